What follows belongs to an exercise in optimizing a design on an open flow for a short achievable clock period and few clock cycles; a production flow would make more cautious choices.
Where RTL was checked, it was by simulation tests only, not by an equivalence proof against the original.
Runs are listed by start time; runs that overlapped did not see each other's results, and the first one shown may already differ from the original design.
Not every run is shown, and edits may drop behaviour that the tests do not exercise.
No functional check of the RTL was part of run 2.
Power is estimated from default activity; no workload was simulated.

File: flow/config.mk
export PLATFORM = sky130hd
export DESIGN_NAME = PipeLineCPU
export DESIGN_NICKNAME = PipeLineCPU
export VERILOG_FILES = /design/flow/design.v
export SDC_FILE = /design/flow/constraint.sdc
export NUM_CORES = 4
export LEC_CHECK = 0
export CAP_MARGIN = 20
export CORE_MARGIN = 2
export CORE_UTILIZATION = 30
export PLACE_DENSITY = 0.5
export SLEW_MARGIN = 20
File: flow/constraint.sdc
create_clock -name core_clock -period 11.0 [get_ports {clk}]
set_input_delay 2.2000 -clock core_clock [delete_from_list [all_inputs] [get_ports {clk}]]
set_output_delay 2.2000 -clock core_clock [all_outputs]
set_load 0.01 [all_outputs]
File: flow/design.v
module ALU_PLUS(
    input  [ 3:0]    ex_op,
    input        ex_branch,
    input  [31:0]     ex_a,
    input  [31:0]     ex_b,
    output    ex_if_branch,
    output [31:0]   ex_cal
    );
    reg [31:0] result;
    assign                      ex_cal = result;
    assign ex_if_branch = result[0] & ex_branch;
    always@(*)
    begin
        case(ex_op)
            4'b0000 :result = ex_a + ex_b;
            4'b0001 :result = ex_a - ex_b;
            4'b0010 :result = ex_a & ex_b;
            4'b0011 :result = ex_a | ex_b;
            4'b0100 :result = ex_a ^ ex_b;
            4'b0101 :result = ex_a << ex_b[4:0];
            4'b0110 :result = ex_a >> ex_b[4:0];
            4'b0111 :result = $signed(ex_a) >>> ex_b[4:0];
            4'b1000 :result = $signed(ex_a) < $signed(ex_b) ?  1 : 0;
            4'b1001 :result = ex_a < ex_b ?  1 : 0;
            4'b1010 :result = ex_a == ex_b ?  1 : 0;
            4'b1011 :result = ex_a != ex_b ?  1 : 0;
            4'b1100 :result = $signed(ex_a) >= $signed(ex_b) ?  1 : 0;
            4'b1101 :result = ex_a >= ex_b ?  1 : 0;
            4'b1110 :result = ex_b;  
            default:result = 32'b0;
        endcase
    end
endmodule
module BUS_PLUS(
    input                     clk,
    input                   rst_n,
    input               mem_write,  
    input  [31:0]   mem_writedata,  
	input  [31:0]     mem_address,  
	output [31:0]    mem_readdata,  
    output [15:0]       dram_addr,
    output                dram_we,
    output [31:0]      dram_wdata,
    input  [31:0]      dram_rdata
    );
    wire bus_en_0;  
    wire bus_en_1;
    wire bus_en_2;
    wire bus_en_3;
    wire bus_en_4;
    wire bus_en_5;
    wire dram_write;
    wire [31:0] dram_address;
    wire [31:0] dram_readdata;
    assign bus_en_0 = mem_address <= 32'h005F_FFFF ? 1 : 0 ;
    assign bus_en_1 = ( mem_address >= 32'hFFFF_F000 && mem_address <= 32'hFFFF_F00E) ? 1 : 0 ;
    assign bus_en_2 = ( mem_address >= 32'hFFFF_F010 && mem_address <= 32'hFFFF_F05E) ? 1 : 0 ;
    assign bus_en_3 = ( mem_address >= 32'hFFFF_F060 && mem_address <= 32'hFFFF_F06E) ? 1 : 0 ;
    assign bus_en_4 = ( mem_address >= 32'hFFFF_F070 && mem_address <= 32'hFFFF_F077) ? 1 : 0 ;
    assign bus_en_5 = mem_address >= 32'hFFFF_F078 ? 1 : 0 ;
    assign mem_readdata = bus_en_0 ? dram_readdata : 
                                                 0 ;
    assign dram_write = bus_en_0 & mem_write;
    assign dram_address = mem_address; 
    assign dram_addr = dram_address[17:2];
    assign dram_we = dram_write;
    assign dram_wdata = mem_writedata;
    assign dram_readdata = dram_rdata;
endmodule
module CTRL_PLUS(
    input  [6:0]   id_opcode,
    input  [6:0]   id_funct7,
    input  [2:0]   id_funct3,
    output [2:0]  id_sext_op,
    output      id_alu_a_sel,
    output      id_alu_b_sel,
    output [3:0]   id_alu_op,
    output [1:0]   id_wd_sel,
    output          id_rf_we,
    output [1:0] id_store_op,
    output         id_bus_we,
    output         id_branch,
    output [1:0]   id_npc_op,
    output [2:0]  id_load_op
    );
    reg [2:0]  SEXT_OP;
    reg      ALU_A_SEL;
    reg      ALU_B_SEL;
    reg [3:0]   ALU_OP;
    reg [1:0]   WD_SEL;
    reg          RF_WE;
    reg [1:0] STORE_OP;
    reg        BUS_WE;
    reg         BRANCH;
    reg [1:0]   NPC_OP;
    reg [2:0]  LOAD_OP;
    assign id_sext_op = SEXT_OP;
    assign id_alu_a_sel = ALU_A_SEL;
    assign id_alu_b_sel = ALU_B_SEL;
    assign id_alu_op = ALU_OP;
    assign id_wd_sel = WD_SEL;
    assign id_rf_we = RF_WE;
    assign id_store_op = STORE_OP;
    assign id_bus_we = BUS_WE;
    assign id_branch = BRANCH;
    assign id_npc_op = NPC_OP;
    assign id_load_op = LOAD_OP;
    always@(*)
    begin
        SEXT_OP = 3'b000;
        ALU_A_SEL = 1'b0;
        ALU_B_SEL = 1'b0;
        ALU_OP = 4'b0000;
        WD_SEL = 2'b11;
        RF_WE = 1'b0;
        STORE_OP = 2'b00;
        BUS_WE = 1'b0;
        BRANCH = 1'b0;
        NPC_OP = 2'b00;
        LOAD_OP = 3'b000;
        case(id_opcode)
            7'b0110011:
            begin
                ALU_A_SEL = 1'b0;
                ALU_B_SEL = 1'b0;
                WD_SEL = 2'b00;
                RF_WE = 1'b1;
                BUS_WE = 1'b0;
                BRANCH = 1'b0;
                NPC_OP = 2'b00;
                case(id_funct3)
                    3'b111:ALU_OP = 4'b0010;
                    3'b110:ALU_OP = 4'b0011;
                    3'b100:ALU_OP = 4'b0100;
                    3'b001:ALU_OP = 4'b0101;
                    3'b010:ALU_OP = 4'b1000;
                    3'b011:ALU_OP = 4'b1001;
                    3'b000:
                    begin
                        if(id_funct7 == 7'b0000000)    ALU_OP = 4'b0000;
                        else if(id_funct7 == 7'b0100000)    ALU_OP = 4'b0001;
                    end
                    3'b101:
                    begin
                        if(id_funct7 == 7'b0000000)    ALU_OP = 4'b0110;
                        else if(id_funct7 == 7'b0100000)    ALU_OP = 4'b0111;
                    end
                    default:;
                endcase
            end
            7'b0010011:
            begin
                ALU_A_SEL = 1'b0;
                ALU_B_SEL = 1'b1;
                WD_SEL = 2'b00;
                RF_WE = 1'b1;
                BUS_WE = 1'b0;
                BRANCH = 1'b0;
                NPC_OP = 2'b00;
                case(id_funct3)
                    3'b000:
                    begin
                        SEXT_OP = 3'b000;
                        ALU_OP = 4'b0000;
                    end
                    3'b111:
                    begin
                        SEXT_OP = 3'b000;
                        ALU_OP = 4'b0010;
                    end
                    3'b110:
                    begin
                        SEXT_OP = 3'b000;
                        ALU_OP = 4'b0011;
                    end
                    3'b100:
                    begin
                        SEXT_OP = 3'b000;
                        ALU_OP = 4'b0100;
                    end
                    3'b010:
                    begin
                        SEXT_OP = 3'b000;
                        ALU_OP = 4'b1000;
                    end
                    3'b011:
                    begin
                        SEXT_OP = 3'b000;
                        ALU_OP = 4'b1001;
                    end
                    3'b001:
                    begin
                        SEXT_OP = 3'b001;
                        ALU_OP = 4'b0101;
                    end
                    3'b101:
                    begin
                        SEXT_OP = 3'b001;
                        if(id_funct7 == 7'b0000000)    ALU_OP = 4'b0110;
                        else if(id_funct7 == 7'b0100000)    ALU_OP = 4'b0111;
                    end
                    default:;
                endcase
            end
            7'b0000011:
            begin
                SEXT_OP = 3'b000;
                ALU_A_SEL = 1'b0;
                ALU_B_SEL = 1'b1;
                ALU_OP = 4'b0000;
                WD_SEL = 2'b01;
                RF_WE = 1'b1;
                BUS_WE = 1'b0;
                BRANCH = 1'b0;
                NPC_OP = 2'b00;
                case(id_funct3)
                    3'b000:LOAD_OP = 3'b000;
                    3'b100:LOAD_OP = 3'b001;
                    3'b001:LOAD_OP = 3'b010;
                    3'b101:LOAD_OP = 3'b011;
                    3'b010:LOAD_OP = 3'b100;
                    default:;
                endcase
            end
            7'b0100011:
            begin
                SEXT_OP = 3'b010;
                ALU_A_SEL = 1'b0;
                ALU_B_SEL = 1'b1;
                ALU_OP = 4'b0000;
                RF_WE = 1'b0;
                case(id_funct3)
                    3'b000:STORE_OP = 2'b00;
                    3'b001:STORE_OP= 2'b01;
                    3'b010:STORE_OP = 2'b10;
                    default:;
                endcase
                BUS_WE = 1'b1;
                BRANCH = 1'b0;
                NPC_OP = 2'b00;
            end
            7'b1100011:
            begin
                SEXT_OP = 3'b011;
                ALU_A_SEL = 1'b0;
                ALU_B_SEL = 1'b0;
                RF_WE = 1'b0;
                BUS_WE = 1'b0;
                BRANCH = 1'b1;
                NPC_OP = 2'b10;
                case(id_funct3)
                    3'b000:ALU_OP = 4'b1010;
                    3'b001:ALU_OP = 4'b1011;
                    3'b100:ALU_OP = 4'b1000;
                    3'b110:ALU_OP = 4'b1001;
                    3'b101:ALU_OP = 4'b1100;
                    3'b111:ALU_OP = 4'b1101;
                    default:;
                endcase
            end
            7'b1100111:
            begin
                if(id_funct3 == 3'b000)
                begin
                    SEXT_OP = 3'b000;
                    ALU_B_SEL = 1'b1;
                    WD_SEL = 2'b10;
                    RF_WE = 1'b1;
                    BUS_WE = 1'b0;
                    BRANCH = 1'b0;
                    NPC_OP = 2'b01;
                end
            end
            7'b0110111:
            begin
                SEXT_OP = 3'b100;
                ALU_A_SEL = 1'b1;
                ALU_B_SEL = 1'b1;
                ALU_OP = 4'b1110;
                WD_SEL = 2'b00;
                RF_WE = 1'b1;
                BUS_WE = 1'b0;
                BRANCH = 1'b0;
                NPC_OP = 2'b00;
            end
            7'b0010111:
            begin
                SEXT_OP = 3'b100;
                ALU_A_SEL = 1'b1;
                ALU_B_SEL = 1'b1;
                ALU_OP = 4'b0000;
                WD_SEL = 2'b00;
                RF_WE = 1'b1;
                BUS_WE = 1'b0;
                BRANCH = 1'b0;
                NPC_OP = 2'b00;
            end
            7'b1101111:
            begin
                SEXT_OP = 3'b101;
                ALU_A_SEL = 1'b1;
                ALU_B_SEL = 1'b1;
                WD_SEL = 2'b10;
                RF_WE = 1'b1;
                BUS_WE = 1'b0;
                BRANCH = 1'b0;
                NPC_OP = 2'b11;
            end
            default:
            begin
                WD_SEL = 2'b11;
                RF_WE = 1'b0;
                BUS_WE = 1'b0;
                NPC_OP = 2'b00;
            end
        endcase
    end
endmodule
module EX_MEM(
    input                    clk,  
    input                  rst_n,  
    input  [4:0]        ex_rf_wr,
    input  [4:0]       ex_rf_rr2,
    input  [1:0]       ex_wd_sel,
    input               ex_rf_we,
    input  [1:0]     ex_store_op,
    input              ex_bus_we,
    input  [2:0]      ex_load_op,
    input  [31:0]      ex_rf_rd2,
    input  [31:0]     ex_alu_cal,
    input  [31:0]     ex_npc_pc4,
    output reg [4:0]      mem_rf_wr,
    output reg [4:0]     mem_rf_rr2,
    output reg [1:0]     mem_wd_sel,
    output reg            mem_rf_we,
    output reg [1:0]   mem_store_op,
    output reg           mem_bus_we,
    output reg [2:0]    mem_load_op,
    output reg [31:0]    mem_rf_rd2,
    output reg [31:0]   mem_alu_cal,
    output reg [31:0]   mem_npc_pc4
    );
    always @(posedge clk or negedge rst_n) 
    begin
        if (~rst_n) mem_rf_wr <= 0;
        else        mem_rf_wr <= ex_rf_wr;
    end
    always @(posedge clk or negedge rst_n) 
    begin
        if (~rst_n) mem_rf_rr2 <= 0;
        else        mem_rf_rr2 <= ex_rf_rr2;
    end
    always @(posedge clk or negedge rst_n) 
    begin
        if (~rst_n) mem_wd_sel <= 0;
        else        mem_wd_sel <= ex_wd_sel;
    end
    always @(posedge clk or negedge rst_n) 
    begin
        if (~rst_n) mem_rf_we <= 0;
        else        mem_rf_we <= ex_rf_we;
    end
    always @(posedge clk or negedge rst_n) 
    begin
        if (~rst_n) mem_store_op <= 0;
        else        mem_store_op <= ex_store_op;
    end
    always @(posedge clk or negedge rst_n) 
    begin
        if (~rst_n) mem_bus_we <= 0;
        else        mem_bus_we <= ex_bus_we;
    end
    always @(posedge clk or negedge rst_n) 
    begin
        if (~rst_n) mem_load_op <= 0;
        else        mem_load_op <= ex_load_op;
    end
    always @(posedge clk or negedge rst_n) 
    begin
        if (~rst_n) mem_rf_rd2 <= 0;
        else        mem_rf_rd2 <= ex_rf_rd2;
    end
    always @(posedge clk or negedge rst_n) 
    begin
        if (~rst_n) mem_alu_cal <= 0;
        else        mem_alu_cal <= ex_alu_cal;
    end
    always @(posedge clk or negedge rst_n) 
    begin
        if (~rst_n) mem_npc_pc4 <= 0;
        else        mem_npc_pc4 <= ex_npc_pc4;
    end
endmodule
module HAVE_INST (
    input              clk,
    input            rst_n,
    input             stop,
    input   [31:0] if_pc_i,
    input   [31:0] if_pc_o,
    input        ex_branch,
    input  [1:0]   ex_npc_op,
    input ex_alu_if_branch,
    output    id_have_inst,
    output    ex_have_inst,
    output   mem_have_inst,
    output    wb_have_inst,
    output    if_if_branch
    );
    reg                id_have;   
    reg                ex_have;   
    reg               mem_have;   
    reg                wb_have;   
    assign if_if_branch = (if_pc_i != if_pc_o + 32'h4 && !(if_pc_i == if_pc_o && stop)) || (ex_branch && ex_alu_if_branch && ex_have_inst) || (ex_npc_op[0] && ex_have_inst) ? 1 : 0;
    assign id_have_inst = id_have;
    assign ex_have_inst = ex_have;
    assign mem_have_inst = mem_have;
    assign wb_have_inst = wb_have;
    always@ (posedge clk or negedge rst_n)
    begin
        if (~rst_n)
        begin
            id_have <= 0;
            ex_have <= 0;
            mem_have <= 0;
            wb_have <= 0;
        end
        else    
        begin
            if (if_if_branch) 
            begin
                id_have <= 0;
                ex_have <= 0;
            end
            else if (stop)
            begin
                id_have <= id_have;
                ex_have <= 0;
            end
            else
            begin
                id_have <= 1;
                ex_have <= id_have;
            end
            mem_have <= ex_have;
            wb_have <= mem_have;
        end
    end
endmodule
module Hazard(
    input             id_rf_rf1,
    input             id_rf_rf2,
    input  [4:0]      id_rf_rr1,
    input  [4:0]      id_rf_rr2,
    input  [4:0]      ex_rf_rr1,
    input  [4:0]     mem_rf_rr2,
    input  [31:0]        id_rd1,
    input  [31:0]        id_rd2,
    input [31:0]           ex_a,
    input [31:0]        mem_rd2,
    input             id_bus_we,
    input             ex_bus_we,
    input              ex_rf_we,
    input  [4:0]       ex_rf_wr,
    input  [31:0]    ex_alu_cal,
    input            mem_bus_we,
    input             mem_rf_we,
    input  [4:0]      mem_rf_wr,
    input  [31:0]   mem_alu_cal,
    input  [31:0]  mem_load_ext,
    input              wb_rf_we,
    input  [4:0]       wb_rf_wr,
    input  [31:0]      wb_rf_wd,
    input  [1:0]      id_wd_sel,
    input  [1:0]      ex_wd_sel,
    input  [1:0]     mem_wd_sel,
    output [31:0]     id_rf_rd1,
    output [31:0]     id_rf_rd2,
    output [31:0]      ex_alu_a,
    output [31:0] mem_store_rd2,
    output                 stop
    );
    reg [31:0] ID_rd1;
    reg [31:0] ID_rd2;
    reg [31:0] EX_a;
    reg [31:0] MEM_rd2;
    reg  if_stop_1;
    reg  if_stop_2;
    assign id_rf_rd1 = ID_rd1;
    assign id_rf_rd2 = ID_rd2;
    assign ex_alu_a = EX_a;
    assign mem_store_rd2 = MEM_rd2;
    assign stop = if_stop_1 || if_stop_2;
    wire rs1_id_ex_hazard;
    wire rs2_id_ex_hazard;
    assign rs1_id_ex_hazard = (ex_rf_wr == id_rf_rr1) && ex_rf_we && id_rf_rf1 && id_rf_rr1 != 0;
    assign rs2_id_ex_hazard = (ex_rf_wr == id_rf_rr2) && ex_rf_we && id_rf_rf2 && id_rf_rr2 != 0;
    wire rs1_id_mem_hazard;
    wire rs2_id_mem_hazard;
    assign rs1_id_mem_hazard = (mem_rf_wr == id_rf_rr1) && mem_rf_we && id_rf_rf1 && id_rf_rr1 != 0;
    assign rs2_id_mem_hazard = (mem_rf_wr == id_rf_rr2) && mem_rf_we && (id_rf_rf2 || (id_bus_we && mem_rf_wr == id_rf_rr2)) && id_rf_rr2 != 0;
    wire rs1_id_wb_hazard;
    wire rs2_id_wb_hazard;
    assign rs1_id_wb_hazard = (wb_rf_wr == id_rf_rr1) && wb_rf_we && id_rf_rf1 && id_rf_rr1 != 0;
    assign rs2_id_wb_hazard = (wb_rf_wr == id_rf_rr2) && wb_rf_we && (id_rf_rf2 || (id_bus_we && wb_rf_wr == id_rf_rr2)) && id_rf_rr2 != 0;
    wire rs1_ex_mem_hazard;
    assign rs1_ex_mem_hazard = (mem_rf_wr == ex_rf_rr1) && mem_rf_we && ex_bus_we && ex_rf_rr1 != 0;
    wire rs2_mem_wb_hazard;
    assign rs2_mem_wb_hazard = (wb_rf_wr == mem_rf_rr2) && wb_rf_we && mem_bus_we && mem_rf_rr2 != 0;
    always@(*)
    begin
        if (rs1_id_ex_hazard)
        begin
            if (ex_wd_sel == 2'b01)
            begin
                ID_rd1 = ex_alu_cal;
                if_stop_1 = 1;
            end
            else
            begin
                ID_rd1 = ex_alu_cal;
                if_stop_1 = 0;
            end
        end   
        else if (rs1_id_mem_hazard)
        begin
            if (mem_wd_sel == 2'b01)
            begin
                ID_rd1 = mem_load_ext;
                if_stop_1 = 0;
            end
            else
            begin
                ID_rd1 = mem_alu_cal;
                if_stop_1 = 0;
            end
        end
        else if (rs1_id_wb_hazard)
        begin
            ID_rd1 = wb_rf_wd;
            if_stop_1 = 0;
        end
        else            
        begin
            ID_rd1 = id_rd1;
            if_stop_1 = 0;
        end
    end
    always@(*)
    begin
        if (rs2_id_ex_hazard)
        begin
            if (ex_wd_sel == 2'b01)
            begin
                ID_rd2 = ex_alu_cal;
                if_stop_2 = 1;
            end
            else
            begin
                ID_rd2 = ex_alu_cal;
                if_stop_2 = 0;
            end
        end   
        else if (rs2_id_mem_hazard)
        begin
            if (mem_wd_sel == 2'b01)
            begin
                ID_rd2 = mem_load_ext;
                if_stop_2 = 0;
            end
            else
            begin
                ID_rd2 = mem_alu_cal;
                if_stop_2 = 0;
            end
        end
        else if (rs2_id_wb_hazard)
        begin
            ID_rd2 = wb_rf_wd;
            if_stop_2 = 0;
        end
        else            
        begin
            ID_rd2 = id_rd2;
            if_stop_2 = 0;
        end
    end
    always@(*)
    begin   
        if(rs1_ex_mem_hazard) 
            EX_a = mem_alu_cal;
        else 
            EX_a = ex_a;
    end
    always@(*)
    begin   
        if(rs2_mem_wb_hazard) 
            MEM_rd2 = wb_rf_wd;
        else 
            MEM_rd2 = mem_rd2;
    end
endmodule
module ID_EX(
    input                    clk,  
    input                  rst_n,  
    input                  flush,  
    input                   stop,  
    input           id_alu_a_sel,
    input           id_alu_b_sel,
    input  [3:0]       id_alu_op,
    input  [4:0]        id_rf_wr,
    input  [1:0]       id_wd_sel,
    input               id_rf_we,
    input  [1:0]     id_store_op,
    input              id_bus_we,
    input  [2:0]      id_load_op,
    input              id_branch,
    input  [1:0]       id_npc_op,
    input  [31:0]        id_pc_o,
    input  [31:0]    id_sext_ext,
    input  [4:0]       id_rf_rr1,
    input  [4:0]       id_rf_rr2,
    input  [31:0]      id_rf_rd1,
    input  [31:0]      id_rf_rd2,
    output reg          ex_alu_a_sel,
    output reg          ex_alu_b_sel,
    output reg [3:0]       ex_alu_op,
    output reg [4:0]        ex_rf_wr,
    output reg [1:0]       ex_wd_sel,
    output reg              ex_rf_we,
    output reg [1:0]     ex_store_op,
    output reg             ex_bus_we,
    output reg [2:0]      ex_load_op,
    output reg             ex_branch,
    output reg [1:0]       ex_npc_op,
    output reg [31:0]        ex_pc_o,
    output reg [31:0]    ex_sext_ext,
    output reg [4:0]       ex_rf_rr1,
    output reg [4:0]       ex_rf_rr2,
    output reg [31:0]      ex_rf_rd1,
    output reg [31:0]      ex_rf_rd2
    );
    always @(posedge clk or negedge rst_n) 
    begin
        if (~rst_n)     ex_alu_a_sel <= 0;
        else if (flush) ex_alu_a_sel <= 0;
        else if (stop)  ex_alu_a_sel <= 0;
        else            ex_alu_a_sel <= id_alu_a_sel;
    end
    always @(posedge clk or negedge rst_n) 
    begin
        if (~rst_n)     ex_alu_b_sel <= 0;
        else if (flush) ex_alu_b_sel <= 0;
        else if (stop)  ex_alu_b_sel <= 0;
        else            ex_alu_b_sel <= id_alu_b_sel;
    end
    always @(posedge clk or negedge rst_n) 
    begin
        if (~rst_n)     ex_alu_op <= 0;
        else if (flush) ex_alu_op <= 0;
        else if (stop)  ex_alu_op <= 0;
        else            ex_alu_op <= id_alu_op;
    end
    always @(posedge clk or negedge rst_n) 
    begin
        if (~rst_n)     ex_wd_sel <= 0;
        else if (flush) ex_wd_sel <= 0;
        else if (stop)  ex_wd_sel <= 0;
        else            ex_wd_sel <= id_wd_sel;
    end
    always @(posedge clk or negedge rst_n) 
    begin
        if (~rst_n)     ex_rf_wr <= 0;
        else if (flush) ex_rf_wr <= 0;
        else if (stop)  ex_rf_wr <= 0;
        else            ex_rf_wr <= id_rf_wr;
    end
    always @(posedge clk or negedge rst_n) 
    begin
        if (~rst_n)     ex_rf_we <= 0;
        else if (flush) ex_rf_we <= 0;
        else if (stop)  ex_rf_we <= 0;
        else            ex_rf_we <= id_rf_we;
    end
    always @(posedge clk or negedge rst_n) 
    begin
        if (~rst_n)     ex_store_op <= 0;
        else if (flush) ex_store_op <= 0;
        else if (stop)  ex_store_op <= 0;
        else            ex_store_op <= id_store_op;
    end
    always @(posedge clk or negedge rst_n) 
    begin
        if (~rst_n)     ex_bus_we <= 0;
        else if (flush) ex_bus_we <= 0;
        else if (stop)  ex_bus_we <= 0;
        else            ex_bus_we <= id_bus_we;
    end
    always @(posedge clk or negedge rst_n) 
    begin
        if (~rst_n)     ex_load_op <= 0;
        else if (flush) ex_load_op <= 0;
        else if (stop)  ex_load_op <= 0;
        else            ex_load_op <= id_load_op;
    end
    always @(posedge clk or negedge rst_n) 
    begin
        if (~rst_n)     ex_branch <= 0;
        else if (flush) ex_branch <= 0;
        else if (stop)  ex_branch <= 0;
        else            ex_branch <= id_branch;
    end
    always @(posedge clk or negedge rst_n) 
    begin
        if (~rst_n)     ex_npc_op <= 0;
        else if (flush) ex_npc_op <= 0;
        else if (stop)  ex_npc_op <= 0;
        else            ex_npc_op <= id_npc_op;
    end
    always @(posedge clk or negedge rst_n) 
    begin
        if (~rst_n)     ex_pc_o <= 0;
        else if (flush) ex_pc_o <= 0;
        else if (stop)  ex_pc_o <= 0;
        else            ex_pc_o <= id_pc_o;
    end
    always @(posedge clk or negedge rst_n) 
    begin
        if (~rst_n)     ex_sext_ext <= 0;
        else if (flush) ex_sext_ext <= 0;
        else if (stop)  ex_sext_ext <= 0;
        else            ex_sext_ext <= id_sext_ext;
    end
    always @(posedge clk or negedge rst_n) 
    begin
        if (~rst_n)     ex_rf_rr1 <= 0;
        else if (flush) ex_rf_rr1 <= 0;
        else if (stop)  ex_rf_rr1 <= 0;
        else            ex_rf_rr1 <= id_rf_rr1;
    end
    always @(posedge clk or negedge rst_n) 
    begin
        if (~rst_n)     ex_rf_rr2 <= 0;
        else if (flush) ex_rf_rr2 <= 0;
        else if (stop)  ex_rf_rr2 <= 0;
        else            ex_rf_rr2 <= id_rf_rr2;
    end
    always @(posedge clk or negedge rst_n) 
    begin
        if (~rst_n)     ex_rf_rd1 <= 0;
        else if (flush) ex_rf_rd1 <= 0;
        else if (stop)  ex_rf_rd1 <= 0;
        else            ex_rf_rd1 <= id_rf_rd1;
    end
    always @(posedge clk or negedge rst_n) 
    begin
        if (~rst_n)     ex_rf_rd2 <= 0;
        else if (flush) ex_rf_rd2 <= 0;
        else if (stop)  ex_rf_rd2 <= 0;
        else            ex_rf_rd2 <= id_rf_rd2;
    end
endmodule
module IF_ID(
    input                    clk,  
    input                  rst_n,  
    input                  flush,  
    input                   stop,  
    input  [31:0]          if_pc,
    input  [31:0] if_instruction,
    output reg [31:0]          id_pc,
    output reg [31:0] id_instruction
    );
    always @(posedge clk or negedge rst_n) 
    begin
        if (~rst_n)     id_pc <= 0;
        else if (flush) id_pc <= 0;
        else if (stop)  id_pc <= id_pc;
        else            id_pc <= if_pc;
    end
    always @(posedge clk or negedge rst_n) 
    begin
        if (~rst_n)     id_instruction <= 0;
        else if (flush) id_instruction <= 0;
        else if (stop)  id_instruction <= id_instruction;
        else            id_instruction <= if_instruction;
    end
endmodule
module LOAD_PLUS (
    input  [ 2:0]   mem_op,
    input  [ 1:0] mem_bite,
    input  [31:0]  mem_din,
    output [31:0]  mem_ext
    );
    reg [31:0] result;
    assign mem_ext = result;
    always@(*)
    begin
        result = 32'b0;
        case(mem_op)
            3'b000:
            begin
                case(mem_bite)
                    2'b00:result = $signed(mem_din[7:0]);
                    2'b01:result = $signed(mem_din[15:8]);
                    2'b10:result = $signed(mem_din[23:16]);
                    2'b11:result = $signed(mem_din[31:24]);
                    default:;
                endcase
            end
            3'b001:
            begin
                case(mem_bite)
                    2'b00:result = mem_din[7:0];
                    2'b01:result = mem_din[15:8];
                    2'b10:result = mem_din[23:16];
                    2'b11:result = mem_din[31:24];
                    default:;
                endcase
            end
            3'b010:
            begin
                case(mem_bite[1])
                    1'b0:result = $signed(mem_din[15:0]);
                    1'b1:result = $signed(mem_din[31:16]);
                    default:;
                endcase
            end
            3'b011:
            begin
                case(mem_bite[1])
                    1'b0:result = mem_din[15:0];
                    1'b1:result = mem_din[31:16];
                    default:;
                endcase
            end
            3'b100:result = mem_din[31:0];
            default:;
        endcase
    end
endmodule
module MEM_WB(
    input                    clk,  
    input                  rst_n,  
    input  [1:0]      mem_wd_sel,
    input              mem_rf_we,
    input  [31:0]    mem_alu_cal,
    input  [31:0]   mem_load_ext,
    input  [31:0]    mem_npc_pc4,
    input  [4:0]       mem_rf_wr,
    output reg [1:0]       wb_wd_sel,
    output reg              wb_rf_we,
    output reg [31:0]     wb_alu_cal,
    output reg [31:0]    wb_load_ext,
    output reg [31:0]     wb_npc_pc4,
    output reg [4:0]        wb_rf_wr
    );
    always @(posedge clk or negedge rst_n) 
    begin
        if (~rst_n) wb_wd_sel <= 0;
        else        wb_wd_sel <= mem_wd_sel;
    end
    always @(posedge clk or negedge rst_n) 
    begin
        if (~rst_n) wb_rf_we <= 0;
        else        wb_rf_we <= mem_rf_we;
    end
    always @(posedge clk or negedge rst_n) 
    begin
        if (~rst_n) wb_alu_cal <= 0;
        else        wb_alu_cal <= mem_alu_cal;
    end
    always @(posedge clk or negedge rst_n) 
    begin
        if (~rst_n) wb_load_ext <= 0;
        else        wb_load_ext <= mem_load_ext;
    end
    always @(posedge clk or negedge rst_n) 
    begin
        if (~rst_n) wb_npc_pc4 <= 0;
        else        wb_npc_pc4 <= mem_npc_pc4;
    end
    always @(posedge clk or negedge rst_n) 
    begin
        if (~rst_n) wb_rf_wr <= 0;
        else        wb_rf_wr <= mem_rf_wr;
    end
endmodule
module NPC_PLUS(
    input           stop,
    input  [1:0]   ex_op,
    input   ex_if_branch,
    input  [31:0]  if_pc,
    input  [31:0]  ex_pc,
    input  [31:0]  ex_ra,
    input  [31:0] ex_imm,
    output [31:0] if_npc,
    output [31:0] ex_pc4
    );
    reg [31:0] result;
    assign if_npc = result;
    assign ex_pc4 = ex_pc + 32'd4;
    always@(*)
    begin
        case(ex_op)
            2'b00 : 
            begin
                if (stop) result = if_pc;
                else      result = if_pc + 32'd4;
            end
            2'b01 : result = ex_ra + ex_imm;
            2'b10 : result = ex_if_branch ? ex_pc + ex_imm : if_pc + 32'd4;
            2'b11 : result = ex_pc + ex_imm;
            default : result = if_pc + 32'd4;
        endcase
    end
endmodule
module PC_PLUS(
    input             rst_n,  
    input               clk,  
    input  [31:0] address_i,
    output [31:0] address_o
    );
    reg [31:0] addr;
    assign address_o = addr;
    always @(posedge clk or negedge rst_n)        
    begin
        if (~rst_n)
        begin
            addr <= 0;
        end
        else
            addr <=  address_i;  
    end  
endmodule
module RegFile_PLUS(
    input                 clk,    
    input               rst_n,
    input               wb_we,    
    input  [ 4:0]      id_rR1,    
    input  [ 4:0]      id_rR2,    
    input  [ 4:0]       wb_wR,    
    input  [31:0]       wb_wD,    
    output [31:0]      id_rD1,    
    output [31:0]      id_rD2   
    );
    reg [31:0] regFile [31:0];  
    assign id_rD1 = regFile[id_rR1];   
    assign id_rD2 = regFile[id_rR2];  
    always@(posedge clk or negedge rst_n) 
    begin
        if(~rst_n)
        begin
            regFile[0] <= 32'b0;
            regFile[1] <= 32'b0;
            regFile[2] <= 32'b0;
            regFile[3] <= 32'b0;
            regFile[4] <= 32'b0;
            regFile[5] <= 32'b0;
            regFile[6] <= 32'b0;
            regFile[7] <= 32'b0;
            regFile[8] <= 32'b0;
            regFile[9] <= 32'b0;
            regFile[10] <= 32'b0;
            regFile[11] <= 32'b0;
            regFile[12] <= 32'b0;
            regFile[13] <= 32'b0;
            regFile[14] <= 32'b0;
            regFile[15] <= 32'b0;
            regFile[16] <= 32'b0;
            regFile[17] <= 32'b0;
            regFile[18] <= 32'b0;
            regFile[19] <= 32'b0;
            regFile[20] <= 32'b0;
            regFile[21] <= 32'b0;
            regFile[22] <= 32'b0;
            regFile[23] <= 32'b0;
            regFile[24] <= 32'b0;
            regFile[25] <= 32'b0;
            regFile[26] <= 32'b0;
            regFile[27] <= 32'b0;
            regFile[28] <= 32'b0;
            regFile[29] <= 32'b0;
            regFile[30] <= 32'b0;
            regFile[31] <= 32'b0;
        end
        else if (wb_we == 1'b1 && wb_wR != 5'b00000) 
            regFile[wb_wR] <= wb_wD;
    end
endmodule
module SEXT_PLUS(
    input  [ 2:0]      id_op,
    input  [24:0]     id_din, 
    output [31:0]     id_ext
    );
    reg [31:0] result;
    assign id_ext = result;
    always@(*)
    begin
        case(id_op)
            3'b000:result = $signed(id_din[24:13]);
            3'b001:result = $unsigned(id_din[17:13]);
            3'b010:result = $signed({id_din[24:18],id_din[4:0]});
            3'b011:result = $signed({id_din[24],id_din[0],id_din[23:18],id_din[4:1],1'b0});
            3'b100:result = $signed({id_din[24:5],{(12){1'b0}}});
            3'b101:result = $signed({id_din[24],id_din[12:5],id_din[13],id_din[23:14],1'b0});
            default:result = 32'b0;
        endcase
    end
endmodule
module STORE_PLUS(
    input  [ 1:0]      mem_op,
    input  [ 1:0]    mem_bite,  
    input  [31:0]     mem_din,  
    input  [31:0]      mem_rd,  
    output [31:0]     mem_ext
    );
    reg [31:0] result;
    assign mem_ext = result;
    always@(*)
    begin
        result = 32'b0;
        case(mem_op)
            2'b00:
            begin
                case(mem_bite)
                    2'b00:result = {mem_rd[31:8],mem_din[7:0]};
                    2'b01:result = {mem_rd[31:16],mem_din[7:0],mem_rd[7:0]};
                    2'b10:result = {mem_rd[31:24],mem_din[7:0],mem_rd[15:0]};
                    2'b11:result = {mem_din[7:0],mem_rd[23:0]};
                    default:;
                endcase
            end
            2'b01:
            begin
                case(mem_bite[1])
                    1'b0:result = {mem_rd[31:16],mem_din[15:0]};
                    1'b1:result = {mem_din[15:0],mem_rd[15:0]};
                    default:;
                endcase
            end
            2'b10:result = mem_din[31:0];
            default:;
        endcase
    end
endmodule
module PipeLineCPU(
    input   clk,
    input rst_n,
    output [15:0] imem_addr,
    input  [31:0] imem_rdata,
    output [15:0] dmem_addr,
    output        dmem_we,
    output [31:0] dmem_wdata,
    input  [31:0] dmem_rdata,
    output        debug_wb_have_inst,    
    output [31:0] debug_wb_pc,           
    output        debug_wb_ena,          
    output [4:0]  debug_wb_reg,          
    output [31:0] debug_wb_value         
    );
    wire [31:0]             if_pc_i;   
    wire [31:0]             if_pc_o;   
    wire               if_if_branch;   
    wire [31:0] if_irom_instruction;   
    wire [31:0]             id_pc_o;   
    wire [31:0] id_irom_instruction;   
    wire [31:0]         id_sext_ext;   
    wire [4:0]             id_rf_wr;   
    wire [31:0]              rf_rd1;   
    wire [31:0]              rf_rd2;   
    wire [31:0]           id_rf_rd1;   
    wire [31:0]           id_rf_rd2;   
    wire [ 2:0]          id_sext_op;   
    wire               id_alu_a_sel;   
    wire               id_alu_b_sel;   
    wire [ 3:0]           id_alu_op;   
    wire [ 1:0]           id_wd_sel;   
    wire                   id_rf_we;   
    wire [ 1:0]         id_store_op;   
    wire                  id_bus_we;   
    wire [ 2:0]          id_load_op;   
    wire                  id_branch;   
    wire [ 1:0]           id_npc_op;   
    wire [31:0]             ex_pc_o;   
    wire [31:0]         ex_sext_ext;   
    wire [4:0]             ex_rf_wr;   
    wire [4:0]            ex_rf_rr1;   
    wire [4:0]            ex_rf_rr2;   
    wire [31:0]           ex_rf_rd1;   
    wire [31:0]           ex_rf_rd2;   
    wire [31:0]            ex_alu_a;   
    wire [31:0]       ex_alu_a_plus;   
    wire [31:0]            ex_alu_b;   
    wire [31:0]          ex_alu_cal;   
    wire           ex_alu_if_branch;   
    wire [31:0]          ex_npc_pc4;   
    wire               ex_alu_a_sel;   
    wire               ex_alu_b_sel;   
    wire [ 3:0]           ex_alu_op;   
    wire [ 1:0]           ex_wd_sel;   
    wire                   ex_rf_we;   
    wire [ 1:0]         ex_store_op;   
    wire                  ex_bus_we;   
    wire [ 2:0]          ex_load_op;   
    wire                  ex_branch;   
    wire [ 1:0]           ex_npc_op;   
    wire [4:0]            mem_rf_wr;   
    wire [4:0]           mem_rf_rr2;   
    wire [31:0]          mem_rf_rd2;   
    wire [31:0]         mem_alu_cal;   
    wire [31:0]        mem_bus_wdin;   
    wire [31:0]          mem_bus_rd;   
    wire [31:0]       mem_store_rd2;   
    wire [31:0]        mem_load_ext;   
    wire [31:0]         mem_npc_pc4;   
    wire [ 1:0]          mem_wd_sel;   
    wire                  mem_rf_we;   
    wire [ 1:0]        mem_store_op;   
    wire                 mem_bus_we;   
    wire [ 2:0]         mem_load_op;   
    wire [31:0]          wb_alu_cal;   
    wire [31:0]         wb_load_ext;   
    wire [31:0]          wb_npc_pc4;   
    wire [ 4:0]            wb_rf_wr;   
    wire [31:0]            wb_rf_wd;   
    wire [ 1:0]           wb_wd_sel;    
    wire                   wb_rf_we;    
    wire stop;
    wire id_have_inst;
    wire ex_have_inst;
    wire mem_have_inst;
    wire wb_have_inst;
    HAVE_INST have_inst (
        .clk                              (clk),     
        .rst_n                          (rst_n),     
        .stop                            (stop),     
        .if_pc_i                      (if_pc_i),     
        .if_pc_o                      (if_pc_o),     
        .ex_branch                  (ex_branch),     
        .ex_npc_op                  (ex_npc_op),
        .ex_alu_if_branch    (ex_alu_if_branch),     
        .id_have_inst            (id_have_inst),     
        .ex_have_inst            (ex_have_inst),     
        .mem_have_inst          (mem_have_inst),     
        .wb_have_inst            (wb_have_inst),     
        .if_if_branch            (if_if_branch)      
    );
    assign debug_wb_have_inst = wb_have_inst;
    assign debug_wb_pc = wb_npc_pc4 - 32'h4;
    assign debug_wb_ena = wb_rf_we;
    assign debug_wb_reg = wb_rf_wr;
    assign debug_wb_value = wb_rf_wd;
    Hazard cpu_hazard(
        .id_rf_rf1              (~id_alu_a_sel),     
        .id_rf_rf2              (~id_alu_b_sel),     
        .id_rf_rr1 (id_irom_instruction[19:15]),     
        .id_rf_rr2 (id_irom_instruction[24:20]),     
        .ex_rf_rr1                  (ex_rf_rr1),     
        .mem_rf_rr2                (mem_rf_rr2),     
        .id_rd1                        (rf_rd1),     
        .id_rd2                        (rf_rd2),     
        .ex_a                        (ex_alu_a),     
        .mem_rd2                   (mem_rf_rd2),     
        .id_bus_we                  (id_bus_we),     
        .ex_bus_we                  (ex_bus_we),     
        .ex_rf_we                    (ex_rf_we),     
        .ex_rf_wr                    (ex_rf_wr),     
        .ex_alu_cal                (ex_alu_cal),     
        .mem_bus_we                (mem_bus_we),     
        .mem_rf_we                  (mem_rf_we),     
        .mem_rf_wr                  (mem_rf_wr),     
        .mem_alu_cal              (mem_alu_cal),     
        .mem_load_ext            (mem_load_ext),     
        .wb_rf_we                    (wb_rf_we),     
        .wb_rf_wr                    (wb_rf_wr),     
        .wb_rf_wd                    (wb_rf_wd),     
        .id_wd_sel                  (id_wd_sel),     
        .ex_wd_sel                  (ex_wd_sel),     
        .mem_wd_sel                (mem_wd_sel),     
        .id_rf_rd1                  (id_rf_rd1),     
        .id_rf_rd2                  (id_rf_rd2),     
        .ex_alu_a               (ex_alu_a_plus),     
        .mem_store_rd2          (mem_store_rd2),     
        .stop                            (stop)      
    );
    PC_PLUS cpu_pc (
        .clk                              (clk),     
        .rst_n                          (rst_n),     
        .address_i                    (if_pc_i),     
        .address_o                    (if_pc_o)      
    );
    NPC_PLUS cpu_npc (
        .stop                            (stop),     
        .ex_op                      (ex_npc_op),     
        .ex_if_branch        (ex_alu_if_branch),     
        .if_pc                        (if_pc_o),     
        .ex_pc                        (ex_pc_o),     
        .ex_ra                      (ex_rf_rd1),     
        .ex_imm                   (ex_sext_ext),     
        .if_npc                       (if_pc_i),     
        .ex_pc4                    (ex_npc_pc4)      
    ); 
    assign imem_addr = if_pc_o[17:2];
    assign if_irom_instruction = imem_rdata;
    IF_ID cpu_if_id (
        .clk                              (clk),     
        .rst_n                          (rst_n),     
        .flush                   (if_if_branch),     
        .stop                            (stop),     
        .if_pc                        (if_pc_o),     
        .if_instruction   (if_irom_instruction),     
        .id_pc                        (id_pc_o),     
        .id_instruction   (id_irom_instruction)      
    );
    CTRL_PLUS cpu_ctrl (
        .id_opcode   (id_irom_instruction[6:0]),     
        .id_funct3 (id_irom_instruction[14:12]),     
        .id_funct7 (id_irom_instruction[31:25]),     
        .id_sext_op                (id_sext_op),     
        .id_alu_a_sel            (id_alu_a_sel),     
        .id_alu_b_sel            (id_alu_b_sel),     
        .id_alu_op                  (id_alu_op),     
        .id_wd_sel                  (id_wd_sel),     
        .id_rf_we                    (id_rf_we),     
        .id_store_op              (id_store_op),     
        .id_bus_we                  (id_bus_we),     
        .id_load_op                (id_load_op),     
        .id_branch                  (id_branch),     
        .id_npc_op                  (id_npc_op)      
    );
    SEXT_PLUS cpu_sext (
        .id_op                     (id_sext_op),     
        .id_din     (id_irom_instruction[31:7]),     
        .id_ext                   (id_sext_ext)      
    );
    assign id_rf_wr = id_irom_instruction[11:7];
    assign wb_rf_wd = (wb_wd_sel == 2'b00) ?  wb_alu_cal:
                      (wb_wd_sel == 2'b01) ? wb_load_ext:
                      (wb_wd_sel == 2'b10) ?  wb_npc_pc4:
                                                       0;
    RegFile_PLUS cpu_regfile (
        .clk                              (clk),     
        .rst_n                          (rst_n),     
        .wb_we                       (wb_rf_we),     
        .id_rR1    (id_irom_instruction[19:15]),     
        .id_rR2    (id_irom_instruction[24:20]),     
        .wb_wR                       (wb_rf_wr),     
        .wb_wD                       (wb_rf_wd),     
        .id_rD1                        (rf_rd1),     
        .id_rD2                        (rf_rd2)      
     );
     ID_EX cpu_id_ex (
        .clk                              (clk),     
        .rst_n                          (rst_n),     
        .flush                   (if_if_branch),     
        .stop                            (stop),     
        .id_alu_a_sel            (id_alu_a_sel),     
        .id_alu_b_sel            (id_alu_b_sel),     
        .id_alu_op                  (id_alu_op),     
        .id_rf_wr                    (id_rf_wr),     
        .id_wd_sel                  (id_wd_sel),     
        .id_rf_we                    (id_rf_we),     
        .id_store_op              (id_store_op),     
        .id_bus_we                  (id_bus_we),     
        .id_load_op                (id_load_op),     
        .id_branch                  (id_branch),     
        .id_npc_op                  (id_npc_op),     
        .id_pc_o                      (id_pc_o),     
        .id_sext_ext              (id_sext_ext),     
        .id_rf_rr1 (id_irom_instruction[19:15]),     
        .id_rf_rr2 (id_irom_instruction[24:20]),     
        .id_rf_rd1                  (id_rf_rd1),     
        .id_rf_rd2                  (id_rf_rd2),     
        .ex_alu_a_sel            (ex_alu_a_sel),     
        .ex_alu_b_sel            (ex_alu_b_sel),     
        .ex_alu_op                  (ex_alu_op),     
        .ex_rf_wr                    (ex_rf_wr),     
        .ex_wd_sel                  (ex_wd_sel),     
        .ex_rf_we                    (ex_rf_we),     
        .ex_store_op              (ex_store_op),     
        .ex_bus_we                  (ex_bus_we),     
        .ex_load_op                (ex_load_op),     
        .ex_branch                  (ex_branch),     
        .ex_npc_op                  (ex_npc_op),     
        .ex_pc_o                      (ex_pc_o),     
        .ex_sext_ext              (ex_sext_ext),     
        .ex_rf_rr1                  (ex_rf_rr1),     
        .ex_rf_rr2                  (ex_rf_rr2),     
        .ex_rf_rd1                  (ex_rf_rd1),     
        .ex_rf_rd2                  (ex_rf_rd2)      
     );
     assign ex_alu_a = (ex_alu_a_sel) ? ex_pc_o : ex_rf_rd1;
     assign ex_alu_b = (ex_alu_b_sel) ? ex_sext_ext : ex_rf_rd2;
    ALU_PLUS cpu_alu (
        .ex_op                      (ex_alu_op),     
        .ex_branch                  (ex_branch),     
        .ex_a                   (ex_alu_a_plus),     
        .ex_b                        (ex_alu_b),     
        .ex_if_branch        (ex_alu_if_branch),     
        .ex_cal                    (ex_alu_cal)      
    );
    EX_MEM cpu_ex_mem (
        .clk                              (clk),     
        .rst_n                          (rst_n),     
        .ex_rf_wr                    (ex_rf_wr),     
        .ex_rf_rr2                  (ex_rf_rr2),     
        .ex_wd_sel                  (ex_wd_sel),     
        .ex_rf_we                    (ex_rf_we),     
        .ex_store_op              (ex_store_op),     
        .ex_bus_we                  (ex_bus_we),     
        .ex_load_op                (ex_load_op),     
        .ex_rf_rd2                  (ex_rf_rd2),     
        .ex_alu_cal                (ex_alu_cal),     
        .ex_npc_pc4                (ex_npc_pc4),     
        .mem_rf_wr                  (mem_rf_wr),     
        .mem_rf_rr2                (mem_rf_rr2),     
        .mem_wd_sel                (mem_wd_sel),     
        .mem_rf_we                  (mem_rf_we),     
        .mem_store_op            (mem_store_op),     
        .mem_bus_we                (mem_bus_we),     
        .mem_load_op              (mem_load_op),     
        .mem_rf_rd2                (mem_rf_rd2),     
        .mem_alu_cal              (mem_alu_cal),     
        .mem_npc_pc4              (mem_npc_pc4)      
    );
    STORE_PLUS cpu_store (
        .mem_op                  (mem_store_op),     
        .mem_bite            (mem_alu_cal[1:0]),     
        .mem_din                (mem_store_rd2),     
        .mem_rd                    (mem_bus_rd),     
        .mem_ext                 (mem_bus_wdin)      
    );  
    BUS_PLUS cpu_bus(
        .clk                              (clk),     
        .rst_n                          (rst_n),     
        .mem_write                 (mem_bus_we),     
        .mem_writedata           (mem_bus_wdin),     
        .mem_address              (mem_alu_cal),     
        .mem_readdata              (mem_bus_rd),     
        .dram_addr                  (dmem_addr),
        .dram_we                      (dmem_we),
        .dram_wdata                (dmem_wdata),
        .dram_rdata                (dmem_rdata)
    );
    LOAD_PLUS cpu_load (
        .mem_op                    (mem_load_op),     
        .mem_bite              (mem_alu_cal[1:0]),     
        .mem_din                     (mem_bus_rd),     
        .mem_ext                   (mem_load_ext)      
    );
    MEM_WB cpu_mem_wb (
        .clk                              (clk),     
        .rst_n                          (rst_n),     
        .mem_wd_sel                (mem_wd_sel),     
        .mem_rf_we                  (mem_rf_we),     
        .mem_alu_cal              (mem_alu_cal),     
        .mem_load_ext            (mem_load_ext),     
        .mem_npc_pc4              (mem_npc_pc4),     
        .mem_rf_wr                  (mem_rf_wr),     
        .wb_wd_sel                  (wb_wd_sel),     
        .wb_rf_we                    (wb_rf_we),     
        .wb_alu_cal                (wb_alu_cal),     
        .wb_load_ext              (wb_load_ext),     
        .wb_npc_pc4                (wb_npc_pc4),     
        .wb_rf_wr                    (wb_rf_wr)      
    );
endmodule
File: flow/run.sh
#!/bin/bash
# synth_recipe.tcl (not shown) runs the flow's synth.tcl, then flattens the netlist and writes it again
# the make line also repeats each setting of config.mk as NAME=value (left out here)
make -C /OpenROAD-flow-scripts/flow DESIGN_CONFIG=/design/flow/config.mk WORK_HOME=/design/flow/orfs CLKGATE_MAP_FILE= SYNTH_SCRIPT=/design/flow/synth_recipe.tcl finish
==> results of run 1 <==
[metal layers]
metal	share of wire [%]	global-route usage [%]	routed length (um)
met4	6.7	18.1	34600
met2	39	47.3	205000
met1	41	46.5	212000
met5	0.039	0	203
met3	13	12.4	67900
[per-stage QoR]
step,power (mW),cell area [sq um],instances
3_5_place_dp,16.4,93500,13400
6_report,23.1,99800,13800
5_1_grt,23.6,99700,13700
4_1_cts,22.6,99500,13700
2_1_floorplan,11.5,86700,10000
3_3_place_gp,16.4,93400,13400
[state kept, by name, summed over array words and instances, names as in the netlist, 3 cells and up]
register and count:
cpu_ex_mem.mem_alu_cal 32, cpu_ex_mem.mem_load_op 3, cpu_ex_mem.mem_npc_pc4 32, cpu_ex_mem.mem_rf_rd2 32, cpu_ex_mem.mem_rf_rr2 5, cpu_ex_mem.mem_rf_wr 5
cpu_id_ex.ex_alu_op 4, cpu_id_ex.ex_load_op 3, cpu_id_ex.ex_pc_o 32, cpu_id_ex.ex_rf_rd1 32, cpu_id_ex.ex_rf_rd2 32, cpu_id_ex.ex_rf_rr1 5
cpu_id_ex.ex_rf_rr2 5, cpu_id_ex.ex_rf_wr 5, cpu_id_ex.ex_sext_ext 32, cpu_if_id.id_instruction 32, cpu_if_id.id_pc 32, cpu_mem_wb.wb_alu_cal 32
cpu_mem_wb.wb_load_ext 32, cpu_mem_wb.wb_npc_pc4 32, cpu_mem_wb.wb_rf_wr 5, cpu_pc.addr 32, cpu_regfile.regFile 1024
[worst register-to-register path, delay by kind of cell (launching register included)]
kind | cells | cell delay, ps
buffers and inverters | 6 | 1340
and+or+nand+nor | 6 | 2460
DFF | 1 | 400
adders and majority gates | 1 | 490
muxes | 2 | 660
AOI/OAI and AO/OA | 11 | 3670
[cell families after synthesis]
group / count (synthesis)
buffers and inverters: 1138
and+or+nand+nor: 3105
xor gates and xnor gates: 227
muxes: 286
AOI/OAI and AO/OA: 3604
DFF: 1504
adders and majority gates: 166
[cells in the final DEF (no fill, tap or decap), types with 137 or more instances in the layout]
cell type / n
nand3_1: 200
clkbuf_16: 171
nor2_1: 1126
a221oi_1: 312
mux2i_1: 157
a21oi_1: 1083
clkdlybuf4s50_1: 200
inv_1: 185
dfrtp_1: 1498
xnor2_1: 137
buf_4: 312
nand2_1: 1015
a22oi_1: 399
nand4_1: 163
a22o_1: 302
o21ai_0: 716
ha_1: 162
[area by class of cell]
cell class / instances / area (sq um) / area share (%)
clock inverter: 76 / 1120 / 1.12
antenna: 43 / 108 / 0.108
inverter: 191 / 717 / 0.718
clock buffer: 239 / 4960 / 4.97
timing repair buffer: 533 / 4790 / 4.80
multi-input combinational: 7388 / 45700 / 45.8
tap: 3781 / 4730 / 4.74
sequential: 1504 / 37600 / 37.7
[power breakdown]
part	switching [mW]	internal, mW
sequential	0.958	6.12
combinational	7.10	2.70
clock	2.64	3.56
[path summary, 6_finish.rpt]
kind | end | cells after the start
min in group asynchronous | cpu_regfile.regFile[11][0] | 1
worst max register to register | cpu_if_id.id_instruction[22] | 26
worst max-delay path | cpu_if_id.id_instruction[22] | 26
max in group asynchronous | cpu_id_ex.ex_pc_o[7] | 4
worst min-delay path | cpu_mem_wb.wb_npc_pc4[0] | 0
worst min register to register | cpu_mem_wb.wb_npc_pc4[0] | 0
==> impl_results.md, run 1 <==
- Startpoint of the worst register-to-register path: cpu_id_ex.ex_rf_rr1[0]
- Startpoint types: register
- Area of the core: ~290000 sq um
- CP max-delay cell: a211oi_2
- Total count of max-transition violations in the final report: 0
- Category of cells accounting for the largest share of critical-path delay: compound AO/OA/AOI/OAI gates
- Worst hold slack: 290 ps
- Total routing usage reported by global routing: between 30% and 40%
- Class of the tightest hold or removal check: reg -> reg
- Type of the setup path with the least slack: reg -> reg
- Post-Synth Simple-Gate Area: about 16%
- Final #Nets: between 10000 and 15000
- Tightest slew margin relative to the limit: 14.8%
- Overflow left after global routing: 0
- Area share of the largest cell type after synthesis: 43.4%
- Number of antenna violations at the first check in global routing: 52
- Vias in the first global route: approximately 84000
- Deepest clock path buffer count: 3
- Dominant combinational cell family by area after synthesis: compound AO/OA/AOI/OAI gates
- Maximum clock rate: between 100 and 150 MHz
- Layout fillers: roughly 30000
- Synth async-reset ratio: between 90% and 100%
- Utilization after layout: 34.7%
- CTS tree: built
- HPWL after detailed placement: roughly 340000 um
- Post-route DRC: 0
- Count of maximum capacitance violations: 0
- Post-synthesis cell count: between 10000 and 15000
- Fraction of final layout cells sized beyond drive strength 1: under 10%
- Maximum fanout along the worst path: 34
- Number of top-level pins: between 200 and 250
- Result of the run: no timing/DRC/antenna violations
- Initial core utilization: ~30%
- Pin slew with the least headroom to its limit: 1270 ps
- HP Start: cpu_ex_mem.mem_npc_pc4[0]
- Endpoint type of the worst setup path: register
- Worst path bufs/invs: 6
- Synthesized Nets: just over 10000
- Largest stage delay on the critical path: slightly above 600 ps
- Clk Tree Root Cell: clkbuf_16
- Critical path launch point: cpu_id_ex.ex_rf_rr1[0]
- Final estimated routing congestion in global placement: 1.00
- Critical path data arrival time: a little under 10000 ps
- Number of synthesis warnings: 15
- Iter 0 DRT Violations: about 14000
- Skew final: 99.7 ps
- Post-cts repair resize count: 0
- Clock buffer count from CTS: roughly 170
- Global-route wire length before repair: around 700000 um
- Sequential share of the synthesized area: between 40% and 50%
- Die Area: 293000 sq um
- Setup violation total in the final timing report: 0
- Maximum number of pins on one net before global-route repair: 172
- Setup Fix Bufs, Post-CTS: 0
- Flip-flop and latch count after synthesis: 1504
- Cell row count: around 200
- Share of the synthesized netlist area taken by xor and xnor gates: under 10%
- Minimum period implied by the final worst setup slack: roughly 9000 ps
- Setup slack of the most critical reg-to-reg path: 1870 ps
- Synth Area in Compound Gates: 27.3%
- Leading post-synthesis cells by instance count: 1504 x dfrtp_1, 1202 x nor2_1, 1117 x a21oi_1
- Adder-cell area share of the yosys netlist: 2.43%
- Total routed wirelength: about 520000 um
- # hold bufs at CTS: 0
- Setup TNS: 0 ps
- Avg Inst Size Synth: around 8.6 sq um
- PortBufs: 201
- Data required time at the worst endpoint: 11740 ps
- Relative area change from synthesis to final layout: 15.1%
- Setup repair after global routing missed its margin: false
- Number of sinks driven by the clock tree: 1504
- Leakage power of the design: ~43 nW
- Post-layout worst setup margin: approximately 1900 ps
- Cell Area, Synth: approximately 87000 sq um
- Drt wl/cell: about 38 um
- Total power density per cell area: between 200 and 250 nW/um^2
- DR vias/cell: roughly 6.5
- Clock-pin slew on the worst setup and hold paths: 70 ps
- Placement Setup Slack: between 1500 and 2000 ps
- First-pass iteration count of the detailed router: 9
- Cells taking the most area after synthesis: dfrtp_1 43%, a21oi_1 6.4%, nor2_1 5.2%
- Synth Flop Type: dfrtp_1
- Number of synthesized flops with an enable pin: 0
- Fin. Hold Viols: 0
- Insertion delay to the later sink of the worst-skew pair: 880 ps
- Number of distinct library cells after synthesis: around 110
- Largest area contributor in the synthesized netlist: dfrtp_1
- Post-route fraction of the period consumed by the critical path: 83.0%
- Die X: 542 um
- Maximum ir drop on the vdd rail: about 0.17 mV
- Most frequent cell after synthesis: dfrtp_1
- Residual antenna-violating net count after detailed routing: 0
- Number of vias after detailed routing: between 80000 and 90000
- CTS H-tree lvls: 4
- Share of cell area taken by muxes after synthesis: under 10%
- Die Y-Extent: between 500 and 600 um
Testbench counts, summed over its fixed seeds: cycles 71,062.
==> run 2, diff against run 1 <==
==> flow/design.v (replaced) <==
module PipeLineCPU(
    input         clk,
    input         rst_n,
    output [15:0] imem_addr,
    input  [31:0] imem_rdata,
    output [15:0] dmem_addr,
    output        dmem_we,
    output [31:0] dmem_wdata,
    input  [31:0] dmem_rdata,
    output        debug_wb_have_inst,
    output [31:0] debug_wb_pc,
    output        debug_wb_ena,
    output [4:0]  debug_wb_reg,
    output [31:0] debug_wb_value
    );
    localparam BIB = 4;              
    localparam BN  = 1 << BIB;       
    localparam TW  = 16 - BIB;       
    reg  [31:0] pc;
    reg         btb_v   [0:BN-1];
    reg  [TW-1:0] btb_tag [0:BN-1];
    reg  [31:0] btb_tgt [0:BN-1];
    reg  [1:0]  btb_ctr [0:BN-1];
    reg         d_valid;
    reg  [31:0] d_inst, d_pc, d_pc4, d_ptgt;
    reg         d_pt, d_hit;
    reg  [1:0]  d_ctr;
    reg         x_valid;
    reg  [31:0] x_a, x_b, x_sd, x_imm, x_pc, x_pc4, x_btgt, x_jcmp;
    reg         x_fam, x_faw, x_fbm, x_fbw, x_fsm, x_fsw;
    reg         x_s_add, x_s_sub, x_s_and, x_s_or, x_s_xor, x_s_sll, x_s_sr, x_s_slt, x_s_sltu, x_s_link;
    reg         x_sra;
    reg         x_c_eq, x_c_ne, x_c_lt, x_c_ge, x_c_ltu, x_c_geu, x_c_odd;
    reg  [4:0]  x_rd;
    reg         x_we, x_load, x_store, x_sw, x_br, x_jal, x_jalr;
    reg  [2:0]  x_f3;
    reg         x_pt, x_tgt_ok, x_hit, x_fhit;
    reg  [1:0]  x_ctr;
    reg         m_valid;
    reg  [31:0] m_res, m_sd, m_pc;
    reg  [1:0]  m_off;
    reg  [4:0]  m_rd;
    reg         m_we, m_load, m_ssub, m_inrange;
    reg  [2:0]  m_f3;
    reg  [15:0] daddr_q;
    reg         dwe_q;
    reg  [31:0] dwdata_q;
    reg         u_en, u_taken, u_br, u_hit, u_inval;
    reg  [1:0]  u_ctr;
    reg  [31:0] u_pc, u_tgt;
    reg         w_valid, w_we;
    reg  [4:0]  w_rd;
    reg  [31:0] w_val, w_pc;
    reg  [31:0] rf [1:31];
    wire [31:0]    pc4   = pc + 32'd4;
    wire [BIB-1:0] f_idx = pc[BIB+1:2];
    wire           f_hit = btb_v[f_idx] && (btb_tag[f_idx] == pc[17:BIB+2]);
    wire [1:0]     f_ctr = btb_ctr[f_idx];
    wire           f_pt  = f_hit && f_ctr[1];
    wire [31:0]    f_ptgt = btb_tgt[f_idx];
    assign imem_addr = pc[17:2];
    wire [6:0] op  = d_inst[6:0];
    wire [2:0] f3  = d_inst[14:12];
    wire [6:0] f7  = d_inst[31:25];
    wire [4:0] rd  = d_inst[11:7];
    wire [4:0] rs1 = d_inst[19:15];
    wire [4:0] rs2 = d_inst[24:20];
    wire is_alur  = op == 7'b0110011;
    wire is_alui  = op == 7'b0010011;
    wire is_load  = op == 7'b0000011;
    wire is_store = op == 7'b0100011;
    wire is_br    = op == 7'b1100011;
    wire is_jalr  = op == 7'b1100111 && f3 == 3'b000;
    wire is_lui   = op == 7'b0110111;
    wire is_auipc = op == 7'b0010111;
    wire is_jal   = op == 7'b1101111;
    wire uses1 = is_alur | is_alui | is_load | is_store | is_br | is_jalr;
    wire uses2 = is_alur | is_store | is_br;
    wire d_we  = is_alur | is_alui | is_load | is_jalr | is_lui | is_auipc | is_jal;
    wire [31:0] imm_i = {{20{d_inst[31]}}, d_inst[31:20]};
    wire [31:0] imm_s = {{20{d_inst[31]}}, d_inst[31:25], d_inst[11:7]};
    wire [31:0] imm_b = {{19{d_inst[31]}}, d_inst[31], d_inst[7], d_inst[30:25], d_inst[11:8], 1'b0};
    wire [31:0] imm_u = {d_inst[31:12], 12'b0};
    wire [31:0] imm_j = {{11{d_inst[31]}}, d_inst[31], d_inst[19:12], d_inst[20], d_inst[30:21], 1'b0};
    wire        shimm = is_alui && (f3 == 3'b001 || f3 == 3'b101);
    wire [31:0] imm_sh = {27'b0, d_inst[24:20]};
    wire [31:0] d_imm = is_store ? imm_s :
                        (is_lui | is_auipc) ? imm_u :
                        shimm ? imm_sh : imm_i;
    wire [31:0] d_btgt = d_pc + (is_jal ? imm_j : imm_b);
    wire        w_wr  = w_valid & w_we;
    wire [31:0] rf1   = (rs1 == 5'd0) ? 32'd0 : rf[rs1];
    wire [31:0] rf2   = (rs2 == 5'd0) ? 32'd0 : rf[rs2];
    wire [31:0] rv1   = (w_wr && w_rd == rs1 && rs1 != 5'd0) ? w_val : rf1;
    wire [31:0] rv2   = (w_wr && w_rd == rs2 && rs2 != 5'd0) ? w_val : rf2;
    wire x_wr = x_valid & x_we;
    wire m_wr = m_valid & m_we;
    wire m1 = x_wr && x_rd == rs1 && rs1 != 5'd0;
    wire m2 = x_wr && x_rd == rs2 && rs2 != 5'd0;
    wire w1 = m_wr && m_rd == rs1 && rs1 != 5'd0;
    wire w2 = m_wr && m_rd == rs2 && rs2 != 5'd0;
    wire a_is_reg = ~(is_lui | is_auipc | is_jal);
    wire b_is_reg = is_alur | is_br;
    wire ld_use   = x_valid & x_load & (x_rd != 5'd0) &
                    ((uses1 && rs1 == x_rd) || (uses2 && rs2 == x_rd));
    wire mem_conf = x_valid & x_store & ~x_sw & (is_load | is_store);
    wire stall    = d_valid & (ld_use | mem_conf);
    reg s_add, s_sub, s_and, s_or, s_xor, s_sll, s_sr, s_sra, s_slt, s_sltu;
    always @(*) begin
        s_add = 1'b0; s_sub = 1'b0; s_and = 1'b0; s_or = 1'b0; s_xor = 1'b0;
        s_sll = 1'b0; s_sr = 1'b0; s_sra = 1'b0; s_slt = 1'b0; s_sltu = 1'b0;
        if (is_alur | is_alui) begin
            case (f3)
                3'b000: if (is_alur && f7 == 7'b0100000) s_sub = 1'b1; else s_add = 1'b1;
                3'b001: s_sll = 1'b1;
                3'b010: s_slt = 1'b1;
                3'b011: s_sltu = 1'b1;
                3'b100: s_xor = 1'b1;
                3'b101: if (f7 == 7'b0000000) s_sr = 1'b1;
                        else if (f7 == 7'b0100000) begin s_sr = 1'b1; s_sra = 1'b1; end
                        else s_add = 1'b1;
                3'b110: s_or = 1'b1;
                default: s_and = 1'b1;
            endcase
        end else if (is_load | is_store | is_lui | is_auipc) begin
            s_add = 1'b1;
        end
    end
    wire s_link = is_jal | is_jalr;
    wire d_nonctl_pt = d_pt & ~(is_br | is_jal | is_jalr);
    wire d_jal_miss  = is_jal & ~d_pt;
    wire d_bwd_miss  = is_br & ~d_hit & d_inst[31];
    wire d_redirect  = d_valid & ~stall & (d_nonctl_pt | d_jal_miss | d_bwd_miss);
    wire [31:0] d_rtgt = d_nonctl_pt ? d_pc4 : d_btgt;
    wire d_pt_eff = (is_jal | is_br) ? (d_pt | d_jal_miss | d_bwd_miss) : (is_jalr & d_pt);
    wire d_tgt_ok = (d_jal_miss | d_bwd_miss) ? 1'b1 : (d_ptgt == d_btgt);
    wire [31:0] A  = x_fam ? m_res : x_faw ? w_val : x_a;
    wire [31:0] B  = x_fbm ? m_res : x_fbw ? w_val : x_b;
    wire [31:0] SD = x_fsm ? m_res : x_fsw ? w_val : x_sd;
    wire [31:0] sum  = A + B;
    wire [32:0] dif  = {1'b0, A} - {1'b0, B};
    wire        ltu  = dif[32];
    wire        lt   = (A[31] ^ B[31]) ? A[31] : dif[31];
    wire        eq   = (A == B);
    wire [31:0] shl  = A << B[4:0];
    wire [31:0] shr  = $signed({x_sra & A[31], A}) >>> B[4:0];
    wire [31:0] agu  = A + x_imm;
    wire [31:0] x_res = ({32{x_s_add}}  & sum)       |
                        ({32{x_s_sub}}  & dif[31:0]) |
                        ({32{x_s_and}}  & (A & B))   |
                        ({32{x_s_or}}   & (A | B))   |
                        ({32{x_s_xor}}  & (A ^ B))   |
                        ({32{x_s_sll}}  & shl)       |
                        ({32{x_s_sr}}   & shr)       |
                        ({32{x_s_slt}}  & {31'b0, lt})  |
                        ({32{x_s_sltu}} & {31'b0, ltu}) |
                        ({32{x_s_link}} & x_pc4);
    wire x_taken = (x_c_eq & eq) | (x_c_ne & ~eq) | (x_c_lt & lt) | (x_c_ge & ~lt) |
                   (x_c_ltu & ltu) | (x_c_geu & ~ltu) | (x_c_odd & (A[0] ^ B[0]));
    wire jalr_ok    = x_pt & (A == x_jcmp);
    wire x_redirect = x_valid & ((x_br & ((x_taken ^ x_pt) | (x_taken & ~x_tgt_ok))) |
                                 (x_jal & ~x_tgt_ok) |
                                 (x_jalr & ~jalr_ok));
    wire [31:0] x_rtgt = x_jalr ? agu : (x_br & ~x_taken) ? x_pc4 : x_btgt;
    wire x_inrange = ~(|agu[31:23]) & ~(agu[22] & agu[21]);
    assign dmem_addr  = daddr_q;
    assign dmem_we    = dwe_q;
    assign dmem_wdata = dwdata_q;
    wire [31:0] rdw = m_inrange ? dmem_rdata : 32'd0;
    wire [7:0]  ld_b = m_off[1] ? (m_off[0] ? rdw[31:24] : rdw[23:16])
                                : (m_off[0] ? rdw[15:8]  : rdw[7:0]);
    wire [15:0] ld_h = m_off[1] ? rdw[31:16] : rdw[15:0];
    reg  [31:0] ld_val;
    always @(*) begin
        case (m_f3)
            3'b100:  ld_val = {24'b0, ld_b};
            3'b001:  ld_val = {{16{ld_h[15]}}, ld_h};
            3'b101:  ld_val = {16'b0, ld_h};
            3'b010:  ld_val = rdw;
            default: ld_val = {{24{ld_b[7]}}, ld_b};
        endcase
    end
    reg [31:0] st_merge;
    always @(*) begin
        st_merge = dmem_rdata;
        if (m_f3 == 3'b001) begin
            if (m_off[1]) st_merge[31:16] = m_sd[15:0];
            else          st_merge[15:0]  = m_sd[15:0];
        end else begin
            case (m_off)
                2'b00: st_merge[7:0]   = m_sd[7:0];
                2'b01: st_merge[15:8]  = m_sd[7:0];
                2'b10: st_merge[23:16] = m_sd[7:0];
                default: st_merge[31:24] = m_sd[7:0];
            endcase
        end
    end
    wire m_rmw = m_valid & m_ssub;
    assign debug_wb_have_inst = w_valid;
    assign debug_wb_pc        = w_pc;
    assign debug_wb_ena       = w_we;
    assign debug_wb_reg       = w_rd;
    assign debug_wb_value     = w_val;
    reg [31:0] pc_n;
    always @(*) begin
        if (x_redirect)      pc_n = x_rtgt;
        else if (stall)      pc_n = pc;
        else if (d_redirect) pc_n = d_rtgt;
        else if (f_pt)       pc_n = f_ptgt;
        else                 pc_n = pc4;
    end
    integer i;
    always @(posedge clk or negedge rst_n) begin
        if (~rst_n) begin
            pc      <= 32'd0;
            d_valid <= 1'b0;
            x_valid <= 1'b0;
            m_valid <= 1'b0;
            w_valid <= 1'b0;
            dwe_q   <= 1'b0;
            u_en    <= 1'b0;
            for (i = 0; i < BN; i = i + 1) btb_v[i] <= 1'b0;
        end else begin
            pc      <= pc_n;
            d_valid <= x_redirect ? 1'b0 : stall ? d_valid : ~d_redirect;
            x_valid <= d_valid & ~stall & ~x_redirect;
            m_valid <= x_valid;
            w_valid <= m_valid;
            dwe_q   <= (x_valid & x_store & x_sw & x_inrange) | (m_rmw & m_inrange);
            u_en    <= x_valid & (x_br | x_jal | x_jalr | x_fhit);
            if (u_en) begin
                if (u_inval) begin
                    if (u_hit) btb_v[u_pc[BIB+1:2]] <= 1'b0;
                end else if (~u_br | u_taken) begin
                    btb_v[u_pc[BIB+1:2]] <= 1'b1;
                end
            end
        end
    end
    always @(posedge clk or negedge rst_n) begin
        if (~rst_n) begin
            for (i = 1; i < 32; i = i + 1) rf[i] <= 32'd0;
        end else if (w_valid & w_we & (w_rd != 5'd0)) begin
            rf[w_rd] <= w_val;
        end
    end
    always @(posedge clk) begin
        if (u_en & ~u_inval & (~u_br | u_taken | u_hit)) begin
            btb_tag[u_pc[BIB+1:2]] <= u_pc[17:BIB+2];
            btb_tgt[u_pc[BIB+1:2]] <= u_taken ? u_tgt : btb_tgt[u_pc[BIB+1:2]];
            btb_ctr[u_pc[BIB+1:2]] <= ~u_br ? 2'b11 :
                                      ~u_hit ? 2'b11 :
                                      u_taken ? (u_ctr == 2'b11 ? 2'b11 : u_ctr + 2'b01) :
                                                (u_ctr == 2'b00 ? 2'b00 : u_ctr - 2'b01);
        end
        if (~stall) begin
            d_inst <= imem_rdata;
            d_pc   <= pc;
            d_pc4  <= pc4;
            d_pt   <= f_pt;
            d_ptgt <= f_ptgt;
            d_hit  <= f_hit;
            d_ctr  <= f_ctr;
        end
        x_a    <= is_auipc | is_jal ? d_pc : is_lui ? 32'd0 : rv1;
        x_b    <= b_is_reg ? rv2 : d_imm;
        x_sd   <= rv2;
        x_imm  <= d_imm;
        x_fam  <= a_is_reg & m1;
        x_faw  <= a_is_reg & ~m1 & w1;
        x_fbm  <= b_is_reg & m2;
        x_fbw  <= b_is_reg & ~m2 & w2;
        x_fsm  <= m2;
        x_fsw  <= ~m2 & w2;
        x_s_add <= s_add; x_s_sub <= s_sub; x_s_and <= s_and; x_s_or <= s_or;
        x_s_xor <= s_xor; x_s_sll <= s_sll; x_s_sr <= s_sr; x_sra <= s_sra;
        x_s_slt <= s_slt; x_s_sltu <= s_sltu; x_s_link <= s_link;
        x_c_eq  <= is_br & (f3 == 3'b000);
        x_c_ne  <= is_br & (f3 == 3'b001);
        x_c_odd <= is_br & (f3[2:1] == 2'b01);
        x_c_lt  <= is_br & (f3 == 3'b100);
        x_c_ge  <= is_br & (f3 == 3'b101);
        x_c_ltu <= is_br & (f3 == 3'b110);
        x_c_geu <= is_br & (f3 == 3'b111);
        x_rd    <= rd;
        x_we    <= d_we;
        x_load  <= is_load;
        x_store <= is_store;
        x_sw    <= f3 == 3'b010;
        x_f3    <= f3;
        x_br    <= is_br;
        x_jal   <= is_jal;
        x_jalr  <= is_jalr;
        x_pc    <= d_pc;
        x_pc4   <= d_pc4;
        x_btgt  <= d_btgt;
        x_jcmp  <= d_ptgt - imm_i;
        x_pt    <= d_pt_eff;
        x_tgt_ok <= d_tgt_ok;
        x_hit   <= d_hit;
        x_fhit  <= d_nonctl_pt;
        x_ctr   <= d_ctr;
        m_res    <= x_res;
        m_sd     <= SD;
        m_pc     <= x_pc;
        m_off    <= agu[1:0];
        m_rd     <= x_rd;
        m_we     <= x_we;
        m_load   <= x_load;
        m_ssub   <= x_store & ~x_sw;
        m_inrange <= x_inrange;
        m_f3     <= x_f3;
        daddr_q  <= m_rmw ? daddr_q : agu[17:2];
        dwdata_q <= m_rmw ? st_merge : SD;
        u_taken <= x_jal | x_jalr | (x_br & x_taken);
        u_br    <= x_br;
        u_inval <= ~(x_br | x_jal | x_jalr);
        u_hit   <= x_hit;
        u_ctr   <= x_ctr;
        u_pc    <= x_pc;
        u_tgt   <= x_jalr ? agu : x_btgt;
        w_we  <= m_we;
        w_rd  <= m_rd;
        w_pc  <= m_pc;
        w_val <= m_load ? ld_val : m_res;
    end
endmodule
==> run 2 against run 1 <==
Clock skew grew 17 ps. Still clean on timing, DRC and antenna. Core utilization grew 0.24 points. Critical path type unchanged. Power grew 24%. Sequential cell count grew 956. Synthesized area grew 35%. First-iteration DRC count is the same. Via count grew 2.2%. Routed wire length grew 7.6%. Combinational power shrank 37%. Critical path depth shrank 1.
==> impl_results.md, run 2 <==
- Number of vias after detailed routing: 91500
- Number of synthesis warnings: 3
- CTS H-tree lvls: 5
- Total routed wirelength: 559000 um
- Vias in the first global route: 88900
- Tightest slew margin relative to the limit: 12.3%
- Portion of total power attributed to sequential cells: between 40 and 50%
- Clock-pin slew on the worst setup and hold paths: 60 ps
- Residual antenna-violating net count after detailed routing: 0
- Most frequent cell after synthesis: mux2_2
- Count of maximum capacitance violations: 0
- Number of synthesized flops with an enable pin: between 800 and 900
- Comb pwr share: a little over a fifth
- Post-cts repair resize count: 0
- Global-route wire length before repair: ~760000 um
- CTS tree: built
- Clock buffer count from CTS: roughly 290
- Most flop-heavy register: rf
- Cell row count: 229
- Leading post-synthesis cells by instance count: 1075 x mux2_2, 1046 x dfrtp_1, 882 x edfxtp_1
- Setup Fix Bufs, Post-CTS: 0
- Data required time at the worst endpoint: approximately 12000 ps
- Maximum number of pins on one net before global-route repair: between 150 and 200
- Synthesized Nets: a little under 10000
- Layout fillers: roughly 38000
- Net switching component of the power: between 9 and 10 mW
- PortBufs: roughly 200
- Class of the tightest hold or removal check: reg -> reg
- Setup TNS: 0 ps
- Leading cell types in the layout, fill and taps excluded: 1075 x mux2_2, 1042 x dfrtp_1, 882 x edfxtp_1
- Leakage power of the design: about 54 nW
- Synth Flop Type: dfrtp_1
- Maximum ir drop on the vdd rail: roughly 0.19 mV
- Total count of max-transition violations in the final report: 0
- Initial core utilization: a little under a third
- Cells taking the most area after synthesis: edfxtp_1 23%, dfrtp_1 22%, mux2_2 10%
- Critical path data arrival time: about 9300 ps
- # hold bufs at CTS: 0
- First-pass iteration count of the detailed router: 13
- Pin slew with the least headroom to its limit: 1300 ps
- Total power density per cell area: 211 nW/um^2
- Final estimated routing congestion in global placement: 1.00
- Share of total power in the clock network: between 30% and 40%
- Most common library cell in the layout ignoring fill and taps: mux2_2
- Setup repair after global routing missed its margin: false
- Insertion delay to the later sink of the worst-skew pair: slightly above 1000 ps
- Largest area contributor in the synthesized netlist: edfxtp_1
- Max reg flops: 992
- Die Y-Extent: 628 um
- Post-route DRC: 0
- Number of top-level pins: between 200 and 250
- Number of sinks driven by the clock tree: ~2500
- Skew final: around 120 ps
- Post-route fraction of the period consumed by the critical path: around 77%
- Flip-flop and latch count after synthesis: approximately 2500
- Endpoint type of the worst setup path: register
- Number of standard cells in the final layout excluding fillers: 15100
- Relative area change from synthesis to final layout: 16.1%
- Internal power: about 19 mW
- Iter 0 DRT Violations: about 14000
- Maximum clock rate: between 100 and 150 MHz
- Fraction of final layout cells sized beyond drive strength 1: between 20% and 30%
- Area of the core: slightly below 400000 sq um
- Post-synthesis cell count: a little under 10000
- Total routing usage reported by global routing: around 27%
- Die X: 628 um
- Setup violation total in the final timing report: 0
- Minimum period implied by the final worst setup slack: about 8500 ps
- Clk Tree Root Cell: clkbuf_16
- Drt wl/cell: about 37 um
- Area occupied by registers: around 63000 sq um
- Synth async-reset ratio: 42.5%
- Avg Inst Size Synth: 12.2 sq um
- Maximum fanout along the worst path: 18
- Startpoint types: register
- Result of the run: no timing/DRC/antenna violations
- Overflow left after global routing: 0
- DR vias/cell: 6.07
- Fin. Hold Viols: 0
- Number of antenna violations at the first check in global routing: 43
- Area occupied by multi-input gates: ~51000 sq um
- Placed Cells: roughly 15000
- Switching Fraction: approximately a third
- Cell Area, Synth: 117000 sq um
- Area share of the largest cell type after synthesis: between 20% and 30%
- Type of the setup path with the least slack: reg -> reg
- Final #Nets: a little under 10000
- Die Area: 394000 sq um
- Number of distinct library cells after synthesis: 102
- HPWL after detailed placement: 358000 um
- Deepest clock path buffer count: 4
- Sequential share of the synthesized area: around 54%
## run 2: critical path, cell delays in order (launching register included)
cell       delay [ps]
dfxtp_1           770
buf_4             340
nand2_1            70
o21ai_1           530
inv_1             220
ha_1              420
o21ba_2           170
o2111ai_1         170
a31oi_1           490
o211ai_1          300
o22ai_1           410
o22ai_1           210
o22ai_1           490
o41a_1            290
nor3_1             70
o31ai_1           220
nand2_1           120
fa_1              650
mux2i_1           190
nand3_1           190
nor3b_1           100
mux2i_4           740
buf_4             410
mux2_2            360
o21ai_0           160
mux2i_1           100
## run 2: worst paths after layout
| path | startpoint | endpoint | slack (ps) | depth (start not counted) |
|---|---|---|---|---|
| max in group asynchronous | rst_n | rf[22][6] | 7680 | 3 |
| worst min register to register | x_pc[10] | u_pc[10] | 320 | 0 |
| worst max-delay path | x_fam | pc[8] | 2500 | 25 |
| worst max register to register | x_fam | pc[8] | 2500 | 25 |
| worst min-delay path | x_pc[10] | u_pc[10] | 320 | 0 |
| min in group asynchronous | rst_n | rf[3][25] | 1070 | 1 |
## run 2: cell type report
class                   count  share of cell area, %
multi-input cells        6155                   37.3
inverters                 196                  0.547
repair buffers            526                   3.39
diodes                     19                 0.0351
clock buffers             404                   6.11
well taps                5197                   4.80
clock inverters           118                   1.10
flip-flops and latches   2460                   46.7
## run 2: logic make-up after synthesis
logic type,count (synthesis),synth area share [%]
xor+xnor,224,1.72
flops,2460,54.2
simple gates,1735,7.00
fa+ha+maj,200,2.18
buf+inv,990,3.36
compound gates,2436,14.6
mux,1560,16.9
## run 2: power groups by stage
stage,clock (mW),sequential [mW],combinational [mW]
final,9.96,12.5,6.18
after global routing,10.4,12.5,6.54
after detailed placement,0,12.6,6.07
after CTS,10.1,12.5,6.10
after global placement,0,12.6,6.07
after floorplan,0,11.5,3.91
## run 2: per-stage QoR
stage                     hold WS (ps)  power, mW  utilization (%)  instance area (sq um)  setup slack (ps)
final                              319       28.6             34.9                 136000              2500
after CTS                          320       28.7             34.8                 135000              2770
after global routing               325       29.5             34.9                 135000              2350
after global placement             314       18.7             32.3                 125000              2930
after floorplan                    310       15.4                -                 117000              4550
after detailed placement           313       18.7             32.3                 126000              2850
## run 2: per-layer routing
metal / up-vias / wire length [um] / track usage, %
met5: - / 216 / 0.0494
li1: 36700 / - / -
met4: 32 / 45600 / 18.5
met1: 47000 / 213000 / 34.0
met2: 5977 / 244000 / 41.9
met3: 1781 / 55800 / 7.54
==> run 3, diff against run 2 <==
--- a/flow/design.v
+++ b/flow/design.v
@@ -28,5 +28,5 @@
     reg         x_valid;
     reg  [31:0] x_a, x_b, x_sd, x_imm, x_pc, x_pc4, x_btgt, x_jcmp;
-    reg         x_fam, x_faw, x_fbm, x_fbw, x_fsm, x_fsw;
+    reg         x_fam, x_fbm, x_fsm;
     reg         x_s_add, x_s_sub, x_s_and, x_s_or, x_s_xor, x_s_sll, x_s_sr, x_s_slt, x_s_sltu, x_s_link;
     reg         x_sra;
@@ -35,5 +35,6 @@
     reg         x_we, x_load, x_store, x_sw, x_br, x_jal, x_jalr;
     reg  [2:0]  x_f3;
-    reg         x_pt, x_tgt_ok, x_hit, x_fhit;
+    reg         x_pt, x_tok, x_hit, x_fhit;
+    reg  [31:0] x_ptgt;
     reg  [1:0]  x_ctr;
     reg         m_valid;
@@ -53,4 +54,40 @@
     reg  [31:0] w_val, w_pc;
     reg  [31:0] rf [1:31];
+    reg  [31:0] ld_val;
+    function [31:0] ksadd;
+        input [31:0] a;
+        input [31:0] b;
+        input        ci;
+        reg   [31:0] p, gg, pp;
+        integer i, k;
+        begin
+            p  = a ^ b;
+            gg = a & b;
+            pp = p;
+            gg[0] = gg[0] | (p[0] & ci);
+            for (k = 1; k < 32; k = k * 2)
+                for (i = 31; i >= k; i = i - 1) begin
+                    gg[i] = gg[i] | (pp[i] & gg[i-k]);
+                    pp[i] = pp[i] & pp[i-k];
+                end
+            ksadd = p ^ {gg[30:0], ci};
+        end
+    endfunction
+    function ltu_tree;
+        input [31:0] a;
+        input [31:0] b;
+        reg   [31:0] l, e;
+        integer i, k;
+        begin
+            l = ~a & b;
+            e = ~(a ^ b);
+            for (k = 1; k < 32; k = k * 2)
+                for (i = 0; i < 32; i = i + 2 * k) begin
+                    l[i] = l[i+k] | (e[i+k] & l[i]);
+                    e[i] = e[i+k] & e[i];
+                end
+            ltu_tree = l[0];
+        end
+    endfunction
     wire [31:0]    pc4   = pc + 32'd4;
     wire [BIB-1:0] f_idx = pc[BIB+1:2];
@@ -88,10 +125,12 @@
                         (is_lui | is_auipc) ? imm_u :
                         shimm ? imm_sh : imm_i;
-    wire [31:0] d_btgt = d_pc + (is_jal ? imm_j : imm_b);
+    wire [31:0] d_jtgt = ksadd(d_pc, imm_j, 1'b0);
+    wire [31:0] d_bbtgt = ksadd(d_pc, imm_b, 1'b0);
+    wire [31:0] d_btgt = is_jal ? d_jtgt : d_bbtgt;
     wire        w_wr  = w_valid & w_we;
     wire [31:0] rf1   = (rs1 == 5'd0) ? 32'd0 : rf[rs1];
     wire [31:0] rf2   = (rs2 == 5'd0) ? 32'd0 : rf[rs2];
-    wire [31:0] rv1   = (w_wr && w_rd == rs1 && rs1 != 5'd0) ? w_val : rf1;
-    wire [31:0] rv2   = (w_wr && w_rd == rs2 && rs2 != 5'd0) ? w_val : rf2;
+    wire [31:0] rb1   = (w_wr && w_rd == rs1 && rs1 != 5'd0) ? w_val : rf1;
+    wire [31:0] rb2   = (w_wr && w_rd == rs2 && rs2 != 5'd0) ? w_val : rf2;
     wire x_wr = x_valid & x_we;
     wire m_wr = m_valid & m_we;
@@ -100,4 +139,7 @@
     wire w1 = m_wr && m_rd == rs1 && rs1 != 5'd0;
     wire w2 = m_wr && m_rd == rs2 && rs2 != 5'd0;
+    wire [31:0] m_fwd = m_load ? ld_val : m_res;
+    wire [31:0] rv1   = w1 ? m_fwd : rb1;
+    wire [31:0] rv2   = w2 ? m_fwd : rb2;
     wire a_is_reg = ~(is_lui | is_auipc | is_jal);
     wire b_is_reg = is_alur | is_br;
@@ -134,18 +176,29 @@
     wire [31:0] d_rtgt = d_nonctl_pt ? d_pc4 : d_btgt;
     wire d_pt_eff = (is_jal | is_br) ? (d_pt | d_jal_miss | d_bwd_miss) : (is_jalr & d_pt);
-    wire d_tgt_ok = (d_jal_miss | d_bwd_miss) ? 1'b1 : (d_ptgt == d_btgt);
-    wire [31:0] A  = x_fam ? m_res : x_faw ? w_val : x_a;
-    wire [31:0] B  = x_fbm ? m_res : x_fbw ? w_val : x_b;
-    wire [31:0] SD = x_fsm ? m_res : x_fsw ? w_val : x_sd;
-    wire [31:0] sum  = A + B;
-    wire [32:0] dif  = {1'b0, A} - {1'b0, B};
-    wire        ltu  = dif[32];
-    wire        lt   = (A[31] ^ B[31]) ? A[31] : dif[31];
-    wire        eq   = (A == B);
+    wire d_tok    = d_jal_miss | d_bwd_miss;    
+    wire [31:0] A  = x_fam ? m_res : x_a;
+    wire [31:0] B  = x_fbm ? m_res : x_b;
+    wire [31:0] SD = x_fsm ? m_res : x_sd;
+    wire [31:0] sum  = ksadd(A, B, 1'b0);
+    wire [31:0] dif  = ksadd(A, ~B, 1'b1);
+    wire eq_aa  = x_a == x_b;
+    wire eq_ma  = m_res == x_b;
+    wire eq_am  = x_a == m_res;
+    wire ltu_aa = ltu_tree(x_a, x_b);
+    wire ltu_ma = ltu_tree(m_res, x_b);
+    wire ltu_am = ltu_tree(x_a, m_res);
+    wire lts_aa = ltu_tree({~x_a[31], x_a[30:0]}, {~x_b[31], x_b[30:0]});
+    wire lts_ma = ltu_tree({~m_res[31], m_res[30:0]}, {~x_b[31], x_b[30:0]});
+    wire lts_am = ltu_tree({~x_a[31], x_a[30:0]}, {~m_res[31], m_res[30:0]});
+    wire eq  = x_fam ? (x_fbm | eq_ma)  : (x_fbm ? eq_am  : eq_aa);
+    wire ltu = x_fam ? (~x_fbm & ltu_ma) : (x_fbm ? ltu_am : ltu_aa);
+    wire lt  = x_fam ? (~x_fbm & lts_ma) : (x_fbm ? lts_am : lts_aa);
     wire [31:0] shl  = A << B[4:0];
     wire [31:0] shr  = $signed({x_sra & A[31], A}) >>> B[4:0];
-    wire [31:0] agu  = A + x_imm;
+    wire [31:0] agu_a = ksadd(x_a, x_imm, 1'b0);
+    wire [31:0] agu_m = ksadd(m_res, x_imm, 1'b0);
+    wire [31:0] agu   = x_fam ? agu_m : agu_a;
     wire [31:0] x_res = ({32{x_s_add}}  & sum)       |
-                        ({32{x_s_sub}}  & dif[31:0]) |
+                        ({32{x_s_sub}}  & dif)       |
                         ({32{x_s_and}}  & (A & B))   |
                         ({32{x_s_or}}   & (A | B))   |
@@ -158,10 +211,15 @@
     wire x_taken = (x_c_eq & eq) | (x_c_ne & ~eq) | (x_c_lt & lt) | (x_c_ge & ~lt) |
                    (x_c_ltu & ltu) | (x_c_geu & ~ltu) | (x_c_odd & (A[0] ^ B[0]));
-    wire jalr_ok    = x_pt & (A == x_jcmp);
-    wire x_redirect = x_valid & ((x_br & ((x_taken ^ x_pt) | (x_taken & ~x_tgt_ok))) |
-                                 (x_jal & ~x_tgt_ok) |
-                                 (x_jalr & ~jalr_ok));
-    wire [31:0] x_rtgt = x_jalr ? agu : (x_br & ~x_taken) ? x_pc4 : x_btgt;
-    wire x_inrange = ~(|agu[31:23]) & ~(agu[22] & agu[21]);
+    wire x_tgt_ok   = x_tok | (x_ptgt == x_btgt);
+    wire jalr_ok    = x_pt & (x_fam ? (m_res == x_jcmp) : (x_a == x_jcmp));
+    wire jmiss      = (x_jal & ~x_tgt_ok) | (x_jalr & ~jalr_ok);
+    wire redir_t    = x_valid & ((x_br & ~(x_pt & x_tgt_ok)) | jmiss);
+    wire redir_n    = x_valid & ((x_br & x_pt) | jmiss);
+    wire [31:0] tgt_t = x_jalr ? agu : x_btgt;
+    wire [31:0] tgt_n = x_jalr ? agu : x_br ? x_pc4 : x_btgt;
+    wire x_redirect = x_taken ? redir_t : redir_n;
+    wire inr_a = ~(|agu_a[31:23]) & ~(agu_a[22] & agu_a[21]);
+    wire inr_m = ~(|agu_m[31:23]) & ~(agu_m[22] & agu_m[21]);
+    wire x_inrange = x_fam ? inr_m : inr_a;
     assign dmem_addr  = daddr_q;
     assign dmem_we    = dwe_q;
@@ -171,5 +229,4 @@
                                 : (m_off[0] ? rdw[15:8]  : rdw[7:0]);
     wire [15:0] ld_h = m_off[1] ? rdw[31:16] : rdw[15:0];
-    reg  [31:0] ld_val;
     always @(*) begin
         case (m_f3)
@@ -202,12 +259,14 @@
     assign debug_wb_reg       = w_rd;
     assign debug_wb_value     = w_val;
-    reg [31:0] pc_n;
+    reg [31:0] pc_norm;
     always @(*) begin
-        if (x_redirect)      pc_n = x_rtgt;
-        else if (stall)      pc_n = pc;
-        else if (d_redirect) pc_n = d_rtgt;
-        else if (f_pt)       pc_n = f_ptgt;
-        else                 pc_n = pc4;
+        if (stall)           pc_norm = pc;
+        else if (d_redirect) pc_norm = d_rtgt;
+        else if (f_pt)       pc_norm = f_ptgt;
+        else                 pc_norm = pc4;
     end
+    wire [31:0] pc_t = redir_t ? tgt_t : pc_norm;
+    wire [31:0] pc_nt = redir_n ? tgt_n : pc_norm;
+    wire [31:0] pc_n = x_taken ? pc_t : pc_nt;
     integer i;
     always @(posedge clk or negedge rst_n) begin
@@ -268,9 +327,6 @@
         x_imm  <= d_imm;
         x_fam  <= a_is_reg & m1;
-        x_faw  <= a_is_reg & ~m1 & w1;
         x_fbm  <= b_is_reg & m2;
-        x_fbw  <= b_is_reg & ~m2 & w2;
         x_fsm  <= m2;
-        x_fsw  <= ~m2 & w2;
         x_s_add <= s_add; x_s_sub <= s_sub; x_s_and <= s_and; x_s_or <= s_or;
         x_s_xor <= s_xor; x_s_sll <= s_sll; x_s_sr <= s_sr; x_sra <= s_sra;
@@ -297,5 +353,6 @@
         x_jcmp  <= d_ptgt - imm_i;
         x_pt    <= d_pt_eff;
-        x_tgt_ok <= d_tgt_ok;
+        x_tok   <= d_tok;
+        x_ptgt  <= d_ptgt;
         x_hit   <= d_hit;
         x_fhit  <= d_nonctl_pt;
@@ -323,5 +380,5 @@
         w_rd  <= m_rd;
         w_pc  <= m_pc;
-        w_val <= m_load ? ld_val : m_res;
+        w_val <= m_fwd;
     end
 endmodule
--- a/flow/config.mk
+++ b/flow/config.mk
@@ -6,7 +6,10 @@
 export NUM_CORES = 4
 export LEC_CHECK = 0
+export ABC_CLOCK_PERIOD_IN_PS = 3000
 export CAP_MARGIN = 20
 export CORE_MARGIN = 2
 export CORE_UTILIZATION = 30
 export PLACE_DENSITY = 0.5
+export SETUP_SLACK_MARGIN = 5
 export SLEW_MARGIN = 20
+export TNS_END_PERCENT = 100
==> run 3 against run 2 <==
Worst hold slack lost 20 ps. Maximum frequency grew 44%. Synthesized area increased by 4.0%. Cell area is 3.3% higher. Via count up 7.0%. Routed wire length grew 3.6%. Final cell count is 5.4% higher. Clock power decreased by 2.7%. Synthesized cell count is 5.9% higher. Clock-buffer cell count is 1 higher.
==> impl_results.md, run 3 <==
- HPWL after detailed placement: 377000 um
- Most flop-heavy register: rf
- Residual antenna-violating net count after detailed routing: 0
- Area share of the largest cell type after synthesis: 21.8%
- Number of top-level pins: approximately 200
- Total power density per cell area: approximately 200 nW/um^2
- Iter 0 DRT Violations: approximately 16000
- WHS Path Cells: 0
- Minimum period implied by the final worst setup slack: 5900 ps
- Maximum clock rate: between 150 and 200 MHz
- Result of the run: no timing/DRC/antenna violations
- Setup repair after global routing missed its margin: false
- Maximum ir drop on the vdd rail: around 0.19 mV
- Die X: between 600 and 700 um
- Fraction of final layout cells sized beyond drive strength 1: between 20% and 30%
- Overflow left after global routing: 0
- Drt wl/cell: around 36 um
- Count of maximum capacitance violations: 0
- Leading cell types in the layout, fill and taps excluded: 1079 x mux2_2, 1042 x dfrtp_1, 882 x edfxtp_1
- Cell row count: 233
- Clock buffer count from CTS: 290
- Setup slack of the most critical reg-to-reg path: 5100 ps
- Net switching component of the power: about 9.7 mW
- Critical path data arrival time: 6710 ps
- Avg Inst Size Synth: 11.9 sq um
- Clock-pin slew on the worst setup and hold paths: roughly 60 ps
- Post-route DRC: 0
- Post-synthesis cell count: between 10000 and 15000
- DR vias/cell: ~6.2
- Portion of total power attributed to sequential cells: a little over two fifths
- Comb pwr share: between 20% and 30%
- PortBufs: ~200
- First-pass iteration count of the detailed router: 8
- Maximum number of pins on one net before global-route repair: 182
- Switching Fraction: between 30% and 40%
- Synthesized Nets: roughly 11000
- Insertion delay to the later sink of the worst-skew pair: 940 ps
- Type of the setup path with the least slack: reg -> reg
- Synth async-reset ratio: 42.0%
- Global-route wire length before repair: just under 800000 um
- Endpoint type of the worst setup path: register
- Flip-flop and latch count after synthesis: 2489
- Pin slew with the least headroom to its limit: 1370 ps
- Internal power: 18.9 mW
- Setup violation total in the final timing report: 0
- Cells taking the most area after synthesis: edfxtp_1 22%, dfrtp_1 22%, mux2_2 10%
- Die Area: slightly above 400000 sq um
- Data required time at the worst endpoint: 11820 ps
- Max reg flops: around 990
- Class of the tightest hold or removal check: reg -> reg
- Leakage power of the design: between 50 and 60 nW
- Number of sinks driven by the clock tree: 2489
- Number of synthesized flops with an enable pin: 882
- Number of antenna violations at the first check in global routing: between 40 and 50
- Cell Area, Synth: 121000 sq um
- Leading post-synthesis cells by instance count: 1079 x mux2_2, 1046 x dfrtp_1, 882 x edfxtp_1
- Largest area contributor in the synthesized netlist: edfxtp_1
- Deepest clock path buffer count: 4
- Total routing usage reported by global routing: a little over a quarter
- Relative area change from synthesis to final layout: 15.4%
- Synth Flop Type: dfrtp_1
- Share of total power in the clock network: approximately 34%
- Skew final: 50.8 ps
- Sequential share of the synthesized area: between 50% and 60%
- Final #Nets: roughly 11000
- Post-route fraction of the period consumed by the critical path: a little over half
- Clk Tree Root Cell: clkbuf_16
- Total routed wirelength: a little under 600000 um
- Number of vias after detailed routing: just under 100k
- Die Y-Extent: ~640 um
- Vias in the first global route: 94100
- Setup Fix Bufs, Post-CTS: 0
- Number of synthesis warnings: 3
- Maximum fanout along the worst path: 47
- Area of the core: between 400000 and 500000 sq um
- Utilization after layout: around a third
- Tightest slew margin relative to the limit: under 10%
- Final estimated routing congestion in global placement: 1.02
- CTS H-tree lvls: 5
- Cell depth of the worst flop-to-flop path: 12
- Total count of max-transition violations in the final report: 0
- Setup TNS: 0 ps
- Most common library cell in the layout ignoring fill and taps: mux2_2
- Most frequent cell after synthesis: mux2_2
- CTS tree: built
- Fin. Hold Viols: 0
- # hold bufs at CTS: 0
- Number of distinct library cells after synthesis: between 90 and 100
- Startpoint types: register
- Initial core utilization: a little under a third
run 3: cell types whose count changed after synthesis, moves of 90 or more:
cell	before	now
a22oi_1	646	451
nor2_1	444	550
nor3_1	103	193
ha_1	194	333
a21oi_1	400	594
a22o_1	146	247
mux2i_1	263	154
run 3: cell type report:
cell class,count,area (sq um)
Fill cell,39700,263000
Sequential cell,2489,63900
Multi-Input combinational cell,6675,54600
Clock buffer,405,8240
Tap cell,5405,6760
Timing Repair Buffer,510,4440
Clock inverter,122,1110
Inverter,265,1000
Antenna cell,22,55.1
run 3: path summary, 6_finish.rpt:
| path | start | to |
|---|---|---|
| min in group asynchronous | rst_n | rf[11][8] |
| worst max register to register | x_fam | pc[14] |
| worst min-delay path | x_pc[23] | m_pc[23] |
| worst min register to register | x_pc[23] | m_pc[23] |
| worst max-delay path | x_fam | pc[14] |
| max in group asynchronous | rst_n | rf[6][29] |
run 3: worst max-delay path, cell delays in order (launching register included):
cell and delay [ps]:
dfxtp_4 680, buf_4 620, mux2i_1 610, xnor2_1 210, nor4_1 380, nand4_1 160, o31ai_2 900, nand2_1 170
nand2_2 370, or3_1 460, nand2_1 550, or3_1 540, o211ai_2 80
run 3: stage by stage:
stage                     worst slack, ps  total power [mW]  cells  area, sq um  hold slack (ps)
after detailed placement             4710              18.9  15300       131000              312
final                                5100              28.6  15900       140000              299
after global placement               4850              18.9  15300       131000              311
after CTS                            5270              28.6  15900       140000              297
after global routing                 5010              29.5  15900       140000              316
after floorplan                      6380              15.6  10200       121000              310
run 3: timing repair:
action	in CTS	in global routing
hold endpoints to repair	0	0
resized for setup	2	2
endpoints found under the setup margin	12	6
cloned	0	0
run 3: metal layers:
layer / share of wire [%] / GRT usage, % / up-vias
met4: 7.5 / 16.8 / 30
li1: - / - / 39100
met5: 0.070 / 0.354 / -
met3: 11 / 7.83 / 1761
met2: 41 / 39.4 / 6838
met1: 40 / 36.1 / 50100
run 3: logic make-up after synthesis:
family	share of synthesized area, %
XOR/XNOR	2.16
buffers and inverters	3.28
adder cells (fa/ha/maj)	3.55
AO/OA/AOI/OAI	15.4
multiplexers	15.6
AND/OR/NAND/NOR	7.35
flip-flops	52.6
run 3: power by group through the flow:
stage	combinational (mW)	clock, mW	sequential (mW)
final	6.34	9.69	12.6
after floorplan	3.90	0	11.7
after CTS	6.28	9.80	12.5
after global routing	6.71	10.2	12.6
after global placement	6.23	0	12.7
after detailed placement	6.24	0	12.7
Testbench counts for the RTL of run 3, summed over its fixed seeds: cycles 60,215.
==> run 4, diff against run 3 <==
==> flow/flow/run.sh (new file) <==
#!/bin/bash
set -euo pipefail
bash standard.sh SETUP_SLACK_MARGIN=8 finish > orfs_make.log 2>&1
==> flow/standard.sh (new file) <==
#!/bin/bash
# synth_recipe.tcl (not shown) runs the flow's synth.tcl, then flattens the netlist and writes it again
# the make line also repeats each setting of config.mk as NAME=value (left out here)
make -C /OpenROAD-flow-scripts/flow DESIGN_CONFIG=/design/flow/config.mk WORK_HOME=/design/flow/orfs CLKGATE_MAP_FILE= SYNTH_SCRIPT=/design/flow/synth_recipe.tcl "${@:-finish}"
removed: flow/run.sh
==> run 4 against run 3 <==
Combinational power is 41% higher. Register-to-register slack improved by 1700 ps. Maximum frequency up 40%. Global-route usage up 4.4 points. Clock-buffer cell count is 10 higher. Via count grew 10%. Critical endpoint is now pc[24]. Largest cell class unchanged. Highest routed layer unchanged.
==> impl_results.md, run 4 <==
- Synth Flop Type: dfrtp_1
- Maximum number of pins on one net before global-route repair: ~160
- Pin slew with the least headroom to its limit: around 1400 ps
- Category of cells accounting for the largest share of critical-path delay: buffers and inverters
- Total power density per cell area: roughly 190 nW/um^2
- Worst path bufs/invs: 9
- Number of distinct library cells after synthesis: between 90 and 100
- Cell row count: ~230
- Post-route DRC: 0
- Minimum period implied by the final worst setup slack: ~4200 ps
- Max reg flops: 992
- Number of synthesized flops with an enable pin: 882
- Cell area after layout: roughly 170000 sq um
- Worst hold slack: approximately 320 ps
- Stages on worst setup path: 20
- Skew final: 64.6 ps
- Layout fillers: roughly 37000
- Total count of max-transition violations in the final report: 0
- DR vias/cell: about 6.3
- Die Y-Extent: approximately 640 um
- Fraction of final layout cells sized beyond drive strength 1: between 40% and 50%
- Deepest clock path buffer count: 4
- Iter 0 DRT Violations: roughly 18000
- Avg Inst Size Synth: about 12 sq um
- CTS tree: built
- Total routing usage reported by global routing: between 30% and 40%
- Post-synthesis cell count: between 10000 and 15000
- Cell Area, Synth: roughly 120000 sq um
- Clock-pin slew on the worst setup and hold paths: roughly 60 ps
- Global-route wire length before repair: 899000 um
- PortBufs: 201
- Type of the setup path with the least slack: reg -> reg
- Largest area contributor in the synthesized netlist: edfxtp_1
- WHS Path Cells: 0
- HPWL after detailed placement: 376000 um
- # hold bufs at CTS: 0
- Startpoint types: register
- Maximum ir drop on the vdd rail: 0.148 mV
- Clk Tree Root Cell: clkbuf_16
- Residual antenna-violating net count after detailed routing: 0
- Setup repair after global routing missed its margin: true
- Synthesized Nets: 10600
- Die Area: 410000 sq um
- Critical path data arrival time: around 5000 ps
- Vias in the first global route: roughly 100k
- Overall power of the completed layout: approximately 32 mW
- Cell breakdown of the critical path: buf_12 -> buf_6 -> buf_16 -> buf_8 -> buf_4 -> mux2i_4 -> xnor2_1 -> nor4_1 -> nand3_1 -> o32ai_4 -> mux2_4 -> o221ai_4 -> buf_12 -> buf_6 -> o21ai_4 -> buf_6 -> a21oi_4 -> buf_12 -> a221o_1 -> a32o_1
- Leakage power of the design: about 68 nW
- Clock buffer count from CTS: around 300
- Number of vias after detailed routing: about 110k
- Cells taking the most area after synthesis: edfxtp_1 22%, dfrtp_1 22%, mux2_2 10%
- Capture point of the worst reg-to-reg path: pc[24]
- Synth async-reset ratio: a little over two fifths
- Setup slack of the most critical reg-to-reg path: between 6000 and 7000 ps
- Class of the tightest hold or removal check: reg -> reg
- Leading post-synthesis cells by instance count: 1079 x mux2_2, 1046 x dfrtp_1, 882 x edfxtp_1
- Initial core utilization: a little under a third
- Drt wl/cell: between 30 and 40 um
- Endpoint with the worst hold slack: w_pc[23]
- Most flop-heavy register: rf
- Internal power: just over 20 mW
- Area occupied by registers: approximately 64000 sq um
- Area occupied by multi-input gates: between 60000 and 70000 sq um
- Startpoint of the worst register-to-register path: x_fbm
- Leading cell types in the layout, fill and taps excluded: 1039 x mux2_2, 1039 x dfrtp_1, 882 x edfxtp_1
- Die X: between 600 and 700 um
- Most frequent cell after synthesis: mux2_2
- Net switching component of the power: 10.8 mW
- Cell depth of the worst flop-to-flop path: 20
- Number of sinks driven by the clock tree: ~2500
- Number of antenna violations at the first check in global routing: 84
- Overflow left after global routing: 0
- Result of the run: no timing/DRC/antenna violations
- Area of the core: around 400000 sq um
- First-pass iteration count of the detailed router: 12
- Final #Nets: ~12000
- Data required time at the worst endpoint: 11810 ps
- Number of top-level pins: 202
- Relative area change from synthesis to final layout: 38.1%
- Maximum fanout along the worst path: 7
- Area share of the largest cell type after synthesis: 21.8%
- Maximum clock rate: around 240 MHz
- Endpoint type of the worst setup path: register
- Setup TNS: 0 ps
- Largest stage delay on the critical path: ~380 ps
- Post-route fraction of the period consumed by the critical path: roughly two fifths
- Count of maximum capacitance violations: 0
- Total routed wirelength: a little under 700000 um
- Comb pwr share: 28.4%
- Fin. Hold Viols: 0
- Tightest slew margin relative to the limit: approximately 3.7%
- Sequential share of the synthesized area: a little over half
- HP Start: m_pc[23]
- Cell area after placement: 132000 sq um
- Number of synthesis warnings: 3
- Share of total power in the clock network: 32.2%
- CTS H-tree lvls: 5
- Switching Fraction: approximately a third
- Portion of total power attributed to sequential cells: about two fifths
- Insertion delay to the later sink of the worst-skew pair: roughly 950 ps
- CP max-delay cell: dfxtp_4
- Final estimated routing congestion in global placement: a little under 1
- Setup violation total in the final timing report: 0
- Flip-flop and latch count after synthesis: 2489
[run 4: cell counts after synthesis]
No cell type changed its count.
[run 4: worst max path at each step]
stage,startpoint,to,slack (ps)
5_1_grt,x_fbm,pc[21],6640
2_1_floorplan,d_inst[31],x_jcmp[31],7230
3_5_place_dp,x_fbm,m_res[31],4990
3_3_place_gp,x_fbm,m_res[31],4990
6_report,x_fbm,pc[24],6800
4_1_cts,x_fbm,m_res[31],6880
[run 4: cell families (layout without fill, tap and decap cells)]
| logic type | after synthesis | in the layout | share of synthesized area, % |
|---|---|---|---|
| mux | 1472 | 1472 | 15.6 |
| other cells | 0 | 45 | 0 |
| buf+inv | 1007 | 2538 | 3.28 |
| fa+ha+maj | 340 | 340 | 3.55 |
| simple gates | 1883 | 1890 | 7.35 |
| flops | 2489 | 2489 | 52.6 |
| compound gates | 2680 | 2680 | 15.4 |
| xor+xnor | 300 | 300 | 2.16 |
[run 4: through the flow]
| stage | setup slack [ps] | cells | utilization, % |
|---|---|---|---|
| floorplan | 7230 | 10200 | - |
| global placement | 4990 | 15300 | 32.6 |
| detailed placement | 4990 | 15400 | 32.7 |
| CTS | 6880 | 16800 | 40.1 |
| global route | 6640 | 17100 | 41.6 |
| finish | 6800 | 17200 | 41.6 |
[run 4: power groups by stage]
stage	logic [mW]	registers, mW	clock network [mW]
floorplan	4.06	11.7	0
global placement	6.38	12.5	0
detailed placement	6.37	12.6	0
CTS	8.19	12.4	10.2
global route	9.31	12.5	10.6
finish	8.97	12.4	10.2
[run 4: timing repair]
action | CTS | global route
setup endpoints to repair | 2217 | 1209
cloned | 124 | 7
pin swaps | 515 | 450
setup buffers | 799 | 279
gates resized for setup | 2862 | 708
[run 4: metal layers]
metal  routed length (um)  vias to the layer above  part of all wire (%)  GRT usage [%]
met4                60900                       39                   9.0           21.9
met1               251000                    54700                    37           39.6
met3                90100                     2809                    13           11.8
li1                     -                    41800                     -              -
met2               274000                     8804                    41           45.1
met5                  609                        -                 0.090          0.839
[run 4: final cells by class]
type | instances | area share [%]
flip-flops and latches | 2489 | 38.3
clock buffers | 415 | 5.11
diodes | 45 | 0.0672
clock inverters | 125 | 0.781
well taps | 5405 | 4.03
inverters | 265 | 0.666
multi-input cells | 6682 | 37.9
repair buffers | 1726 | 13.1
repair inverters | 7 | 0.0702
==> run 5, diff against run 4 <==
--- a/flow/design.v
+++ b/flow/design.v
@@ -21,12 +21,18 @@
     reg  [TW-1:0] btb_tag [0:BN-1];
     reg  [31:0] btb_tgt [0:BN-1];
-    reg  [1:0]  btb_ctr [0:BN-1];
+    reg         btb_dir [0:BN-1];    
+    reg         btb_ret [0:BN-1];    
+    reg  [2:0]  btb_hist[0:BN-1];    
+    reg  [15:0] btb_ctr [0:BN-1];    
+    reg  [31:0] ras_q;               
+    reg         ras_v;
     reg         d_valid;
     reg  [31:0] d_inst, d_pc, d_pc4, d_ptgt;
     reg         d_pt, d_hit;
-    reg  [1:0]  d_ctr;
+    reg  [2:0]  d_h;
+    reg  [15:0] d_c;
     reg         x_valid;
     reg  [31:0] x_a, x_b, x_sd, x_imm, x_pc, x_pc4, x_btgt, x_jcmp;
-    reg         x_fam, x_fbm, x_fsm;
+    reg  [31:0] m_fa, m_fb, m_fs;
     reg         x_s_add, x_s_sub, x_s_and, x_s_or, x_s_xor, x_s_sll, x_s_sr, x_s_slt, x_s_sltu, x_s_link;
     reg         x_sra;
@@ -35,7 +41,8 @@
     reg         x_we, x_load, x_store, x_sw, x_br, x_jal, x_jalr;
     reg  [2:0]  x_f3;
-    reg         x_pt, x_tok, x_hit, x_fhit;
+    reg         x_pt, x_tok, x_fhit, x_rd0, x_hit;
+    reg  [2:0]  x_h;
+    reg  [15:0] x_c;
     reg  [31:0] x_ptgt;
-    reg  [1:0]  x_ctr;
     reg         m_valid;
     reg  [31:0] m_res, m_sd, m_pc;
@@ -47,7 +54,8 @@
     reg         dwe_q;
     reg  [31:0] dwdata_q;
-    reg         u_en, u_taken, u_br, u_hit, u_inval;
-    reg  [1:0]  u_ctr;
-    reg  [31:0] u_pc, u_tgt;
+    reg         u_en, u_taken, u_br, u_inval, u_jalr, u_rd0, u_hit;
+    reg  [2:0]  u_h;
+    reg  [15:0] u_c;
+    reg  [31:0] u_pc, u_pc4, u_tgt;
     reg         w_valid, w_we;
     reg  [4:0]  w_rd;
@@ -91,10 +99,36 @@
     endfunction
     wire [31:0]    pc4   = pc + 32'd4;
-    wire [BIB-1:0] f_idx = pc[BIB+1:2];
-    wire           f_hit = btb_v[f_idx] && (btb_tag[f_idx] == pc[17:BIB+2]);
-    wire [1:0]     f_ctr = btb_ctr[f_idx];
-    wire           f_pt  = f_hit && f_ctr[1];
-    wire [31:0]    f_ptgt = btb_tgt[f_idx];
+    reg  [BN-1:0]  f_oh;
+    reg  [BN-1:0]  f_mt;
+    reg            f_hit, f_pt, f_ret;
+    reg  [15:0]    f_ctr;
+    reg  [2:0]     f_h;
+    reg  [31:0]    f_tgt;
+    integer fi;
+    always @(*) begin
+        f_hit = 1'b0; f_pt = 1'b0; f_ret = 1'b0;
+        f_ctr = 16'd0; f_h = 3'd0; f_tgt = 32'd0;
+        for (fi = 0; fi < BN; fi = fi + 1) begin
+            f_mt[fi] = btb_v[fi] && (btb_tag[fi] == pc[17:BIB+2]);
+            f_hit = f_hit | (f_oh[fi] & f_mt[fi]);
+            f_pt  = f_pt  | (f_oh[fi] & f_mt[fi] & btb_dir[fi]);
+            f_ret = f_ret | (f_oh[fi] & btb_ret[fi]);
+            f_ctr = f_ctr | ({16{f_oh[fi]}} & btb_ctr[fi]);
+            f_h   = f_h   | ({3{f_oh[fi]}} & btb_hist[fi]);
+            f_tgt = f_tgt | ({32{f_oh[fi]}} & btb_tgt[fi]);
+        end
+    end
+    wire [31:0]    f_ptgt = (f_ret && ras_v) ? ras_q : f_tgt;
     assign imem_addr = pc[17:2];
+    wire [BIB-1:0] u_idx = u_pc[BIB+1:2];
+    wire [1:0]     u_co  = u_c[{u_h, 1'b0} +: 2];
+    wire [1:0]     u_cn  = u_taken ? (u_co == 2'b11 ? 2'b11 : u_co + 2'b01)
+                                   : (u_co == 2'b00 ? 2'b00 : u_co - 2'b01);
+    reg  [15:0]    u_cnew;
+    always @(*) begin
+        u_cnew = u_c;
+        u_cnew[{u_h, 1'b0} +: 2] = u_cn;
+    end
+    wire [2:0]     u_hn  = {u_h[1:0], u_taken};
     wire [6:0] op  = d_inst[6:0];
     wire [2:0] f3  = d_inst[14:12];
@@ -177,26 +211,15 @@
     wire d_pt_eff = (is_jal | is_br) ? (d_pt | d_jal_miss | d_bwd_miss) : (is_jalr & d_pt);
     wire d_tok    = d_jal_miss | d_bwd_miss;    
-    wire [31:0] A  = x_fam ? m_res : x_a;
-    wire [31:0] B  = x_fbm ? m_res : x_b;
-    wire [31:0] SD = x_fsm ? m_res : x_sd;
+    wire [31:0] A  = x_a  | m_fa;
+    wire [31:0] B  = x_b  | m_fb;
+    wire [31:0] SD = x_sd | m_fs;
     wire [31:0] sum  = ksadd(A, B, 1'b0);
     wire [31:0] dif  = ksadd(A, ~B, 1'b1);
-    wire eq_aa  = x_a == x_b;
-    wire eq_ma  = m_res == x_b;
-    wire eq_am  = x_a == m_res;
-    wire ltu_aa = ltu_tree(x_a, x_b);
-    wire ltu_ma = ltu_tree(m_res, x_b);
-    wire ltu_am = ltu_tree(x_a, m_res);
-    wire lts_aa = ltu_tree({~x_a[31], x_a[30:0]}, {~x_b[31], x_b[30:0]});
-    wire lts_ma = ltu_tree({~m_res[31], m_res[30:0]}, {~x_b[31], x_b[30:0]});
-    wire lts_am = ltu_tree({~x_a[31], x_a[30:0]}, {~m_res[31], m_res[30:0]});
-    wire eq  = x_fam ? (x_fbm | eq_ma)  : (x_fbm ? eq_am  : eq_aa);
-    wire ltu = x_fam ? (~x_fbm & ltu_ma) : (x_fbm ? ltu_am : ltu_aa);
-    wire lt  = x_fam ? (~x_fbm & lts_ma) : (x_fbm ? lts_am : lts_aa);
+    wire eq  = A == B;
+    wire ltu = ltu_tree(A, B);
+    wire lt  = ltu_tree({~A[31], A[30:0]}, {~B[31], B[30:0]});
     wire [31:0] shl  = A << B[4:0];
     wire [31:0] shr  = $signed({x_sra & A[31], A}) >>> B[4:0];
-    wire [31:0] agu_a = ksadd(x_a, x_imm, 1'b0);
-    wire [31:0] agu_m = ksadd(m_res, x_imm, 1'b0);
-    wire [31:0] agu   = x_fam ? agu_m : agu_a;
+    wire [31:0] agu   = ksadd(A, x_imm, 1'b0);
     wire [31:0] x_res = ({32{x_s_add}}  & sum)       |
                         ({32{x_s_sub}}  & dif)       |
@@ -212,5 +235,5 @@
                    (x_c_ltu & ltu) | (x_c_geu & ~ltu) | (x_c_odd & (A[0] ^ B[0]));
     wire x_tgt_ok   = x_tok | (x_ptgt == x_btgt);
-    wire jalr_ok    = x_pt & (x_fam ? (m_res == x_jcmp) : (x_a == x_jcmp));
+    wire jalr_ok    = x_pt & (A == x_jcmp);
     wire jmiss      = (x_jal & ~x_tgt_ok) | (x_jalr & ~jalr_ok);
     wire redir_t    = x_valid & ((x_br & ~(x_pt & x_tgt_ok)) | jmiss);
@@ -219,7 +242,5 @@
     wire [31:0] tgt_n = x_jalr ? agu : x_br ? x_pc4 : x_btgt;
     wire x_redirect = x_taken ? redir_t : redir_n;
-    wire inr_a = ~(|agu_a[31:23]) & ~(agu_a[22] & agu_a[21]);
-    wire inr_m = ~(|agu_m[31:23]) & ~(agu_m[22] & agu_m[21]);
-    wire x_inrange = x_fam ? inr_m : inr_a;
+    wire x_inrange = ~(|agu[31:23]) & ~(agu[22] & agu[21]);
     assign dmem_addr  = daddr_q;
     assign dmem_we    = dwe_q;
@@ -269,8 +290,15 @@
     wire [31:0] pc_nt = redir_n ? tgt_n : pc_norm;
     wire [31:0] pc_n = x_taken ? pc_t : pc_nt;
+    reg  [BN-1:0] oh_n;
+    integer oi;
+    always @(*) begin
+        for (oi = 0; oi < BN; oi = oi + 1)
+            oh_n[oi] = (pc_n[BIB+1:2] == oi);
+    end
     integer i;
     always @(posedge clk or negedge rst_n) begin
         if (~rst_n) begin
             pc      <= 32'd0;
+            f_oh    <= {{(BN-1){1'b0}}, 1'b1};
             d_valid <= 1'b0;
             x_valid <= 1'b0;
@@ -279,7 +307,9 @@
             dwe_q   <= 1'b0;
             u_en    <= 1'b0;
+            ras_v   <= 1'b0;
             for (i = 0; i < BN; i = i + 1) btb_v[i] <= 1'b0;
         end else begin
             pc      <= pc_n;
+            f_oh    <= oh_n;
             d_valid <= x_redirect ? 1'b0 : stall ? d_valid : ~d_redirect;
             x_valid <= d_valid & ~stall & ~x_redirect;
@@ -288,9 +318,13 @@
             dwe_q   <= (x_valid & x_store & x_sw & x_inrange) | (m_rmw & m_inrange);
             u_en    <= x_valid & (x_br | x_jal | x_jalr | x_fhit);
+            if (u_en & ~u_inval & ~u_br) begin
+                if (~u_rd0)     ras_v <= 1'b1;
+                else if (u_jalr) ras_v <= 1'b0;
+            end
             if (u_en) begin
                 if (u_inval) begin
-                    if (u_hit) btb_v[u_pc[BIB+1:2]] <= 1'b0;
+                    if (u_hit) btb_v[u_idx] <= 1'b0;
                 end else if (~u_br | u_taken) begin
-                    btb_v[u_pc[BIB+1:2]] <= 1'b1;
+                    btb_v[u_idx] <= 1'b1;
                 end
             end
@@ -306,11 +340,12 @@
     always @(posedge clk) begin
         if (u_en & ~u_inval & (~u_br | u_taken | u_hit)) begin
-            btb_tag[u_pc[BIB+1:2]] <= u_pc[17:BIB+2];
-            btb_tgt[u_pc[BIB+1:2]] <= u_taken ? u_tgt : btb_tgt[u_pc[BIB+1:2]];
-            btb_ctr[u_pc[BIB+1:2]] <= ~u_br ? 2'b11 :
-                                      ~u_hit ? 2'b11 :
-                                      u_taken ? (u_ctr == 2'b11 ? 2'b11 : u_ctr + 2'b01) :
-                                                (u_ctr == 2'b00 ? 2'b00 : u_ctr - 2'b01);
+            btb_tag[u_idx]  <= u_pc[17:BIB+2];
+            if (u_taken) btb_tgt[u_idx] <= u_tgt;
+            btb_dir[u_idx]  <= ~u_br | ~u_hit | u_cnew[{u_hn, 1'b1}];
+            btb_ret[u_idx]  <= u_jalr & u_rd0;
+            btb_hist[u_idx] <= (u_br & u_hit) ? u_hn : 3'b001;
+            btb_ctr[u_idx]  <= (u_br & u_hit) ? u_cnew : 16'haaaa;
         end
+        if (u_en & ~u_inval & ~u_br & ~u_rd0) ras_q <= u_pc4;
         if (~stall) begin
             d_inst <= imem_rdata;
@@ -320,13 +355,14 @@
             d_ptgt <= f_ptgt;
             d_hit  <= f_hit;
-            d_ctr  <= f_ctr;
+            d_h    <= f_h;
+            d_c    <= f_ctr;
         end
-        x_a    <= is_auipc | is_jal ? d_pc : is_lui ? 32'd0 : rv1;
-        x_b    <= b_is_reg ? rv2 : d_imm;
-        x_sd   <= rv2;
+        x_a    <= (is_auipc | is_jal) ? d_pc : (is_lui | m1) ? 32'd0 : rv1;
+        x_b    <= b_is_reg ? (m2 ? 32'd0 : rv2) : d_imm;
+        x_sd   <= m2 ? 32'd0 : rv2;
         x_imm  <= d_imm;
-        x_fam  <= a_is_reg & m1;
-        x_fbm  <= b_is_reg & m2;
-        x_fsm  <= m2;
+        m_fa   <= (a_is_reg & m1) ? x_res : 32'd0;
+        m_fb   <= (b_is_reg & m2) ? x_res : 32'd0;
+        m_fs   <= m2 ? x_res : 32'd0;
         x_s_add <= s_add; x_s_sub <= s_sub; x_s_and <= s_and; x_s_or <= s_or;
         x_s_xor <= s_xor; x_s_sll <= s_sll; x_s_sr <= s_sr; x_sra <= s_sra;
@@ -355,7 +391,9 @@
         x_tok   <= d_tok;
         x_ptgt  <= d_ptgt;
+        x_rd0   <= rd == 5'd0;
         x_hit   <= d_hit;
+        x_h     <= d_h;
+        x_c     <= d_c;
         x_fhit  <= d_nonctl_pt;
-        x_ctr   <= d_ctr;
         m_res    <= x_res;
         m_sd     <= SD;
@@ -373,7 +411,11 @@
         u_br    <= x_br;
         u_inval <= ~(x_br | x_jal | x_jalr);
+        u_jalr  <= x_jalr;
         u_hit   <= x_hit;
-        u_ctr   <= x_ctr;
+        u_h     <= x_h;
+        u_c     <= x_c;
+        u_rd0   <= x_rd0;
         u_pc    <= x_pc;
+        u_pc4   <= x_pc4;
         u_tgt   <= x_jalr ? agu : x_btgt;
         w_we  <= m_we;
--- a/flow/config.mk
+++ b/flow/config.mk
@@ -6,5 +6,4 @@
 export NUM_CORES = 4
 export LEC_CHECK = 0
-export ABC_CLOCK_PERIOD_IN_PS = 3000
 export CAP_MARGIN = 20
 export CORE_MARGIN = 2
==> run 5 against run 4 <==
First-iteration DRC count is 4.5% higher. Cell area grew 8.0%. Combinational power is 7.1% higher. Sequential cell count up 530. Sequential share of layout area grew 5.0 points. Synthesized area up 11%. Non-clock buffer count shrank 62. Sequential power is 19% higher. Critical path type unchanged.
==> impl_results.md, run 5 <==
- Result of the run: no timing/DRC/antenna violations
- Placement Setup Slack: approximately 5200 ps
- Flip-flop and latch count after synthesis: 3019
- Class of the tightest hold or removal check: reg -> reg
- Drt wl/cell: ~40 um
- Fraction of final layout cells sized beyond drive strength 1: roughly two fifths
- Setup violation total in the final timing report: 0
- Synth async-reset ratio: a little over a third
- Cells taking the most area after synthesis: edfxtp_1 28%, dfrtp_1 20%, dfxtp_1 11%
- Deepest clock path buffer count: 4
- Total power density per cell area: a little under 200 nW/um^2
- Clock-pin slew on the worst setup and hold paths: 60 ps
- PortBufs: around 200
- Pin slew with the least headroom to its limit: ~1300 ps
- Cell depth of the worst flop-to-flop path: 18
- Largest area contributor in the synthesized netlist: edfxtp_1
- Total count of max-transition violations in the final report: 0
- Total routing usage reported by global routing: a little under a third
- CTS H-tree lvls: 5
- Area of the core: between 400000 and 500000 sq um
- Number of synthesis warnings: 3
- Maximum clock rate: 247 MHz
- Data required time at the worst endpoint: about 12000 ps
- Startpoint types: register
- Setup slack of the most critical reg-to-reg path: about 6900 ps
- Clk Tree Root Cell: clkbuf_16
- DR vias/cell: between 6 and 7
- Iter 0 DRT Violations: ~19000
- Number of top-level pins: 202
- Tightest slew margin relative to the limit: about an eighth
- WHS Path Cells: 0
- Number of vias after detailed routing: 116000
- Die Y-Extent: just under 700 um
- Vias in the first global route: about 110k
- Area share of the largest cell type after synthesis: 27.6%
- Minimum period implied by the final worst setup slack: between 4000 and 5000 ps
- Number of antenna violations at the first check in global routing: 83
- Post-route DRC: 0
- Initial core utilization: a little under a third
- Largest stage delay on the critical path: ~550 ps
- Insertion delay to the later sink of the worst-skew pair: about 1100 ps
- Global-route wire length before repair: between 900000 and 1000000 um
- Avg Inst Size Synth: between 10 and 15 sq um
- Number of sinks driven by the clock tree: between 3000 and 4000
- Sequential share of the synthesized area: 58.1%
- Most common library cell in the layout ignoring fill and taps: edfxtp_1
- Critical path data arrival time: 4890 ps
- Number of synthesized flops with an enable pin: 1235
- Maximum number of pins on one net before global-route repair: about 140
- Post-route fraction of the period consumed by the critical path: a little under two fifths
- Skew final: roughly 120 ps
- Layout fillers: 41100
- Maximum fanout along the worst path: 6
- Most frequent cell after synthesis: edfxtp_1
- Endpoint with the worst hold slack: u_c[12]
- Residual antenna-violating net count after detailed routing: 0
- Cell row count: between 200 and 250
- Count of maximum capacitance violations: 0
- Library cell appearing most often on the critical path: buf_12
- Synth Flop Type: edfxtp_1
- Leading cell types in the layout, fill and taps excluded: 1235 x edfxtp_1, 1029 x dfrtp_1, 1025 x mux2_2
- Type of the setup path with the least slack: reg -> reg
- Relative area change from synthesis to final layout: 34.7%
- HPWL after detailed placement: ~410000 um
- Cell Area, Synth: between 100000 and 150000 sq um
- Most flop-heavy register: rf
- Overflow left after global routing: 0
- Startpoint of the worst register-to-register path: x_b[1]
- Capture point of the worst reg-to-reg path: f_oh[3]
- Post-layout worst setup margin: ~6900 ps
- Utilization after layout: a little over 40%
- Die X: 674 um
- Setup TNS: 0 ps
- Setup repair after global routing missed its margin: true
- Number of distinct library cells after synthesis: 109
- Final #Nets: about 12000
- Leading post-synthesis cells by instance count: 1235 x edfxtp_1, 1071 x mux2_2, 1062 x dfrtp_1
- Cell breakdown of the critical path: or2_4 -> buf_12 -> ha_4 -> or4_4 -> nor3_4 -> nand4_1 -> mux2i_2 -> nor2_2 -> mux2i_4 -> buf_12 -> nor3_4 -> buf_12 -> buf_6 -> buf_6 -> a32o_2 -> a21oi_4 -> nand2b_4 -> nor2_2
- Die Area: between 400000 and 500000 sq um
- Fin. Hold Viols: 0
- First-pass iteration count of the detailed router: 15
- Max reg flops: between 900 and 1000
- Leakage power of the design: between 70 and 80 nW
- Final estimated routing congestion in global placement: roughly 0.96
- CTS tree: built
- Synthesized Nets: between 10000 and 15000
- HP Start: x_c[12]
- Total routed wirelength: between 700000 and 800000 um
- Clock buffer count from CTS: 332
- Endpoint type of the worst setup path: register
- CP max-delay cell: or4_4
- Maximum ir drop on the vdd rail: about 0.15 mV
- Post-synthesis cell count: between 10000 and 15000
==> run 5: metal layers <==
layer | vias up | GRT usage, % | share of wire, %
li1 | 44600 | - | -
met3 | 2989 | 11.6 | 13
met4 | 78 | 21.5 | 8.9
met5 | - | 2.09 | 0.37
met2 | 9206 | 43.3 | 41
met1 | 58700 | 37.8 | 37
==> run 5: worst max path at each step <==
stage / slack (ps) / depth (start not counted) / end / from
finish: 6940 / 18 / f_oh[3] / x_b[1]
global route: 6860 / 18 / f_oh[3] / x_b[1]
CTS: 7010 / 2 / imem_addr[8] / pc[10]
detailed placement: 5150 / 13 / pc[15] / m_fa[26]
global placement: 5190 / 14 / pc[18] / m_fa[26]
floorplan: 7220 / 8 / x_b[5] / dmem_rdata[29]
==> run 5: cells by family after synthesis <==
| kind of cell | Yosys count | share of synthesized area [%] |
|---|---|---|
| XOR/XNOR | 417 | 2.72 |
| AO/OA/AOI/OAI | 2850 | 15.8 |
| AND/OR/NAND/NOR | 2200 | 7.92 |
| adder cells (fa/ha/maj) | 247 | 2.34 |
| multiplexers | 1196 | 10.1 |
| flip-flops | 3019 | 58.1 |
| buffers and inverters | 1049 | 3.08 |
==> run 5: metrics by stage <==
| stage | power, mW | instances | instance area, sq um | hold slack (ps) |
|---|---|---|---|---|
| floorplan | 18.2 | 11000 | 136000 | 310 |
| global placement | 22.3 | 16700 | 145000 | 310 |
| detailed placement | 22.4 | 16700 | 145000 | 312 |
| CTS | 35.4 | 18100 | 175000 | 322 |
| global route | 36.8 | 18400 | 181000 | 327 |
| finish | 36.0 | 18400 | 181000 | 313 |
==> run 5: layout make-up <==
type	count	area [sq um]	area share (%)
timing repair buffer	1664	21100	11.6
inverter	234	990	0.547
sequential	3019	78400	43.3
antenna	57	143	0.0788
clock buffer	467	9530	5.26
multi-input combinational	6920	61900	34.2
timing repair inverter	3	27.5	0.0152
clock inverter	147	1600	0.886
tap	5928	7420	4.10
==> run 5: worst max-delay path: cells and delay by family, from the launching register on <==
family,cells,cell delay (ps)
DFF,1,350
buffers and inverters,5,660
adders and majority gates,1,250
AOI/OAI and AO/OA,2,490
and+or+nand+nor,8,1700
muxes,2,460
==> run 5: where the power goes <==
part / internal, mW / leakage, nW / switching, mW
Clock: 6.65 / 5.49 / 4.93
Sequential: 13.3 / 31.9 / 1.56
Combinational: 3.65 / 33.7 / 5.96
==> run 5: timing repair <==
| item | 4_1_cts | 5_1_grt |
|---|---|---|
| hold buffers | 0 | 0 |
| resized for setup | 2793 | 719 |
| gates cloned | 111 | 13 |
| setup endpoints to repair | 1997 | 1599 |
| setup buffers | 754 | 229 |
| pin swaps | 533 | 526 |
Testbench counts for the RTL of run 5, summed over its fixed seeds: cycles 58,523.
==> run 6, diff against run 5 <==
--- a/flow/design.v
+++ b/flow/design.v
@@ -14,7 +14,6 @@
     output [31:0] debug_wb_value
     );
-    localparam BIB = 4;              
-    localparam BN  = 1 << BIB;       
-    localparam TW  = 16 - BIB;       
+    localparam BN  = 8;              
+    localparam TW  = 16;             
     reg  [31:0] pc;
     reg         btb_v   [0:BN-1];
@@ -27,7 +26,9 @@
     reg  [31:0] ras_q;               
     reg         ras_v;
+    reg  [2:0]  btb_rr;              
     reg         d_valid;
     reg  [31:0] d_inst, d_pc, d_pc4, d_ptgt;
     reg         d_pt, d_hit;
+    reg  [BN-1:0] d_m;               
     reg  [2:0]  d_h;
     reg  [15:0] d_c;
@@ -41,5 +42,6 @@
     reg         x_we, x_load, x_store, x_sw, x_br, x_jal, x_jalr;
     reg  [2:0]  x_f3;
-    reg         x_pt, x_tok, x_fhit, x_rd0, x_hit;
+    reg         x_pt, x_tok, x_fhit, x_rd0;
+    reg  [BN-1:0] x_m;
     reg  [2:0]  x_h;
     reg  [15:0] x_c;
@@ -54,5 +56,6 @@
     reg         dwe_q;
     reg  [31:0] dwdata_q;
-    reg         u_en, u_taken, u_br, u_inval, u_jalr, u_rd0, u_hit;
+    reg         u_en, u_taken, u_br, u_inval, u_jalr, u_rd0;
+    reg  [BN-1:0] u_m;
     reg  [2:0]  u_h;
     reg  [15:0] u_c;
@@ -99,27 +102,28 @@
     endfunction
     wire [31:0]    pc4   = pc + 32'd4;
-    reg  [BN-1:0]  f_oh;
     reg  [BN-1:0]  f_mt;
     reg            f_hit, f_pt, f_ret;
-    reg  [15:0]    f_ctr;
-    reg  [2:0]     f_h;
     reg  [31:0]    f_tgt;
+    reg  [2:0]     f_h;
+    reg  [15:0]    f_c;
     integer fi;
     always @(*) begin
-        f_hit = 1'b0; f_pt = 1'b0; f_ret = 1'b0;
-        f_ctr = 16'd0; f_h = 3'd0; f_tgt = 32'd0;
+        f_hit = 1'b0; f_pt = 1'b0; f_ret = 1'b0; f_tgt = 32'd0;
+        f_h = 3'd0; f_c = 16'd0;
         for (fi = 0; fi < BN; fi = fi + 1) begin
-            f_mt[fi] = btb_v[fi] && (btb_tag[fi] == pc[17:BIB+2]);
-            f_hit = f_hit | (f_oh[fi] & f_mt[fi]);
-            f_pt  = f_pt  | (f_oh[fi] & f_mt[fi] & btb_dir[fi]);
-            f_ret = f_ret | (f_oh[fi] & btb_ret[fi]);
-            f_ctr = f_ctr | ({16{f_oh[fi]}} & btb_ctr[fi]);
-            f_h   = f_h   | ({3{f_oh[fi]}} & btb_hist[fi]);
-            f_tgt = f_tgt | ({32{f_oh[fi]}} & btb_tgt[fi]);
+            f_mt[fi] = btb_v[fi] && (btb_tag[fi] == pc[17:2]);
+            f_hit = f_hit | f_mt[fi];
+            f_pt  = f_pt  | (f_mt[fi] & btb_dir[fi]);
+            f_ret = f_ret | (f_mt[fi] & btb_ret[fi]);
+            f_tgt = f_tgt | ({32{f_mt[fi]}} & btb_tgt[fi]);
+            f_h   = f_h   | ({3{f_mt[fi]}} & btb_hist[fi]);
+            f_c   = f_c   | ({16{f_mt[fi]}} & btb_ctr[fi]);
         end
     end
     wire [31:0]    f_ptgt = (f_ret && ras_v) ? ras_q : f_tgt;
     assign imem_addr = pc[17:2];
-    wire [BIB-1:0] u_idx = u_pc[BIB+1:2];
+    wire           u_hit   = |u_m;
+    wire           u_alloc = u_en & ~u_inval & (~u_br | u_taken) & ~u_hit;
+    wire           u_upd   = u_en & ~u_inval & u_hit;
     wire [1:0]     u_co  = u_c[{u_h, 1'b0} +: 2];
     wire [1:0]     u_cn  = u_taken ? (u_co == 2'b11 ? 2'b11 : u_co + 2'b01)
@@ -290,15 +294,9 @@
     wire [31:0] pc_nt = redir_n ? tgt_n : pc_norm;
     wire [31:0] pc_n = x_taken ? pc_t : pc_nt;
-    reg  [BN-1:0] oh_n;
-    integer oi;
-    always @(*) begin
-        for (oi = 0; oi < BN; oi = oi + 1)
-            oh_n[oi] = (pc_n[BIB+1:2] == oi);
-    end
     integer i;
     always @(posedge clk or negedge rst_n) begin
         if (~rst_n) begin
             pc      <= 32'd0;
-            f_oh    <= {{(BN-1){1'b0}}, 1'b1};
+            btb_rr  <= 3'd0;
             d_valid <= 1'b0;
             x_valid <= 1'b0;
@@ -311,5 +309,4 @@
         end else begin
             pc      <= pc_n;
-            f_oh    <= oh_n;
             d_valid <= x_redirect ? 1'b0 : stall ? d_valid : ~d_redirect;
             x_valid <= d_valid & ~stall & ~x_redirect;
@@ -322,11 +319,10 @@
                 else if (u_jalr) ras_v <= 1'b0;
             end
-            if (u_en) begin
-                if (u_inval) begin
-                    if (u_hit) btb_v[u_idx] <= 1'b0;
-                end else if (~u_br | u_taken) begin
-                    btb_v[u_idx] <= 1'b1;
-                end
+            if (u_alloc) begin
+                btb_v[btb_rr] <= 1'b1;
+                btb_rr <= btb_rr + 3'd1;
             end
+            for (i = 0; i < BN; i = i + 1)
+                if (u_en & u_inval & u_m[i]) btb_v[i] <= 1'b0;
         end
     end
@@ -339,12 +335,13 @@
     end
     always @(posedge clk) begin
-        if (u_en & ~u_inval & (~u_br | u_taken | u_hit)) begin
-            btb_tag[u_idx]  <= u_pc[17:BIB+2];
-            if (u_taken) btb_tgt[u_idx] <= u_tgt;
-            btb_dir[u_idx]  <= ~u_br | ~u_hit | u_cnew[{u_hn, 1'b1}];
-            btb_ret[u_idx]  <= u_jalr & u_rd0;
-            btb_hist[u_idx] <= (u_br & u_hit) ? u_hn : 3'b001;
-            btb_ctr[u_idx]  <= (u_br & u_hit) ? u_cnew : 16'haaaa;
-        end
+        for (i = 0; i < BN; i = i + 1)
+            if (u_upd ? u_m[i] : (u_alloc && btb_rr == i)) begin
+                btb_tag[i]  <= u_pc[17:2];
+                if (u_taken) btb_tgt[i] <= u_tgt;
+                btb_dir[i]  <= ~u_br | ~u_hit | u_cnew[{u_hn, 1'b1}];
+                btb_ret[i]  <= u_jalr & u_rd0;
+                btb_hist[i] <= (u_br & u_hit) ? u_hn : 3'b001;
+                btb_ctr[i]  <= (u_br & u_hit) ? u_cnew : 16'haaaa;
+            end
         if (u_en & ~u_inval & ~u_br & ~u_rd0) ras_q <= u_pc4;
         if (~stall) begin
@@ -355,6 +352,7 @@
             d_ptgt <= f_ptgt;
             d_hit  <= f_hit;
+            d_m    <= f_mt;
             d_h    <= f_h;
-            d_c    <= f_ctr;
+            d_c    <= f_c;
         end
         x_a    <= (is_auipc | is_jal) ? d_pc : (is_lui | m1) ? 32'd0 : rv1;
@@ -392,5 +390,5 @@
         x_ptgt  <= d_ptgt;
         x_rd0   <= rd == 5'd0;
-        x_hit   <= d_hit;
+        x_m     <= d_m;
         x_h     <= d_h;
         x_c     <= d_c;
@@ -412,5 +410,5 @@
         u_inval <= ~(x_br | x_jal | x_jalr);
         u_jalr  <= x_jalr;
-        u_hit   <= x_hit;
+        u_m     <= x_m;
         u_h     <= x_h;
         u_c     <= x_c;
==> run 6 against run 5 <==
Synthesized cell count decreased by 7.8%. Routed wire length shrank 5.8%. Critical endpoint is now pc[24]. Non-clock buffer count is 134 higher. Sequential power shrank 19%. Sequential share of layout area fell by 4.7 points.
==> impl_results.md, run 6 <==
- CTS tree: built
- Avg Inst Size Synth: between 10 and 15 sq um
- Number of top-level pins: between 200 and 250
- Setup TNS: 0 ps
- Pin slew with the least headroom to its limit: between 1000 and 1500 ps
- Overall power of the completed layout: 28.1 mW
- GR met1 Demand/Resource: between 40% and 50%
- HPWL after detailed placement: 381000 um
- Setup slack of the most critical reg-to-reg path: between 6000 and 7000 ps
- Clk Tree Root Cell: clkbuf_16
- Number of standard cells in the final layout excluding fillers: approximately 17000
- Total routed wirelength: 685000 um
- Endpoint type of the worst setup path: register
- Top Usage Layer GRT: met2
- Vias in the first global route: between 100k and 150k
- Max reg flops: between 900 and 1000
- Cell row count: about 230
- Skew final: ~120 ps
- Number of sinks driven by the clock tree: 2532
- Class of the tightest hold or removal check: reg -> reg
- Number of antenna violations at the first check in global routing: between 90 and 100
- Number of distinct library cells after synthesis: roughly 100
- Global routing usage on met3: about an eighth
- Die Area: between 300000 and 400000 sq um
- Placed Cells: between 15000 and 20000
- Clock buffer count from CTS: around 300
- Cell Area, Synth: 117000 sq um
- CTS H-tree lvls: 5
- Leading post-synthesis cells by instance count: 1057 x mux2_2, 1042 x dfrtp_1, 755 x edfxtp_1
- Type of the setup path with the least slack: reg -> reg
- Overflow left after global routing: 0
- Post-layout worst setup margin: 6660 ps
- Area share of the largest cell type after synthesis: roughly 22%
- Die X: ~630 um
- Final estimated routing congestion in global placement: ~0.97
- Initial core utilization: 30.2%
- Synthesized Nets: roughly 10000
- Synth Flop Type: dfrtp_1
- Maximum ir drop on the vdd rail: 0.138 mV
- Post-synthesis cell count: just over 10000
- Deepest clock path buffer count: 4
- Post-route DRC: 0
- Maximum clock rate: roughly 230 MHz
- Global-route wire length before repair: 888000 um
- Iter 0 DRT Violations: 19600
- Count of maximum capacitance violations: 0
- Relative area change from synthesis to final layout: 40.7%
- Largest area contributor in the synthesized netlist: dfrtp_1
- Die Y-Extent: around 630 um
- Post-route fraction of the period consumed by the critical path: between 30% and 40%
- Placement Setup Slack: ~5500 ps
- Final #Nets: between 10000 and 15000
- First-pass iteration count of the detailed router: 13
- Number of synthesized flops with an enable pin: 755
- Fraction of final layout cells sized beyond drive strength 1: between 40% and 50%
- Startpoint types: register
- Number of vias after detailed routing: 109000
- Result of the run: no timing/DRC/antenna violations
- Minimum period implied by the final worst setup slack: approximately 4300 ps
- Utilization after layout: between 40% and 50%
- Insertion delay to the later sink of the worst-skew pair: approximately 1000 ps
- Total power density per cell area: roughly 170 nW/um^2
- Synth async-reset ratio: approximately two fifths
- Data required time at the worst endpoint: between 10000 and 15000 ps
- Drt wl/cell: 40.4 um
- Setup violation total in the final timing report: 0
- Sequential share of the synthesized area: 54.0%
- Flip-flop and latch count after synthesis: roughly 2500
- Critical path data arrival time: 5130 ps
- Area of the core: a little under 400000 sq um
- Most frequent cell after synthesis: mux2_2
- DR vias/cell: ~6.5
- Total count of max-transition violations in the final report: 0
- Most common library cell in the layout ignoring fill and taps: dfrtp_1
- Maximum number of pins on one net before global-route repair: roughly 160
- Leakage power of the design: just under 70 nW
- Maximum fanout along the worst path: 5
- Most flop-heavy register: rf
- Leading cell types in the layout, fill and taps excluded: 1037 x dfrtp_1, 1020 x mux2_2, 789 x buf_4
- Setup repair after global routing missed its margin: true
- Clock-pin slew on the worst setup and hold paths: approximately 60 ps
- Cells taking the most area after synthesis: dfrtp_1 22%, edfxtp_1 19%, dfxtp_1 13%
- PortBufs: 201
- Total routing usage reported by global routing: 32.2%
- Residual antenna-violating net count after detailed routing: 0
- Fin. Hold Viols: 0
- Tightest slew margin relative to the limit: between 10% and 20%
- Met2 demand-to-capacity share in global routing: about 45%
- Number of synthesis warnings: 9
-- run 6: where the power goes --
part	switching [mW]	internal (mW)
registers	1.29	10.7
clock network	4.30	6.03
logic	3.43	2.35
-- run 6: worst max-delay path, cell delays in order (launching register included) --
cell and delay, ps:
dfxtp_2 320, or2_4 280, ha_4 270, or4_4 570
nor4_4 430, nand4_1 310, mux2_4 390, a21oi_4 120
nor4b_4 280, or2_4 220, buf_6 110, nand3_4 70
buf_12 180, o21ai_4 200, buf_6 170, a22oi_2 90
o221ai_1 170
-- run 6: what timing repair did --
action | in CTS | in global routing
pin swaps | 542 | 572
resized for setup | 2882 | 894
endpoints found under the setup margin | 2558 | 1498
gates cloned | 116 | 37
buffers inserted | 813 | 352
hold buffers | 0 | 0
-- run 6: worst paths after layout --
check,start,end,cells past startpoint
worst max-delay path,x_a[27],pc[24],16
worst min-delay path,x_h[1],u_h[1],0
worst max register to register,x_a[27],pc[24],16
worst min register to register,x_h[1],u_h[1],0
max in group asynchronous,rst_n,rf[19][28],2
min in group asynchronous,rst_n,rf[6][14],1
-- run 6: layout make-up --
type                            count  area [sq um]
Sequential cell                  2532         63700
Timing Repair inverter              3          42.5
Tap cell                         5197          6500
Multi-Input combinational cell   6589         60900
Timing Repair Buffer             1798         23000
Clock buffer                      423          8480
Clock inverter                    106          1450
Inverter                          243          1050
Fill cell                       35500        224000
Antenna cell                       57           143
-- run 6: cells by family (layout without fill, tap and decap cells) --
| logic type | Yosys count | in the layout | synth area share, % |
|---|---|---|---|
| mux | 1164 | 1164 | 11.4 |
| compound gates | 2759 | 2761 | 17.5 |
| xor+xnor | 347 | 347 | 2.59 |
| fa+ha+maj | 258 | 258 | 2.77 |
| buf+inv | 1015 | 2573 | 3.38 |
| flops | 2532 | 2532 | 54.0 |
| simple gates | 2044 | 2059 | 8.32 |
| other cells | 0 | 57 | 0 |
-- run 6: metal layers --
metal / vias up / wire [um]
li1: 41500 / -
met1: 55300 / 250000
met2: 9627 / 273000
met3: 3016 / 96600
met4: 41 / 64700
met5: - / 926
-- run 6: metrics by stage --
stage,cell area (sq um),hold WS (ps)
after floorplan,119000,310
after global placement,127000,310
after detailed placement,127000,312
after CTS,157000,260
after global routing,165000,285
final,165000,256
Testbench counts for the RTL of run 6, summed over its fixed seeds: cycles 57,881.
==> run 7, diff against run 6 <==
--- a/flow/design.v
+++ b/flow/design.v
@@ -38,5 +38,5 @@
     reg         x_s_add, x_s_sub, x_s_and, x_s_or, x_s_xor, x_s_sll, x_s_sr, x_s_slt, x_s_sltu, x_s_link;
     reg         x_sra;
-    reg         x_c_eq, x_c_ne, x_c_lt, x_c_ge, x_c_ltu, x_c_geu, x_c_odd;
+    reg         x_c_eq, x_c_lt, x_c_ltu, x_c_odd, x_c_neg;
     reg  [4:0]  x_rd;
     reg         x_we, x_load, x_store, x_sw, x_br, x_jal, x_jalr;
@@ -236,6 +236,6 @@
                         ({32{x_s_sltu}} & {31'b0, ltu}) |
                         ({32{x_s_link}} & x_pc4);
-    wire x_taken = (x_c_eq & eq) | (x_c_ne & ~eq) | (x_c_lt & lt) | (x_c_ge & ~lt) |
-                   (x_c_ltu & ltu) | (x_c_geu & ~ltu) | (x_c_odd & (A[0] ^ B[0]));
+    wire x_cond  = (x_c_eq & eq) | (x_c_lt & lt) | (x_c_ltu & ltu) | (x_c_odd & (A[0] ^ B[0]));
+    wire x_taken = x_cond ^ x_c_neg;
     wire x_tgt_ok   = x_tok | (x_ptgt == x_btgt);
     wire jalr_ok    = x_pt & (A == x_jcmp);
@@ -245,5 +245,5 @@
     wire [31:0] tgt_t = x_jalr ? agu : x_btgt;
     wire [31:0] tgt_n = x_jalr ? agu : x_br ? x_pc4 : x_btgt;
-    wire x_redirect = x_taken ? redir_t : redir_n;
+    wire x_redirect = x_cond ? (x_c_neg ? redir_n : redir_t) : (x_c_neg ? redir_t : redir_n);
     wire x_inrange = ~(|agu[31:23]) & ~(agu[22] & agu[21]);
     assign dmem_addr  = daddr_q;
@@ -293,5 +293,7 @@
     wire [31:0] pc_t = redir_t ? tgt_t : pc_norm;
     wire [31:0] pc_nt = redir_n ? tgt_n : pc_norm;
-    wire [31:0] pc_n = x_taken ? pc_t : pc_nt;
+    wire [31:0] pc_c1 = x_c_neg ? pc_nt : pc_t;
+    wire [31:0] pc_c0 = x_c_neg ? pc_t : pc_nt;
+    wire [31:0] pc_n = x_cond ? pc_c1 : pc_c0;
     integer i;
     always @(posedge clk or negedge rst_n) begin
@@ -366,11 +368,9 @@
         x_s_xor <= s_xor; x_s_sll <= s_sll; x_s_sr <= s_sr; x_sra <= s_sra;
         x_s_slt <= s_slt; x_s_sltu <= s_sltu; x_s_link <= s_link;
-        x_c_eq  <= is_br & (f3 == 3'b000);
-        x_c_ne  <= is_br & (f3 == 3'b001);
+        x_c_eq  <= is_br & (f3[2:1] == 2'b00);
         x_c_odd <= is_br & (f3[2:1] == 2'b01);
-        x_c_lt  <= is_br & (f3 == 3'b100);
-        x_c_ge  <= is_br & (f3 == 3'b101);
-        x_c_ltu <= is_br & (f3 == 3'b110);
-        x_c_geu <= is_br & (f3 == 3'b111);
+        x_c_lt  <= is_br & (f3[2:1] == 2'b10);
+        x_c_ltu <= is_br & (f3[2:1] == 2'b11);
+        x_c_neg <= is_br & f3[0] & (f3[2:1] != 2'b01);
         x_rd    <= rd;
         x_we    <= d_we;
==> run 7 against run 6 <==
Largest cell class unchanged. Sequential power about the same. Global-route usage decreased by 0.59 points. Still clean on timing, DRC and antenna. First-iteration DRC count decreased by 8.0%. Sequential cell count decreased by 2. Critical endpoint is now pc[6]. Critical path depth increased by 1. Routed wire length decreased by 3.2%. Synthesized cell count increased by 2.1%. Worst hold slack improved by 56 ps. Worst setup slack improved by 150 ps. Combinational power decreased by 8.0%. Highest routed layer unchanged. Core utilization decreased by 0.86 points. Synthesized area about the same.
==> impl_results.md, run 7 <==
- Flip-flop and latch count after synthesis: 2530
- Most common library cell in the layout ignoring fill and taps: dfrtp_1
- Sequential share of the synthesized area: ~54%
- Iter 0 DRT Violations: 18100
- Maximum ir drop on the vdd rail: between 0.1 and 0.15 mV
- PortBufs: 201
- Result of the run: no timing/DRC/antenna violations
- Post-synthesis cell count: approximately 10000
- Largest stage delay on the critical path: approximately 430 ps
- Die Y-Extent: 630 um
- Area occupied by registers: around 64000 sq um
- Number of top-level pins: 202
- DR vias/cell: roughly 6.3
- Vias in the first global route: 101000
- Initial core utilization: 30.2%
- Area of the core: roughly 400000 sq um
- Cell breakdown of the critical path: or2_4 -> ha_4 -> clkinvlp_4 -> buf_6 -> buf_6 -> a221oi_4 -> o211ai_1 -> o22ai_2 -> buf_6 -> a41oi_4 -> nor4_4 -> clkbuf_16 -> buf_6 -> o211ai_1 -> buf_4 -> o22a_1 -> o221a_2
- Critical path data arrival time: ~5000 ps
- CP max-delay cell: nor4_4
- Total routed wirelength: between 600000 and 700000 um
- Final estimated routing congestion in global placement: roughly 0.98
- Most frequent cell after synthesis: mux2_2
- Minimum period implied by the final worst setup slack: about 4200 ps
- First-pass iteration count of the detailed router: 13
- Max reg flops: 992
- Placed Cells: roughly 15000
- Number of standard cells in the final layout excluding fillers: around 17000
- Worst hold slack: 312 ps
- Leading cell types in the layout, fill and taps excluded: 1038 x dfrtp_1, 1031 x mux2_2, 850 x buf_4
- Pin slew with the least headroom to its limit: approximately 1300 ps
- Total routing usage reported by global routing: about a third
- Count of maximum capacitance violations: 0
- Setup repair after global routing missed its margin: true
- Number of synthesized flops with an enable pin: ~760
- CTS tree: built
- Clk Tree Root Cell: clkbuf_16
- HPWL after detailed placement: between 300000 and 400000 um
- Data required time at the worst endpoint: 11770 ps
- Global-route wire length before repair: about 900000 um
- Drt wl/cell: 38.9 um
- Class of the tightest hold or removal check: reg -> reg
- Startpoint types: register
- Number of sinks driven by the clock tree: between 2000 and 3000
- # hold bufs at CTS: 0
- Post-route DRC: 0
- Leading post-synthesis cells by instance count: 1073 x mux2_2, 1042 x dfrtp_1, 897 x a22oi_1
- Synth async-reset ratio: 41.2%
- Relative area change from synthesis to final layout: 37.9%
- Largest area contributor in the synthesized netlist: dfrtp_1
- Total count of max-transition violations in the final report: 0
- Synth Flop Type: dfrtp_1
- Number of synthesis warnings: 9
- Number of distinct library cells after synthesis: approximately 100
- Utilization after layout: roughly 42%
- Setup violation total in the final timing report: 0
- Area share of the largest cell type after synthesis: between 20% and 30%
- Number of vias after detailed routing: between 100k and 150k
- Post-route fraction of the period consumed by the critical path: 38.1%
- Avg Inst Size Synth: 11.4 sq um
- Setup TNS: 0 ps
- Layout fillers: between 30000 and 40000
- Tightest slew margin relative to the limit: approximately 11%
- Maximum fanout along the worst path: 23
- Skew final: ~66 ps
- CTS H-tree lvls: 5
- Cell Area, Synth: around 120000 sq um
- Area occupied by multi-input gates: 59800 sq um
- Deepest clock path buffer count: 4
- Endpoint type of the worst setup path: register
- Cells taking the most area after synthesis: dfrtp_1 22%, edfxtp_1 19%, dfxtp_1 12%
- Residual antenna-violating net count after detailed routing: 0
- Overflow left after global routing: 0
- Die X: 630 um
- Clock-pin slew on the worst setup and hold paths: about 60 ps
- Most flop-heavy register: rf
- Cell row count: between 200 and 250
- Final #Nets: between 10000 and 15000
- Insertion delay to the later sink of the worst-skew pair: 960 ps
- Type of the setup path with the least slack: reg -> reg
- Total power density per cell area: approximately 170 nW/um^2
- Maximum clock rate: 239 MHz
- Number of antenna violations at the first check in global routing: 69
- Library cell appearing most often on the critical path: buf_6
- Maximum number of pins on one net before global-route repair: around 180
- Fraction of final layout cells sized beyond drive strength 1: 40.5%
- Synthesized Nets: approximately 11000
- Fin. Hold Viols: 0
- Clock buffer count from CTS: 291
- Leakage power of the design: roughly 66 nW
- Die Area: 397000 sq um
## run 7: cell types whose count changed after synthesis, moves of 22 or more
| cell | delta |
|---|---|
| nor2_1 | -45 |
| nand4_1 | -22 |
| a31oi_1 | -52 |
| a21oi_1 | +134 |
| o22ai_1 | +23 |
| nand2_1 | +57 |
| a211oi_1 | +37 |
| nor3_1 | +30 |
| a221oi_1 | -309 |
| a22oi_1 | +533 |
| a22o_1 | -291 |
| o221ai_1 | -41 |
| o21ai_0 | +72 |
## run 7: report_power, final
group	switching, mW	internal (mW)
Clock	4.29	6.04
Sequential	1.19	10.6
Combinational	3.11	2.21
Total	8.59	18.9
## run 7: final cells by class
type	instances	area share, %
Clock inverter	120	0.895
Timing Repair Buffer	1709	12.8
Clock buffer	418	5.31
Multi-Input combinational cell	6788	36.9
Antenna cell	38	0.0587
Timing Repair inverter	2	0.00773
Tap cell	5197	4.02
Sequential cell	2530	39.3
Inverter	251	0.645
## run 7: timing repair
item                                    in CTS  in global routing
endpoints found under the setup margin    1922               1464
resized for setup                         2890                720
pin swaps                                  495                456
setup buffers                              837                262
gates cloned                                90                 15
## run 7: per-layer routing
layer | global-route usage [%] | routed length [um] | up-vias
met1 | 38.9 | 241000 | 54100
met2 | 44.9 | 268000 | 8945
met4 | 23.0 | 63800 | 49
met5 | 0.169 | 835 | -
li1 | - | - | 41600
met3 | 12.2 | 89100 | 2893
## run 7: worst paths after layout
check | slack (ps) | startpoint | depth (start not counted) | endpoint
max | 6810 | x_a[7] | 17 | pc[6]
min | 310 | d_m[0] | 0 | x_m[0]
max reg2reg | 6810 | x_a[7] | 17 | pc[6]
min reg2reg | 310 | d_m[0] | 0 | x_m[0]
max in group asynchronous | 8190 | rst_n | 3 | rf[5][23]
min in group asynchronous | 1220 | rst_n | 1 | rf[29][2]
## run 7: critical path: cells and delay by family (launching register included)
| kind | cells | cell delay (ps) |
|---|---|---|
| compound gates | 7 | 1470 |
| buf+inv | 7 | 1160 |
| flops | 1 | 300 |
| fa+ha+maj | 1 | 310 |
| simple gates | 2 | 750 |
## run 7: metrics by stage
step	cell area [sq um]	power, mW	setup slack (ps)
4_1_cts	156000	26.9	6960
6_report	162000	27.5	6810
2_1_floorplan	119000	13.3	7140
3_3_place_gp	127000	15.5	5560
5_1_grt	162000	28.0	6810
3_5_place_dp	127000	15.5	5640
## run 7: cell families (layout without fill, tap and decap cells)
logic type	Yosys count	count (layout)	share of synthesized area, %
XOR/XNOR	349	349	2.60
AND/OR/NAND/NOR	2145	2157	8.78
AO/OA/AOI/OAI	2869	2872	17.2
adder cells (fa/ha/maj)	249	249	2.68
other	0	38	0
buffers and inverters	1031	2500	3.45
multiplexers	1161	1161	11.3
flip-flops	2530	2530	54.0
Testbench counts for the RTL of run 7, summed over its fixed seeds: cycles 57,881.
==> run 8, diff against run 7 <==
--- a/flow/design.v
+++ b/flow/design.v
@@ -14,6 +14,7 @@
     output [31:0] debug_wb_value
     );
-    localparam BN  = 8;              
-    localparam TW  = 16;             
+    localparam BIB = 4;              
+    localparam BN  = 1 << BIB;       
+    localparam TW  = 16 - BIB;       
     reg  [31:0] pc;
     reg         btb_v   [0:BN-1];
@@ -26,9 +27,7 @@
     reg  [31:0] ras_q;               
     reg         ras_v;
-    reg  [2:0]  btb_rr;              
     reg         d_valid;
     reg  [31:0] d_inst, d_pc, d_pc4, d_ptgt;
     reg         d_pt, d_hit;
-    reg  [BN-1:0] d_m;               
     reg  [2:0]  d_h;
     reg  [15:0] d_c;
@@ -42,6 +41,5 @@
     reg         x_we, x_load, x_store, x_sw, x_br, x_jal, x_jalr;
     reg  [2:0]  x_f3;
-    reg         x_pt, x_tok, x_fhit, x_rd0;
-    reg  [BN-1:0] x_m;
+    reg         x_pt, x_tok, x_fhit, x_rd0, x_hit;
     reg  [2:0]  x_h;
     reg  [15:0] x_c;
@@ -56,6 +54,5 @@
     reg         dwe_q;
     reg  [31:0] dwdata_q;
-    reg         u_en, u_taken, u_br, u_inval, u_jalr, u_rd0;
-    reg  [BN-1:0] u_m;
+    reg         u_en, u_taken, u_br, u_inval, u_jalr, u_rd0, u_hit;
     reg  [2:0]  u_h;
     reg  [15:0] u_c;
@@ -102,28 +99,27 @@
     endfunction
     wire [31:0]    pc4   = pc + 32'd4;
+    reg  [BN-1:0]  f_oh;
     reg  [BN-1:0]  f_mt;
     reg            f_hit, f_pt, f_ret;
-    reg  [31:0]    f_tgt;
+    reg  [15:0]    f_ctr;
     reg  [2:0]     f_h;
-    reg  [15:0]    f_c;
+    reg  [31:0]    f_tgt;
     integer fi;
     always @(*) begin
-        f_hit = 1'b0; f_pt = 1'b0; f_ret = 1'b0; f_tgt = 32'd0;
-        f_h = 3'd0; f_c = 16'd0;
+        f_hit = 1'b0; f_pt = 1'b0; f_ret = 1'b0;
+        f_ctr = 16'd0; f_h = 3'd0; f_tgt = 32'd0;
         for (fi = 0; fi < BN; fi = fi + 1) begin
-            f_mt[fi] = btb_v[fi] && (btb_tag[fi] == pc[17:2]);
-            f_hit = f_hit | f_mt[fi];
-            f_pt  = f_pt  | (f_mt[fi] & btb_dir[fi]);
-            f_ret = f_ret | (f_mt[fi] & btb_ret[fi]);
-            f_tgt = f_tgt | ({32{f_mt[fi]}} & btb_tgt[fi]);
-            f_h   = f_h   | ({3{f_mt[fi]}} & btb_hist[fi]);
-            f_c   = f_c   | ({16{f_mt[fi]}} & btb_ctr[fi]);
+            f_mt[fi] = btb_v[fi] && (btb_tag[fi] == pc[17:BIB+2]);
+            f_hit = f_hit | (f_oh[fi] & f_mt[fi]);
+            f_pt  = f_pt  | (f_oh[fi] & f_mt[fi] & btb_dir[fi]);
+            f_ret = f_ret | (f_oh[fi] & btb_ret[fi]);
+            f_ctr = f_ctr | ({16{f_oh[fi]}} & btb_ctr[fi]);
+            f_h   = f_h   | ({3{f_oh[fi]}} & btb_hist[fi]);
+            f_tgt = f_tgt | ({32{f_oh[fi]}} & btb_tgt[fi]);
         end
     end
     wire [31:0]    f_ptgt = (f_ret && ras_v) ? ras_q : f_tgt;
     assign imem_addr = pc[17:2];
-    wire           u_hit   = |u_m;
-    wire           u_alloc = u_en & ~u_inval & (~u_br | u_taken) & ~u_hit;
-    wire           u_upd   = u_en & ~u_inval & u_hit;
+    wire [BIB-1:0] u_idx = u_pc[BIB+1:2];
     wire [1:0]     u_co  = u_c[{u_h, 1'b0} +: 2];
     wire [1:0]     u_cn  = u_taken ? (u_co == 2'b11 ? 2'b11 : u_co + 2'b01)
@@ -226,14 +222,22 @@
     wire [31:0] shr  = $signed({x_sra & A[31], A}) >>> B[4:0];
     wire [31:0] agu   = ksadd(A, x_imm, 1'b0);
-    wire [31:0] x_res = ({32{x_s_add}}  & sum)       |
-                        ({32{x_s_sub}}  & dif)       |
-                        ({32{x_s_and}}  & (A & B))   |
-                        ({32{x_s_or}}   & (A | B))   |
-                        ({32{x_s_xor}}  & (A ^ B))   |
-                        ({32{x_s_sll}}  & shl)       |
-                        ({32{x_s_sr}}   & shr)       |
-                        ({32{x_s_slt}}  & {31'b0, lt})  |
-                        ({32{x_s_sltu}} & {31'b0, ltu}) |
-                        ({32{x_s_link}} & x_pc4);
+    function [31:0] alu_pick;
+        input [9:0]  s;
+        input [31:0] r_add, r_sub, r_and, r_or, r_xor, r_sll, r_sr, r_link;
+        input        r_slt, r_sltu;
+        alu_pick = ({32{s[0]}} & r_add) | ({32{s[1]}} & r_sub) |
+                   ({32{s[2]}} & r_and) | ({32{s[3]}} & r_or)  |
+                   ({32{s[4]}} & r_xor) | ({32{s[5]}} & r_sll) |
+                   ({32{s[6]}} & r_sr)  | ({32{s[7]}} & {31'b0, r_slt}) |
+                   ({32{s[8]}} & {31'b0, r_sltu}) | ({32{s[9]}} & r_link);
+    endfunction
+    wire [9:0]  x_sel = {x_s_link, x_s_sltu, x_s_slt, x_s_sr, x_s_sll,
+                         x_s_xor, x_s_or, x_s_and, x_s_sub, x_s_add};
+    wire [31:0] x_res = alu_pick(x_sel, sum, dif, A & B, A | B, A ^ B, shl, shr, x_pc4, lt, ltu);
+    wire        g_fa  = a_is_reg & m1;
+    wire        g_fb  = b_is_reg & m2;
+    wire [31:0] res_fa = alu_pick(x_sel & {10{g_fa}}, sum, dif, A & B, A | B, A ^ B, shl, shr, x_pc4, lt, ltu);
+    wire [31:0] res_fb = alu_pick(x_sel & {10{g_fb}}, sum, dif, A & B, A | B, A ^ B, shl, shr, x_pc4, lt, ltu);
+    wire [31:0] res_fs = alu_pick(x_sel & {10{m2}},   sum, dif, A & B, A | B, A ^ B, shl, shr, x_pc4, lt, ltu);
     wire x_cond  = (x_c_eq & eq) | (x_c_lt & lt) | (x_c_ltu & ltu) | (x_c_odd & (A[0] ^ B[0]));
     wire x_taken = x_cond ^ x_c_neg;
@@ -296,9 +300,15 @@
     wire [31:0] pc_c0 = x_c_neg ? pc_t : pc_nt;
     wire [31:0] pc_n = x_cond ? pc_c1 : pc_c0;
+    reg  [BN-1:0] oh_n;
+    integer oi;
+    always @(*) begin
+        for (oi = 0; oi < BN; oi = oi + 1)
+            oh_n[oi] = (pc_n[BIB+1:2] == oi);
+    end
     integer i;
     always @(posedge clk or negedge rst_n) begin
         if (~rst_n) begin
             pc      <= 32'd0;
-            btb_rr  <= 3'd0;
+            f_oh    <= {{(BN-1){1'b0}}, 1'b1};
             d_valid <= 1'b0;
             x_valid <= 1'b0;
@@ -311,4 +321,5 @@
         end else begin
             pc      <= pc_n;
+            f_oh    <= oh_n;
             d_valid <= x_redirect ? 1'b0 : stall ? d_valid : ~d_redirect;
             x_valid <= d_valid & ~stall & ~x_redirect;
@@ -321,10 +332,11 @@
                 else if (u_jalr) ras_v <= 1'b0;
             end
-            if (u_alloc) begin
-                btb_v[btb_rr] <= 1'b1;
-                btb_rr <= btb_rr + 3'd1;
+            if (u_en) begin
+                if (u_inval) begin
+                    if (u_hit) btb_v[u_idx] <= 1'b0;
+                end else if (~u_br | u_taken) begin
+                    btb_v[u_idx] <= 1'b1;
+                end
             end
-            for (i = 0; i < BN; i = i + 1)
-                if (u_en & u_inval & u_m[i]) btb_v[i] <= 1'b0;
         end
     end
@@ -337,13 +349,12 @@
     end
     always @(posedge clk) begin
-        for (i = 0; i < BN; i = i + 1)
-            if (u_upd ? u_m[i] : (u_alloc && btb_rr == i)) begin
-                btb_tag[i]  <= u_pc[17:2];
-                if (u_taken) btb_tgt[i] <= u_tgt;
-                btb_dir[i]  <= ~u_br | ~u_hit | u_cnew[{u_hn, 1'b1}];
-                btb_ret[i]  <= u_jalr & u_rd0;
-                btb_hist[i] <= (u_br & u_hit) ? u_hn : 3'b001;
-                btb_ctr[i]  <= (u_br & u_hit) ? u_cnew : 16'haaaa;
-            end
+        if (u_en & ~u_inval & (~u_br | u_taken | u_hit)) begin
+            btb_tag[u_idx]  <= u_pc[17:BIB+2];
+            if (u_taken) btb_tgt[u_idx] <= u_tgt;
+            btb_dir[u_idx]  <= ~u_br | ~u_hit | u_cnew[{u_hn, 1'b1}];
+            btb_ret[u_idx]  <= u_jalr & u_rd0;
+            btb_hist[u_idx] <= (u_br & u_hit) ? u_hn : 3'b001;
+            btb_ctr[u_idx]  <= (u_br & u_hit) ? u_cnew : 16'haaaa;
+        end
         if (u_en & ~u_inval & ~u_br & ~u_rd0) ras_q <= u_pc4;
         if (~stall) begin
@@ -354,7 +365,6 @@
             d_ptgt <= f_ptgt;
             d_hit  <= f_hit;
-            d_m    <= f_mt;
             d_h    <= f_h;
-            d_c    <= f_c;
+            d_c    <= f_ctr;
         end
         x_a    <= (is_auipc | is_jal) ? d_pc : (is_lui | m1) ? 32'd0 : rv1;
@@ -362,7 +372,7 @@
         x_sd   <= m2 ? 32'd0 : rv2;
         x_imm  <= d_imm;
-        m_fa   <= (a_is_reg & m1) ? x_res : 32'd0;
-        m_fb   <= (b_is_reg & m2) ? x_res : 32'd0;
-        m_fs   <= m2 ? x_res : 32'd0;
+        m_fa   <= res_fa;
+        m_fb   <= res_fb;
+        m_fs   <= res_fs;
         x_s_add <= s_add; x_s_sub <= s_sub; x_s_and <= s_and; x_s_or <= s_or;
         x_s_xor <= s_xor; x_s_sll <= s_sll; x_s_sr <= s_sr; x_sra <= s_sra;
@@ -390,5 +400,5 @@
         x_ptgt  <= d_ptgt;
         x_rd0   <= rd == 5'd0;
-        x_m     <= d_m;
+        x_hit   <= d_hit;
         x_h     <= d_h;
         x_c     <= d_c;
@@ -410,5 +420,5 @@
         u_inval <= ~(x_br | x_jal | x_jalr);
         u_jalr  <= x_jalr;
-        u_m     <= x_m;
+        u_hit   <= x_hit;
         u_h     <= x_h;
         u_c     <= x_c;
==> run 8 against run 7 <==
Still clean. Clock power rose by 16%. Via count is 7.1% higher. Clock skew rose by 12 ps. Critical path type unchanged.
==> impl_results.md, run 8 <==
- Result of the run: no timing/DRC/antenna violations
- Startpoint types: register
- Most frequent cell after synthesis: edfxtp_1
- Tightest slew margin relative to the limit: about 14%
- Maximum ir drop on the vdd rail: approximately 0.17 mV
- Most common library cell in the layout ignoring fill and taps: edfxtp_1
- Setup TNS: 0 ps
- Drt wl/cell: 38.6 um
- Most flop-heavy register: rf
- CP max-delay cell: or4_4
- Maximum number of pins on one net before global-route repair: 114
- WHS Path Cells: 0
- Die X: between 600 and 700 um
- Iter 0 DRT Violations: roughly 19000
- Sequential share of the synthesized area: 58.1%
- Flip-flop and latch count after synthesis: 3017
- Final #Nets: 12600
- Setup repair after global routing missed its margin: true
- Category of cells accounting for the largest share of critical-path delay: compound AO/OA/AOI/OAI gates
- Placement Setup Slack: ~5300 ps
- Number of distinct library cells after synthesis: 118
- Cell row count: 245
- Class of the tightest hold or removal check: reg -> reg
- Cells taking the most area after synthesis: edfxtp_1 28%, dfrtp_1 20%, dfxtp_1 11%
- Total count of max-transition violations in the final report: 0
- Insertion delay to the later sink of the worst-skew pair: 1030 ps
- Leading post-synthesis cells by instance count: 1235 x edfxtp_1, 1062 x dfrtp_1, 1050 x mux2_2
- Die Area: ~450000 sq um
- Post-route DRC: 0
- Clk Tree Root Cell: clkbuf_16
- Setup violation total in the final timing report: 0
- Maximum fanout along the worst path: 16
- Endpoint with the worst hold slack: m_pc[18]
- Endpoint type of the worst setup path: register
- CTS tree: built
- Dominant combinational cell family by area after synthesis: compound AO/OA/AOI/OAI gates
- Data required time at the worst endpoint: 11850 ps
- Largest area contributor in the synthesized netlist: edfxtp_1
- Final estimated routing congestion in global placement: 0.975
- Area share of the largest cell type after synthesis: between 20 and 30%
- Max reg flops: approximately 990
- Synthesized Nets: approximately 11000
- Number of sinks driven by the clock tree: 3017
- Number of synthesis warnings: 3
- Cell depth of the worst flop-to-flop path: 17
- Synth async-reset ratio: around a third
- Share of cell area taken by muxes after synthesis: ~10%
- Skew final: just under 80 ps
- Worst path bufs/invs: 4
- First-pass iteration count of the detailed router: 11
- Count of maximum capacitance violations: 0
- Number of vias after detailed routing: around 120k
- Post-route fraction of the period consumed by the critical path: between 30% and 40%
- Startpoint of the worst register-to-register path: x_b[12]
- Die Y-Extent: 673 um
- CTS H-tree lvls: 5
- Leakage power of the design: between 70 and 80 nW
- Cell Area, Synth: ~130000 sq um
- Setup slack of the most critical reg-to-reg path: ~6700 ps
- Residual antenna-violating net count after detailed routing: 0
- Initial core utilization: between 30% and 40%
- Capture point of the worst reg-to-reg path: pc[11]
- Largest stage delay on the critical path: roughly 550 ps
- Pin slew with the least headroom to its limit: ~1300 ps
- Share of the synthesized netlist area taken by xor and xnor gates: under 10%
- Total routed wirelength: roughly 710000 um
- Global-route wire length before repair: approximately 940000 um
- Vias in the first global route: approximately 110k
- PortBufs: approximately 200
- Fraction of final layout cells sized beyond drive strength 1: about two fifths
- Critical path data arrival time: just over 5000 ps
- Area of the core: approximately 450000 sq um
- DR vias/cell: around 6.2
- HPWL after detailed placement: about 410000 um
- Overflow left after global routing: 0
- Maximum clock rate: approximately 230 MHz
- Relative area change from synthesis to final layout: 34.5%
- Clock buffer count from CTS: 339
- Minimum period implied by the final worst setup slack: approximately 4300 ps
- # hold bufs at CTS: 0
- Clock-pin slew on the worst setup and hold paths: ~60 ps
- Post-Synth Simple-Gate Area: under 10%
- Synth Area in Compound Gates: between 10% and 20%
- HP Start: x_pc[18]
- Number of antenna violations at the first check in global routing: 69
- Adder-cell area share of the yosys netlist: 2.34%
- Synth Flop Type: edfxtp_1
- Total power density per cell area: ~200 nW/um^2
- Post-synthesis cell count: roughly 11000
- Number of synthesized flops with an enable pin: 1235
- Type of the setup path with the least slack: reg -> reg
- Fin. Hold Viols: 0
- Leading cell types in the layout, fill and taps excluded: 1235 x edfxtp_1, 1029 x dfrtp_1, 1004 x mux2_2
- Deepest clock path buffer count: 4
- Post-layout worst setup margin: about 6700 ps
- Cell breakdown of the critical path: or2_4 -> ha_4 -> or4_4 -> nand4b_1 -> a41oi_2 -> o211ai_1 -> o211ai_4 -> buf_12 -> nor4_4 -> buf_6 -> o31a_4 -> a31oi_4 -> buf_6 -> a21oi_4 -> buf_12 -> o22a_1 -> o221a_2
- Avg Inst Size Synth: approximately 12 sq um
- Number of top-level pins: roughly 200
- Total routing usage reported by global routing: ~30%
run 8: cell count changes after synthesis, moves of 80 or more:
cell,previous run,this run
xnor2_1,178,369
edfxtp_1,755,1235
a221oi_1,143,346
a21oi_1,496,416
xor2_1,171,66
a22o_1,148,329
a22oi_1,897,697
run 8: routing by layer:
| layer | vias up | share of wire, % | GRT usage [%] |
|---|---|---|---|
| met2 | 9149 | 41 | 42.6 |
| met3 | 2763 | 13 | 11.9 |
| met5 | - | 0.20 | 0.957 |
| li1 | 44600 | - | - |
| met1 | 58600 | 37 | 37.0 |
| met4 | 66 | 8.3 | 19.3 |
run 8: kinds of logic after synthesis:
kind of cell | after synthesis
buf+inv | 1042
xor+xnor | 435
mux | 1161
simple gates | 2234
flops | 3017
compound gates | 2898
fa+ha+maj | 248
run 8: power breakdown:
| part | total (mW) | internal [mW] | leakage, nW | switching [mW] |
|---|---|---|---|---|
| sequential | 14.8 | 13.2 | 31.9 | 1.53 |
| combinational | 9.72 | 3.71 | 33.2 | 6.01 |
| clock | 11.9 | 6.89 | 5.67 | 5.00 |
run 8: worst max path at each step:
stage	from	depth (start not counted)	slack, ps	end
6_report	x_b[12]	17	6690	pc[11]
5_1_grt	x_a[10]	18	6650	pc[11]
4_1_cts	x_b[27]	17	6830	pc[11]
3_5_place_dp	m_fa[23]	13	5330	f_oh[15]
3_3_place_gp	m_fa[23]	14	5450	f_oh[6]
2_1_floorplan	x_b[2]	18	7120	m_fa[25]
run 8: worst reg2reg max path: stages (launching register included):
cell,delay [ps]
dfxtp_4,370
or2_4,330
ha_4,240
or4_4,550
nand4b_1,280
a41oi_2,220
o211ai_1,180
o211ai_4,130
buf_12,160
nor4_4,60
buf_6,150
o31a_4,390
a31oi_4,280
buf_6,150
a21oi_4,50
buf_12,170
o22a_1,210
o221a_2,280
run 8: layout make-up:
type	instances	area, sq um
clock inverters	162	1940
flip-flops and latches	3017	78400
multi-input cells	6980	62200
diodes	43	108
fillers	41400	265000
well taps	5928	7420
repair buffers	1671	20000
repair inverters	5	37.5
clock buffers	467	9640
inverters	231	998
run 8: what timing repair did:
item                                    in CTS  in global routing
buffers inserted                           743                283
resized for setup                         2656                715
endpoints found under the setup margin    2038               1032
cloned                                      93                 15
pin swaps                                  533                466
run 8: metrics by stage:
| step | util [%] | cell area, sq um | cells | hold WS [ps] | power, mW |
|---|---|---|---|---|---|
| 2_1_floorplan | - | 136000 | 11000 | 310 | 18.2 |
| 3_3_place_gp | 32.6 | 145000 | 16700 | 310 | 22.3 |
| 3_5_place_dp | 32.7 | 146000 | 16700 | 312 | 22.3 |
| 4_1_cts | 39.2 | 175000 | 18200 | 312 | 35.7 |
| 5_1_grt | 40.5 | 181000 | 18500 | 326 | 37.2 |
| 6_report | 40.5 | 181000 | 18500 | 310 | 36.4 |
Testbench counts for the RTL of run 8, summed over its fixed seeds: cycles 58,523.
==> run 9, diff against run 8 <==
--- a/flow/design.v
+++ b/flow/design.v
@@ -14,7 +14,6 @@
     output [31:0] debug_wb_value
     );
-    localparam BIB = 4;              
-    localparam BN  = 1 << BIB;       
-    localparam TW  = 16 - BIB;       
+    localparam BN  = 8;              
+    localparam TW  = 16;             
     reg  [31:0] pc;
     reg         btb_v   [0:BN-1];
@@ -27,7 +26,9 @@
     reg  [31:0] ras_q;               
     reg         ras_v;
+    reg  [2:0]  btb_rr;              
     reg         d_valid;
     reg  [31:0] d_inst, d_pc, d_pc4, d_ptgt;
     reg         d_pt, d_hit;
+    reg  [BN-1:0] d_m;               
     reg  [2:0]  d_h;
     reg  [15:0] d_c;
@@ -41,5 +42,6 @@
     reg         x_we, x_load, x_store, x_sw, x_br, x_jal, x_jalr;
     reg  [2:0]  x_f3;
-    reg         x_pt, x_tok, x_fhit, x_rd0, x_hit;
+    reg         x_pt, x_tok, x_fhit, x_rd0;
+    reg  [BN-1:0] x_m;
     reg  [2:0]  x_h;
     reg  [15:0] x_c;
@@ -54,5 +56,6 @@
     reg         dwe_q;
     reg  [31:0] dwdata_q;
-    reg         u_en, u_taken, u_br, u_inval, u_jalr, u_rd0, u_hit;
+    reg         u_en, u_taken, u_br, u_inval, u_jalr, u_rd0;
+    reg  [BN-1:0] u_m;
     reg  [2:0]  u_h;
     reg  [15:0] u_c;
@@ -99,27 +102,28 @@
     endfunction
     wire [31:0]    pc4   = pc + 32'd4;
-    reg  [BN-1:0]  f_oh;
     reg  [BN-1:0]  f_mt;
     reg            f_hit, f_pt, f_ret;
-    reg  [15:0]    f_ctr;
-    reg  [2:0]     f_h;
     reg  [31:0]    f_tgt;
+    reg  [2:0]     f_h;
+    reg  [15:0]    f_c;
     integer fi;
     always @(*) begin
-        f_hit = 1'b0; f_pt = 1'b0; f_ret = 1'b0;
-        f_ctr = 16'd0; f_h = 3'd0; f_tgt = 32'd0;
+        f_hit = 1'b0; f_pt = 1'b0; f_ret = 1'b0; f_tgt = 32'd0;
+        f_h = 3'd0; f_c = 16'd0;
         for (fi = 0; fi < BN; fi = fi + 1) begin
-            f_mt[fi] = btb_v[fi] && (btb_tag[fi] == pc[17:BIB+2]);
-            f_hit = f_hit | (f_oh[fi] & f_mt[fi]);
-            f_pt  = f_pt  | (f_oh[fi] & f_mt[fi] & btb_dir[fi]);
-            f_ret = f_ret | (f_oh[fi] & btb_ret[fi]);
-            f_ctr = f_ctr | ({16{f_oh[fi]}} & btb_ctr[fi]);
-            f_h   = f_h   | ({3{f_oh[fi]}} & btb_hist[fi]);
-            f_tgt = f_tgt | ({32{f_oh[fi]}} & btb_tgt[fi]);
+            f_mt[fi] = btb_v[fi] && (btb_tag[fi] == pc[17:2]);
+            f_hit = f_hit | f_mt[fi];
+            f_pt  = f_pt  | (f_mt[fi] & btb_dir[fi]);
+            f_ret = f_ret | (f_mt[fi] & btb_ret[fi]);
+            f_tgt = f_tgt | ({32{f_mt[fi]}} & btb_tgt[fi]);
+            f_h   = f_h   | ({3{f_mt[fi]}} & btb_hist[fi]);
+            f_c   = f_c   | ({16{f_mt[fi]}} & btb_ctr[fi]);
         end
     end
     wire [31:0]    f_ptgt = (f_ret && ras_v) ? ras_q : f_tgt;
     assign imem_addr = pc[17:2];
-    wire [BIB-1:0] u_idx = u_pc[BIB+1:2];
+    wire           u_hit   = |u_m;
+    wire           u_alloc = u_en & ~u_inval & (~u_br | u_taken) & ~u_hit;
+    wire           u_upd   = u_en & ~u_inval & u_hit;
     wire [1:0]     u_co  = u_c[{u_h, 1'b0} +: 2];
     wire [1:0]     u_cn  = u_taken ? (u_co == 2'b11 ? 2'b11 : u_co + 2'b01)
@@ -300,15 +304,9 @@
     wire [31:0] pc_c0 = x_c_neg ? pc_t : pc_nt;
     wire [31:0] pc_n = x_cond ? pc_c1 : pc_c0;
-    reg  [BN-1:0] oh_n;
-    integer oi;
-    always @(*) begin
-        for (oi = 0; oi < BN; oi = oi + 1)
-            oh_n[oi] = (pc_n[BIB+1:2] == oi);
-    end
     integer i;
     always @(posedge clk or negedge rst_n) begin
         if (~rst_n) begin
             pc      <= 32'd0;
-            f_oh    <= {{(BN-1){1'b0}}, 1'b1};
+            btb_rr  <= 3'd0;
             d_valid <= 1'b0;
             x_valid <= 1'b0;
@@ -321,5 +319,4 @@
         end else begin
             pc      <= pc_n;
-            f_oh    <= oh_n;
             d_valid <= x_redirect ? 1'b0 : stall ? d_valid : ~d_redirect;
             x_valid <= d_valid & ~stall & ~x_redirect;
@@ -332,11 +329,10 @@
                 else if (u_jalr) ras_v <= 1'b0;
             end
-            if (u_en) begin
-                if (u_inval) begin
-                    if (u_hit) btb_v[u_idx] <= 1'b0;
-                end else if (~u_br | u_taken) begin
-                    btb_v[u_idx] <= 1'b1;
-                end
+            if (u_alloc) begin
+                btb_v[btb_rr] <= 1'b1;
+                btb_rr <= btb_rr + 3'd1;
             end
+            for (i = 0; i < BN; i = i + 1)
+                if (u_en & u_inval & u_m[i]) btb_v[i] <= 1'b0;
         end
     end
@@ -349,12 +345,13 @@
     end
     always @(posedge clk) begin
-        if (u_en & ~u_inval & (~u_br | u_taken | u_hit)) begin
-            btb_tag[u_idx]  <= u_pc[17:BIB+2];
-            if (u_taken) btb_tgt[u_idx] <= u_tgt;
-            btb_dir[u_idx]  <= ~u_br | ~u_hit | u_cnew[{u_hn, 1'b1}];
-            btb_ret[u_idx]  <= u_jalr & u_rd0;
-            btb_hist[u_idx] <= (u_br & u_hit) ? u_hn : 3'b001;
-            btb_ctr[u_idx]  <= (u_br & u_hit) ? u_cnew : 16'haaaa;
-        end
+        for (i = 0; i < BN; i = i + 1)
+            if (u_upd ? u_m[i] : (u_alloc && btb_rr == i)) begin
+                btb_tag[i]  <= u_pc[17:2];
+                if (u_taken) btb_tgt[i] <= u_tgt;
+                btb_dir[i]  <= ~u_br | ~u_hit | u_cnew[{u_hn, 1'b1}];
+                btb_ret[i]  <= u_jalr & u_rd0;
+                btb_hist[i] <= (u_br & u_hit) ? u_hn : 3'b001;
+                btb_ctr[i]  <= (u_br & u_hit) ? u_cnew : 16'haaaa;
+            end
         if (u_en & ~u_inval & ~u_br & ~u_rd0) ras_q <= u_pc4;
         if (~stall) begin
@@ -365,6 +362,7 @@
             d_ptgt <= f_ptgt;
             d_hit  <= f_hit;
+            d_m    <= f_mt;
             d_h    <= f_h;
-            d_c    <= f_ctr;
+            d_c    <= f_c;
         end
         x_a    <= (is_auipc | is_jal) ? d_pc : (is_lui | m1) ? 32'd0 : rv1;
@@ -400,5 +398,5 @@
         x_ptgt  <= d_ptgt;
         x_rd0   <= rd == 5'd0;
-        x_hit   <= d_hit;
+        x_m     <= d_m;
         x_h     <= d_h;
         x_c     <= d_c;
@@ -420,5 +418,5 @@
         u_inval <= ~(x_br | x_jal | x_jalr);
         u_jalr  <= x_jalr;
-        u_hit   <= x_hit;
+        u_m     <= x_m;
         u_h     <= x_h;
         u_c     <= x_c;
==> run 9 against run 8 <==
Still clean. Combinational power shrank 48%. Via count shrank 4.3%. Clock power is 13% lower. Maximum frequency rose by 5.5%. Global-route usage increased by 3.0 points. Power shrank 26%. Routed wire length fell by 3.7%. Sequential share of layout area decreased by 4.7 points. Synthesized area shrank 13%. Non-clock buffer count up 203. Worst setup slack improved by 230 ps. Critical path type unchanged. Critical endpoint is now x_b[14]. Largest cell class unchanged.
==> impl_results.md, run 9 <==
- Number of top-level pins: 202
- Fraction of final layout cells sized beyond drive strength 1: a little over two fifths
- Leakage power of the design: 67.0 nW
- Cell depth of the worst flop-to-flop path: 16
- Drt wl/cell: 40.0 um
- Max reg flops: 992
- Relative area change from synthesis to final layout: 40.4%
- Number of synthesis warnings: 9
- Cell Area, Synth: between 100000 and 150000 sq um
- Area occupied by multi-input gates: between 60000 and 70000 sq um
- Total power density per cell area: about 160 nW/um^2
- Count of maximum capacitance violations: 0
- Pin slew with the least headroom to its limit: around 1400 ps
- Die Area: roughly 400000 sq um
- Cell row count: 229
- Most frequent cell after synthesis: mux2_2
- Die X: between 600 and 700 um
- Data required time at the worst endpoint: 11810 ps
- Deepest clock path buffer count: 4
- Endpoint type of the worst setup path: register
- Endpoint with the worst hold slack: m_pc[20]
- Leading post-synthesis cells by instance count: 1064 x mux2_2, 1042 x dfrtp_1, 788 x a22oi_1
- Area of the core: 389000 sq um
- Number of synthesized flops with an enable pin: about 760
- Maximum ir drop on the vdd rail: around 0.15 mV
- Skew final: approximately 110 ps
- Type of the setup path with the least slack: reg -> reg
- Post-route DRC: 0
- Die Y-Extent: 630 um
- Iter 0 DRT Violations: between 20000 and 25000
- Critical path launch point: d_inst[23]
- Startpoint of the worst register-to-register path: d_inst[23]
- Largest area contributor in the synthesized netlist: dfrtp_1
- Setup violation total in the final timing report: 0
- Startpoint types: register
- Synth async-reset ratio: 41.2%
- HPWL after detailed placement: ~390000 um
- Total routed wirelength: between 600000 and 700000 um
- Number of vias after detailed routing: 110000
- Post-route fraction of the period consumed by the critical path: between 30% and 40%
- Number of antenna violations at the first check in global routing: 75
- Area share of the largest cell type after synthesis: between 20 and 25%
- Class of the tightest hold or removal check: reg -> reg
- Result of the run: no timing/DRC/antenna violations
- Setup repair after global routing missed its margin: true
- Post-synthesis cell count: around 10000
- Number of distinct library cells after synthesis: roughly 110
- Cells taking the most area after synthesis: dfrtp_1 22%, edfxtp_1 19%, dfxtp_1 12%
- Synth Flop Type: dfrtp_1
- Flip-flop and latch count after synthesis: 2530
- Capture point of the worst reg-to-reg path: x_b[14]
- Total count of max-transition violations in the final report: 0
- Global-route wire length before repair: ~900000 um
- Maximum number of pins on one net before global-route repair: 154
- Synthesized Nets: ~11000
- Fin. Hold Viols: 0
- Avg Inst Size Synth: between 10 and 15 sq um
- Setup TNS: 0 ps
- Setup slack of the most critical reg-to-reg path: about 6900 ps
- Clk Tree Root Cell: clkbuf_16
- Leading cell types in the layout, fill and taps excluded: 1039 x dfrtp_1, 1033 x mux2_2, 919 x buf_4
- Maximum fanout along the worst path: 7
- Most common library cell in the layout ignoring fill and taps: dfrtp_1
- First-pass iteration count of the detailed router: 15
- Layout fillers: between 30000 and 40000
- Final #Nets: 12000
- HP Start: x_pc[20]
- PortBufs: between 200 and 250
- Overall power of the completed layout: 27.0 mW
- Most flop-heavy register: rf
- Minimum period implied by the final worst setup slack: slightly above 4000 ps
- Clock buffer count from CTS: between 200 and 300
- DR vias/cell: approximately 6.4
- Critical path data arrival time: between 4000 and 5000 ps
- CTS tree: built
- Sequential share of the synthesized area: ~54%
- Insertion delay to the later sink of the worst-skew pair: around 1000 ps
- Vias in the first global route: around 100k
- Tightest slew margin relative to the limit: 7.58%
- Clock-pin slew on the worst setup and hold paths: about 60 ps
- Initial core utilization: about 30%
- WHS Path Cells: 0
- Total routing usage reported by global routing: 32.8%
- Number of sinks driven by the clock tree: about 2500
- Maximum clock rate: ~240 MHz
- Final estimated routing congestion in global placement: ~1
- Area occupied by registers: about 64000 sq um
- # hold bufs at CTS: 0
- Residual antenna-violating net count after detailed routing: 0
- Overflow left after global routing: 0
- CTS H-tree lvls: 5
[run 9: how the worst max path moves through the flow]
stage / cells after the start / endpoint / slack (ps)
final: 16 / x_b[14] / 6910
after global routing: 19 / x_b[14] / 6790
after CTS: 2 / imem_addr[10] / 7080
after detailed placement: 7 / x_a[7] / 5650
after global placement: 7 / x_a[7] / 5600
after floorplan: 9 / x_b[30] / 7260
[run 9: cell type report]
cell class,instances,area share (%)
clock inverters,114,0.849
inverters,237,0.611
well taps,5197,3.94
repair inverters,5,0.0372
multi-input cells,6723,36.8
clock buffers,424,5.18
repair buffers,1874,13.8
flip-flops and latches,2530,38.6
diodes,72,0.109
[run 9: cells by family after synthesis]
kind of cell | share of synthesized area (%)
compound gates | 17.1
xor+xnor | 2.85
fa+ha+maj | 2.63
buf+inv | 3.41
flops | 54.0
mux | 11.3
simple gates | 8.73
[run 9: routing by layer]
layer / share of wire (%) / GRT usage (%)
met5: 0.11 / 0.314
met4: 9.8 / 24.4
met2: 40 / 45.3
met3: 14 / 13.0
met1: 37 / 40.8
[run 9: power breakdown]
group          switching, mW  internal (mW)
Sequential              1.09           10.5
Clock                   4.35           5.90
Combinational           3.00           2.07
[run 9: worst max-delay path, stage by stage, from the launching register on]
cell	delay, ps
edfxtp_1	400
buf_12	130
buf_4	180
nand2b_4	230
buf_4	180
nor2_4	80
buf_12	170
buf_12	140
buf_4	150
a22o_1	190
a221oi_2	200
nand4_1	830
o211ai_1	360
nand3_1	140
o21ai_2	100
nor2_2	60
mux2_4	300
[run 9: what timing repair did]
item | in CTS | in global routing
buffers inserted | 922 | 308
gates resized for setup | 2944 | 732
pin swaps | 613 | 542
cloned | 123 | 12
endpoints found under the setup margin | 1927 | 1165
[run 9: metrics by stage]
step | utilization [%] | std cells | setup WS, ps | hold WS [ps] | instance area [sq um]
4_1_cts | 40.7 | 16800 | 7080 | 316 | 158000
3_3_place_gp | 32.7 | 15200 | 5600 | 312 | 127000
5_1_grt | 42.3 | 17100 | 6790 | 328 | 165000
6_report | 42.3 | 17200 | 6910 | 322 | 165000
3_5_place_dp | 32.7 | 15200 | 5650 | 312 | 127000
2_1_floorplan | - | 10200 | 7260 | 310 | 119000
Testbench counts for the RTL of run 9, summed over its fixed seeds: cycles 57,881.
==> run 10, diff against run 9 <==
--- a/flow/design.v
+++ b/flow/design.v
@@ -167,8 +167,6 @@
     wire [31:0] d_btgt = is_jal ? d_jtgt : d_bbtgt;
     wire        w_wr  = w_valid & w_we;
-    wire [31:0] rf1   = (rs1 == 5'd0) ? 32'd0 : rf[rs1];
-    wire [31:0] rf2   = (rs2 == 5'd0) ? 32'd0 : rf[rs2];
-    wire [31:0] rb1   = (w_wr && w_rd == rs1 && rs1 != 5'd0) ? w_val : rf1;
-    wire [31:0] rb2   = (w_wr && w_rd == rs2 && rs2 != 5'd0) ? w_val : rf2;
+    wire        wb1   = w_wr && w_rd == rs1 && rs1 != 5'd0;
+    wire        wb2   = w_wr && w_rd == rs2 && rs2 != 5'd0;
     wire x_wr = x_valid & x_we;
     wire m_wr = m_valid & m_we;
@@ -178,8 +176,18 @@
     wire w2 = m_wr && m_rd == rs2 && rs2 != 5'd0;
     wire [31:0] m_fwd = m_load ? ld_val : m_res;
-    wire [31:0] rv1   = w1 ? m_fwd : rb1;
-    wire [31:0] rv2   = w2 ? m_fwd : rb2;
     wire a_is_reg = ~(is_lui | is_auipc | is_jal);
     wire b_is_reg = is_alur | is_br;
+    wire a_pc = is_auipc | is_jal;
+    wire a_ok = a_is_reg & ~m1;
+    wire a_mf = a_ok & w1;
+    wire a_wv = a_ok & ~w1 & wb1;
+    wire a_rf = a_ok & ~w1 & ~wb1 & (rs1 != 5'd0);
+    wire b_im = ~b_is_reg;
+    wire s_mf = ~m2 & w2;
+    wire s_wv = ~m2 & ~w2 & wb2;
+    wire s_rf = ~m2 & ~w2 & ~wb2 & (rs2 != 5'd0);
+    wire b_mf = b_is_reg & s_mf;
+    wire b_wv = b_is_reg & s_wv;
+    wire b_rf = b_is_reg & s_rf;
     wire ld_use   = x_valid & x_load & (x_rd != 5'd0) &
                     ((uses1 && rs1 == x_rd) || (uses2 && rs2 == x_rd));
@@ -366,7 +374,9 @@
             d_c    <= f_c;
         end
-        x_a    <= (is_auipc | is_jal) ? d_pc : (is_lui | m1) ? 32'd0 : rv1;
-        x_b    <= b_is_reg ? (m2 ? 32'd0 : rv2) : d_imm;
-        x_sd   <= m2 ? 32'd0 : rv2;
+        x_a    <= ({32{a_pc}} & d_pc) | ({32{a_mf}} & m_fwd) |
+                  ({32{a_wv}} & w_val) | ({32{a_rf}} & rf[rs1]);
+        x_b    <= ({32{b_im}} & d_imm) | ({32{b_mf}} & m_fwd) |
+                  ({32{b_wv}} & w_val) | ({32{b_rf}} & rf[rs2]);
+        x_sd   <= ({32{s_mf}} & m_fwd) | ({32{s_wv}} & w_val) | ({32{s_rf}} & rf[rs2]);
         x_imm  <= d_imm;
         m_fa   <= res_fa;
==> run 10 against run 9 <==
Still clean. Sequential cell count unchanged. Core utilization fell by 1.6 points. Global-route usage down 2.1 points. Sequential share of layout area up 2.2 points. Sequential power is essentially flat. Worst hold slack improved by 3.2 ps. Final cell count shrank 5.4%. Clock power barely moved. Critical path type unchanged.
==> impl_results.md, run 10 <==
- Result of the run: no timing/DRC/antenna violations
- Critical path launch point: x_b[3]
- Cell Area, Synth: ~120000 sq um
- Stages on worst setup path: 18
- Largest area contributor in the synthesized netlist: dfrtp_1
- Setup violation total in the final timing report: 0
- Vias in the first global route: between 90000 and 100k
- Number of vias after detailed routing: ~100k
- Max reg flops: 992
- Sequential share of the synthesized area: between 50% and 60%
- Flip-flop and latch count after synthesis: 2530
- Leading post-synthesis cells by instance count: 1075 x mux2_2, 1042 x dfrtp_1, 755 x edfxtp_1
- Setup slack of the most critical reg-to-reg path: ~7000 ps
- Residual antenna-violating net count after detailed routing: 0
- Pin slew with the least headroom to its limit: between 1000 and 1500 ps
- Iter 0 DRT Violations: approximately 16000
- PortBufs: 201
- # hold bufs at CTS: 0
- CTS tree: built
- Fraction of final layout cells sized beyond drive strength 1: 39.7%
- CTS H-tree lvls: 5
- Leakage power of the design: 63.2 nW
- Maximum ir drop on the vdd rail: around 0.19 mV
- Tightest slew margin relative to the limit: between 10% and 20%
- Data required time at the worst endpoint: approximately 12000 ps
- Maximum fanout along the worst path: 7
- Total power density per cell area: ~170 nW/um^2
- Startpoint of the worst register-to-register path: x_b[3]
- Minimum period implied by the final worst setup slack: a little over 4000 ps
- Endpoint type of the worst setup path: register
- Area share of the largest cell type after synthesis: a little under a quarter
- Number of distinct library cells after synthesis: 96
- Class of the tightest hold or removal check: reg -> reg
- Initial core utilization: 30.1%
- Count of maximum capacitance violations: 0
- Number of top-level pins: slightly above 200
- Die Area: 389000 sq um
- HP Start: x_c[5]
- Number of synthesis warnings: 9
- Capture point of the worst reg-to-reg path: pc[19]
- Post-route DRC: 0
- Relative area change from synthesis to final layout: 35.3%
- First-pass iteration count of the detailed router: 14
- Leading cell types in the layout, fill and taps excluded: 1039 x dfrtp_1, 1030 x mux2_2, 755 x edfxtp_1
- Synthesized Nets: 10100
- Total routed wirelength: about 630000 um
- Category of cells accounting for the largest share of critical-path delay: compound AO/OA/AOI/OAI gates
- End of the critical path: pc[19]
- Drt wl/cell: a little under 40 um
- Post-route fraction of the period consumed by the critical path: 36.8%
- Post-synthesis cell count: ~9800
- Overflow left after global routing: 0
- Die X: about 620 um
- Clock buffer count from CTS: slightly below 300
- Number of antenna violations at the first check in global routing: a little under 60
- Cell row count: approximately 230
- Die Y-Extent: approximately 620 um
- Most common library cell in the layout ignoring fill and taps: dfrtp_1
- Total routing usage reported by global routing: between 30% and 40%
- Overall power of the completed layout: ~26 mW
- Startpoint types: register
- Number of sinks driven by the clock tree: 2530
- DR vias/cell: 6.27
- Synth Flop Type: dfrtp_1
- Maximum number of pins on one net before global-route repair: 156
- Clk Tree Root Cell: clkbuf_16
- Fin. Hold Viols: 0
- Layout fillers: 35600
- Skew final: around 84 ps
- Type of the setup path with the least slack: reg -> reg
- Cells taking the most area after synthesis: dfrtp_1 23%, edfxtp_1 20%, dfxtp_1 13%
- Synth async-reset ratio: about two fifths
- Clock-pin slew on the worst setup and hold paths: 60 ps
- Setup TNS: 0 ps
- Final #Nets: around 11000
- Setup repair after global routing missed its margin: true
- Total count of max-transition violations in the final report: 0
- Avg Inst Size Synth: approximately 12 sq um
- Worst path bufs/invs: 6
- Cell breakdown of the critical path: nor2_4 -> buf_12 -> buf_4 -> ha_4 -> inv_4 -> or3_4 -> a311oi_4 -> o211ai_1 -> and3_4 -> o221a_4 -> o2111ai_4 -> buf_6 -> a21oi_4 -> buf_12 -> nor2_4 -> clkbuf_16 -> nor2_2 -> a221oi_2
- Post-layout worst setup margin: approximately 7000 ps
- Global-route wire length before repair: 832000 um
- Placement Setup Slack: ~5700 ps
- HPWL after detailed placement: around 370000 um
- Final estimated routing congestion in global placement: 0.975
- Maximum clock rate: ~250 MHz
- Most frequent cell after synthesis: mux2_2
- Critical path data arrival time: 4860 ps
- Number of synthesized flops with an enable pin: 755
- Most flop-heavy register: rf
- CP max-delay cell: dfxtp_4
- Largest stage delay on the critical path: 400 ps
- Deepest clock path buffer count: 4
- Area of the core: roughly 380000 sq um
- Insertion delay to the later sink of the worst-skew pair: around 950 ps
- Cell depth of the worst flop-to-flop path: 18
run 10: cell count changes after synthesis, moves of 23 or more:
cell      delta
xor2_1      -90
a211oi_1    -44
a21oi_1     -66
a221oi_1    +93
nor2_1      -89
or2_2       -25
o21ai_0     -72
a22o_1      +80
xnor2_1     +94
a222oi_1    -23
a221o_1     +40
a22oi_1    -239
buf_1       -25
run 10: cell type report:
cell class	count	area [sq um]	share of cell area [%]
diodes	27	67.6	0.0433
clock buffers	419	8430	5.41
clock inverters	114	1340	0.857
inverters	251	1170	0.751
multi-input cells	6327	56800	36.4
flip-flops and latches	2530	63700	40.8
well taps	5038	6300	4.04
repair buffers	1539	18100	11.6
repair inverters	4	31.3	0.0201
run 10: per-stage QoR:
| step | hold slack (ps) | cells | utilization, % | area, sq um |
|---|---|---|---|---|
| 3_5_place_dp | 313 | 14700 | 32.7 | 125000 |
| 5_1_grt | 330 | 16200 | 40.8 | 156000 |
| 2_1_floorplan | 310 | 9826 | - | 116000 |
| 6_report | 325 | 16200 | 40.8 | 156000 |
| 4_1_cts | 324 | 15900 | 39.3 | 150000 |
| 3_3_place_gp | 311 | 14700 | 32.7 | 125000 |
run 10: worst min path at each step:
stage	endpoint	cells past startpoint
floorplan	m_f3[0]	0
global placement	u_h[1]	0
detailed placement	u_m[6]	0
CTS	m_pc[5]	0
global route	m_pc[3]	0
finish	u_c[5]	0
run 10: cell families after synthesis:
kind of cell / count (synthesis) / synth area share (%)
flip-flops: 2530 / 55.0
XOR/XNOR: 386 / 2.93
adder cells (fa/ha/maj): 247 / 2.71
multiplexers: 1167 / 11.5
buffers and inverters: 979 / 3.31
AND/OR/NAND/NOR: 1946 / 8.11
AO/OA/AOI/OAI: 2571 / 16.4
run 10: repair_timing:
action	4_1_cts	5_1_grt
resized for setup	2685	614
buffers inserted	671	262
pin swaps	364	332
cloned	76	22
endpoints found under the setup margin	2169	1493
run 10: metal layers:
metal	up-vias	share of wire, %	track usage (%)
met1	51600	37	37.7
li1	39700	-	-
met2	8077	41	44.3
met4	44	9.5	22.4
met3	2574	13	10.8
met5	-	0.12	0.728
run 10: power breakdown:
part / internal [mW] / switching (mW) / total [mW]
registers: 10.6 / 1.10 / 11.7
logic: 1.99 / 2.76 / 4.75
clock network: 5.79 / 4.25 / 10.0
Testbench counts for the RTL of run 10, summed over its fixed seeds: cycles 57,881.
==> run 11, diff against run 10 <==
--- a/flow/config.mk
+++ b/flow/config.mk
@@ -8,6 +8,6 @@
 export CAP_MARGIN = 20
 export CORE_MARGIN = 2
-export CORE_UTILIZATION = 30
-export PLACE_DENSITY = 0.5
+export CORE_UTILIZATION = 35
+export PLACE_DENSITY = 0.55
 export SETUP_SLACK_MARGIN = 5
 export SLEW_MARGIN = 20
==> run 11 against run 10 <==
Still clean. Sequential share of layout area fell by 0.38 points. Routed wire length rose by 0.26%. Critical path depth did not move. Combinational power rose by 4%. Critical endpoint unchanged. Critical path type unchanged. Die area fell by 14%. Sequential cell count did not move.
==> impl_results.md, run 11 <==
- Result of the run: no timing/DRC/antenna violations
- Overflow left after global routing: 0
- Maximum ir drop on the vdd rail: approximately 0.13 mV
- Critical path data arrival time: 4880 ps
- Maximum number of pins on one net before global-route repair: 164
- Minimum period implied by the final worst setup slack: 4100 ps
- Total power density per cell area: between 150 and 200 nW/um^2
- Tightest slew margin relative to the limit: between 10 and 15%
- Clock buffer count from CTS: 284
- Max reg flops: around 990
- Class of the tightest hold or removal check: reg -> reg
- Most common library cell in the layout ignoring fill and taps: dfrtp_1
- Initial core utilization: 35.2%
- Total routed wirelength: about 630000 um
- Drt wl/cell: between 40 and 50 um
- PortBufs: between 200 and 250
- Placed Cells: between 10000 and 15000
- CTS H-tree lvls: 5
- Number of sinks driven by the clock tree: ~2500
- Final estimated routing congestion in global placement: around 1.0
- Most flop-heavy register: rf
- Number of antenna violations at the first check in global routing: 64
- Insertion delay to the later sink of the worst-skew pair: around 950 ps
- Post-route DRC: 0
- Critical path launch point: m_fa[4]
- Clk Tree Root Cell: clkbuf_16
- Fin. Hold Viols: 0
- Fraction of final layout cells sized beyond drive strength 1: approximately two fifths
- Leading cell types in the layout, fill and taps excluded: 1040 x dfrtp_1, 1036 x mux2_2, 755 x edfxtp_1
- Number of standard cells in the final layout excluding fillers: between 15000 and 20000
- Leading post-synthesis cells by instance count: 1075 x mux2_2, 1042 x dfrtp_1, 755 x edfxtp_1
- Post-layout worst setup margin: 6900 ps
- Sequential share of the synthesized area: a little under three fifths
- Largest area contributor in the synthesized netlist: dfrtp_1
- DR vias/cell: 6.70
- Startpoint of the worst register-to-register path: m_fa[4]
- Synth Flop Type: dfrtp_1
- Most frequent cell after synthesis: mux2_2
- Maximum fanout along the worst path: 7
- Endpoint type of the worst setup path: register
- Relative area change from synthesis to final layout: 36.5%
- Setup repair after global routing missed its margin: true
- Global-route wire length before repair: slightly above 800000 um
- Number of top-level pins: roughly 200
- Total routing usage reported by global routing: ~36%
- Cell Area, Synth: between 100000 and 150000 sq um
- First-pass iteration count of the detailed router: 17
- Leakage power of the design: 64.2 nW
- Startpoint types: register
- Number of synthesized flops with an enable pin: ~760
- Met2 demand-to-capacity share in global routing: approximately half
- Area share of the largest cell type after synthesis: between 20% and 30%
- GR met1 Demand/Resource: a little over two fifths
- CTS tree: built
- Final #Nets: about 11000
- Type of the setup path with the least slack: reg -> reg
- Global routing usage on met3: 14.6%
- Iter 0 DRT Violations: 19900
- Maximum clock rate: roughly 240 MHz
- Total count of max-transition violations in the final report: 0
- Pin slew with the least headroom to its limit: approximately 1300 ps
- Deepest clock path buffer count: 4
- Cell row count: 210
- Count of maximum capacitance violations: 0
- Placement Setup Slack: between 5000 and 6000 ps
- Die Y-Extent: between 500 and 600 um
- Top Usage Layer GRT: met2
- Vias in the first global route: a little under 100k
- Number of vias after detailed routing: 105000
- Cells taking the most area after synthesis: dfrtp_1 23%, edfxtp_1 20%, dfxtp_1 13%
- Die X: slightly below 600 um
- Synth async-reset ratio: between 40% and 50%
- Number of distinct library cells after synthesis: 96
- Synthesized Nets: 10100
- Setup violation total in the final timing report: 0
- Area of the core: approximately 330000 sq um
- Number of synthesis warnings: 9
- Avg Inst Size Synth: 11.7 sq um
- Clock-pin slew on the worst setup and hold paths: approximately 60 ps
- Flip-flop and latch count after synthesis: ~2500
- Overall power of the completed layout: between 20 and 30 mW
- HP Start: d_m[6]
- Residual antenna-violating net count after detailed routing: 0
- Setup TNS: 0 ps
- HPWL after detailed placement: about 350000 um
- Post-synthesis cell count: approximately 9800
- Skew final: ~87 ps
- Die Area: between 300000 and 400000 sq um
- Data required time at the worst endpoint: about 12000 ps
- Post-route fraction of the period consumed by the critical path: ~37%
[run 11: changes by cell type in the layout (fill, tap and decap cells not counted), sizes merged, moves of 8 or more]
cell and delta:
diode +12, bufbuf +10, bufinv +8, clkbuf -31, buf +76, inv +8
[run 11: kinds of logic (layout without fill, tap and decap cells)]
kind of cell	Yosys count	count (layout)	synth area share [%]
multiplexers	1167	1167	11.5
AO/OA/AOI/OAI	2571	2573	16.4
AND/OR/NAND/NOR	1946	1957	8.11
other	0	39	0
XOR/XNOR	386	386	2.93
flip-flops	2530	2530	55.0
adder cells (fa/ha/maj)	247	247	2.71
buffers and inverters	979	2392	3.31
[run 11: final timing paths]
path                             end  slack [ps]  cells after the start
setup / recovery              pc[19]        6900                     18
hold / removal                x_m[6]         290                      0
setup reg to reg              pc[19]        6900                     18
hold reg to reg               x_m[6]         290                      0
max in group asynchronous  rf[22][1]        8140                      2
min in group asynchronous  rf[2][17]        1220                      1
[run 11: final cells by class]
| cell class | count | area (sq um) |
|---|---|---|
| multi-input combinational | 6330 | 57400 |
| antenna | 39 | 97.6 |
| clock buffer | 386 | 8130 |
| tap | 4346 | 5440 |
| inverter | 251 | 1100 |
| fill | 28600 | 170000 |
| sequential | 2530 | 63600 |
| clock inverter | 123 | 1500 |
| timing repair buffer | 1630 | 19900 |
| timing repair inverter | 2 | 25.0 |
[run 11: stage by stage]
step                utilization, %  instance area (sq um)  hold slack, ps
floorplan                        -                 116000             310
global placement              37.8                 124000             311
detailed placement            37.8                 124000             312
CTS                           45.8                 150000             289
global route                  48.0                 157000             301
finish                        48.1                 157000             289
[run 11: what timing repair did]
| item | CTS | global route |
|---|---|---|
| setup buffers | 708 | 305 |
| setup endpoints to repair | 2025 | 1083 |
| resized for setup | 2664 | 820 |
| pin swaps | 375 | 460 |
| gates cloned | 96 | 25 |
| hold buffers | 0 | 0 |
[run 11: critical path, stage by stage, from the launching register on]
cell,delay [ps]
dfxtp_2,330
nor2_4,270
clkinvlp_4,170
buf_6,150
ha_4,280
nor2_4,40
or3_4,340
a311oi_4,360
o211ai_1,200
and3_4,230
o221a_4,250
o2111ai_4,280
nand2_4,100
buf_12,150
buf_12,130
o21ai_4,190
buf_12,170
o32ai_2,90
a221oi_2,230
[run 11: routing by layer]
layer	wire, um	up-vias	part of all wire, %
li1	-	39800	-
met1	224000	52500	36
met2	252000	9290	40
met3	90900	3115	14
met4	61600	54	9.8
met5	1290	-	0.21
[run 11: where the power goes]
part,switching (mW),total (mW),internal [mW],leakage [nW]
Combinational,2.89,4.92,2.02,32.0
Clock,4.16,10.0,5.85,4.71
Sequential,1.13,11.7,10.6,27.5

-- static timing again, ports no longer ideal --
How much do the figures lean on ideal ports? The routed layouts below were timed once more, with nothing changed but the port constraints. Step 1, drivers: a clkbuf_16 drives clk and a buf_2 each remaining input, both assumed. Step 2 times the ports against the registers' clock, not the clock port: input delays grow and output delays shrink by t, the midpoint of the rising clock arrivals with the driver on. Slacks: ideal / step 1 / step 2; pairs: ideal / step 1.
run | t (ns) | setup WS [ns] | hold WS [ns] | worst register clock-pin slew, ns
run 1 | 0.936 | 1.872 / 1.872 / 1.872 | 0.290 / 0.290 / 0.290 | 0.07 / 0.07
run 2 | 1.050 | 2.496 / 2.496 / 2.496 | 0.319 / 0.319 / 0.319 | 0.07 / 0.07
run 3 | 1.026 | 5.103 / 5.103 / 5.103 | 0.299 / 0.299 / 0.299 | 0.07 / 0.07
run 4 | 1.044 | 6.795 / 6.795 / 6.670 | 0.324 / 0.324 / 0.324 | 0.07 / 0.07
run 5 | 1.105 | 6.944 / 6.924 / 6.608 | 0.313 / 0.313 / 0.313 | 0.07 / 0.07
run 6 | 1.034 | 6.662 / 6.662 / 6.662 | 0.256 / 0.256 / 0.256 | 0.07 / 0.07
run 7 | 1.031 | 6.813 / 6.813 / 6.663 | 0.312 / 0.312 / 0.312 | 0.07 / 0.07
run 8 | 1.077 | 6.686 / 6.686 / 6.637 | 0.310 / 0.310 / 0.310 | 0.07 / 0.07
run 9 | 1.063 | 6.912 / 6.912 / 6.650 | 0.322 / 0.322 / 0.322 | 0.08 / 0.08
run 10 | 1.026 | 6.955 / 6.955 / 6.269 | 0.325 / 0.325 / 0.325 | 0.07 / 0.07
run 11 | 1.017 | 6.898 / 6.898 / 6.384 | 0.289 / 0.289 / 0.289 | 0.08 / 0.08
After both steps every run listed still meets setup and hold. For run 10, which loses most, drivers alone change the setup slack by 0.000 ns; drivers and shift together by -0.686 ns.
